What follows belongs to an exercise in optimizing a design on an open flow for small area and a short achievable clock period; a production flow would make more cautious choices. Where RTL was checked, it was by simulation tests only, not by an equivalence proof against the original. The runs stand in the order in which they began. Some may have run side by side, so a run need not build on the results above it, and the first need not be the original design. Some runs may be left out. An edit can pass the tests and still lose a function that they never use. No functional check of the RTL was part of runs 6 to 10, 15, 18, 19, 23, 24 and 29. The clock cells of runs 15 to 30 come from the design's own scripts or RTL, not from TritonCTS. The clock port is modelled as an ideal driver, which makes a skipped or thinned clock tree look cheaper than it is; a real chip needs a root buffer or a tree. No activity file was given, so power comes from the tool's default toggle rates.

$ cat flow/constraint.sdc
create_clock -name core_clock -period 5.0 [get_ports {clk}]
set_input_delay 1.0000 -clock core_clock [delete_from_list [all_inputs] [get_ports {clk}]]
set_output_delay 1.0000 -clock core_clock [all_outputs]
set_load 0.01 [all_outputs]
$ cat flow/design.v
`timescale 1ns / 1ps
module FIFO(
    input  wire clk,
    input  wire rstn,
    input  wire wr_en,
    input  wire rd_en,
    input  wire [7:0] data_in,
    output wire full,
    output wire empty,
    output wire [7:0] data_out
 );
    reg [7:0] mem [0:31];
    reg [5:0] wr_pntr;
    reg [5:0] rd_pntr;
    always@(posedge clk or negedge rstn) begin
        if(!rstn) begin
            wr_pntr <= 5'd0;
        end else if(wr_en && !full)begin
            wr_pntr <= wr_pntr+1;
        end else begin
            wr_pntr <= wr_pntr; 
        end   
    end
    always@(posedge clk or negedge rstn) begin
        if(!rstn) begin
            rd_pntr <= 5'd0;
        end else if(rd_en && !empty)begin
            rd_pntr <= rd_pntr+1;
        end else begin
            rd_pntr <= rd_pntr; 
        end   
    end    
    always@(posedge clk) begin
        if(wr_en && !full)
            mem[wr_pntr[4:0]] <= data_in;
    end
    assign data_out = mem[rd_pntr[4:0]];
    assign empty = (wr_pntr == rd_pntr) ? 1'b1 : 1'b0;
    assign full  = (wr_pntr[5] == !rd_pntr[5]) &&(wr_pntr[4:0] == rd_pntr[4:0]); 
endmodule
$ cat flow/config.mk
export PLATFORM = sky130hd
export DESIGN_NAME = FIFO
export DESIGN_NICKNAME = FIFO
export VERILOG_FILES = /design/flow/design.v
export SDC_FILE = /design/flow/constraint.sdc
export NUM_CORES = 4
export LEC_CHECK = 0
export CAP_MARGIN = 20
export CORE_MARGIN = 2
export CORE_UTILIZATION = 40
export SLEW_MARGIN = 20
$ cat flow/run.sh
#!/bin/bash
# synth_recipe.tcl (not shown) runs the flow's synth.tcl, then flattens the netlist and writes it again
# the make line also repeats each setting of config.mk as NAME=value (left out here)
make -C /OpenROAD-flow-scripts/flow DESIGN_CONFIG=/design/flow/config.mk WORK_HOME=/design/flow/orfs CLKGATE_MAP_FILE= SYNTH_SCRIPT=/design/flow/synth_recipe.tcl finish
==> impl_results.md, run 1 <==
- Run status: timing/DRC/antenna clean
- Worst Path Required: 4000 ps
- Starting DRC count in detailed routing: 467
- Worst slack at placement: 900 ps
- Clock H-tree levels: 1
- Number of synthesis warnings: 1
- Critical path arrival: 3590 ps
- Highest clock frequency the design can meet: 218 MHz
- Number of cell rows: 59
- Power per Cell Area: 574 nW/um2
- Area Overhead vs Synth: 13.8%
- Critical Path Start Type: flip-flop
- CP Capture Type: output port
- CTS Root Cell: sky130_fd_sc_hd__clkbuf_16
- Die ar.: 27700 um2
- Worst hold-check path type: reg2reg
- Aggregate global-route resource usage: 16.0%
- Post-synthesis compound-gate area fraction: 0.415%
- Final worst path period share: 91.7%
- Post-synthesis share of cell area spent on and, or, nand and nor gates: 2.67%
- Drt via density: 5.62
- Skew-Pair Late Insertion Delay: 530 ps
- # Max-Cap Violations: 0
- Detailed-router iteration count before antenna repair: 5
- Number of setup buffers added after CTS: 0
- Placed cell count: 811
- Startpoint of the most critical setup path: rd_pntr[1]
- Buffer depth of the longest clock path: 3
- Final Hold Fails: 0
- Total Nets Final: 523
- Peak supply drop: 714 uV
- Flip-flop and latch count after synthesis: 268
- Residual DRC count: 0
- Post-synthesis instance area: 10600 um2
- Layout Cells excl Fill: 863
- RSZ-0062 raised after global routing: false
- R2R setup slack: 1450 ps
- Setup violation total in the final timing report: 0
- Post-cts hold buffer count: 0
- Commonest non-fill, non-tap cells in the layout: sky130_fd_sc_hd__edfxtp_1, sky130_fd_sc_hd__mux4_2, sky130_fd_sc_hd__nor2_1, sky130_fd_sc_hd__clkbuf_16, sky130_fd_sc_hd__clkdlybuf4s50_1
- Multiplexer area fraction after synthesis: 18.0%
- Startpoint-to-endpoint class of the critical path: reg2out
- Aggregate routed wire length: 22000 um
- Fin worst setup slack: 413 ps
- Aggregate negative setup slack: 0 ps
- Post-layout power: 6.89 mW
- Total global routing overflow: 0
- Worst r2r path cells: 5
- Post-Synth XOR/XNOR Area: 1.16%
- Fraction of final layout cells sized beyond drive strength 1: 27.1%
- Initial Utilization: 40.6%
- CTS clock-pin slew for the worst setup and hold paths: 60 ps
- Routed via count: 4846
- Boundary pin count: 22
- Critical path destination: data_out[0]
- Number of diodes added for antenna fixing: 0
- Relative slew slack: 23.4%
- Maximum fanout encountered on the critical timing path: 41
- Slew at the pin closest to its max-slew limit: 1150 ps
- Hpwl dp: 13500 um
- Share of synthesized cell area in full adder, half adder and majority cells: 0.593%
- Sink Count: 268
- Number of antenna-violating nets in the routed design: 0
- Average footprint of a synthesized cell: 22.2 um2
- Vias in the first global route: 5044
- Resized cells post-CTS: 0
- Final min period: 4590 ps
- Post-synthesis cell type count: 25
- Total count of max-transition violations in the final report: 0
- Die Y-Extent: 166 um
- Placer congestion estimate: 0.768
- Synthesized instance count: 476
- First-pass GRT wire length: 33100 um
- Worst reg2reg endpoint: mem[29][6]
- WL/cell: 25.4 um
- Share of synthesized area occupied by flip-flops and latches: 75.7%
- Horizontal extent of the die: 166 um
- Combinational family with the most area after synthesis: multiplexers
- TritonCTS clock tree: built
- Critical register-to-register path startpoint: rd_pntr[4]
- Largest net degree at the start of global routing: 69
- CTS buffer count: 28
- Number of antenna violations at the first check in global routing: 0
- Number of buffers added on ports: 21
- Clock skew: 10.1 ps
- CORE AREA: 26000 um2
- Most frequent standard cell in the layout excluding fill and tap cells: sky130_fd_sc_hd__edfxtp_1
- Leakage component of the power: 3.77 nW
## cell type report
type	count	area [um2]
Multi-Input combinational cell	177	2410
Clock inverter	10	124
Tap cell	335	419
Sequential cell	268	7990
Inverter	6	22.5
Fill cell	2125	14000
Timing Repair Buffer	25	238
Clock buffer	42	805
## kinds of logic (layout without fill, tap and decap cells)
group / Yosys count / count (layout)
adder cells (fa/ha/maj): 5 / 5
AND/OR/NAND/NOR: 65 / 65
buffers and inverters: 31 / 83
AO/OA/AOI/OAI: 4 / 4
XOR/XNOR: 14 / 14
flip-flops: 268 / 268
multiplexers: 89 / 89
## registers in the layout, indices dropped and copies added (netlist names)
signal / flops
rd_pntr: 6
wr_pntr: 6
mem: 256
## per-layer routing
layer  GRT usage [%]  part of all wire, %  vias up
li1                -                    -     2025
met1            23.8                   44     2595
met2            25.2                   48      194
met3            2.78                  6.6       32
met4            3.15                  1.4        0
met5               0                    0        -
## worst max-delay path, stage by stage, from the launching register on
cell	delay, ps
sky130_fd_sc_hd__dfrtp_4	950
sky130_fd_sc_hd__buf_12	270
sky130_fd_sc_hd__mux4_2	550
sky130_fd_sc_hd__mux4_2	460
sky130_fd_sc_hd__mux2_2	280
sky130_fd_sc_hd__clkdlybuf4s50_1	480
## metrics by stage
step	hold WS [ps]	util [%]	instance area, um2
floorplan	462	-	10600
global placement	478	42.8	11100
detailed placement	491	42.8	11100
CTS	499	46.4	12100
global route	515	46.2	12000
finish	495	46.2	12000
## worst min path at each step
stage	startpoint	to	cells after the start
global route	rd_pntr[5]	rd_pntr[5]	1
floorplan	rd_pntr[5]	rd_pntr[5]	1
detailed placement	wr_pntr[5]	wr_pntr[5]	1
CTS	wr_pntr[5]	wr_pntr[5]	1
global placement	rd_pntr[5]	rd_pntr[5]	1
finish	wr_pntr[5]	wr_pntr[5]	1
## report_power, final
group	internal (mW)	leakage, nW	switching (mW)
logic	1.05	0.867	0.880
clock network	1.26	0.450	0.806
registers	2.65	2.45	0.250
## cell usage after synthesis (all sizes together)
| cell type | instances | area share (%) |
|---|---|---|
| edfxtp | 256 | 73 |
| mux4 | 80 | 17 |
| nor2 | 40 | 1.4 |
| clkbuf | 14 | 0.50 |
| dfrtp | 12 | 2.8 |
| buf | 11 | 0.76 |
| nand2 | 10 | 0.38 |
| mux2 | 9 | 0.96 |
| xnor2 | 8 | 0.66 |
| inv | 6 | 0.21 |
| xor2 | 6 | 0.50 |
| ha | 5 | 0.59 |
| nand3 | 4 | 0.19 |
| nand3b | 3 | 0.21 |
| nand4 | 3 | 0.18 |
| nor2b | 2 | 0.12 |
| nor3 | 2 | 0.095 |
| o21ai | 1 | 0.047 |
| o221ai | 1 | 0.083 |
| o31a | 1 | 0.083 |
| o31ai | 1 | 0.20 |
| or4 | 1 | 0.071 |
==> run 2, diff against run 1 <==
==> flow/design.v (replaced) <==
module FIFO(
    input  wire clk,
    input  wire rstn,
    input  wire wr_en,
    input  wire rd_en,
    input  wire [7:0] data_in,
    output wire full,
    output wire empty,
    output wire [7:0] data_out
 );
    reg [7:0] mem [0:31];
    reg [4:0] wp;        
    reg [4:0] np;        
    reg       empty_r;
    reg       full_r;
    reg [7:0] out_r;     
    wire w   = wr_en & ~full_r;
    wire r   = rd_en & ~empty_r;
    wire eq1  = (wp == np);              
    wire eq31 = (wp + 5'd2 == np);       
    always @(posedge clk or negedge rstn) begin
        if (!rstn) begin
            wp      <= 5'd0;
            np      <= 5'd1;
            empty_r <= 1'b1;
            full_r  <= 1'b0;
        end else begin
            if (w) wp <= wp + 5'd1;
            if (r) np <= np + 5'd1;
            if (w & ~r) begin
                empty_r <= 1'b0;
                full_r  <= eq31;
            end else if (r & ~w) begin
                empty_r <= eq1;
                full_r  <= 1'b0;
            end
        end
    end
    always @(posedge clk) begin
        if (w) mem[wp] <= data_in;
    end
    always @(posedge clk) begin
        if (empty_r ? wr_en : rd_en)
            out_r <= (empty_r | eq1) ? data_in : mem[np];
    end
    assign data_out = out_r;
    assign empty    = empty_r;
    assign full     = full_r;
endmodule
==> impl_results.md, run 2 <==
- Run status: timing/DRC/antenna clean
- Leakage component of the power: 3.96 nW (+5.0%)
- Worst r2r path cells: 4 (-1)
- Aggregate global-route resource usage: 17.0% (+1.1 points)
- Wire length the detailed router placed on met1: 10400 um (+7.1%)
- Top cells by count, synth: sky130_fd_sc_hd__edfxtp_1, sky130_fd_sc_hd__mux4_2, sky130_fd_sc_hd__nor2_1
- TritonCTS clock tree: built
- Post-synthesis instance area: 11000 um2 (+4.0%)
- Maximum fanout encountered on the critical timing path: 9 (-78%)
- Largest net degree at the start of global routing: 42 (-39%)
- Number of buffers added on ports: 21 (unchanged)
- Skew-Pair Late Insertion Delay: 540 ps (about the same)
- CP Cell Sequence: clkdlybuf4s50_1, nor2b_1, nand2_1, nor2_1
- Critical Path Start Type: input pin
- Hpwl dp: 15400 um (+14%)
- Startpoint-to-endpoint class of the critical path: in2reg
- Die ar.: 28800 um2 (+3.9%)
- Boundary pin count: 22 (unchanged)
- Flip-flop and latch count after synthesis: 276 (+3.0%)
- Final Hold Fails: 0 (unchanged)
- Horizontal extent of the die: 170 um (+1.9%)
- Initial Utilization: 40.7% (+0.095 points)
- Placer congestion estimate: 0.809 (+5.4%)
- Aggregate negative setup slack: 0 ps (unchanged)
- Buffer depth of the longest clock path: 3 (unchanged)
- Clock H-tree levels: 1 (unchanged)
- Average footprint of a synthesized cell: 20.9 um2 (-5.7%)
- Area Overhead vs Synth: 14.0%
- Met3 Routed Length: 1960 um (+35%)
- Post-cts hold buffer count: 0 (unchanged)
- Detailed-router iteration count before antenna repair: 5 (unchanged)
- Fill cell instance count of the final layout: 2169 (+2.1%)
- Cell depth of the worst min-delay path: 2 (+1)
- Number of synthesized flops with an enable pin: 264 (+3.1%)
- Clock skew: 13.9 ps (+3.84 ps)
- Relative slew slack: 41.6% (+18 points)
- Number of antenna-violating nets in the routed design: 0 (unchanged)
- Sink Count: 276 (+3.0%)
- Number of synthesis warnings: 1 (unchanged)
- Most numerous cell in the Yosys netlist: sky130_fd_sc_hd__edfxtp_1
- RSZ-0062 raised after global routing: false
- Post-synth top flop: sky130_fd_sc_hd__edfxtp_1
- WL/cell: 26.1 um (+2.7%)
- Flip-flop count of the largest register, all copies and words added: 256 (unchanged)
- Fraction of final layout cells sized beyond drive strength 1: 21.6% (-5.5 points)
- Vias in the first global route: 5363 (+6.3%)
- # Max-Cap Violations: 0 (unchanged)
- Critical path arrival: 3390 ps (-200 ps)
- Drt via density: 5.81 (+3.5%)
- Total count of max-transition violations in the final report: 0 (unchanged)
- Total global routing overflow: 0 (unchanged)
- Wire length on met2: 11200 um (+6.6%)
- Routed via count: 5346 (+10%)
- Library cell with the largest summed area after synthesis: sky130_fd_sc_hd__edfxtp_1
- Number of cell rows: 60 (+1.7%)
- Post-synthesis cell type count: 40 (+60%)
- Most frequent standard cell in the layout excluding fill and tap cells: sky130_fd_sc_hd__edfxtp_1
- Total Nets Final: 578 (+11%)
- Aggregate routed wire length: 24000 um (+9.5%)
- Setup violation total in the final timing report: 0 (unchanged)
- Slowest stage cell on the critical path: sky130_fd_sc_hd__nor2_1
- Slowest stage delay, CP: 750 ps (-200 ps)
- Power per Cell Area: 574 nW/um2 (about the same)
- Worst hold-check path type: reg2reg
- Worst Path Required: 5170 ps (+1170 ps)
- Final worst path period share: 64.4% (-27 points)
- Die Y-Extent: 170 um (+1.9%)
- Layout Utilization: 46.4% (+0.20 points)
- CTS clock-pin slew for the worst setup and hold paths: 60 ps (about the same)
- First-pass GRT wire length: 36000 um (+8.5%)
- Residual DRC count: 0 (unchanged)
- Slew at the pin closest to its max-slew limit: 873 ps (-276 ps)
- Async S/R FF share, synth: 4.35% (-0.13 points)
- Final min period: 3220 ps (-1370 ps)
- Number of antenna violations at the first check in global routing: 0 (unchanged)
- Resized cells post-CTS: 0 (unchanged)
- Synthesized instance count: 525 (+10%)
- Highest clock frequency the design can meet: 310 MHz (+42%)
- Peak supply drop: 372 uV (-48%)
- Commonest non-fill, non-tap cells in the layout: sky130_fd_sc_hd__edfxtp_1, sky130_fd_sc_hd__mux4_2, sky130_fd_sc_hd__nor2_1, sky130_fd_sc_hd__clkbuf_16, sky130_fd_sc_hd__clkdlybuf4s50_1
- Share of synthesized area occupied by flip-flops and latches: 75.0% (-0.67 points)
- Portion of synthesized cell area occupied by the leading cell type: 72.2% (-0.58 points)
- Number of setup buffers added after CTS: 0 (unchanged)
- CTS Root Cell: sky130_fd_sc_hd__clkbuf_16
- Dominant cells by area after synthesis: sky130_fd_sc_hd__edfxtp_1, sky130_fd_sc_hd__mux4_2, sky130_fd_sc_hd__dfrtp_1, sky130_fd_sc_hd__mux4_1, sky130_fd_sc_hd__nor2_1
- Number of diodes added for antenna fixing: 0 (unchanged)
- Starting DRC count in detailed routing: 738 (+58%)
- CORE AREA: 27000 um2 (+3.7%)
- DR top layer: met4
- CTS buffer count: 27 (-3.6%)
- CP Capture Type: flip-flop
==> run 2: worst paths after layout <==
kind	from	endpoint	slack, ps
setup / recovery	wr_en	mem[5][5]	1780
hold / removal	full_r	full_r	530
setup reg to reg	np[0]	out_r[1]	1930
hold reg to reg	full_r	full_r	530
max in group asynchronous	rstn	np[1]	3780
min in group asynchronous	rstn	full_r	820
==> run 2: layer usage <==
metal	GRT usage, %	vias up
li1	-	2253
met1	25.2	2792
met2	26.4	261
met3	3.03	40
met4	4.50	0
met5	0	-
==> run 2: worst max-delay path: cells and delay by family <==
kind	cells	cell delay (ps)
AND/OR/NAND/NOR	3	1900
buffers and inverters	1	470
==> run 2: power by group <==
part	internal [mW]	switching, mW	leakage [nW]
registers	2.79	0.309	2.53
clock network	1.31	0.851	0.459
logic	0.959	0.970	0.971
total	5.05	2.13	3.96
==> run 2: per-stage QoR <==
step | cells | hold slack (ps) | setup slack, ps | power (mW) | instance area (um2)
3_5_place_dp | 870 | 529 | 1250 | 5.07 | 11600
2_1_floorplan | 525 | 529 | 2550 | 4.44 | 11000
4_1_cts | 919 | 543 | 1800 | 7.23 | 12500
6_report | 920 | 535 | 1780 | 7.18 | 12500
5_1_grt | 920 | 550 | 1610 | 7.47 | 12500
3_3_place_gp | 869 | 503 | 1370 | 5.02 | 11500
==> run 2: cell families (layout without fill, tap and decap cells) <==
| group | count (synthesis) | after routing | synth area share (%) |
|---|---|---|---|
| fa+ha+maj | 7 | 7 | 0.798 |
| compound gates | 35 | 35 | 2.58 |
| simple gates | 82 | 82 | 3.79 |
| xor+xnor | 15 | 15 | 1.20 |
| buf+inv | 33 | 87 | 1.64 |
| flops | 276 | 276 | 75.0 |
| mux | 77 | 77 | 15.0 |
==> run 2: cell type report <==
type,instances,area [um2],area share [%]
Clock buffer,32,694,5.55
Multi-Input combinational cell,216,2560,20.5
Timing Repair Buffer,35,330,2.64
Inverter,3,11.3,0.0900
Tap cell,341,427,3.41
Clock inverter,17,251,2.01
Sequential cell,276,8240,65.8
==> run 3, diff against run 2 <==
--- a/flow/config.mk
+++ b/flow/config.mk
@@ -9,3 +9,4 @@
 export CORE_MARGIN = 2
 export CORE_UTILIZATION = 40
+export SETUP_SLACK_MARGIN = 3.0
 export SLEW_MARGIN = 20
==> impl_results.md, run 3 <==
- Run status: timing/DRC/antenna clean
- CTS Root Cell: sky130_fd_sc_hd__clkbuf_16
- Average footprint of a synthesized cell: 20.9 um2 (unchanged)
- Worst slack at placement: 1820 ps (+568 ps)
- Startpoint-to-endpoint class of the critical path: reg2reg
- # Max-Cap Violations: 0 (unchanged)
- Setup violation total in the final timing report: 0 (unchanged)
- Worst hold-check path type: reg2reg
- Number of diodes added for antenna fixing: 0 (unchanged)
- Hpwl dp: 14500 um (-5.8%)
- Critical Path Start Type: flip-flop
- Flip-flop and latch count after synthesis: 276 (unchanged)
- Dominant cells by area after synthesis: sky130_fd_sc_hd__edfxtp_1, sky130_fd_sc_hd__mux4_2, sky130_fd_sc_hd__dfrtp_1, sky130_fd_sc_hd__mux4_1, sky130_fd_sc_hd__nor2_1
- Share of synthesized area occupied by flip-flops and latches: 75.0% (unchanged)
- Power per Cell Area: 571 nW/um2 (-0.63%)
- Clock H-tree levels: 1 (unchanged)
- Total Nets Final: 623 (+7.8%)
- Share of synthesized cell area in full adder, half adder and majority cells: 0.798% (unchanged)
- Detailed-router iteration count before antenna repair: 5 (unchanged)
- Post-synthesis compound-gate area fraction: 2.58% (unchanged)
- Worst Path Required: 5290 ps (+120 ps)
- Final worst path period share: 49.6% (-15 points)
- Starting DRC count in detailed routing: 445 (-40%)
- Skew-Pair Late Insertion Delay: 540 ps (about the same)
- Net switching power: 2.42 mW (+14%)
- CTS buffer count: 28 (+3.7%)
- Number of antenna violations at the first check in global routing: 0 (unchanged)
- Post-Synth XOR/XNOR Area: 1.20% (unchanged)
- Number of cell rows: 60 (unchanged)
- Vias in the first global route: 5631 (+5.0%)
- Drt via density: 5.61 (-3.5%)
- Clock skew: 15.7 ps (+1.77 ps)
- Aggregate routed wire length: 25000 um (+4.2%)
- Number of buffers added on ports: 21 (unchanged)
- Sw frac: 31.4% (+1.8 points)
- TritonCTS clock tree: built
- Placed cell count: 870 (unchanged)
- Dpl cell area: 11800 um2 (+2.2%)
- Combinational family with the most area after synthesis: multiplexers
- RSZ-0062 raised after global routing: true
- Post-layout power: 7.70 mW (+7.2%)
- Die Y-Extent: 170 um (unchanged)
- Number of antenna-violating nets in the routed design: 0 (unchanged)
- Library cell with the largest summed area after synthesis: sky130_fd_sc_hd__edfxtp_1
- Worst Hold Slack: 625 ps (+89.6 ps)
- Fin worst setup slack: 2520 ps (+740 ps)
- Synthesized instance count: 525 (unchanged)
- Post-cts hold buffer count: 0 (unchanged)
- Number of synthesis warnings: 1 (unchanged)
- Final min period: 2480 ps (-740 ps)
- CTS clock-pin slew for the worst setup and hold paths: 60 ps (about the same)
- Die ar.: 28800 um2 (unchanged)
- Post-synth top flop: sky130_fd_sc_hd__edfxtp_1
- Aggregate global-route resource usage: 17.6% (+0.60 points)
- Placer congestion estimate: 0.776 (-4.2%)
- Boundary pin count: 22 (unchanged)
- Buffer depth of the longest clock path: 3 (unchanged)
- Post-synthesis instance area: 11000 um2 (unchanged)
- Highest clock frequency the design can meet: 403 MHz (+30%)
- Portion of synthesized cell area occupied by the leading cell type: 72.2% (unchanged)
- Fraction of power consumed by sequential logic: 39.1% (-4.0 points)
- Fill cell instance count of the final layout: 2109 (-2.8%)
- WL/cell: 25.9 um (-0.67%)
- Flip-flop count of the largest register, all copies and words added: 256 (unchanged)
- Area Overhead vs Synth: 23.0%
- Async S/R FF share, synth: 4.35% (unchanged)
- Multiplexer area fraction after synthesis: 15.0% (unchanged)
- Clock network power share: 25.5% (-4.6 points)
- Layout Utilization: 50.1% (+3.7 points)
- Routed via count: 5412 (+1.2%)
- Largest net degree at the start of global routing: 34 (-19%)
- Layout Cells excl Fill: 965 (+4.9%)
- Residual DRC count: 0 (unchanged)
- Top cells by count, synth: sky130_fd_sc_hd__edfxtp_1, sky130_fd_sc_hd__mux4_2, sky130_fd_sc_hd__nor2_1
- Fraction of final layout cells sized beyond drive strength 1: 37.3% (+16 points)
- Initial Utilization: 40.7% (unchanged)
- Post-synthesis share of cell area spent on and, or, nand and nor gates: 3.79% (unchanged)
- Internal power: 5.28 mW (+4.5%)
- Most numerous cell in the Yosys netlist: sky130_fd_sc_hd__edfxtp_1
- Post-synthesis cell type count: 40 (unchanged)
- Sink Count: 276 (unchanged)
- Leakage component of the power: 4.28 nW (+8.1%)
- Total global routing overflow: 0 (unchanged)
- First-pass GRT wire length: 36900 um (+2.5%)
- Total count of max-transition violations in the final report: 0 (unchanged)
- Aggregate negative setup slack: 0 ps (unchanged)
- Combinational group share of total power: 35.4% (+8.6 points)
- Most frequent standard cell in the layout excluding fill and tap cells: sky130_fd_sc_hd__edfxtp_1
- Horizontal extent of the die: 170 um (unchanged)
- Slew at the pin closest to its max-slew limit: 1010 ps (+140 ps)
- Peak supply drop: 252 uV (-32%)
- Critical path arrival: 2770 ps (-620 ps)
- Number of synthesized flops with an enable pin: 264 (unchanged)
- CP Capture Type: flip-flop
- Maximum fanout encountered on the critical timing path: 4 (-5)
- Final Hold Fails: 0 (unchanged)
- Final instance area: 13500 um2 (+7.9%)
- Relative slew slack: 32.4% (-9.2 points)
- CORE AREA: 27000 um2 (unchanged)
- Commonest non-fill, non-tap cells in the layout: sky130_fd_sc_hd__edfxtp_1, sky130_fd_sc_hd__mux4_2, sky130_fd_sc_hd__nor2_4, sky130_fd_sc_hd__clkbuf_16, sky130_fd_sc_hd__buf_4
-- run 3: changes by cell type in the layout (fill, tap and decap cells not counted), sizes merged, moves of 3 or more --
cell	delta
clkinv	+7
dlygate4sd2	+3
inv	-3
clkdlybuf4s50	-12
bufinv	-4
clkbuf	+3
buf	+49
-- run 3: cells by family after synthesis --
| kind of cell | Yosys count |
|---|---|
| compound gates | 35 |
| xor+xnor | 15 |
| fa+ha+maj | 7 |
| buf+inv | 33 |
| flops | 276 |
| mux | 77 |
| simple gates | 82 |
-- run 3: cell type report --
class | instances | area [um2] | area share [%]
Multi-Input combinational cell | 217 | 2960 | 21.9
Clock inverter | 17 | 125 | 0.927
Timing Repair Buffer | 78 | 997 | 7.39
Clock buffer | 33 | 741 | 5.49
Sequential cell | 276 | 8240 | 61.0
Tap cell | 341 | 427 | 3.16
Inverter | 3 | 11.3 | 0.0834
-- run 3: per-layer routing --
| metal | vias up | part of all wire [%] | track usage [%] |
|---|---|---|---|
| met5 | - | 0 | 0 |
| met4 | 0 | 2.5 | 5.35 |
| met3 | 40 | 6.3 | 2.85 |
| met2 | 180 | 47 | 27.7 |
| met1 | 2855 | 45 | 25.6 |
| li1 | 2337 | - | - |
-- run 3: repair_timing --
item | in CTS | in global routing
endpoints found under the hold margin | 0 | 0
pin swaps | 15 | 4
setup endpoints to repair | 333 | 20
buffers inserted | 36 | 5
gates cloned | 2 | 2
resized for setup | 69 | 14
-- run 3: final timing paths --
check	from	endpoint	slack [ps]	depth (start not counted)
setup / recovery	np[0]	out_r[5]	2520	5
hold reg to reg	full_r	full_r	620	3
hold / removal	full_r	full_r	620	3
min in group asynchronous	rstn	wp[2]	850	1
max in group asynchronous	rstn	np[1]	3710	1
setup reg to reg	np[0]	out_r[5]	2520	5
-- run 3: worst max-delay path, stage by stage (launching register included) --
cell and delay, ps:
sky130_fd_sc_hd__dfstp_4 650, sky130_fd_sc_hd__buf_6 150, sky130_fd_sc_hd__buf_6 130, sky130_fd_sc_hd__mux4_2 560, sky130_fd_sc_hd__mux4_2 530, sky130_fd_sc_hd__o221a_1 220
-- run 3: power groups by stage --
stage	logic (mW)	registers [mW]	clock network, mW
CTS	2.54	3.00	2.01
global placement	1.99	3.20	0
detailed placement	2.02	3.21	0
floorplan	1.71	2.91	0
global route	2.88	3.03	2.10
finish	2.72	3.01	1.97
==> run 4, diff against run 3 <==
--- a/flow/config.mk
+++ b/flow/config.mk
@@ -6,7 +6,8 @@
 export NUM_CORES = 4
 export LEC_CHECK = 0
+export ABC_CLOCK_PERIOD_IN_PS = 1500
 export CAP_MARGIN = 20
 export CORE_MARGIN = 2
 export CORE_UTILIZATION = 40
-export SETUP_SLACK_MARGIN = 3.0
+export SETUP_SLACK_MARGIN = 3.3
 export SLEW_MARGIN = 20
==> impl_results.md, run 4 <==
- Async S/R FF share, synth: 4.35% (unchanged)
- Boundary pin count: 22 (unchanged)
- Setup violation total in the final timing report: 0 (unchanged)
- Post-synthesis compound-gate area fraction: 2.58% (unchanged)
- Vias in the first global route: 5592 (-0.69%)
- Aggregate global-route resource usage: 18.0% (+0.39 points)
- GR met3 Demand/Resource: 3.36% (+0.51 points)
- Worst Path Required: 5290 ps (about the same)
- Leakage component of the power: 4.34 nW (+1.5%)
- Internal power: 5.38 mW (+1.9%)
- Total Nets Final: 629 (+0.96%)
- Clock network power share: 27.0% (+1.5 points)
- Most frequent standard cell in the layout excluding fill and tap cells: sky130_fd_sc_hd__edfxtp_1
- Critical Path Start Type: flip-flop
- Fill cell instance count of the final layout: 2087 (-1.0%)
- Slowest stage delay, CP: 690 ps (+40 ps)
- Share of synthesized area occupied by flip-flops and latches: 75.0% (unchanged)
- Die ar.: 28800 um2 (unchanged)
- Portion of synthesized cell area occupied by the leading cell type: 72.2% (unchanged)
- R2R setup slack: 2500 ps (-20 ps)
- Flip-flop count of the largest register, all copies and words added: 256 (unchanged)
- Cell depth of the worst min-delay path: 3 (unchanged)
- Post-synthesis share of cell area spent on and, or, nand and nor gates: 3.79% (unchanged)
- Horizontal extent of the die: 170 um (unchanged)
- Critical register-to-register path startpoint: np[0]
- First-pass GRT wire length: 37500 um (+1.7%)
- CTS clock-pin slew for the worst setup and hold paths: 60 ps (about the same)
- Share of synthesized cell area in full adder, half adder and majority cells: 0.798% (unchanged)
- Number of cell rows: 60 (unchanged)
- Combinational group share of total power: 34.3% (-1.1 points)
- TritonCTS clock tree: built
- Aggregate routed wire length: 25500 um (+1.7%)
- Peak supply drop: 262 uV (+4.0%)
- Worst r2r path cells: 5 (unchanged)
- Post-synthesis cell type count: 40 (unchanged)
- CP Cell Sequence: buf_12, buf_16, mux4_2, mux4_2, o221a_1
- CTS Root Cell: sky130_fd_sc_hd__clkbuf_16
- Number of antenna-violating nets in the routed design: 0 (unchanged)
- Met2 capacity usage during global routing: 28.7% (+0.99 points)
- Critical path's most frequent cell: sky130_fd_sc_hd__mux4_2
- Hpwl dp: 14800 um (+2.3%)
- Buffers plus inverters on the worst setup path: 2 (unchanged)
- Number of diodes added for antenna fixing: 0 (unchanged)
- Final Hold Fails: 0 (unchanged)
- Slowest stage cell on the critical path: sky130_fd_sc_hd__dfstp_4
- CP top delay family: multiplexers
- Worst reg2reg endpoint: out_r[7]
- Post-layout power: 7.85 mW (+2.0%)
- Synthesized instance count: 525 (unchanged)
- Clock skew: 12.2 ps (-3.53 ps)
- Total count of max-transition violations in the final report: 0 (unchanged)
- CORE AREA: 27000 um2 (unchanged)
- Combinational family with the most area after synthesis: multiplexers
- Number of buffers added on ports: 21 (unchanged)
- Post-synthesis instance area: 11000 um2 (unchanged)
- Buffer depth of the longest clock path: 3 (unchanged)
- Final min period: 2500 ps (+23.0 ps)
- Post-synth top flop: sky130_fd_sc_hd__edfxtp_1
- Initial Utilization: 40.7% (unchanged)
- Skew-Pair Late Insertion Delay: 540 ps (about the same)
- Multiplexer area fraction after synthesis: 15.0% (unchanged)
- Total global routing overflow: 0 (unchanged)
- Routed via count: 5582 (+3.1%)
- Most crowded layer after global routing: met2
- End point of the most critical hold path: full_r
- Fraction of final layout cells sized beyond drive strength 1: 41.9% (+4.6 points)
- Most numerous cell in the Yosys netlist: sky130_fd_sc_hd__edfxtp_1
- Placer congestion estimate: 0.764 (-1.5%)
- Net switching power: 2.47 mW (+2.0%)
- Post-Synth XOR/XNOR Area: 1.20% (unchanged)
- WL/cell: 26.2 um (+0.89%)
- Post-cts hold buffer count: 0 (unchanged)
- Maximum fanout encountered on the critical timing path: 11 (+7)
- # Max-Cap Violations: 0 (unchanged)
- Critical path arrival: 2800 ps (+30 ps)
- Highest clock frequency the design can meet: 399 MHz (-0.92%)
- Starting DRC count in detailed routing: 488 (+9.7%)
- Run status: timing/DRC/antenna clean
- Commonest non-fill, non-tap cells in the layout: sky130_fd_sc_hd__edfxtp_1, sky130_fd_sc_hd__mux4_2, sky130_fd_sc_hd__nor2_4, sky130_fd_sc_hd__clkbuf_16, sky130_fd_sc_hd__buf_4
- Largest net degree at the start of global routing: 34 (unchanged)
- Library cell with the largest summed area after synthesis: sky130_fd_sc_hd__edfxtp_1
- Die Y-Extent: 170 um (unchanged)
- Worst hold-check path type: reg2reg
- Relative slew slack: 51.0% (+19 points)
- Startpoint-to-endpoint class of the critical path: reg2reg
- Met1 global-route usage: 25.5% (-0.10 points)
- Number of synthesis warnings: 1 (unchanged)
- Aggregate negative setup slack: 0 ps (unchanged)
- Number of antenna violations at the first check in global routing: 0 (unchanged)
- Sink Count: 276 (unchanged)
- Detailed-router iteration count before antenna repair: 5 (unchanged)
- Area Overhead vs Synth: 24.6%
- Dominant cells by area after synthesis: sky130_fd_sc_hd__edfxtp_1, sky130_fd_sc_hd__mux4_2, sky130_fd_sc_hd__dfrtp_1, sky130_fd_sc_hd__mux4_1, sky130_fd_sc_hd__nor2_1
- Top cells by count, synth: sky130_fd_sc_hd__edfxtp_1, sky130_fd_sc_hd__mux4_2, sky130_fd_sc_hd__nor2_1
- CTS buffer count: 29 (+3.6%)
- Fraction of power consumed by sequential logic: 38.6% (-0.5 points)
- Residual DRC count: 0 (unchanged)
- Clock H-tree levels: 1 (unchanged)
- Sw frac: 31.5% (about the same)
- RSZ-0062 raised after global routing: true
- Drt via density: 5.74 (+2.3%)
- Final worst path period share: 50.1% (+0.46 points)
- Number of synthesized flops with an enable pin: 264 (unchanged)
- Min-delay src: full_r
- CP Capture Type: flip-flop
- Flip-flop and latch count after synthesis: 276 (unchanged)
- Slew at the pin closest to its max-slew limit: 733 ps (-281 ps)
- Power per Cell Area: 574 nW/um2 (+0.68%)
- Average footprint of a synthesized cell: 20.9 um2 (unchanged)
run 4: worst register-to-register path, stage by stage, from the launching register on:
cell and delay, ps:
sky130_fd_sc_hd__dfstp_4 690, sky130_fd_sc_hd__buf_12 160, sky130_fd_sc_hd__buf_16 170, sky130_fd_sc_hd__mux4_2 560, sky130_fd_sc_hd__mux4_2 480, sky130_fd_sc_hd__o221a_1 210
run 4: cells by family (layout without fill, tap and decap cells):
kind of cell,Yosys count,after routing
flip-flops,276,276
AND/OR/NAND/NOR,82,83
multiplexers,77,77
AO/OA/AOI/OAI,35,35
buffers and inverters,33,139
XOR/XNOR,15,15
adder cells (fa/ha/maj),7,7
run 4: how the worst max path moves through the flow:
| stage | startpoint | endpoint | slack, ps | cells past startpoint |
|---|---|---|---|---|
| floorplan | np[0] | out_r[0] | 2790 | 5 |
| global placement | np[0] | out_r[7] | 1240 | 5 |
| detailed placement | np[0] | out_r[4] | 1790 | 5 |
| CTS | np[0] | out_r[5] | 2510 | 5 |
| global route | np[0] | out_r[3] | 2460 | 5 |
| finish | np[0] | out_r[7] | 2500 | 5 |
run 4: metal layers:
layer	wire (um)	up-vias	part of all wire [%]
li1	-	2351	-
met1	10800	2991	42
met2	12300	202	48
met3	1790	38	7.0
met4	611	0	2.4
met5	0	-	0
run 4: cell type report:
type / count / area (um2) / area share, %
timing repair buffer: 83 / 1010 / 7.42
tap: 341 / 427 / 3.12
clock inverter: 18 / 174 / 1.27
clock buffer: 35 / 778 / 5.69
multi-input combinational: 217 / 3020 / 22.1
inverter: 3 / 11.3 / 0.0824
sequential: 276 / 8240 / 60.3
run 4: power groups by stage:
stage               Sequential (mW)  Clock [mW]  Combinational, mW
floorplan                      2.91           0               1.74
global placement               3.18           0               2.04
detailed placement             3.19           0               2.09
CTS                            3.03        2.16               2.55
global route                   3.05        2.26               2.86
finish                         3.03        2.12               2.70
run 4: per-stage QoR:
stage / worst slack [ps] / instance area (um2) / util (%) / cells / hold slack, ps
floorplan: 2790 / 11300 / - / 525 / 579
global placement: 1240 / 11800 / 44.0 / 870 / 554
detailed placement: 1790 / 11900 / 44.0 / 871 / 596
CTS: 2510 / 13300 / 49.4 / 958 / 657
global route: 2460 / 13700 / 50.7 / 973 / 701
finish: 2500 / 13700 / 50.7 / 973 / 653
run 4: timing repair:
| item | CTS | global route |
|---|---|---|
| endpoints found under the setup margin | 421 | 263 |
| resized for setup | 86 | 25 |
| buffers inserted | 31 | 14 |
| gates cloned | 3 | 1 |
| pin swaps | 12 | 23 |
==> run 5, diff against run 4 <==
--- a/flow/design.v
+++ b/flow/design.v
@@ -15,8 +15,18 @@
     reg       full_r;
     reg [7:0] out_r;     
-    wire w   = wr_en & ~full_r;
-    wire r   = rd_en & ~empty_r;
+    wire w    = wr_en & ~full_r;
+    wire r    = rd_en & ~empty_r;
     wire eq1  = (wp == np);              
     wire eq31 = (wp + 5'd2 == np);       
+    wire [31:0] wsel, rsel;
+    fifo_dec32 u_wdec (.a(wp), .y(wsel));
+    fifo_dec32 u_rdec (.a(np), .y(rsel));
+    wire [255:0] flat;
+    genvar g;
+    generate for (g = 0; g < 32; g = g + 1) begin : fl
+        assign flat[8*g +: 8] = mem[g];
+    end endgenerate
+    wire [7:0] rdata;
+    fifo_aomux u_rmux (.d(flat), .sel(rsel), .y(rdata));
     always @(posedge clk or negedge rstn) begin
         if (!rstn) begin
@@ -37,10 +47,12 @@
         end
     end
+    integer i;
     always @(posedge clk) begin
-        if (w) mem[wp] <= data_in;
+        for (i = 0; i < 32; i = i + 1)
+            if (w & wsel[i]) mem[i] <= data_in;
     end
     always @(posedge clk) begin
         if (empty_r ? wr_en : rd_en)
-            out_r <= (empty_r | eq1) ? data_in : mem[np];
+            out_r <= (empty_r | eq1) ? data_in : rdata;
     end
     assign data_out = out_r;
@@ -48,2 +60,25 @@
     assign full     = full_r;
 endmodule
+module fifo_dec32(
+    input  wire [4:0]  a,
+    output wire [31:0] y
+);
+    wire [3:0] lo = 4'd1 << a[1:0];
+    wire [7:0] hi = 8'd1 << a[4:2];
+    genvar g;
+    generate for (g = 0; g < 32; g = g + 1) begin : d
+        assign y[g] = lo[g % 4] & hi[g / 4];
+    end endgenerate
+endmodule
+module fifo_aomux(
+    input  wire [255:0] d,
+    input  wire [31:0]  sel,
+    output reg  [7:0]   y
+);
+    integer i;
+    always @(*) begin
+        y = 8'd0;
+        for (i = 0; i < 32; i = i + 1)
+            y = y | (d[8*i +: 8] & {8{sel[i]}});
+    end
+endmodule
--- a/flow/config.mk
+++ b/flow/config.mk
@@ -6,8 +6,8 @@
 export NUM_CORES = 4
 export LEC_CHECK = 0
-export ABC_CLOCK_PERIOD_IN_PS = 1500
 export CAP_MARGIN = 20
 export CORE_MARGIN = 2
 export CORE_UTILIZATION = 40
-export SETUP_SLACK_MARGIN = 3.3
+export SETUP_SLACK_MARGIN = 3.1
 export SLEW_MARGIN = 20
+export SYNTH_HIERARCHICAL = 1
==> impl_results.md, run 5 <==
- Peak supply drop: 323 uV (+23%)
- Maximum fanout encountered on the critical timing path: 8 (-3)
- Routed via count: 6362 (+14%)
- Die ar.: 28200 um2 (-1.9%)
- First-pass GRT wire length: 40900 um (+9.1%)
- Met1 global-route usage: 26.5% (+0.94 points)
- CTS Root Cell: sky130_fd_sc_hd__clkbuf_16
- Share of synthesized cell area in full adder, half adder and majority cells: 0.465% (-0.33 points)
- Detailed-router iteration count before antenna repair: 5 (unchanged)
- Aggregate routed wire length: 28300 um (+11%)
- Relative slew slack: 40.3% (-11 points)
- Fill cell instance count of the final layout: 2178 (+4.4%)
- Post-Synth XOR/XNOR Area: 1.30% (+0.10 points)
- Fin worst setup slack: 2380 ps (-119 ps)
- Most crowded layer after global routing: met2
- WL/cell: 26.4 um (+0.84%)
- RSZ-0062 raised after global routing: true
- Dominant cells by area after synthesis: sky130_fd_sc_hd__edfxtp_1, sky130_fd_sc_hd__a22oi_1, sky130_fd_sc_hd__dfrtp_1, sky130_fd_sc_hd__nor2_1, sky130_fd_sc_hd__nand4_1
- Most frequent standard cell in the layout excluding fill and tap cells: sky130_fd_sc_hd__edfxtp_1
- Number of antenna violations at the first check in global routing: 1 (+1)
- Total Nets Final: 729 (+16%)
- Fraction of final layout cells sized beyond drive strength 1: 33.5% (-8.5 points)
- Total global routing overflow: 0 (unchanged)
- Number of synthesis warnings: 9 (+8)
- Post-synthesis compound-gate area fraction: 9.26% (+6.7 points)
- Post-synthesis cell type count: 34 (-15%)
- Critical Path Start Type: flip-flop
- Commonest non-fill, non-tap cells in the layout: sky130_fd_sc_hd__edfxtp_1, sky130_fd_sc_hd__a22oi_1, sky130_fd_sc_hd__nor2_1, sky130_fd_sc_hd__a22oi_2, sky130_fd_sc_hd__buf_4
- Library cell with the largest summed area after synthesis: sky130_fd_sc_hd__edfxtp_1
- Combinational family with the most area after synthesis: compound AO/OA/AOI/OAI gates
- Power per Cell Area: 550 nW/um2 (-4.2%)
- Buffer depth of the longest clock path: 3 (unchanged)
- Share of synthesized area occupied by flip-flops and latches: 76.5% (+1.5 points)
- Worst Path Required: 5290 ps (about the same)
- Horizontal extent of the die: 168 um (-0.94%)
- Number of cell rows: 60 (unchanged)
- CTS clock-pin slew for the worst setup and hold paths: 60 ps (about the same)
- Die Y-Extent: 168 um (-0.94%)
- Clock skew: 7.25 ps (-4.91 ps)
- Aggregate global-route resource usage: 19.9% (+1.8 points)
- # Max-Cap Violations: 0 (unchanged)
- Post-synth top flop: sky130_fd_sc_hd__edfxtp_1
- Min-delay src: wp[2]
- Hpwl dp: 17600 um (+19%)
- Most numerous cell in the Yosys netlist: sky130_fd_sc_hd__edfxtp_1
- Vias in the first global route: 6320 (+13%)
- Residual DRC count: 0 (unchanged)
- Number of synthesized flops with an enable pin: 264 (unchanged)
- Area Overhead vs Synth: 20.2%
- Aggregate negative setup slack: 0 ps (unchanged)
- CORE AREA: 26700 um2 (-1.1%)
- Critical register-to-register path startpoint: np[0]
- Flip-flop and latch count after synthesis: 276 (unchanged)
- Skew-Pair Late Insertion Delay: 540 ps (about the same)
- Starting DRC count in detailed routing: 873 (+79%)
- Largest net degree at the start of global routing: 34 (unchanged)
- Multiplexer area fraction after synthesis: 1.12% (-14 points)
- Drt via density: 5.93 (+3.4%)
- Final worst path period share: 52.5% (+2.4 points)
- Final Hold Fails: 0 (unchanged)
- Worst hold-check path type: reg2reg
- Number of diodes added for antenna fixing: 0 (unchanged)
- Post-cts hold buffer count: 0 (unchanged)
- Average footprint of a synthesized cell: 16.3 um2 (-22%)
- Highest clock frequency the design can meet: 381 MHz (-4.5%)
- Top cells by count, synth: sky130_fd_sc_hd__edfxtp_1, sky130_fd_sc_hd__a22oi_1, sky130_fd_sc_hd__nor2_1
- Clock H-tree levels: 1 (unchanged)
- Boundary pin count: 22 (unchanged)
- Placer congestion estimate: 0.889 (+16%)
- Total count of max-transition violations in the final report: 0 (unchanged)
- Run status: timing/DRC/antenna clean
- Async S/R FF share, synth: 4.35% (unchanged)
- Sink Count: 276 (unchanged)
- Post-synthesis instance area: 10800 um2 (-1.9%)
- CP Capture Type: flip-flop
- Worst slack at placement: 1750 ps (-43.7 ps)
- CTS buffer count: 29 (unchanged)
- Setup violation total in the final timing report: 0 (unchanged)
- Met2 capacity usage during global routing: 31.8% (+3.2 points)
- Synthesized instance count: 659 (+26%)
- GR met3 Demand/Resource: 5.01% (+1.6 points)
- Critical path arrival: 2910 ps (+110 ps)
- Startpoint of the most critical setup path: np[0]
- Final min period: 2620 ps (+119 ps)
- Flip-flop count of the largest register, all copies and words added: 256 (unchanged)
- Leakage component of the power: 4.13 nW (-4.8%)
- Slew at the pin closest to its max-slew limit: 895 ps (+162 ps)
- Startpoint-to-endpoint class of the critical path: reg2reg
- Post-synthesis share of cell area spent on and, or, nand and nor gates: 9.05% (+5.3 points)
- Portion of synthesized cell area occupied by the leading cell type: 73.6% (+1.4 points)
- Initial Utilization: 40.4% (-0.33 points)
- Number of buffers added on ports: 21 (unchanged)
- Number of antenna-violating nets in the routed design: 0 (unchanged)
- TritonCTS clock tree: built
## run 5: cell types whose count changed after synthesis, sizes merged, moves of 8 or more
cell / before / now
a22oi: 15 / 128
and2: 1 / 32
buf: 17 / 26
mux4: 67 / 0
nand2: 15 / 7
nand4: 2 / 35
nor2: 36 / 66
or4: 0 / 8
## run 5: per-layer routing
layer	part of all wire (%)	vias to the layer above	wire length [um]
li1	-	2728	-
met1	40	3182	11400
met2	46	374	13200
met3	9.8	76	2770
met4	3.4	2	973
met5	0.042	-	12
## run 5: area by class of cell
type                    count  area, um2  area share (%)
clock inverters            19        194            1.50
inverters                   1       3.75          0.0290
flip-flops and latches    276       8240            63.7
repair buffers             66        569            4.40
well taps                 341        427            3.30
clock buffers              31        733            5.67
multi-input cells         339       2780            21.5
## run 5: cells by family after synthesis
group	count (synthesis)
mux	10
buf+inv	45
fa+ha+maj	4
xor+xnor	16
simple gates	177
flops	276
compound gates	131
## run 5: final timing paths
| check | slack [ps] | cells after the start | to |
|---|---|---|---|
| min in group asynchronous | 820 | 1 | wp[1] |
| setup reg to reg | 2380 | 7 | out_r[7] |
| max in group asynchronous | 3780 | 1 | full_r |
| hold reg to reg | 660 | 1 | wp[2] |
| setup / recovery | 2380 | 7 | out_r[7] |
| hold / removal | 660 | 1 | wp[2] |
## run 5: worst max-delay path: stages, from the launching register on
cell                       delay, ps
sky130_fd_sc_hd__dfstp_2         600
sky130_fd_sc_hd__nand2b_4        290
sky130_fd_sc_hd__buf_6           150
sky130_fd_sc_hd__nor2_4           60
sky130_fd_sc_hd__a22oi_2         180
sky130_fd_sc_hd__nand4_1         230
sky130_fd_sc_hd__or4_4           590
sky130_fd_sc_hd__mux2_4          270
## run 5: Yosys stat by module (local to each module, per instance)
module | cells | copies in the design
FIFO | 365 | 1
fifo_dec32 | 47 | 2
fifo_aomux | 200 | 1
## run 5: power breakdown
group | internal (mW) | total (mW) | switching [mW]
Clock | 1.25 | 2.09 | 0.840
Sequential | 2.81 | 2.99 | 0.177
Combinational | 0.869 | 2.04 | 1.17
Total | 4.93 | 7.12 | 2.19
## run 5: through the flow
stage	hold slack, ps	cells	power, mW	utilization [%]	instance area [um2]
3_5_place_dp	595	984	4.57	42.3	11300
6_report	664	1073	7.12	48.6	12900
2_1_floorplan	547	659	3.99	-	10900
4_1_cts	668	1064	6.89	47.5	12700
5_1_grt	708	1073	7.36	48.6	12900
3_3_place_gp	583	984	4.54	42.3	11300
## run 5: timing repair
action / 4_1_cts / 5_1_grt
endpoints found under the hold margin: 0 / 0
gates resized for setup: 107 / 58
setup endpoints to repair: 355 / 103
pin swaps: 32 / 30
gates cloned: 1 / 0
setup buffers: 29 / 9
==> run 6, diff against run 5 <==
==> flow/design.v (replaced) <==
module FIFO(
    input  wire clk,
    input  wire rstn,
    input  wire wr_en,
    input  wire rd_en,
    input  wire [7:0] data_in,
    output wire full,
    output wire empty,
    output wire [7:0] data_out
 );
    reg [7:0] mem [0:30];
    reg [4:0] tp;        
    reg [4:0] hp;        
    reg       empty_r;
    reg       full_r;
    reg [7:0] out_r;     
    wire w    = wr_en & ~full_r;
    wire r    = rd_en & ~empty_r;
    wire [4:0] tp1 = (tp == 5'd30) ? 5'd0 : tp + 5'd1;
    wire [4:0] hp1 = (hp == 5'd30) ? 5'd0 : hp + 5'd1;
    wire one  = ~empty_r & ~full_r & (hp == tp);    
    wire n31  = (tp1 == hp);                         
    wire [31:0] wsel, rsel;
    fifo_dec32 u_wdec (.a(tp), .en(w),    .y(wsel));
    fifo_dec32 u_rdec (.a(hp), .en(1'b1), .y(rsel));
    wire [247:0] flat;
    genvar g;
    generate for (g = 0; g < 31; g = g + 1) begin : fl
        assign flat[8*g +: 8] = mem[g];
    end endgenerate
    wire [7:0] rdata;
    fifo_aomux u_rmux (.d(flat), .sel(rsel[30:0]), .y(rdata));
    always @(posedge clk or negedge rstn) begin
        if (!rstn) begin
            tp      <= 5'd0;
            hp      <= 5'd0;
            empty_r <= 1'b1;
            full_r  <= 1'b0;
        end else begin
            if (w) tp <= tp1;
            if (empty_r ? wr_en : (rd_en & (~one | wr_en))) hp <= hp1;
            if (w & ~r) begin
                empty_r <= 1'b0;
                full_r  <= n31;
            end else if (r & ~w) begin
                empty_r <= one;
                full_r  <= 1'b0;
            end
        end
    end
    integer i;
    always @(posedge clk) begin
        for (i = 0; i < 31; i = i + 1)
            if (wsel[i]) mem[i] <= data_in;
    end
    always @(posedge clk) begin
        if (empty_r ? wr_en : rd_en)
            out_r <= (empty_r | one) ? data_in : rdata;
    end
    assign data_out = out_r;
    assign empty    = empty_r;
    assign full     = full_r;
endmodule
module fifo_dec32(
    input  wire [4:0]  a,
    input  wire        en,
    output wire [31:0] y
);
    wire [3:0] lo = {3'd0, en} << a[1:0];
    wire [7:0] hi = 8'd1 << a[4:2];
    genvar g;
    generate for (g = 0; g < 32; g = g + 1) begin : d
        assign y[g] = lo[g % 4] & hi[g / 4];
    end endgenerate
endmodule
module fifo_aomux(
    input  wire [247:0] d,
    input  wire [30:0]  sel,
    output reg  [7:0]   y
);
    integer i;
    always @(*) begin
        y = 8'd0;
        for (i = 0; i < 31; i = i + 1)
            y = y | (d[8*i +: 8] & {8{sel[i]}});
    end
endmodule
--- a/flow/config.mk
+++ b/flow/config.mk
@@ -6,8 +6,9 @@
 export NUM_CORES = 4
 export LEC_CHECK = 0
+export ABC_CLOCK_PERIOD_IN_PS = 1000
 export CAP_MARGIN = 20
 export CORE_MARGIN = 2
 export CORE_UTILIZATION = 40
-export SETUP_SLACK_MARGIN = 3.1
+export SETUP_SLACK_MARGIN = 3.2
 export SLEW_MARGIN = 20
 export SYNTH_HIERARCHICAL = 1
==> impl_results.md, run 6 <==
- First-pass GRT wire length: 41000 um (+0.24%)
- Layout Utilization: 50.3% (+1.7 points)
- Die ar.: 27500 um2 (-2.6%)
- Post-cts hold buffer count: 0 (unchanged)
- Aggregate routed wire length: 27800 um (-2.0%)
- CTS clock-pin slew for the worst setup and hold paths: 60 ps (about the same)
- Critical path's most frequent cell: sky130_fd_sc_hd__buf_6
- Average footprint of a synthesized cell: 16.3 um2 (-0.37%)
- Drt via density: 5.97 (+0.73%)
- Most frequent standard cell in the layout excluding fill and tap cells: sky130_fd_sc_hd__edfxtp_1
- Buffers plus inverters on the worst setup path: 2 (+1)
- Final instance area: 13000 um2 (+0.63%)
- Initial Utilization: 40.4% (+0.057 points)
- Number of antenna-violating nets in the routed design: 0 (unchanged)
- CTS buffer count: 27 (-6.9%)
- Slowest stage cell on the critical path: sky130_fd_sc_hd__or4_1
- R2R setup slack: 2410 ps (+30 ps)
- Routed via count: 6450 (+1.4%)
- Power per Cell Area: 503 nW/um2 (-8.7%)
- Vias in the first global route: 6510 (+3.0%)
- Worst Hold Slack: 637 ps (-27.1 ps)
- Maximum fanout encountered on the critical timing path: 8 (unchanged)
- Placed cell count: 971 (-1.3%)
- End point of the most critical hold path: full_r
- Post-synthesis instance area: 10500 um2 (-2.6%)
- Flip-flop count of the largest register, all copies and words added: 248 (-3.1%)
- Dpl cell area: 11100 um2 (-1.8%)
- Startpoint-to-endpoint class of the critical path: reg2reg
- Highest clock frequency the design can meet: 386 MHz (+1.3%)
- CP Capture Type: flip-flop
- Number of diodes added for antenna fixing: 0 (unchanged)
- Critical Path Start Type: flip-flop
- Aggregate global-route resource usage: 19.7% (-0.23 points)
- Number of synthesis warnings: 9 (unchanged)
- Critical path arrival: 2860 ps (-50 ps)
- Relative slew slack: 45.4% (+5.1 points)
- Final worst path period share: 51.8% (-0.66 points)
- CP Cell Sequence: buf_6, nand4_1, buf_6, nor2_4, a222oi_1, nand3_1, or4_1, mux2_4
- Skew-Pair Late Insertion Delay: 520 ps (-20 ps)
- RSZ-0062 raised after global routing: true
- WL/cell: 25.7 um (-2.6%)
- Number of cell rows: 59 (-1.7%)
- Aggregate negative setup slack: 0 ps (unchanged)
- Worst hold-check path type: reg2reg
- Worst reg2reg endpoint: out_r[7]
- Sink Count: 268 (-2.9%)
- Post-layout power: 6.55 mW (-8.1%)
- Leakage component of the power: 4.14 nW (+0.27%)
- Hpwl dp: 17100 um (-3.1%)
- Total global routing overflow: 0 (unchanged)
- Fin worst setup slack: 2410 ps (+32.9 ps)
- Residual DRC count: 0 (unchanged)
- CP top delay family: simple AND/OR/NAND/NOR gates
- # Max-Cap Violations: 0 (unchanged)
- Worst Path Required: 5270 ps (-20 ps)
- Synthesized instance count: 644 (-2.3%)
- Area Overhead vs Synth: 24.3%
- Placer congestion estimate: 0.852 (-4.2%)
- Clock H-tree levels: 1 (unchanged)
- Starting DRC count in detailed routing: 795 (-8.9%)
- Detailed-router iteration count before antenna repair: 5 (unchanged)
- Number of buffers added on ports: 21 (unchanged)
- Die Y-Extent: 166 um (-1.3%)
- Worst r2r path cells: 8 (+1)
- Buffer depth of the longest clock path: 3 (unchanged)
- Commonest non-fill, non-tap cells in the layout: sky130_fd_sc_hd__edfxtp_1, sky130_fd_sc_hd__a22oi_1, sky130_fd_sc_hd__buf_4, sky130_fd_sc_hd__nor2_4, sky130_fd_sc_hd__clkbuf_16
- Peak supply drop: 338 uV (+4.7%)
- Boundary pin count: 22 (unchanged)
- Fraction of final layout cells sized beyond drive strength 1: 34.2% (+0.76 points)
- Layout Cells excl Fill: 1080 (+0.65%)
- Critical register-to-register path startpoint: hp[0]
- Total Nets Final: 745 (+2.2%)
- Clock skew: 5.87 ps (-1.38 ps)
- Total count of max-transition violations in the final report: 0 (unchanged)
- Horizontal extent of the die: 166 um (-1.3%)
- Slew at the pin closest to its max-slew limit: 819 ps (-76.3 ps)
- CORE AREA: 25900 um2 (-2.8%)
- Cell depth of the worst min-delay path: 3 (+2)
- TritonCTS clock tree: built
- Run status: timing/DRC/antenna clean
- Final Hold Fails: 0 (unchanged)
- Slowest stage delay, CP: 500 ps (-100 ps)
- Startpoint of the most critical setup path: hp[0]
- Setup violation total in the final timing report: 0 (unchanged)
- Final min period: 2590 ps (-32.9 ps)
- Min-delay src: full_r
- CTS Root Cell: sky130_fd_sc_hd__clkbuf_16
- Number of antenna violations at the first check in global routing: 0 (-1)
- Largest net degree at the start of global routing: 33 (-2.9%)
- Worst slack at placement: 1680 ps (-72.2 ps)
[run 6: worst max path at each step]
| stage | slack (ps) | endpoint | cells past startpoint |
|---|---|---|---|
| detailed placement | 1680 | mem[19][1] | 5 |
| CTS | 2490 | out_r[7] | 8 |
| floorplan | 2700 | mem[18][0] | 5 |
| global route | 2380 | out_r[1] | 8 |
| finish | 2410 | out_r[7] | 8 |
| global placement | 1710 | mem[19][2] | 5 |
[run 6: area by class of cell]
| cell class | count | area [um2] |
|---|---|---|
| sequential | 268 | 8000 |
| timing repair buffer | 91 | 766 |
| tap | 335 | 419 |
| clock inverter | 15 | 170 |
| clock buffer | 31 | 691 |
| multi-input combinational | 336 | 2950 |
| inverter | 4 | 22.5 |
| fill | 2063 | 12900 |
[run 6: worst reg2reg max path, cell delays in order, from the launching register on]
cell and delay (ps):
sky130_fd_sc_hd__dfrtp_2 400, sky130_fd_sc_hd__buf_6 140, sky130_fd_sc_hd__nand4_1 150, sky130_fd_sc_hd__buf_6 140, sky130_fd_sc_hd__nor2_4 60, sky130_fd_sc_hd__a222oi_1 480
sky130_fd_sc_hd__nand3_1 200, sky130_fd_sc_hd__or4_1 500, sky130_fd_sc_hd__mux2_4 280
[run 6: repair_timing]
action	in CTS	in global routing
gates resized for setup	179	20
setup buffers	47	16
setup endpoints to repair	343	218
pin swaps	49	31
[run 6: power by group]
group          switching [mW]  internal [mW]
Sequential              0.158           2.69
Combinational            1.02          0.732
Clock                   0.804           1.15
[run 6: per-layer routing]
metal / up-vias / part of all wire [%] / GRT usage (%)
li1: 2779 / - / -
met1: 3279 / 40 / 26.0
met2: 337 / 50 / 34.1
met3: 55 / 7.3 / 3.05
met4: 0 / 2.4 / 5.07
met5: - / 0 / 0
==> run 7, diff against run 6 <==
--- a/flow/config.mk
+++ b/flow/config.mk
@@ -10,4 +10,7 @@
 export CORE_MARGIN = 2
 export CORE_UTILIZATION = 40
+export CTS_BUF_LIST = sky130_fd_sc_hd__clkbuf_8
+export CTS_CLUSTER_DIAMETER = 60
+export CTS_CLUSTER_SIZE = 30
 export SETUP_SLACK_MARGIN = 3.2
 export SLEW_MARGIN = 20
==> impl_results.md, run 7 <==
- CORE AREA: 25900 um2 (unchanged)
- Initial Utilization: 40.4% (unchanged)
- Number of diodes added for antenna fixing: 0 (unchanged)
- CP Cell Sequence: buf_6, nand4_1, buf_6, nor2_4, a222oi_1, nand3_1, or4_1, mux2_4
- Number of synthesis warnings: 9 (unchanged)
- Starting DRC count in detailed routing: 860 (+8.2%)
- RSZ-0062 raised after global routing: true
- Worst Hold Slack: 641 ps (+3.59 ps)
- First-pass GRT wire length: 40600 um (-1.1%)
- Slowest stage cell on the critical path: sky130_fd_sc_hd__or4_1
- Routed via count: 6333 (-1.8%)
- Final worst path period share: 51.6% (-0.23 points)
- Largest net degree at the start of global routing: 33 (unchanged)
- Clock skew: 25.9 ps (+20.1 ps)
- Number of cell rows: 59 (unchanged)
- Worst Path Required: 5310 ps (+40 ps)
- CTS clock-pin slew for the worst setup and hold paths: 120 ps (+60 ps)
- Leakage component of the power: 3.96 nW (-4.3%)
- Maximum fanout encountered on the critical timing path: 8 (unchanged)
- Post-synthesis instance area: 10500 um2 (unchanged)
- Dpl cell area: 11100 um2 (unchanged)
- Final Hold Fails: 0 (unchanged)
- Power per Cell Area: 475 nW/um2 (-5.5%)
- Worst hold-check path type: reg2reg
- Critical path's most frequent cell: sky130_fd_sc_hd__buf_6
- Area Overhead vs Synth: 20.3%
- CP Capture Type: flip-flop
- Synthesized instance count: 644 (unchanged)
- Sink Count: 268 (unchanged)
- Die Y-Extent: 166 um (unchanged)
- Drt via density: 5.98 (+0.13%)
- Slowest stage delay, CP: 500 ps (about the same)
- Number of antenna-violating nets in the routed design: 0 (unchanged)
- Placer congestion estimate: 0.852 (unchanged)
- Critical path arrival: 2890 ps (+30 ps)
- Number of antenna violations at the first check in global routing: 0 (unchanged)
- CTS buffer count: 19 (-30%)
- Aggregate routed wire length: 27100 um (-2.5%)
- Detailed-router iteration count before antenna repair: 7 (+2)
- WL/cell: 25.6 um (-0.56%)
- Number of buffers added on ports: 21 (unchanged)
- Residual DRC count: 0 (unchanged)
- Average footprint of a synthesized cell: 16.3 um2 (unchanged)
- Total count of max-transition violations in the final report: 0 (unchanged)
- TritonCTS clock tree: built
- Final instance area: 12600 um2 (-3.2%)
- Relative slew slack: 39.0% (-6.4 points)
- Startpoint-to-endpoint class of the critical path: reg2reg
- Slew at the pin closest to its max-slew limit: 911 ps (+92.4 ps)
- Fraction of final layout cells sized beyond drive strength 1: 32.3% (-1.9 points)
- Peak supply drop: 321 uV (-5.0%)
- Commonest non-fill, non-tap cells in the layout: sky130_fd_sc_hd__edfxtp_1, sky130_fd_sc_hd__a22oi_1, sky130_fd_sc_hd__buf_4, sky130_fd_sc_hd__nor2_4, sky130_fd_sc_hd__nor2_2
- Highest clock frequency the design can meet: 388 MHz (+0.46%)
- Die ar.: 27500 um2 (unchanged)
- Aggregate global-route resource usage: 19.4% (-0.21 points)
- Flip-flop count of the largest register, all copies and words added: 248 (unchanged)
- Hpwl dp: 17100 um (unchanged)
- Buffer depth of the longest clock path: 3 (unchanged)
- Total global routing overflow: 0 (unchanged)
- CTS Root Cell: sky130_fd_sc_hd__clkbuf_8
- Final min period: 2580 ps (-11.8 ps)
- # Max-Cap Violations: 0 (unchanged)
- Vias in the first global route: 6367 (-2.2%)
- Aggregate negative setup slack: 0 ps (unchanged)
- Fill cell instance count of the final layout: 2111 (+2.3%)
- Most frequent standard cell in the layout excluding fill and tap cells: sky130_fd_sc_hd__edfxtp_1
- Clock H-tree levels: 1 (unchanged)
- Total Nets Final: 728 (-2.3%)
- Run status: timing/DRC/antenna clean
- Critical Path Start Type: flip-flop
- Boundary pin count: 22 (unchanged)
- Setup violation total in the final timing report: 0 (unchanged)
- Skew-Pair Late Insertion Delay: 540 ps (+20 ps)
- Horizontal extent of the die: 166 um (unchanged)
## run 7: cell type report
| cell class | instances | area, um2 | share of cell area [%] |
|---|---|---|---|
| Inverter | 4 | 25.0 | 0.199 |
| Clock buffer | 19 | 262 | 2.07 |
| Timing Repair Buffer | 82 | 698 | 5.54 |
| Tap cell | 335 | 419 | 3.33 |
| Sequential cell | 268 | 8000 | 63.5 |
| Multi-Input combinational cell | 336 | 2950 | 23.4 |
| Clock inverter | 15 | 248 | 1.97 |
## run 7: worst max-delay path, delay by kind of cell (launching register included)
kind            cells  cell delay [ps]
compound gates      1              480
buf+inv             2              280
flops               1              420
mux                 1              280
simple gates        4              890
## run 7: metrics by stage
step | total power, mW | setup slack (ps) | instances | utilization [%]
3_5_place_dp | 4.14 | 1680 | 971 | 42.8
4_1_cts | 5.90 | 2490 | 1052 | 48.1
6_report | 5.99 | 2420 | 1059 | 48.7
3_3_place_gp | 4.11 | 1710 | 971 | 42.8
2_1_floorplan | 3.72 | 2700 | 651 | -
5_1_grt | 6.20 | 2360 | 1059 | 48.7
## run 7: path summary, 6_finish.rpt
check                        from  endpoint  cells past startpoint  slack [ps]
setup / recovery            hp[0]  out_r[7]                      8        2420
setup reg to reg            hp[0]  out_r[7]                      8        2420
hold reg to reg            full_r    full_r                      3         640
max in group asynchronous    rstn     hp[4]                      1        3750
min in group asynchronous    rstn     tp[4]                      1         820
hold / removal             full_r    full_r                      3         640
## run 7: metal layers
layer  vias to the layer above  routed length [um]  GRT usage [%]  share of wire [%]
met5                         -                   0              0                  0
met4                         0                 539           4.35                2.0
met3                        42                1610           2.74                6.0
met2                       283               13500           33.6                 50
met1                      3276               11400           26.3                 42
li1                       2732                   -              -                  -
## run 7: repair_timing
item | in CTS | in global routing
hold buffers | 0 | 0
pin swaps | 42 | 19
setup buffers | 47 | 7
endpoints found under the hold margin | 0 | 0
gates resized for setup | 176 | 20
setup endpoints to repair | 343 | 273
## run 7: where the power goes
| group | switching (mW) | internal [mW] |
|---|---|---|
| Combinational | 1.02 | 0.745 |
| Clock | 0.730 | 0.651 |
| Sequential | 0.161 | 2.68 |
| Total | 1.91 | 4.08 |
==> run 8, diff against run 7 <==
==> flow/design.v (replaced) <==
module FIFO(
    input  wire clk,
    input  wire rstn,
    input  wire wr_en,
    input  wire rd_en,
    input  wire [7:0] data_in,
    output wire full,
    output wire empty,
    output wire [7:0] data_out
 );
    reg [7:0] mem [0:30];
    reg [4:0] tp;        
    reg [4:0] hp;        
    reg       ne_r;      
    reg       full_r;
    reg       le1_r;     
    reg [3:0] rlo_r;     
    reg [7:0] rhi_r;     
    reg [7:0] out_r;     
    wire empty_r = ~ne_r;
    wire w    = wr_en & ~full_r;
    wire r    = rd_en & ne_r;
    wire [4:0] tp1 = (tp == 5'd30) ? 5'd0 : tp + 5'd1;
    wire [4:0] hp1 = (hp == 5'd30) ? 5'd0 : hp + 5'd1;
    wire one  = ne_r & ~full_r & (hp == tp);     
    wire two  = (tp == hp1);                      
    wire n31  = (tp1 == hp);                      
    wire       hp_inc = empty_r ? wr_en : (rd_en & (~one | wr_en));
    wire [4:0] hp_nx  = hp_inc ? hp1 : hp;
    wire       le1_nx = (w & ~r) ? empty_r : (r & ~w) ? (one | two) : le1_r;
    wire [31:0] wsel, rsel;
    fifo_dec32 u_wdec (.a(tp), .en(w), .y(wsel));
    fifo_and8x4 u_rdec (.lo(rlo_r), .hi(rhi_r), .y(rsel));
    wire [7:0] nhead;
    genvar g, b;
    generate for (b = 0; b < 8; b = b + 1) begin : bit_
        wire [31:0] d;
        wire [31:0] s;
        for (g = 0; g < 31; g = g + 1) begin : sl
            assign d[g] = mem[g][b];
            assign s[g] = rsel[g];
        end
        assign d[31] = data_in[b];
        assign s[31] = le1_r;
        fifo_ao32 u_ao (.d(d), .s(s), .y(nhead[b]));
    end endgenerate
    wire [7:0] out_nx;
    fifo_mux2x8 u_omux (.s(empty_r ? wr_en : rd_en), .a(out_r), .b(nhead), .y(out_nx));
    always @(posedge clk or negedge rstn) begin
        if (!rstn) begin
            tp     <= 5'd0;
            hp     <= 5'd0;
            ne_r   <= 1'b0;
            full_r <= 1'b0;
            le1_r  <= 1'b1;
            rlo_r  <= 4'd0;
        end else begin
            if (w) tp <= tp1;
            hp    <= hp_nx;
            le1_r <= le1_nx;
            rlo_r <= le1_nx ? 4'd0 : (4'd1 << hp_nx[1:0]);
            if (w & ~r) begin
                ne_r   <= 1'b1;
                full_r <= n31;
            end else if (r & ~w) begin
                ne_r   <= ~one;
                full_r <= 1'b0;
            end
        end
    end
    always @(posedge clk) begin
        rhi_r <= 8'd1 << hp_nx[4:2];
        out_r <= out_nx;
    end
    integer i;
    always @(posedge clk) begin
        for (i = 0; i < 31; i = i + 1)
            if (wsel[i]) mem[i] <= data_in;
    end
    assign data_out = out_r;
    assign empty    = empty_r;
    assign full     = full_r;
endmodule
module fifo_dec32(
    input  wire [4:0]  a,
    input  wire        en,
    output wire [31:0] y
);
    wire [3:0] lo = {3'd0, en} << a[1:0];
    wire [7:0] hi = 8'd1 << a[4:2];
    genvar g;
    generate for (g = 0; g < 32; g = g + 1) begin : d
        assign y[g] = lo[g % 4] & hi[g / 4];
    end endgenerate
endmodule
module fifo_and8x4(
    input  wire [3:0]  lo,
    input  wire [7:0]  hi,
    output wire [31:0] y
);
    genvar g;
    generate for (g = 0; g < 32; g = g + 1) begin : d
        assign y[g] = lo[g % 4] & hi[g / 4];
    end endgenerate
endmodule
module fifo_mux2x8(
    input  wire       s,
    input  wire [7:0] a,
    input  wire [7:0] b,
    output wire [7:0] y
);
    assign y = s ? b : a;
endmodule
module fifo_ao32(
    input  wire [31:0] d,
    input  wire [31:0] s,
    output wire        y
);
    wire [3:0] l2;
    wire [1:0] l3;
    genvar g;
    generate
        for (g = 0; g < 4; g = g + 1) begin : n
            fifo_ao8 u (.d(d[8*g +: 8]), .s(s[8*g +: 8]), .y(l2[g]));
        end
        for (g = 0; g < 2; g = g + 1) begin : o
            fifo_nor2 u (.a(l2[2*g]), .b(l2[2*g+1]), .y(l3[g]));
        end
    endgenerate
    fifo_nand2 u_y (.a(l3[0]), .b(l3[1]), .y(y));
endmodule
module fifo_ao8(
    input  wire [7:0] d,
    input  wire [7:0] s,
    output wire       y
);
    assign y = |(d & s);
endmodule
module fifo_nor2(input wire a, b, output wire y);
    assign y = ~(a | b);
endmodule
module fifo_nand2(input wire a, b, output wire y);
    assign y = ~(a & b);
endmodule
==> flow/config.mk (replaced) <==
export PLATFORM = sky130hd
export DESIGN_NAME = FIFO
export DESIGN_NICKNAME = FIFO
export VERILOG_FILES = /design/flow/design.v
export SDC_FILE = /design/flow/constraint.sdc
export NUM_CORES = 4
export LEC_CHECK = 0
export CAP_MARGIN = 20
export CORE_MARGIN = 2
export CORE_UTILIZATION = 40
export CTS_BUF_LIST = sky130_fd_sc_hd__clkbuf_8
export CTS_CLUSTER_DIAMETER = 50
export CTS_CLUSTER_SIZE = 20
export SETUP_SLACK_MARGIN = 3.3
export SLEW_MARGIN = 20
export SYNTH_HIERARCHICAL = 1
==> impl_results.md, run 8 <==
- Number of antenna-violating nets in the routed design: 0 (unchanged)
- Aggregate routed wire length: 30900 um (+14%)
- CP Cell Sequence: inv_2, ha_4, o211ai_1, a21boi_2, xor2_1, a41oi_2, a211oi_2, buf_4, nor4_4
- Number of antenna violations at the first check in global routing: 0 (unchanged)
- Aggregate negative setup slack: 0 ps (unchanged)
- Number of buffers added on ports: 21 (unchanged)
- Peak supply drop: 387 uV (+21%)
- Total Nets Final: 837 (+15%)
- Fraction of final layout cells sized beyond drive strength 1: 46.7% (+14 points)
- Skew-Pair Late Insertion Delay: 600 ps (+60 ps)
- WL/cell: 26.1 um (+2.2%)
- Highest clock frequency the design can meet: 456 MHz (+18%)
- Worst Path Required: 5460 ps (+150 ps)
- Slew at the pin closest to its max-slew limit: 823 ps (-88.3 ps)
- Worst hold-check path type: reg2reg
- RSZ-0062 raised after global routing: true
- Run status: timing/DRC/antenna clean
- Number of synthesis warnings: 8 (-1)
- Number of diodes added for antenna fixing: 0 (unchanged)
- Slowest stage cell on the critical path: sky130_fd_sc_hd__dfrtp_2
- Number of cell rows: 60 (+1.7%)
- Placer congestion estimate: 0.855 (+0.33%)
- CP Capture Type: flip-flop
- Buffer depth of the longest clock path: 3 (unchanged)
- Area Overhead vs Synth: 30.8%
- Drt via density: 5.97 (-0.16%)
- Commonest non-fill, non-tap cells in the layout: sky130_fd_sc_hd__edfxtp_1, sky130_fd_sc_hd__a22oi_2, sky130_fd_sc_hd__a22oi_1, sky130_fd_sc_hd__buf_4, sky130_fd_sc_hd__nor2_4
- Layout Cells excl Fill: 1182 (+12%)
- Startpoint-to-endpoint class of the critical path: reg2reg
- Boundary pin count: 22 (unchanged)
- Critical path arrival: 2660 ps (-230 ps)
- Total count of max-transition violations in the final report: 0 (unchanged)
- Post-synthesis instance area: 10900 um2 (+4.2%)
- Clock skew: 43.6 ps (+17.7 ps)
- Hpwl dp: 17900 um (+4.6%)
- Vias in the first global route: 7321 (+15%)
- Horizontal extent of the die: 169 um (+2.0%)
- TritonCTS clock tree: built
- Flip-flop count of the largest register, all copies and words added: 248 (unchanged)
- Residual DRC count: 0 (unchanged)
- Power per Cell Area: 502 nW/um2 (+5.7%)
- Leakage component of the power: 4.61 nW (+16%)
- CORE AREA: 26900 um2 (+3.7%)
- Synthesized instance count: 696 (+8.1%)
- Initial Utilization: 40.6% (+0.17 points)
- Total global routing overflow: 0 (unchanged)
- First-pass GRT wire length: 45300 um (+12%)
- Routed via count: 7057 (+11%)
- Die ar.: 28600 um2 (+4.0%)
- Sink Count: 281 (+4.9%)
- Aggregate global-route resource usage: 21.5% (+2.1 points)
- Post-cts hold buffer count: 0 (unchanged)
- Placed cell count: 1054 (+8.5%)
- Clock H-tree levels: 1 (unchanged)
- Setup violation total in the final timing report: 0 (unchanged)
- Final Hold Fails: 0 (unchanged)
- Die Y-Extent: 169 um (+2.0%)
- Critical Path Start Type: flip-flop
- CTS clock-pin slew for the worst setup and hold paths: 110 ps (about the same)
- # Max-Cap Violations: 0 (unchanged)
- Buffers plus inverters on the worst setup path: 2 (unchanged)
- Relative slew slack: 45.0% (+5.9 points)
- Average footprint of a synthesized cell: 15.7 um2 (-3.6%)
- Final min period: 2190 ps (-386 ps)
- Maximum fanout encountered on the critical timing path: 6 (-2)
- Detailed-router iteration count before antenna repair: 6 (-1)
- Slowest stage delay, CP: 500 ps (about the same)
- Largest net degree at the start of global routing: 32 (-3.0%)
- Starting DRC count in detailed routing: 690 (-20%)
- CTS buffer count: 28 (+9)
- CP top delay family: compound AO/OA/AOI/OAI gates
- Most frequent standard cell in the layout excluding fill and tap cells: sky130_fd_sc_hd__edfxtp_1
- Fill cell instance count of the final layout: 2094 (-0.81%)
- Final worst path period share: 43.9% (-7.7 points)
- Post-layout power: 7.17 mW (+20%)
- Worst Hold Slack: 557 ps (-83.0 ps)
- CTS Root Cell: sky130_fd_sc_hd__clkbuf_8
-- run 8: through the flow --
step	utilization, %	instance area (um2)	worst slack [ps]
2_1_floorplan	-	11100	2780
4_1_cts	51.8	13900	2810
5_1_grt	53.1	14300	2710
6_report	53.1	14300	2810
3_5_place_dp	43.7	11700	1580
3_3_place_gp	43.7	11700	1650
-- run 8: metal layers --
metal | part of all wire (%) | GRT usage [%]
met1 | 38 | 26.8
met2 | 50 | 37.3
met3 | 7.8 | 4.01
met4 | 4.6 | 8.58
met5 | 0 | 0
-- run 8: final timing paths --
path,start,cells after the start,to,slack (ps)
max,hp[0],9,rlo_r[0],2810
min,out_r[2],1,out_r[2],560
max reg2reg,hp[0],9,rlo_r[0],2810
min reg2reg,out_r[2],1,out_r[2],560
max in group asynchronous,rstn,1,tp[2],3500
min in group asynchronous,rstn,1,rlo_r[1],890
-- run 8: power by group --
| part | switching, mW | internal (mW) |
|---|---|---|
| registers | 0.370 | 2.81 |
| logic | 1.30 | 1.14 |
| clock network | 0.933 | 0.620 |
-- run 8: timing repair --
action / 4_1_cts / 5_1_grt
gates resized for setup: 354 / 60
setup endpoints to repair: 321 / 286
buffers inserted: 53 / 16
pin swaps: 66 / 49
cloned: 7 / 0
-- run 8: cell type report --
cell class              instances  area [um2]  share of cell area, %
clock inverters                24         251                   1.76
well taps                     341         427                   2.99
clock buffers                  28         385                   2.70
flip-flops and latches        281        8230                   57.6
repair buffers                105        1180                   8.24
inverters                      10        60.1                  0.421
multi-input cells             393        3750                   26.3
-- run 8: worst register-to-register path: stages, from the launching register on --
cell and delay (ps):
sky130_fd_sc_hd__dfrtp_2 500, sky130_fd_sc_hd__inv_2 110, sky130_fd_sc_hd__ha_4 200, sky130_fd_sc_hd__o211ai_1 150, sky130_fd_sc_hd__a21boi_2 210, sky130_fd_sc_hd__xor2_1 200
sky130_fd_sc_hd__a41oi_2 190, sky130_fd_sc_hd__a211oi_2 270, sky130_fd_sc_hd__buf_4 220, sky130_fd_sc_hd__nor4_4 50
==> run 9, diff against run 8 <==
--- a/flow/design.v
+++ b/flow/design.v
@@ -9,5 +9,5 @@
     output wire [7:0] data_out
  );
-    reg [7:0] mem [0:30];
+    reg [7:0] mem [1:31];
     reg [4:0] tp;        
     reg [4:0] hp;        
@@ -21,6 +21,6 @@
     wire w    = wr_en & ~full_r;
     wire r    = rd_en & ne_r;
-    wire [4:0] tp1 = (tp == 5'd30) ? 5'd0 : tp + 5'd1;
-    wire [4:0] hp1 = (hp == 5'd30) ? 5'd0 : hp + 5'd1;
+    wire [4:0] tp1 = {tp[3:0], tp[4] ^ tp[2]};
+    wire [4:0] hp1 = {hp[3:0], hp[4] ^ hp[2]};
     wire one  = ne_r & ~full_r & (hp == tp);     
     wire two  = (tp == hp1);                      
@@ -37,10 +37,10 @@
         wire [31:0] d;
         wire [31:0] s;
-        for (g = 0; g < 31; g = g + 1) begin : sl
+        for (g = 1; g < 32; g = g + 1) begin : sl
             assign d[g] = mem[g][b];
             assign s[g] = rsel[g];
         end
-        assign d[31] = data_in[b];
-        assign s[31] = le1_r;
+        assign d[0] = data_in[b];
+        assign s[0] = le1_r;
         fifo_ao32 u_ao (.d(d), .s(s), .y(nhead[b]));
     end endgenerate
@@ -49,6 +49,6 @@
     always @(posedge clk or negedge rstn) begin
         if (!rstn) begin
-            tp     <= 5'd0;
-            hp     <= 5'd0;
+            tp     <= 5'd1;
+            hp     <= 5'd1;
             ne_r   <= 1'b0;
             full_r <= 1'b0;
@@ -75,5 +75,5 @@
     integer i;
     always @(posedge clk) begin
-        for (i = 0; i < 31; i = i + 1)
+        for (i = 1; i < 32; i = i + 1)
             if (wsel[i]) mem[i] <= data_in;
     end
--- a/flow/config.mk
+++ b/flow/config.mk
@@ -12,5 +12,5 @@
 export CTS_CLUSTER_DIAMETER = 50
 export CTS_CLUSTER_SIZE = 20
-export SETUP_SLACK_MARGIN = 3.3
+export SETUP_SLACK_MARGIN = 2.95
 export SLEW_MARGIN = 20
 export SYNTH_HIERARCHICAL = 1
==> impl_results.md, run 9 <==
- Drt via density: 5.87 (-1.8%)
- Slew at the pin closest to its max-slew limit: 855 ps (+32.1 ps)
- Post-cts hold buffer count: 0 (unchanged)
- Layout Utilization: 47.9% (-5.2 points)
- Boundary pin count: 22 (unchanged)
- Setup violation total in the final timing report: 0 (unchanged)
- Number of antenna-violating nets in the routed design: 0 (unchanged)
- Hpwl dp: 17600 um (-1.5%)
- Routed via count: 6317 (-10%)
- Cell depth of the worst min-delay path: 1 (unchanged)
- Clock H-tree levels: 1 (unchanged)
- Starting DRC count in detailed routing: 792 (+15%)
- R2R setup slack: 2850 ps (+40 ps)
- Worst Path Required: 5460 ps (about the same)
- Dpl cell area: 11600 um2 (-0.81%)
- Buffer depth of the longest clock path: 3 (unchanged)
- Total count of max-transition violations in the final report: 0 (unchanged)
- Aggregate negative setup slack: 0 ps (unchanged)
- RSZ-0062 raised after global routing: true
- Skew-Pair Late Insertion Delay: 580 ps (-20 ps)
- Wire length on met2: 13100 um (-14%)
- Critical path arrival: 2630 ps (-30 ps)
- CTS Root Cell: sky130_fd_sc_hd__clkbuf_8
- Horizontal extent of the die: 168 um (-0.84%)
- Leakage component of the power: 3.98 nW (-14%)
- Post-synthesis instance area: 10700 um2 (-1.7%)
- WL/cell: 25.4 um (-2.9%)
- Area Overhead vs Synth: 17.1%
- Run status: timing/DRC/antenna clean
- Worst hold-check path type: reg2reg
- Relative slew slack: 42.1% (-2.9 points)
- Aggregate global-route resource usage: 19.4% (-2.1 points)
- Initial Utilization: 40.9% (+0.32 points)
- Highest clock frequency the design can meet: 461 MHz (+0.98%)
- Number of synthesis warnings: 8 (unchanged)
- Number of diodes added for antenna fixing: 0 (unchanged)
- Number of cell rows: 59 (-1.7%)
- Flip-flop count of the largest register, all copies and words added: 248 (unchanged)
- Final instance area: 12600 um2 (-12%)
- Final min period: 2170 ps (-21.3 ps)
- DR top layer: met4
- Synthesized instance count: 660 (-5.2%)
- Final worst path period share: 43.4% (-0.43 points)
- Die Y-Extent: 168 um (-0.84%)
- Aggregate routed wire length: 27300 um (-12%)
- Wire length the detailed router placed on met1: 11600 um (-1.7%)
- Detailed-router iteration count before antenna repair: 5 (-1)
- CTS buffer count: 24 (-14%)
- Vias in the first global route: 6372 (-13%)
- Worst reg2reg endpoint: rlo_r[2]
- CORE AREA: 26200 um2 (-2.5%)
- Number of buffers added on ports: 21 (unchanged)
- Clock skew: 36.4 ps (-7.21 ps)
- Residual DRC count: 0 (unchanged)
- Largest net degree at the start of global routing: 33 (+3.1%)
- Number of antenna violations at the first check in global routing: 0 (unchanged)
- Placer congestion estimate: 0.928 (+8.6%)
- Critical Path Start Type: input pin
- Worst r2r path cells: 7 (-2)
- Final Hold Fails: 0 (unchanged)
- CTS clock-pin slew for the worst setup and hold paths: 100 ps (about the same)
- Total global routing overflow: 0 (unchanged)
- Die ar.: 28100 um2 (-1.7%)
- First-pass GRT wire length: 40600 um (-10%)
- End point of the most critical hold path: out_r[0]
- Min-delay src: out_r[0]
- Peak supply drop: 349 uV (-9.9%)
- Fraction of final layout cells sized beyond drive strength 1: 24.0% (-23 points)
- CP Capture Type: flip-flop
- Fill cell instance count of the final layout: 2140 (+2.2%)
- Total Nets Final: 740 (-12%)
- # Max-Cap Violations: 0 (unchanged)
- Average footprint of a synthesized cell: 16.3 um2 (+3.6%)
- Power per Cell Area: 486 nW/um2 (-3.2%)
- Fin worst setup slack: 2830 ps (+21.3 ps)
- Maximum fanout encountered on the critical timing path: 6 (unchanged)
- Startpoint-to-endpoint class of the critical path: in2reg
- Most frequent standard cell in the layout excluding fill and tap cells: sky130_fd_sc_hd__edfxtp_1
- Sink Count: 281 (unchanged)
- Met3 Routed Length: 1540 um (-36%)
- Critical register-to-register path startpoint: full_r
- Worst slack at placement: 1580 ps (-6.42 ps)
- Commonest non-fill, non-tap cells in the layout: sky130_fd_sc_hd__edfxtp_1, sky130_fd_sc_hd__a22oi_1, sky130_fd_sc_hd__nand4_1, sky130_fd_sc_hd__and2_1, sky130_fd_sc_hd__nor2_4
- TritonCTS clock tree: built
## run 9: how the worst max path moves through the flow
stage                             to   from  depth (start not counted)  slack (ps)
final                       rlo_r[2]  wr_en                          7        2830
after global routing        rlo_r[0]   ne_r                          7        2780
after CTS                      empty   ne_r                          2        2820
after detailed placement  mem[28][0]  wr_en                          5        1580
after global placement    mem[14][0]  wr_en                          5        1630
after floorplan             rlo_r[2]  wr_en                          7        2400
## run 9: per-stage QoR
stage	instances	hold slack (ps)	power (mW)
after global placement	1010	481	4.44
after detailed placement	1010	472	4.48
after floorplan	660	533	3.97
after global routing	1077	525	6.36
after CTS	1070	504	6.08
final	1077	504	6.11
## run 9: where the power goes
group	switching (mW)	total (mW)	internal (mW)
sequential	0.278	3.08	2.80
combinational	0.930	1.60	0.668
clock	0.825	1.43	0.608
## run 9: timing repair
item / CTS / global route
buffers inserted: 18 / 7
setup endpoints to repair: 286 / 55
gates cloned: 0 / 0
gates resized for setup: 97 / 10
pin swaps: 9 / 4
## run 9: final cells by class
cell class	instances	area [um2]	share of cell area, %
sequential	281	8230	65.5
timing repair buffer	54	503	4.00
multi-input combinational	359	2830	22.5
inverter	6	35.0	0.279
clock buffer	24	330	2.63
tap	335	419	3.34
clock inverter	18	218	1.73
## run 9: worst max-delay path: stages
cell	delay, ps
sky130_fd_sc_hd__buf_4	140
sky130_fd_sc_hd__or3b_1	340
sky130_fd_sc_hd__or4_4	460
sky130_fd_sc_hd__o21a_4	250
sky130_fd_sc_hd__mux2i_4	210
sky130_fd_sc_hd__inv_2	90
sky130_fd_sc_hd__nor4_4	140
## run 9: metal layers
metal	global-route usage, %	vias up
met5	0	-
met4	7.98	0
met3	2.34	56
met2	31.9	244
met1	26.3	3220
li1	-	2797
==> run 10, diff against run 9 <==
--- a/flow/config.mk
+++ b/flow/config.mk
@@ -9,7 +9,4 @@
 export CORE_MARGIN = 2
 export CORE_UTILIZATION = 40
-export CTS_BUF_LIST = sky130_fd_sc_hd__clkbuf_8
-export CTS_CLUSTER_DIAMETER = 50
-export CTS_CLUSTER_SIZE = 20
 export SETUP_SLACK_MARGIN = 2.95
 export SLEW_MARGIN = 20
==> impl_results.md, run 10 <==
- Fin worst setup slack: 2760 ps (-70.5 ps)
- Min-delay src: out_r[3]
- Buffer depth of the longest clock path: 3 (unchanged)
- CTS buffer count: 27 (+13%)
- Hpwl dp: 17600 um (unchanged)
- Post-cts hold buffer count: 0 (unchanged)
- Residual DRC count: 0 (unchanged)
- Final worst path period share: 44.8% (+1.4 points)
- Number of synthesis warnings: 8 (unchanged)
- Total Nets Final: 749 (+1.2%)
- Dpl cell area: 11600 um2 (unchanged)
- Skew-Pair Late Insertion Delay: 550 ps (-30 ps)
- Initial Utilization: 40.9% (unchanged)
- Number of antenna violations at the first check in global routing: 0 (unchanged)
- Area Overhead vs Synth: 22.0%
- Worst Hold Slack: 484 ps (-20.5 ps)
- Worst r2r path cells: 6 (-1)
- WL/cell: 26.4 um (+4.2%)
- Net switching power: 2.11 mW (+3.9%)
- Total global routing overflow: 0 (unchanged)
- Clock skew: 30.1 ps (-6.29 ps)
- Combinational group share of total power: 24.5% (-1.7 points)
- Placer congestion estimate: 0.928 (unchanged)
- Post-synthesis instance area: 10700 um2 (unchanged)
- Worst reg2reg endpoint: rlo_r[2]
- Fraction of power consumed by sequential logic: 45.7% (-4.7 points)
- Sink Count: 281 (unchanged)
- Clock H-tree levels: 1 (unchanged)
- Startpoint of the most critical setup path: wr_en
- Layout Utilization: 49.9% (+2.0 points)
- Routed via count: 6498 (+2.9%)
- Starting DRC count in detailed routing: 792 (unchanged)
- Boundary pin count: 22 (unchanged)
- Run status: timing/DRC/antenna clean
- Average footprint of a synthesized cell: 16.3 um2 (unchanged)
- Number of diodes added for antenna fixing: 0 (unchanged)
- Aggregate routed wire length: 28800 um (+5.5%)
- Clock network power share: 29.8% (+6.3 points)
- End point of the most critical hold path: out_r[3]
- Final Hold Fails: 0 (unchanged)
- Post-layout power: 6.74 mW (+10%)
- Highest clock frequency the design can meet: 446 MHz (-3.1%)
- Worst slack at placement: 1580 ps (unchanged)
- Largest net degree at the start of global routing: 33 (unchanged)
- Horizontal extent of the die: 168 um (unchanged)
- Flip-flop count of the largest register, all copies and words added: 248 (unchanged)
- Drt via density: 5.96 (+1.6%)
- Detailed-router iteration count before antenna repair: 5 (unchanged)
- Power per Cell Area: 515 nW/um2 (+6.0%)
- Critical Path Start Type: input pin
- Die ar.: 28100 um2 (unchanged)
- Synthesized instance count: 660 (unchanged)
- Internal power: 4.63 mW (+14%)
- # Max-Cap Violations: 0 (unchanged)
- Final min period: 2240 ps (+70.5 ps)
- Setup violation total in the final timing report: 0 (unchanged)
- Number of cell rows: 59 (unchanged)
- Peak supply drop: 349 uV (about the same)
- Sw frac: 31.3% (-2.0 points)
- Layout Cells excl Fill: 1090 (+1.2%)
- Relative slew slack: 42.5% (+0.37 points)
- R2R setup slack: 2780 ps (-70 ps)
- CTS Root Cell: sky130_fd_sc_hd__clkbuf_16
- First-pass GRT wire length: 40900 um (+0.80%)
- TritonCTS clock tree: built
- CTS clock-pin slew for the worst setup and hold paths: 60 ps (-40 ps)
- Cell depth of the worst min-delay path: 1 (unchanged)
- CORE AREA: 26200 um2 (unchanged)
- Total count of max-transition violations in the final report: 0 (unchanged)
- Slew at the pin closest to its max-slew limit: 850 ps (-5.44 ps)
- Final instance area: 13100 um2 (+4.1%)
- Worst hold-check path type: reg2reg
- Number of buffers added on ports: 21 (unchanged)
- Critical register-to-register path startpoint: hp[4]
- Startpoint-to-endpoint class of the critical path: in2reg
- Aggregate global-route resource usage: 19.5% (+0.11 points)
- RSZ-0062 raised after global routing: true
- Number of antenna-violating nets in the routed design: 0 (unchanged)
- Maximum fanout encountered on the critical timing path: 3 (-3)
- CP Capture Type: flip-flop
- Vias in the first global route: 6427 (+0.86%)
- Die Y-Extent: 168 um (unchanged)
- Critical path arrival: 2670 ps (+40 ps)
- Worst Path Required: 5430 ps (-30 ps)
- Leakage component of the power: 4.23 nW (+6.4%)
- Aggregate negative setup slack: 0 ps (unchanged)
- Fraction of final layout cells sized beyond drive strength 1: 26.4% (+2.4 points)
- Placed cell count: 1010 (unchanged)
- Commonest non-fill, non-tap cells in the layout: sky130_fd_sc_hd__edfxtp_1, sky130_fd_sc_hd__a22oi_1, sky130_fd_sc_hd__nand4_1, sky130_fd_sc_hd__nor2_4, sky130_fd_sc_hd__clkbuf_16
- Most frequent standard cell in the layout excluding fill and tap cells: sky130_fd_sc_hd__edfxtp_1
==> run 10: layout make-up <==
type,count,area [um2]
tap,335,419
fill,2119,13100
clock buffer,31,691
timing repair buffer,60,624
multi-input combinational,359,2910
sequential,281,8230
clock inverter,18,180
inverter,6,35.0
==> run 10: per-layer routing <==
layer | vias to the layer above | global-route usage (%) | share of wire, % | wire, um
li1 | 2822 | - | - | -
met1 | 3336 | 26.0 | 41 | 11900
met2 | 277 | 32.2 | 49 | 14000
met3 | 63 | 2.36 | 5.6 | 1600
met4 | 0 | 8.92 | 4.7 | 1350
met5 | - | 0 | 0 | 0
==> run 10: worst max-delay path, stage by stage <==
cell and delay [ps]:
sky130_fd_sc_hd__buf_8 90, sky130_fd_sc_hd__or3b_1 350, sky130_fd_sc_hd__or4_4 470, sky130_fd_sc_hd__o21a_4 240
sky130_fd_sc_hd__mux2i_4 180, sky130_fd_sc_hd__inv_2 80, sky130_fd_sc_hd__nor4_4 260
==> run 10: how the worst max path moves through the flow <==
stage / depth (start not counted) / to
2_1_floorplan: 7 / rlo_r[2]
3_3_place_gp: 5 / mem[14][0]
3_5_place_dp: 5 / mem[28][0]
4_1_cts: 7 / rlo_r[2]
5_1_grt: 7 / rlo_r[2]
6_report: 7 / rlo_r[2]
==> run 10: timing repair <==
item | in CTS | in global routing
gates cloned | 0 | 4
pin swaps | 9 | 7
resized for setup | 90 | 51
endpoints found under the setup margin | 286 | 42
buffers inserted | 17 | 10
==> run 10: power groups by stage <==
| stage | registers [mW] | clock network [mW] | logic, mW |
|---|---|---|---|
| after floorplan | 2.96 | 0 | 1.01 |
| after global placement | 3.13 | 0 | 1.31 |
| after detailed placement | 3.13 | 0 | 1.34 |
| after CTS | 3.07 | 2.02 | 1.50 |
| after global routing | 3.10 | 2.12 | 1.76 |
| final | 3.08 | 2.01 | 1.65 |
==> run 11, diff against run 10 <==
--- a/flow/design.v
+++ b/flow/design.v
@@ -26,7 +26,10 @@
     wire two  = (tp == hp1);                      
     wire n31  = (tp1 == hp);                      
-    wire       hp_inc = empty_r ? wr_en : (rd_en & (~one | wr_en));
+    wire       hp_inc, le1_nx;
+    fifo_ctl u_ctl (.wr(wr_en), .rd(rd_en), .e(empty_r), .f(full_r), .one(one),
+                    .le1(le1_r), .le1_rd(one | two), .hp_inc(hp_inc), .le1_nx(le1_nx));
     wire [4:0] hp_nx  = hp_inc ? hp1 : hp;
-    wire       le1_nx = (w & ~r) ? empty_r : (r & ~w) ? (one | two) : le1_r;
+    wire [3:0] rlo_nx = {4{~le1_nx}} & (hp_inc ? (4'd1 << hp1[1:0]) : (4'd1 << hp[1:0]));
+    wire [7:0] rhi_nx = hp_inc ? (8'd1 << hp1[4:2]) : (8'd1 << hp[4:2]);
     wire [31:0] wsel, rsel;
     fifo_dec32 u_wdec (.a(tp), .en(w), .y(wsel));
@@ -59,5 +62,5 @@
             hp    <= hp_nx;
             le1_r <= le1_nx;
-            rlo_r <= le1_nx ? 4'd0 : (4'd1 << hp_nx[1:0]);
+            rlo_r <= rlo_nx;
             if (w & ~r) begin
                 ne_r   <= 1'b1;
@@ -70,5 +73,5 @@
     end
     always @(posedge clk) begin
-        rhi_r <= 8'd1 << hp_nx[4:2];
+        rhi_r <= rhi_nx;
         out_r <= out_nx;
     end
@@ -81,4 +84,20 @@
     assign empty    = empty_r;
     assign full     = full_r;
+endmodule
+module fifo_ctl(
+    input  wire wr,
+    input  wire rd,
+    input  wire e,        
+    input  wire f,        
+    input  wire one,      
+    input  wire le1,      
+    input  wire le1_rd,   
+    output wire hp_inc,
+    output wire le1_nx
+);
+    assign hp_inc = (wr & rd) | (wr & e) | (rd & ~e & ~one);
+    wire wo = wr & ~rd & ~f;
+    wire ro = rd & ~wr & ~e;
+    assign le1_nx = wo ? e : ro ? le1_rd : le1;
 endmodule
 module fifo_dec32(
--- a/flow/config.mk
+++ b/flow/config.mk
@@ -9,4 +9,7 @@
 export CORE_MARGIN = 2
 export CORE_UTILIZATION = 40
+export CTS_BUF_LIST = sky130_fd_sc_hd__clkbuf_8
+export CTS_CLUSTER_DIAMETER = 50
+export CTS_CLUSTER_SIZE = 20
 export SETUP_SLACK_MARGIN = 2.95
 export SLEW_MARGIN = 20
==> impl_results.md, run 11 <==
- Final Hold Fails: 0 (unchanged)
- Slew at the pin closest to its max-slew limit: 1070 ps (+221 ps)
- Skew-Pair Late Insertion Delay: 570 ps (+20 ps)
- Setup violation total in the final timing report: 0 (unchanged)
- Sink Count: 281 (unchanged)
- Detailed-router iteration count before antenna repair: 5 (unchanged)
- Area Overhead vs Synth: 19.8%
- Critical path arrival: 1140 ps (-1530 ps)
- CTS Root Cell: sky130_fd_sc_hd__clkbuf_8
- Leakage component of the power: 4.03 nW (-4.7%)
- RSZ-0062 raised after global routing: true
- Boundary pin count: 22 (unchanged)
- Aggregate global-route resource usage: 19.3% (-0.24 points)
- Horizontal extent of the die: 167 um (-0.55%)
- Synthesized instance count: 642 (-2.7%)
- Placed cell count: 995 (-1.5%)
- Net switching power: 2.18 mW (+3.1%)
- Buffer depth of the longest clock path: 3 (unchanged)
- Final worst path period share: 42.7% (-2.1 points)
- Die ar.: 27800 um2 (-1.1%)
- Number of antenna-violating nets in the routed design: 0 (unchanged)
- Vias in the first global route: 6225 (-3.1%)
- Worst hold-check path type: reg2reg
- Power per Cell Area: 503 nW/um2 (-2.4%)
- Combinational group share of total power: 29.4% (+4.9 points)
- First-pass GRT wire length: 39900 um (-2.5%)
- Critical register-to-register path startpoint: rlo_r[2]
- CTS buffer count: 26 (-3.7%)
- Clock skew: 23.2 ps (-6.90 ps)
- TritonCTS clock tree: built
- Total count of max-transition violations in the final report: 0 (unchanged)
- WL/cell: 25.4 um (-4.0%)
- Fraction of final layout cells sized beyond drive strength 1: 29.7% (+3.3 points)
- Flip-flop count of the largest register, all copies and words added: 248 (unchanged)
- Post-synthesis instance area: 10600 um2 (-1.1%)
- CP Capture Type: output port
- Number of buffers added on ports: 21 (unchanged)
- Peak supply drop: 369 uV (+5.9%)
- Layout Cells excl Fill: 1093 (+0.28%)
- Sw frac: 34.1% (+2.7 points)
- Clock H-tree levels: 1 (unchanged)
- CTS clock-pin slew for the worst setup and hold paths: 100 ps (+40 ps)
- Min-delay src: out_r[3]
- Relative slew slack: 28.6% (-14 points)
- Startpoint of the most critical setup path: ne_r
- Commonest non-fill, non-tap cells in the layout: sky130_fd_sc_hd__edfxtp_1, sky130_fd_sc_hd__a22oi_1, sky130_fd_sc_hd__buf_4, sky130_fd_sc_hd__nand4_1, sky130_fd_sc_hd__nor2_4
- Drt via density: 5.81 (-2.6%)
- Fill cell instance count of the final layout: 2137 (+0.85%)
- Critical Path Start Type: flip-flop
- Aggregate routed wire length: 27700 um (-3.7%)
- Placer congestion estimate: 0.890 (-4.1%)
- Initial Utilization: 40.7% (-0.23 points)
- Run status: timing/DRC/antenna clean
- Routed via count: 6346 (-2.3%)
- Startpoint-to-endpoint class of the critical path: reg2out
- Worst Hold Slack: 491 ps (+7.29 ps)
- Final min period: 2140 ps (-107 ps)
- Number of cell rows: 59 (unchanged)
- Clock network power share: 22.7% (-7.1 points)
- Number of antenna violations at the first check in global routing: 0 (unchanged)
- Internal power: 4.22 mW (-8.9%)
- Most frequent standard cell in the layout excluding fill and tap cells: sky130_fd_sc_hd__edfxtp_1
- Largest net degree at the start of global routing: 33 (unchanged)
- Aggregate negative setup slack: 0 ps (unchanged)
- Maximum fanout encountered on the critical timing path: 2 (-1)
- CORE AREA: 26100 um2 (-0.56%)
- Fraction of power consumed by sequential logic: 47.9% (+2.2 points)
- Starting DRC count in detailed routing: 759 (-4.2%)
- # Max-Cap Violations: 0 (unchanged)
- Number of synthesis warnings: 8 (unchanged)
- Highest clock frequency the design can meet: 468 MHz (+5.0%)
- Post-cts hold buffer count: 0 (unchanged)
- Worst Path Required: 4000 ps (-1430 ps)
- Die Y-Extent: 167 um (-0.55%)
- Average footprint of a synthesized cell: 16.5 um2 (+1.7%)
- Residual DRC count: 0 (unchanged)
- Total global routing overflow: 0 (unchanged)
- Hpwl dp: 17600 um (-0.27%)
- Total Nets Final: 752 (+0.40%)
- Number of diodes added for antenna fixing: 0 (unchanged)
[run 11: per-layer routing]
metal,track usage [%],wire length (um)
met4,5.21,735
met5,0,0
met2,33.3,13900
met3,2.47,1820
met1,25.7,11300
[run 11: worst max-delay path, cell delays in order (launching register included)]
cell and delay, ps:
sky130_fd_sc_hd__dfrtp_1 410, sky130_fd_sc_hd__inv_2 70, sky130_fd_sc_hd__buf_6 100
[run 11: layout make-up]
type                    count  area, um2  share of cell area [%]
clock inverters            20        221                    1.74
multi-input cells         345       2760                    21.7
inverters                   5       26.3                   0.207
repair buffers             80        682                    5.36
flip-flops and latches    281       8230                    64.8
well taps                 335        419                    3.30
clock buffers              27        372                    2.92
[run 11: what timing repair did]
action                                  CTS  global route
resized for setup                       134            40
setup buffers                            13            37
gates cloned                              1             0
pin swaps                                 2             5
endpoints found under the setup margin  301            86
[run 11: worst paths after layout]
kind / to / slack [ps] / cells past startpoint
setup / recovery: empty / 2860 / 2
hold / removal: out_r[3] / 490 / 1
setup reg to reg: out_r[5] / 2950 / 6
hold reg to reg: out_r[3] / 490 / 1
max in group asynchronous: tp[2] / 3580 / 1
min in group asynchronous: ne_r / 880 / 1
[run 11: power by group through the flow]
stage	clock network (mW)	registers (mW)	logic, mW
floorplan	0	2.97	0.945
global placement	0	3.14	1.32
detailed placement	0	3.15	1.34
CTS	1.48	3.10	1.52
global route	1.57	3.09	1.99
finish	1.45	3.07	1.88
[run 11: through the flow]
step	setup WS [ps]	area [um2]	power (mW)	utilization, %
floorplan	2720	10700	3.92	-
global placement	1890	11300	4.47	43.4
detailed placement	1800	11300	4.49	43.4
CTS	2860	12300	6.10	47.1
global route	2830	12700	6.65	48.8
finish	2860	12700	6.39	48.8
==> run 12, diff against run 11 <==
--- a/flow/config.mk
+++ b/flow/config.mk
@@ -9,7 +9,7 @@
 export CORE_MARGIN = 2
 export CORE_UTILIZATION = 40
-export CTS_BUF_LIST = sky130_fd_sc_hd__clkbuf_8
-export CTS_CLUSTER_DIAMETER = 50
-export CTS_CLUSTER_SIZE = 20
+export CTS_BUF_LIST = sky130_fd_sc_hd__clkbuf_16
+export CTS_CLUSTER_DIAMETER = 45
+export CTS_CLUSTER_SIZE = 25
 export SETUP_SLACK_MARGIN = 2.95
 export SLEW_MARGIN = 20
==> impl_results.md, run 12 <==
- Critical Path Start Type: flip-flop
- Fill cell instance count of the final layout: 2128 (-0.42%)
- First-pass GRT wire length: 40300 um (+1.0%)
- Hpwl dp: 17600 um (unchanged)
- Leakage component of the power: 4.14 nW (+2.8%)
- Total count of max-transition violations in the final report: 0 (unchanged)
- Largest net degree at the start of global routing: 33 (unchanged)
- Drt via density: 5.85 (+0.70%)
- Detailed-router iteration count before antenna repair: 5 (unchanged)
- Final min period: 2100 ps (-37.2 ps)
- Highest clock frequency the design can meet: 477 MHz (+1.8%)
- CTS Root Cell: sky130_fd_sc_hd__clkbuf_16
- TritonCTS clock tree: built
- Number of diodes added for antenna fixing: 0 (unchanged)
- Area Overhead vs Synth: 22.0%
- Run status: timing/DRC/antenna clean
- Total Nets Final: 734 (-2.4%)
- CTS clock-pin slew for the worst setup and hold paths: 60 ps (-40 ps)
- Final worst path period share: 42.0% (-0.74 points)
- Horizontal extent of the die: 167 um (unchanged)
- Maximum fanout encountered on the critical timing path: 2 (unchanged)
- WL/cell: 25.6 um (+0.95%)
- Aggregate routed wire length: 27600 um (-0.43%)
- Commonest non-fill, non-tap cells in the layout: sky130_fd_sc_hd__edfxtp_1, sky130_fd_sc_hd__a22oi_1, sky130_fd_sc_hd__buf_4, sky130_fd_sc_hd__nand4_1, sky130_fd_sc_hd__and2_1
- Worst hold-check path type: reg2reg
- Boundary pin count: 22 (unchanged)
- Clock skew: 27.4 ps (+4.20 ps)
- Synthesized instance count: 642 (unchanged)
- Die ar.: 27800 um2 (unchanged)
- Slowest stage cell on the critical path: sky130_fd_sc_hd__dfrtp_1
- Total global routing overflow: 0 (unchanged)
- Starting DRC count in detailed routing: 780 (+2.8%)
- Number of buffers added on ports: 21 (unchanged)
- RSZ-0062 raised after global routing: true
- Initial Utilization: 40.7% (unchanged)
- # Max-Cap Violations: 0 (unchanged)
- Die Y-Extent: 167 um (unchanged)
- Worst Path Required: 4000 ps (about the same)
- Routed via count: 6303 (-0.68%)
- Critical path arrival: 1100 ps (-40 ps)
- Clock H-tree levels: 1 (unchanged)
- Placer congestion estimate: 0.890 (unchanged)
- Most frequent standard cell in the layout excluding fill and tap cells: sky130_fd_sc_hd__edfxtp_1
- Skew-Pair Late Insertion Delay: 550 ps (-20 ps)
- Number of cell rows: 59 (unchanged)
- Aggregate negative setup slack: 0 ps (unchanged)
- Relative slew slack: 42.8% (+14 points)
- Post-cts hold buffer count: 0 (unchanged)
- Startpoint-to-endpoint class of the critical path: reg2out
- Aggregate global-route resource usage: 19.4% (+0.17 points)
- Sink Count: 281 (unchanged)
- Buffer depth of the longest clock path: 3 (unchanged)
- CORE AREA: 26100 um2 (unchanged)
- Residual DRC count: 0 (unchanged)
- Flip-flop count of the largest register, all copies and words added: 248 (unchanged)
- CP Cell Sequence: inv_2, buf_6
- Vias in the first global route: 6307 (+1.3%)
- Fraction of final layout cells sized beyond drive strength 1: 27.7% (-2.0 points)
- Post-synthesis instance area: 10600 um2 (unchanged)
- Power per Cell Area: 545 nW/um2 (+8.3%)
- CP Capture Type: output port
- Number of synthesis warnings: 8 (unchanged)
- Number of antenna violations at the first check in global routing: 0 (unchanged)
- CTS buffer count: 29 (+12%)
- Number of antenna-violating nets in the routed design: 0 (unchanged)
- Setup violation total in the final timing report: 0 (unchanged)
- Slew at the pin closest to its max-slew limit: 857 ps (-213 ps)
- Slowest stage delay, CP: 390 ps (-20 ps)
- Final Hold Fails: 0 (unchanged)
- Peak supply drop: 422 uV (+14%)
- Post-layout power: 7.05 mW (+10%)
- Average footprint of a synthesized cell: 16.5 um2 (unchanged)
[run 12: worst paths after layout]
check,start,endpoint,slack [ps],depth (start not counted)
worst max-delay path,ne_r,empty,2900,2
worst min-delay path,out_r[4],out_r[4],490,1
worst max register to register,rlo_r[2],out_r[6],2960,6
worst min register to register,out_r[4],out_r[4],490,1
max in group asynchronous,rstn,tp[2],3510,1
min in group asynchronous,rstn,hp[4],920,1
[run 12: layout make-up]
class	count	area, um2	area share, %
flip-flops and latches	281	8230	63.6
repair buffers	59	497	3.84
clock inverters	24	318	2.46
clock buffers	29	726	5.61
well taps	335	419	3.24
multi-input cells	345	2720	21.0
inverters	5	26.3	0.203
[run 12: power by group]
group,internal (mW),switching [mW]
Clock,1.24,1.01
Sequential,2.82,0.272
Combinational,0.711,0.989
Total,4.77,2.28
[run 12: metrics by stage]
stage          instance area (um2)  hold slack (ps)  setup WS [ps]  utilization (%)  instances
4_1_cts                      12700              496           2880             48.6       1062
5_1_grt                      12900              510           2870             49.7       1078
3_3_place_gp                 11300              492           1890             43.4        995
2_1_floorplan                10700              533           2720                -        642
3_5_place_dp                 11300              481           1800             43.4        995
6_report                     12900              486           2900             49.7       1078
[run 12: layer usage]
| layer | global-route usage, % | up-vias | part of all wire, % |
|---|---|---|---|
| li1 | - | 2768 | - |
| met1 | 26.3 | 3220 | 41 |
| met2 | 33.2 | 253 | 50 |
| met3 | 2.61 | 62 | 6.1 |
| met4 | 5.13 | 0 | 3.0 |
| met5 | 0 | - | 0 |
[run 12: what timing repair did]
action,4_1_cts,5_1_grt
cloned,1,0
pin swaps,3,4
resized for setup,130,37
buffers inserted,13,16
endpoints found under the setup margin,302,64
[run 12: critical path, delay by kind of cell (launching register included)]
kind	cells	cell delay, ps
buf+inv	2	170
flops	1	390
==> run 13, diff against run 12 <==
--- a/flow/config.mk
+++ b/flow/config.mk
@@ -8,8 +8,9 @@
 export CAP_MARGIN = 20
 export CORE_MARGIN = 2
-export CORE_UTILIZATION = 40
+export CORE_UTILIZATION = 60
 export CTS_BUF_LIST = sky130_fd_sc_hd__clkbuf_16
 export CTS_CLUSTER_DIAMETER = 45
 export CTS_CLUSTER_SIZE = 25
+export PLACE_DENSITY = 0.7
 export SETUP_SLACK_MARGIN = 2.95
 export SLEW_MARGIN = 20
==> impl_results.md, run 13 <==
- CTS Root Cell: sky130_fd_sc_hd__clkbuf_16
- Number of antenna violations at the first check in global routing: 0 (unchanged)
- Worst reg2reg endpoint: out_r[5]
- Clock skew: 22.2 ps (-5.20 ps)
- Fin worst setup slack: 2850 ps (-51.1 ps)
- First-pass GRT wire length: 39400 um (-2.3%)
- Detailed-router iteration count before antenna repair: 9 (+4)
- CP Cell Sequence: and2_1, a22oi_1, nand4_1, nor2_2, nand2_1, mux2_4
- CTS clock-pin slew for the worst setup and hold paths: 70 ps (about the same)
- WL/cell: 28.7 um (+12%)
- Most frequent standard cell in the layout excluding fill and tap cells: sky130_fd_sc_hd__edfxtp_1
- Sink Count: 281 (unchanged)
- Area Overhead vs Synth: 22.1%
- Number of diodes added for antenna fixing: 0 (unchanged)
- Critical register-to-register path startpoint: rlo_r[0]
- Dpl cell area: 11200 um2 (-1.2%)
- Layout Cells excl Fill: 976 (-9.5%)
- Average footprint of a synthesized cell: 16.5 um2 (unchanged)
- Final Hold Fails: 0 (unchanged)
- Largest net degree at the start of global routing: 33 (unchanged)
- Slowest stage cell on the critical path: sky130_fd_sc_hd__dfrtp_1
- Setup violation total in the final timing report: 0 (unchanged)
- CORE AREA: 17300 um2 (-34%)
- Slowest stage delay, CP: 550 ps (+160 ps)
- CTS buffer count: 27 (-6.9%)
- Critical Path Start Type: flip-flop
- Starting DRC count in detailed routing: 1197 (+53%)
- Commonest non-fill, non-tap cells in the layout: sky130_fd_sc_hd__edfxtp_1, sky130_fd_sc_hd__a22oi_1, sky130_fd_sc_hd__buf_4, sky130_fd_sc_hd__nand4_1, sky130_fd_sc_hd__nor2_4
- Worst slack at placement: 1650 ps (-146 ps)
- Run status: timing/DRC/antenna clean
- Maximum fanout encountered on the critical timing path: 8 (+6)
- Fill cell instance count of the final layout: 1007 (-53%)
- Die ar.: 18800 um2 (-33%)
- Residual DRC count: 0 (unchanged)
- Flip-flop count of the largest register, all copies and words added: 248 (unchanged)
- # Max-Cap Violations: 0 (unchanged)
- Power per Cell Area: 541 nW/um2 (-0.66%)
- Boundary pin count: 22 (unchanged)
- Final min period: 2150 ps (+51.1 ps)
- Cell depth of the worst min-delay path: 1 (unchanged)
- Fraction of final layout cells sized beyond drive strength 1: 27.0% (-0.69 points)
- Drt via density: 6.83 (+17%)
- Startpoint-to-endpoint class of the critical path: reg2reg
- Final instance area: 13000 um2 (+0.12%)
- R2R setup slack: 2850 ps (-110 ps)
- Number of cell rows: 48 (-19%)
- Initial Utilization: 61.3% (+21 points)
- Worst hold-check path type: reg2reg
- Highest clock frequency the design can meet: 465 MHz (-2.4%)
- Vias in the first global route: 6243 (-1.0%)
- Slew at the pin closest to its max-slew limit: 1060 ps (+206 ps)
- Aggregate global-route resource usage: 29.9% (+10 points)
- Relative slew slack: 29.1% (-14 points)
- Worst Hold Slack: 491 ps (+5.03 ps)
- Horizontal extent of the die: 137 um (-18%)
- Buffer depth of the longest clock path: 3 (unchanged)
- End point of the most critical hold path: out_r[7]
- Peak supply drop: 411 uV (-2.5%)
- Number of synthesis warnings: 8 (unchanged)
- Aggregate negative setup slack: 0 ps (unchanged)
- Total global routing overflow: 0 (unchanged)
- Synthesized instance count: 642 (unchanged)
- TritonCTS clock tree: built
- Critical path arrival: 2580 ps (+1480 ps)
- Number of buffers added on ports: 21 (unchanged)
- Final worst path period share: 43.0% (+1.0 points)
- Min-delay src: out_r[7]
- Die Y-Extent: 137 um (-18%)
- Total count of max-transition violations in the final report: 0 (unchanged)
- Aggregate routed wire length: 28000 um (+1.5%)
- Routed via count: 6666 (+5.8%)
- Placed cell count: 885 (-11%)
- CP Capture Type: flip-flop
- Number of antenna-violating nets in the routed design: 0 (unchanged)
- Worst Path Required: 5430 ps (+1430 ps)
- RSZ-0062 raised after global routing: true
- Post-synthesis instance area: 10600 um2 (unchanged)
- Total area of multi-input combinational cells: 2720 um2 (-0.23%)
- Skew-Pair Late Insertion Delay: 550 ps (about the same)
- Leakage component of the power: 4.26 nW (+2.7%)
- Hpwl dp: 16000 um (-9.1%)
- Total Nets Final: 743 (+1.2%)
- Clock H-tree levels: 1 (unchanged)
- Storage element area: 8220 um2 (-0.20%)
- Worst r2r path cells: 6 (unchanged)
- Placer congestion estimate: 0.971 (+9.1%)
## run 13: critical path, delay by kind of cell, from the launching register on
kind / cells / cell delay [ps]
AND/OR/NAND/NOR: 4 / 940
flip-flops: 1 / 550
AO/OA/AOI/OAI: 1 / 280
multiplexers: 1 / 270
## run 13: cell type report
cell class | instances | area share [%]
Tap cell | 225 | 2.17
Sequential cell | 281 | 63.4
Inverter | 5 | 0.241
Clock inverter | 23 | 2.28
Clock buffer | 27 | 5.22
Multi-Input combinational cell | 345 | 21.0
Timing Repair Buffer | 70 | 5.71
## run 13: where the power goes
group          total (mW)  internal, mW  switching (mW)
Combinational        1.82         0.758            1.06
Clock                2.14          1.10            1.04
Sequential           3.05          2.81           0.243
## run 13: worst max path at each step
stage	slack, ps	endpoint	startpoint	cells past startpoint
after global routing	2860	empty	ne_r	2
after CTS	2870	empty	ne_r	2
after global placement	1820	mem[26][7]	wr_en	5
after floorplan	2720	mem[18][0]	wr_en	5
after detailed placement	1650	mem[24][7]	wr_en	5
final	2850	out_r[5]	rlo_r[0]	6
## run 13: timing repair
item,in CTS,in global routing
endpoints found under the hold margin,0,0
setup buffers,16,19
gates cloned,5,1
pin swaps,6,7
hold buffers,0,0
setup endpoints to repair,285,172
resized for setup,134,35
## run 13: metrics by stage
step / utilization (%) / total power [mW]
6_report: 74.9 / 7.01
5_1_grt: 74.9 / 7.21
4_1_cts: 73.2 / 6.73
3_5_place_dp: 64.7 / 4.44
3_3_place_gp: 64.7 / 4.41
2_1_floorplan: - / 3.92
## run 13: routing by layer
layer  routed length, um  vias to the layer above  global-route usage [%]
met1               10900                     3253                    43.8
met5                   0                        -                       0
met4                1500                        0                    12.4
met2               12400                      515                    44.3
li1                    -                     2778                       -
met3                3170                      120                    6.11
==> run 14, diff against run 13 <==
--- a/flow/config.mk
+++ b/flow/config.mk
@@ -8,9 +8,9 @@
 export CAP_MARGIN = 20
 export CORE_MARGIN = 2
-export CORE_UTILIZATION = 60
+export CORE_UTILIZATION = 70
 export CTS_BUF_LIST = sky130_fd_sc_hd__clkbuf_16
 export CTS_CLUSTER_DIAMETER = 45
 export CTS_CLUSTER_SIZE = 25
-export PLACE_DENSITY = 0.7
+export PLACE_DENSITY = 0.8
 export SETUP_SLACK_MARGIN = 2.95
 export SLEW_MARGIN = 20
==> impl_results.md, run 14 <==
- Sw frac: 33.3% (-0.19 points)
- Aggregate routed wire length: 28100 um (+0.32%)
- Final min period: 2150 ps (-3.69 ps)
- Clock skew: 33.5 ps (+11.2 ps)
- Number of cell rows: 44 (-8.3%)
- Startpoint-to-endpoint class of the critical path: reg2reg
- Vias in the first global route: 6394 (+2.4%)
- Critical Path Start Type: flip-flop
- Residual DRC count: 0 (unchanged)
- Commonest non-fill, non-tap cells in the layout: sky130_fd_sc_hd__edfxtp_1, sky130_fd_sc_hd__a22oi_1, sky130_fd_sc_hd__buf_4, sky130_fd_sc_hd__nand4_1
- Number of buffers added on ports: 21 (unchanged)
- Fraction of final layout cells sized beyond drive strength 1: 26.4% (-0.62 points)
- Hpwl dp: 15600 um (-2.4%)
- Post-synthesis instance area: 10600 um2 (unchanged)
- Worst Path Required: 5430 ps (about the same)
- Total count of max-transition violations in the final report: 0 (unchanged)
- Average footprint of a synthesized cell: 16.5 um2 (unchanged)
- Number of synthesis warnings: 8 (unchanged)
- Final Hold Fails: 0 (unchanged)
- CTS Root Cell: sky130_fd_sc_hd__clkbuf_16
- Fraction of power consumed by sequential logic: 45.7% (+2.2 points)
- Buffer depth of the longest clock path: 3 (unchanged)
- Net switching power: 2.26 mW (-4.0%)
- CTS clock-pin slew for the worst setup and hold paths: 90 ps (+20 ps)
- Sink Count: 281 (unchanged)
- Clock H-tree levels: 1 (unchanged)
- Clock network power share: 27.6% (-2.9 points)
- Total global routing overflow: 0 (unchanged)
- # Max-Cap Violations: 0 (unchanged)
- Routed via count: 6832 (+2.5%)
- Skew-Pair Late Insertion Delay: 540 ps (about the same)
- Power per Cell Area: 534 nW/um2 (-1.3%)
- Setup violation total in the final timing report: 0 (unchanged)
- Synthesized instance count: 642 (unchanged)
- Flip-flop count of the largest register, all copies and words added: 248 (unchanged)
- Highest clock frequency the design can meet: 466 MHz (+0.17%)
- Horizontal extent of the die: 127 um (-7.2%)
- Layout Cells excl Fill: 926 (-5.1%)
- CP Capture Type: flip-flop
- First-pass GRT wire length: 39900 um (+1.3%)
- Slew at the pin closest to its max-slew limit: 1010 ps (-51.0 ps)
- Die ar.: 16200 um2 (-14%)
- Peak supply drop: 496 uV (+21%)
- Critical path arrival: 2570 ps (about the same)
- Number of antenna violations at the first check in global routing: 1 (+1)
- CTS buffer count: 22 (-19%)
- Combinational group share of total power: 26.7% (+0.7 points)
- CP Cell Sequence: xnor2_1, nand4_1, buf_4, nor2_4, nor2_1, o22a_2, mux2i_4, inv_2, nor3b_2
- Placer congestion estimate: 0.904 (-6.9%)
- CORE AREA: 14600 um2 (-15%)
- Area Overhead vs Synth: 19.4%
- Starting DRC count in detailed routing: 1425 (+19%)
- Number of diodes added for antenna fixing: 0 (unchanged)
- Number of antenna-violating nets in the routed design: 0 (unchanged)
- RSZ-0062 raised after global routing: true
- Aggregate global-route resource usage: 34.1% (+4.2 points)
- Detailed-router iteration count before antenna repair: 6 (-3)
- Largest net degree at the start of global routing: 33 (unchanged)
- Aggregate negative setup slack: 0 ps (unchanged)
- WL/cell: 30.4 um (+5.7%)
- Boundary pin count: 22 (unchanged)
- Most frequent standard cell in the layout excluding fill and tap cells: sky130_fd_sc_hd__edfxtp_1
- Total Nets Final: 739 (-0.54%)
- TritonCTS clock tree: built
- Initial Utilization: 72.4% (+11 points)
- Placed cell count: 843 (-4.7%)
- Drt via density: 7.38 (+8.0%)
- Die Y-Extent: 127 um (-7.2%)
- Maximum fanout encountered on the critical timing path: 9 (+1)
- Slowest stage delay, CP: 550 ps (about the same)
- Final worst path period share: 42.9% (-0.074 points)
- Worst Hold Slack: 515 ps (+24.1 ps)
- Internal power: 4.51 mW (-3.2%)
- Slowest stage cell on the critical path: sky130_fd_sc_hd__dfrtp_4
- Relative slew slack: 32.5% (+3.4 points)
- Leakage component of the power: 4.14 nW (-2.7%)
- Worst hold-check path type: reg2reg
- Run status: timing/DRC/antenna clean
[run 14: what timing repair did]
| item | CTS | global route |
|---|---|---|
| pin swaps | 7 | 5 |
| hold buffers | 0 | 0 |
| cloned | 3 | 2 |
| resized for setup | 128 | 33 |
| endpoints found under the hold margin | 0 | 0 |
| setup endpoints to repair | 286 | 74 |
| buffers inserted | 18 | 20 |
[run 14: layout make-up]
| class | instances | area, um2 |
|---|---|---|
| well taps | 184 | 230 |
| clock buffers | 24 | 601 |
| multi-input cells | 345 | 2710 |
| fillers | 567 | 1970 |
| clock inverters | 16 | 184 |
| repair buffers | 71 | 702 |
| inverters | 5 | 23.8 |
| flip-flops and latches | 281 | 8220 |
[run 14: metrics by stage]
| stage | setup WS (ps) | util [%] | instance area (um2) | total power [mW] |
|---|---|---|---|---|
| floorplan | 2720 | - | 10700 | 3.92 |
| global placement | 1880 | 76.0 | 11100 | 4.36 |
| detailed placement | 1790 | 76.0 | 11100 | 4.42 |
| CTS | 2900 | 84.4 | 12400 | 6.39 |
| global route | 2750 | 86.5 | 12700 | 6.93 |
| finish | 2850 | 86.5 | 12700 | 6.77 |
[run 14: power by group through the flow]
| stage | logic, mW | clock network, mW | registers [mW] |
|---|---|---|---|
| detailed placement | 1.28 | 0 | 3.14 |
| finish | 1.81 | 1.87 | 3.09 |
| floorplan | 0.945 | 0 | 2.97 |
| global placement | 1.24 | 0 | 3.12 |
| global route | 1.89 | 1.94 | 3.10 |
| CTS | 1.46 | 1.85 | 3.08 |
[run 14: path summary, 6_finish.rpt]
path	start	end	slack, ps	cells after the start
min in group asynchronous	rstn	tp[1]	920	1
max in group asynchronous	rstn	tp[2]	3520	1
worst max register to register	tp[2]	rlo_r[1]	2850	9
worst min-delay path	out_r[0]	out_r[0]	520	1
worst min register to register	out_r[0]	out_r[0]	520	1
worst max-delay path	tp[2]	rlo_r[1]	2850	9
[run 14: critical path, delay by kind of cell, from the launching register on]
family | cells | cell delay, ps
mux | 1 | 350
xor+xnor | 1 | 150
buf+inv | 2 | 230
simple gates | 4 | 470
compound gates | 1 | 300
flops | 1 | 550
[run 14: metal layers]
| layer | global-route usage (%) | up-vias | part of all wire [%] |
|---|---|---|---|
| met5 | 0 | - | 0 |
| met4 | 13.4 | 0 | 4.8 |
| met3 | 5.53 | 123 | 12 |
| met2 | 52.9 | 666 | 48 |
| met1 | 49.9 | 3264 | 36 |
| li1 | - | 2779 | - |
==> run 15, diff against run 14 <==
--- a/flow/design.v
+++ b/flow/design.v
@@ -33,18 +33,24 @@
     wire [7:0] rhi_nx = hp_inc ? (8'd1 << hp1[4:2]) : (8'd1 << hp[4:2]);
     wire [31:0] wsel, rsel;
-    fifo_dec32 u_wdec (.a(tp), .en(w), .y(wsel));
+    wire [3:0] wlo_pre = {4{~full_r}} & (4'd1 << tp[1:0]);
+    wire [7:0] whi_n   = ~(8'd1 << tp[4:2]);
+    wire [3:0] wlo_n;
+    genvar k;
+    generate for (k = 0; k < 4; k = k + 1) begin : wl
+        fifo_nand2 u (.a(wr_en), .b(wlo_pre[k]), .y(wlo_n[k]));
+    end
+    for (k = 1; k < 32; k = k + 1) begin : ws
+        fifo_nor2 u (.a(wlo_n[k % 4]), .b(whi_n[k / 4]), .y(wsel[k]));
+    end endgenerate
+    assign wsel[0] = 1'b0;
     fifo_and8x4 u_rdec (.lo(rlo_r), .hi(rhi_r), .y(rsel));
     wire [7:0] nhead;
-    genvar g, b;
+    genvar b;
     generate for (b = 0; b < 8; b = b + 1) begin : bit_
-        wire [31:0] d;
-        wire [31:0] s;
-        for (g = 1; g < 32; g = g + 1) begin : sl
-            assign d[g] = mem[g][b];
-            assign s[g] = rsel[g];
+        wire [30:0] d;
+        for (k = 1; k < 32; k = k + 1) begin : sl
+            assign d[k-1] = mem[k][b];
         end
-        assign d[0] = data_in[b];
-        assign s[0] = le1_r;
-        fifo_ao32 u_ao (.d(d), .s(s), .y(nhead[b]));
+        fifo_ao31 u_ao (.d(d), .s(rsel[31:1]), .din(data_in[b]), .sdin(le1_r), .y(nhead[b]));
     end endgenerate
     wire [7:0] out_nx;
@@ -101,16 +107,4 @@
     assign le1_nx = wo ? e : ro ? le1_rd : le1;
 endmodule
-module fifo_dec32(
-    input  wire [4:0]  a,
-    input  wire        en,
-    output wire [31:0] y
-);
-    wire [3:0] lo = {3'd0, en} << a[1:0];
-    wire [7:0] hi = 8'd1 << a[4:2];
-    genvar g;
-    generate for (g = 0; g < 32; g = g + 1) begin : d
-        assign y[g] = lo[g % 4] & hi[g / 4];
-    end endgenerate
-endmodule
 module fifo_and8x4(
     input  wire [3:0]  lo,
@@ -131,21 +125,32 @@
     assign y = s ? b : a;
 endmodule
-module fifo_ao32(
-    input  wire [31:0] d,
-    input  wire [31:0] s,
+module fifo_ao31(
+    input  wire [30:0] d,
+    input  wire [30:0] s,
+    input  wire        din,
+    input  wire        sdin,
     output wire        y
 );
     wire [3:0] l2;
     wire [1:0] l3;
-    genvar g;
-    generate
-        for (g = 0; g < 4; g = g + 1) begin : n
-            fifo_ao8 u (.d(d[8*g +: 8]), .s(s[8*g +: 8]), .y(l2[g]));
-        end
-        for (g = 0; g < 2; g = g + 1) begin : o
-            fifo_nor2 u (.a(l2[2*g]), .b(l2[2*g+1]), .y(l3[g]));
-        end
-    endgenerate
-    fifo_nand2 u_y (.a(l3[0]), .b(l3[1]), .y(y));
+    wire       dn;
+    fifo_ao8 u0 (.d(d[7:0]),   .s(s[7:0]),   .y(l2[0]));
+    fifo_ao8 u1 (.d(d[15:8]),  .s(s[15:8]),  .y(l2[1]));
+    fifo_ao8 u2 (.d(d[23:16]), .s(s[23:16]), .y(l2[2]));
+    fifo_ao7 u3 (.d(d[30:24]), .s(s[30:24]), .y(l2[3]));
+    fifo_nor2 o0 (.a(l2[0]), .b(l2[1]), .y(l3[0]));
+    fifo_nor2 o1 (.a(l2[2]), .b(l2[3]), .y(l3[1]));
+    fifo_nand2 n0 (.a(din), .b(sdin), .y(dn));
+    fifo_nand3 n1 (.a(l3[0]), .b(l3[1]), .c(dn), .y(y));
+endmodule
+module fifo_ao7(
+    input  wire [6:0] d,
+    input  wire [6:0] s,
+    output wire       y
+);
+    assign y = |(d & s);
+endmodule
+module fifo_nand3(input wire a, b, c, output wire y);
+    assign y = ~(a & b & c);
 endmodule
 module fifo_ao8(
==> flow/flow/run.sh (new file) <==
#!/bin/bash
# The standard layout, with the clock tree built by flow/cts_pre.tcl in
# place of TritonCTS. make's output goes to standard.log; each ORFS step
# keeps its own log under orfs/logs.
set -euo pipefail
export PRE_CTS_TCL="$PWD/flow/cts_pre.tcl"
bash standard.sh PRE_CTS_TCL="$PRE_CTS_TCL" finish > standard.log 2>&1
==> flow/flow/clock_tree.tcl (new file) <==
# Manual two-level clock tree: a root clkbuf_16 next to the clock port
# drives one clkbuf_16 per cluster of flip-flops (k-means on position).
proc build_clock_tree { k leafcell rootcell {nroot 1} } {
  set block [ord::get_db_block]
  set clknet [$block findNet clk]
  set sinks {}
  foreach it [$clknet getITerms] {
    set inst [$it getInst]
    set bb [$inst getBBox]
    lappend sinks [list $it [expr {([$bb xMin]+[$bb xMax])/2}] [expr {([$bb yMin]+[$bb yMax])/2}]]
  }
  set n [llength $sinks]
  # init centers: spread along sorted order
  set sorted [lsort -real -index 1 $sinks]
  set cx {}; set cy {}
  for {set i 0} {$i < $k} {incr i} {
    set s [lindex $sorted [expr {int(($i+0.5)*$n/$k)}]]
    lappend cx [lindex $s 1]; lappend cy [lindex $s 2]
  }
  set cap [expr {int(ceil(1.0*$n/$k))+2}]
  for {set iter 0} {$iter < 30} {incr iter} {
    # capacitated greedy assignment: sinks in order of best distance
    set cnt [lrepeat $k 0]
    set assign [dict create]
    set pairs {}
    foreach s $sinks {
      set best 1e18; set bi 0
      for {set i 0} {$i < $k} {incr i} {
        set d [expr {abs([lindex $s 1]-[lindex $cx $i]) + abs([lindex $s 2]-[lindex $cy $i])}]
        lappend pairs [list $d [lindex $s 0] $i [lindex $s 1] [lindex $s 2]]
      }
    }
    set sx [lrepeat $k 0.0]; set sy [lrepeat $k 0.0]
    foreach p [lsort -real -index 0 $pairs] {
      lassign $p d it i x y
      if {[dict exists $assign $it]} continue
      if {[lindex $cnt $i] >= $cap} continue
      dict set assign $it [list $i $x $y]
      lset cnt $i [expr {[lindex $cnt $i]+1}]
      lset sx $i [expr {[lindex $sx $i]+$x}]; lset sy $i [expr {[lindex $sy $i]+$y}]
    }
    for {set i 0} {$i < $k} {incr i} {
      if {[lindex $cnt $i] > 0} {
        lset cx $i [expr {[lindex $sx $i]/[lindex $cnt $i]}]
        lset cy $i [expr {[lindex $sy $i]/[lindex $cnt $i]}]
      }
    }
  }
  set db [ord::get_db]
  set leafm [$db findMaster $leafcell]
  set rootm [$db findMaster $rootcell]
  # R roots, each driving the leaves nearest to it (leaves split by x then y)
  set order {}
  for {set i 0} {$i < $k} {incr i} { lappend order [list $i [lindex $cx $i] [lindex $cy $i]] }
  set groups {}
  if {$nroot == 1} {
    set groups [list $order]
  } elseif {$nroot == 2} {
    set o [lsort -real -index 1 $order]
    set h [expr {$k/2}]
    set groups [list [lrange $o 0 [expr {$h-1}]] [lrange $o $h end]]
  } else {
    set o [lsort -real -index 1 $order]
    set h [expr {$k/2}]
    foreach half [list [lrange $o 0 [expr {$h-1}]] [lrange $o $h end]] {
      set oo [lsort -real -index 2 $half]
      set hh [expr {[llength $oo]/2}]
      lappend groups [lrange $oo 0 [expr {$hh-1}]] [lrange $oo $hh end]
    }
  }
  set leaves [lrepeat $k {}]
  set r 0
  foreach grp $groups {
    set rx 0; set ry 0
    foreach e $grp { set rx [expr {$rx+[lindex $e 1]}]; set ry [expr {$ry+[lindex $e 2]}] }
    set rx [expr {int($rx/[llength $grp])}]; set ry [expr {int($ry/[llength $grp])}]
    set root [odb::dbInst_create $block $rootm clktree_root_$r]
    $root setLocation $rx $ry; $root setPlacementStatus PLACED
    set rootnet [odb::dbNet_create $block clktree_rootnet_$r]
    $rootnet setSigType CLOCK
    [$root findITerm A] connect $clknet
    [$root findITerm X] connect $rootnet
    foreach e $grp {
      set i [lindex $e 0]
      set b [odb::dbInst_create $block $leafm clktree_leaf_$i]
      $b setLocation [expr {int([lindex $cx $i])}] [expr {int([lindex $cy $i])}]
      $b setPlacementStatus PLACED
      set net [odb::dbNet_create $block clktree_net_$i]
      $net setSigType CLOCK
      [$b findITerm A] connect $rootnet
      [$b findITerm X] connect $net
      lset leaves $i $net
    }
    incr r
  }
  dict for {it v} $assign {
    set i [lindex $v 0]
    $it disconnect
    $it connect [lindex $leaves $i]
  }
  puts "clock tree: $n sinks, $nroot roots, $k leaves, counts $cnt"
}
==> flow/flow/cts_pre.tcl (new file) <==
# Runs before ORFS's CTS step (PRE_CTS_TCL): builds the clock tree by hand,
# then makes the step's clock_tree_synthesis call a no-op. The clock port
# drives 4 root buffers; each drives the leaf buffers of its quarter of the
# core; each leaf buffer drives a cluster of about 24 flip-flops. The tree
# is balanced: every flip-flop is two buffers from the port.
source [file join [file dirname [info script]] clock_tree.tcl]
build_clock_tree 12 sky130_fd_sc_hd__clkbuf_16 sky130_fd_sc_hd__clkbuf_16 4
rename clock_tree_synthesis orig_clock_tree_synthesis
proc clock_tree_synthesis { args } {
  puts "clock tree built by cts_pre.tcl; skipping clock_tree_synthesis $args"
}
==> flow/standard.sh (new file) <==
#!/bin/bash
# synth_recipe.tcl (not shown) runs the flow's synth.tcl, then flattens the netlist and writes it again
# the make line also repeats each setting of config.mk as NAME=value (left out here)
make -C /OpenROAD-flow-scripts/flow DESIGN_CONFIG=/design/flow/config.mk WORK_HOME=/design/flow/orfs CLKGATE_MAP_FILE= SYNTH_SCRIPT=/design/flow/synth_recipe.tcl "${@:-finish}"
==> flow/config.mk (replaced) <==
export PLATFORM = sky130hd
export DESIGN_NAME = FIFO
export DESIGN_NICKNAME = FIFO
export VERILOG_FILES = /design/flow/design.v
export SDC_FILE = /design/flow/constraint.sdc
export NUM_CORES = 4
export LEC_CHECK = 0
export CAP_MARGIN = 20
export CORE_MARGIN = 2
export CORE_UTILIZATION = 40
export SETUP_SLACK_MARGIN = 3.1
export SLEW_MARGIN = 20
export SYNTH_HIERARCHICAL = 1
removed: flow/run.sh
==> impl_results.md, run 15 <==
- Run status: timing/DRC/antenna clean
- Storage element area: 8210 um2 (-0.11%)
- Peak supply drop: 303 uV (-39%)
- Fraction of final layout cells sized beyond drive strength 1: 30.8% (+4.4 points)
- Starting DRC count in detailed routing: 745 (-48%)
- Number of synthesis warnings: 8 (unchanged)
- Placed cell count: 1003 (+19%)
- Detailed-router iteration count before antenna repair: 7 (+1)
- Number of buffers added on ports: 21 (unchanged)
- WL/cell: 25.4 um (-16%)
- Largest net degree at the start of global routing: 27 (-18%)
- CTS clock-pin slew for the worst setup and hold paths: 90 ps (about the same)
- CP Capture Type: flip-flop
- First-pass GRT wire length: 39700 um (-0.59%)
- Setup violation total in the final timing report: 0 (unchanged)
- Number of antenna-violating nets in the routed design: 0 (unchanged)
- Drt via density: 5.90 (-20%)
- Synthesized instance count: 646 (+0.62%)
- Worst hold-check path type: reg2reg
- Average footprint of a synthesized cell: 16.4 um2 (-0.64%)
- Final Hold Fails: 0 (unchanged)
- Commonest non-fill, non-tap cells in the layout: sky130_fd_sc_hd__edfxtp_1, sky130_fd_sc_hd__a22oi_1, sky130_fd_sc_hd__buf_4, sky130_fd_sc_hd__nor2_4, sky130_fd_sc_hd__nand4_1
- Leakage component of the power: 4.09 nW (-1.3%)
- Number of antenna violations at the first check in global routing: 0 (-1)
- Total global routing overflow: 0 (unchanged)
- Post-layout power: 6.02 mW (-11%)
- Fill cell instance count of the final layout: 2100 (+270%)
- Initial Utilization: 40.7% (-32 points)
- Aggregate global-route resource usage: 18.7% (-15 points)
- Routed via count: 6233 (-8.8%)
- Die ar.: 27800 um2 (+72%)
- Critical Path Start Type: flip-flop
- Startpoint-to-endpoint class of the critical path: reg2reg
- Final instance area: 12600 um2 (-0.40%)
- Post-cts hold buffer count: 0 (unchanged)
- Flip-flop count of the largest register, all copies and words added: 248 (unchanged)
- Total Nets Final: 736 (-0.41%)
- # Max-Cap Violations: 0 (unchanged)
- Number of cell rows: 59 (+34%)
- Total area of multi-input combinational cells: 2870 um2 (+6.0%)
- Number of diodes added for antenna fixing: 0 (unchanged)
- Placer congestion estimate: 0.873 (-3.4%)
- Clock skew: 18.2 ps (-15.3 ps)
- Dpl cell area: 11300 um2 (+1.5%)
- Maximum fanout encountered on the critical timing path: 8 (-1)
- Hpwl dp: 17900 um (+15%)
- Most frequent standard cell in the layout excluding fill and tap cells: sky130_fd_sc_hd__edfxtp_1
- RSZ-0062 raised after global routing: true
- Area Overhead vs Synth: 19.0%
- Critical path arrival: 2240 ps (-330 ps)
- Residual DRC count: 0 (unchanged)
- Slew at the pin closest to its max-slew limit: 790 ps (-223 ps)
- CORE AREA: 26100 um2 (+78%)
- Aggregate negative setup slack: 0 ps (unchanged)
- Layout Cells excl Fill: 1056 (+14%)
- Aggregate routed wire length: 26800 um (-4.6%)
- Worst Path Required: 5200 ps (-230 ps)
- Boundary pin count: 22 (unchanged)
- Power per Cell Area: 477 nW/um2 (-11%)
- Skew-Pair Late Insertion Delay: 300 ps (-240 ps)
- Die Y-Extent: 167 um (+31%)
- Total count of max-transition violations in the final report: 0 (unchanged)
- Vias in the first global route: 6242 (-2.4%)
- Post-synthesis instance area: 10600 um2 (about the same)
- Horizontal extent of the die: 167 um (+31%)
- Worst Hold Slack: 492 ps (-23.2 ps)
- Final worst path period share: 40.7% (-2.2 points)
- Final min period: 2030 ps (-111 ps)
- Relative slew slack: 47.4% (+15 points)
- Highest clock frequency the design can meet: 491 MHz (+5.5%)
[run 15: final cells by class]
type,count,share of cell area (%)
tap,335,3.32
timing repair buffer,70,5.24
buffer,16,3.17
multi-input combinational,340,22.8
sequential,281,65.1
inverter,14,0.436
[run 15: final timing paths]
path	startpoint	to	slack (ps)	cells after the start
max in group asynchronous	rstn	hp[1]	3570	1
worst min register to register	out_r[6]	out_r[6]	490	1
worst min-delay path	out_r[6]	out_r[6]	490	1
worst max-delay path	rlo_r[1]	out_r[6]	2970	6
min in group asynchronous	rstn	tp[3]	880	1
worst max register to register	rlo_r[1]	out_r[6]	2970	6
[run 15: worst max-delay path: stages (launching register included)]
cell	delay, ps
sky130_fd_sc_hd__dfrtp_2	520
sky130_fd_sc_hd__and2_4	210
sky130_fd_sc_hd__a222oi_1	420
sky130_fd_sc_hd__nand3_1	180
sky130_fd_sc_hd__nor2_2	180
sky130_fd_sc_hd__nand3_1	150
sky130_fd_sc_hd__mux2_4	280
[run 15: where the power goes]
| group | total (mW) | internal (mW) | switching (mW) | leakage, nW |
|---|---|---|---|---|
| Combinational | 1.79 | 0.762 | 1.03 | 1.33 |
| Sequential | 3.02 | 2.79 | 0.233 | 2.55 |
| Clock | 1.21 | 0.576 | 0.631 | 0.197 |
| Total | 6.02 | 4.13 | 1.90 | 4.09 |
[run 15: per-stage QoR]
stage	utilization (%)	worst slack, ps
floorplan	-	3010
CTS	47.3	2960
detailed placement	43.3	1700
finish	48.4	2970
global route	48.4	2870
global placement	43.3	1790
[run 15: timing repair]
action | in CTS | in global routing
cloned | 1 | 0
setup endpoints to repair | 548 | 284
pin swaps | 21 | 27
setup buffers | 20 | 16
resized for setup | 174 | 70
[run 15: per-layer routing]
metal | track usage (%) | vias to the layer above | wire (um)
met3 | 2.28 | 48 | 1720
met4 | 4.01 | 0 | 629
met5 | 0 | - | 0
met2 | 32.4 | 276 | 13300
met1 | 25.5 | 3186 | 11200
li1 | - | 2723 | -
==> run 16, diff against run 15 <==
--- a/flow/design.v
+++ b/flow/design.v
@@ -14,4 +14,5 @@
     reg       ne_r;      
     reg       full_r;
+    reg       one_r;     
     reg       le1_r;     
     reg [3:0] rlo_r;     
@@ -23,10 +24,11 @@
     wire [4:0] tp1 = {tp[3:0], tp[4] ^ tp[2]};
     wire [4:0] hp1 = {hp[3:0], hp[4] ^ hp[2]};
-    wire one  = ne_r & ~full_r & (hp == tp);     
     wire two  = (tp == hp1);                      
     wire n31  = (tp1 == hp);                      
-    wire       hp_inc, le1_nx;
+    wire       one = one_r;
+    wire       hp_inc, le1_nx, one_nx;
     fifo_ctl u_ctl (.wr(wr_en), .rd(rd_en), .e(empty_r), .f(full_r), .one(one),
-                    .le1(le1_r), .le1_rd(one | two), .hp_inc(hp_inc), .le1_nx(le1_nx));
+                    .le1(le1_r), .le1_rd(one | two), .two(two),
+                    .hp_inc(hp_inc), .le1_nx(le1_nx), .one_nx(one_nx));
     wire [4:0] hp_nx  = hp_inc ? hp1 : hp;
     wire [3:0] rlo_nx = {4{~le1_nx}} & (hp_inc ? (4'd1 << hp1[1:0]) : (4'd1 << hp[1:0]));
@@ -54,6 +56,4 @@
         fifo_ao31 u_ao (.d(d), .s(rsel[31:1]), .din(data_in[b]), .sdin(le1_r), .y(nhead[b]));
     end endgenerate
-    wire [7:0] out_nx;
-    fifo_mux2x8 u_omux (.s(empty_r ? wr_en : rd_en), .a(out_r), .b(nhead), .y(out_nx));
     always @(posedge clk or negedge rstn) begin
         if (!rstn) begin
@@ -63,4 +63,5 @@
             full_r <= 1'b0;
             le1_r  <= 1'b1;
+            one_r  <= 1'b0;
             rlo_r  <= 4'd0;
         end else begin
@@ -68,4 +69,5 @@
             hp    <= hp_nx;
             le1_r <= le1_nx;
+            one_r <= one_nx;
             rlo_r <= rlo_nx;
             if (w & ~r) begin
@@ -80,5 +82,5 @@
     always @(posedge clk) begin
         rhi_r <= rhi_nx;
-        out_r <= out_nx;
+        if (empty_r ? wr_en : rd_en) out_r <= nhead;
     end
     integer i;
@@ -99,6 +101,8 @@
     input  wire le1,      
     input  wire le1_rd,   
+    input  wire two,      
     output wire hp_inc,
-    output wire le1_nx
+    output wire le1_nx,
+    output wire one_nx
 );
     assign hp_inc = (wr & rd) | (wr & e) | (rd & ~e & ~one);
@@ -106,4 +110,5 @@
     wire ro = rd & ~wr & ~e;
     assign le1_nx = wo ? e : ro ? le1_rd : le1;
+    assign one_nx = wo ? e : ro ? two : (one | (wr & e));
 endmodule
 module fifo_and8x4(
@@ -116,12 +121,4 @@
         assign y[g] = lo[g % 4] & hi[g / 4];
     end endgenerate
-endmodule
-module fifo_mux2x8(
-    input  wire       s,
-    input  wire [7:0] a,
-    input  wire [7:0] b,
-    output wire [7:0] y
-);
-    assign y = s ? b : a;
 endmodule
 module fifo_ao31(
@@ -138,16 +135,9 @@
     fifo_ao8 u1 (.d(d[15:8]),  .s(s[15:8]),  .y(l2[1]));
     fifo_ao8 u2 (.d(d[23:16]), .s(s[23:16]), .y(l2[2]));
-    fifo_ao7 u3 (.d(d[30:24]), .s(s[30:24]), .y(l2[3]));
+    fifo_ao8 u3 (.d({1'b0, d[30:24]}), .s({1'b0, s[30:24]}), .y(l2[3]));
     fifo_nor2 o0 (.a(l2[0]), .b(l2[1]), .y(l3[0]));
     fifo_nor2 o1 (.a(l2[2]), .b(l2[3]), .y(l3[1]));
     fifo_nand2 n0 (.a(din), .b(sdin), .y(dn));
     fifo_nand3 n1 (.a(l3[0]), .b(l3[1]), .c(dn), .y(y));
-endmodule
-module fifo_ao7(
-    input  wire [6:0] d,
-    input  wire [6:0] s,
-    output wire       y
-);
-    assign y = |(d & s);
 endmodule
 module fifo_nand3(input wire a, b, c, output wire y);
--- a/flow/config.mk
+++ b/flow/config.mk
@@ -9,5 +9,5 @@
 export CORE_MARGIN = 2
 export CORE_UTILIZATION = 40
-export SETUP_SLACK_MARGIN = 3.1
+export SETUP_SLACK_MARGIN = 3.25
 export SLEW_MARGIN = 20
 export SYNTH_HIERARCHICAL = 1
==> impl_results.md, run 16 <==
- Run status: timing/DRC/antenna clean
- Worst reg2reg endpoint: out_r[3]
- Total count of max-transition violations in the final report: 0 (unchanged)
- Final min period: 1910 ps (-129 ps)
- Drt via density: 5.70 (-3.4%)
- Maximum fanout encountered on the critical timing path: 3 (-5)
- Buffers plus inverters on the worst setup path: 2 (+2)
- Aggregate global-route resource usage: 18.8% (+0.074 points)
- Detailed-router iteration count before antenna repair: 5 (-2)
- CP Capture Type: output port
- Aggregate routed wire length: 26400 um (-1.7%)
- Total Nets Final: 760 (+3.3%)
- Leakage component of the power: 4.20 nW (+2.8%)
- Power per Cell Area: 444 nW/um2 (-7.1%)
- # Max-Cap Violations: 0 (unchanged)
- DR top layer: met4
- Worst slack at placement: 1850 ps (+153 ps)
- Worst r2r path cells: 5 (-1)
- Startpoint-to-endpoint class of the critical path: reg2out
- Critical register-to-register path startpoint: rlo_r[1]
- Met3 Routed Length: 1720 um (unchanged)
- Stages on worst setup path: 2 (-4)
- Slowest stage cell on the critical path: sky130_fd_sc_hd__dfrtp_2
- Worst hold-check path type: reg2reg
- Wire length on met2: 12700 um (-4.6%)
- Worst Path Required: 4000 ps (-1200 ps)
- Number of synthesis warnings: 8 (unchanged)
- Clock skew: 20.4 ps (+2.26 ps)
- Synthesized instance count: 647 (+0.15%)
- WL/cell: 24.4 um (-3.9%)
- Routed via count: 6157 (-1.2%)
- Die ar.: 27700 um2 (-0.46%)
- CP Cell Sequence: inv_2, buf_6
- Aggregate negative setup slack: 0 ps (unchanged)
- Number of diodes added for antenna fixing: 0 (unchanged)
- CTS clock-pin slew for the worst setup and hold paths: 80 ps (about the same)
- Startpoint of the most critical setup path: ne_r
- Peak supply drop: 393 uV (+30%)
- Vias in the first global route: 6165 (-1.2%)
- Boundary pin count: 22 (unchanged)
- Horizontal extent of the die: 166 um (-0.23%)
- Layout Utilization: 51.2% (+2.7 points)
- Skew-Pair Late Insertion Delay: 310 ps (about the same)
- Number of antenna-violating nets in the routed design: 0 (unchanged)
- R2R setup slack: 3250 ps (+280 ps)
- Starting DRC count in detailed routing: 606 (-19%)
- RSZ-0062 raised after global routing: true
- Slowest stage delay, CP: 440 ps (-80 ps)
- Final Hold Fails: 0 (unchanged)
- Final worst path period share: 38.1% (-2.6 points)
- Post-synthesis instance area: 10600 um2 (-0.47%)
- CORE AREA: 26000 um2 (-0.28%)
- First-pass GRT wire length: 39500 um (-0.28%)
- Initial Utilization: 40.6% (-0.077 points)
- Number of antenna violations at the first check in global routing: 0 (unchanged)
- Most frequent standard cell in the layout excluding fill and tap cells: sky130_fd_sc_hd__edfxtp_1
- Critical Path Start Type: flip-flop
- Average footprint of a synthesized cell: 16.3 um2 (-0.63%)
- Residual DRC count: 0 (unchanged)
- Total global routing overflow: 0 (unchanged)
- Hpwl dp: 16300 um (-9.3%)
- CP top delay family: flip-flops
- Final instance area: 13300 um2 (+5.3%)
- Critical path destination: empty
- Post-layout power: 5.90 mW (-2.1%)
- Number of buffers added on ports: 21 (unchanged)
- Highest clock frequency the design can meet: 525 MHz (+6.8%)
- Area Overhead vs Synth: 25.9%
- Wire length the detailed router placed on met1: 11400 um (+2.2%)
- Largest net degree at the start of global routing: 33 (+22%)
- Placer congestion estimate: 0.855 (-2.1%)
- Critical path arrival: 910 ps (-1330 ps)
- Setup violation total in the final timing report: 0 (unchanged)
- Fin worst setup slack: 3090 ps (+129 ps)
- Die Y-Extent: 166 um (-0.23%)
- Dpl cell area: 11600 um2 (+2.7%)
- Flip-flop count of the largest register, all copies and words added: 248 (unchanged)
- Fraction of final layout cells sized beyond drive strength 1: 36.9% (+6.1 points)
- Number of cell rows: 59 (unchanged)
- Commonest non-fill, non-tap cells in the layout: sky130_fd_sc_hd__edfxtp_1, sky130_fd_sc_hd__a22oi_1, sky130_fd_sc_hd__a22oi_2, sky130_fd_sc_hd__nand4_1, sky130_fd_sc_hd__nor2_4
==> run 16: metrics by stage <==
step / std cells / hold WS, ps
final: 1080 / 600
after global placement: 1013 / 547
after floorplan: 655 / 554
after global routing: 1080 / 614
after detailed placement: 1013 / 569
after CTS: 1064 / 574
==> run 16: layout make-up <==
type | instances | area [um2]
Sequential cell | 282 | 8320
Fill cell | 2094 | 12700
Buffer | 16 | 400
Tap cell | 335 | 419
Timing Repair Buffer | 79 | 1030
Inverter | 12 | 45.0
Multi-Input combinational cell | 356 | 3080
==> run 16: worst min path at each step <==
stage / slack (ps) / depth (start not counted) / startpoint / endpoint
2_1_floorplan: 550 / 2 / hp[0] / hp[0]
3_3_place_gp: 550 / 2 / tp[0] / tp[0]
3_5_place_dp: 570 / 2 / tp[0] / tp[0]
4_1_cts: 570 / 2 / tp[0] / tp[0]
5_1_grt: 610 / 1 / tp[1] / tp[1]
6_report: 600 / 1 / tp[1] / tp[1]
==> run 16: power by group <==
group	internal [mW]	total (mW)	switching (mW)
registers	2.83	3.09	0.256
clock network	0.576	1.22	0.640
logic	0.675	1.59	0.916
==> run 16: worst reg2reg max path: stages, from the launching register on <==
cell,delay (ps)
sky130_fd_sc_hd__dfrtp_2,530
sky130_fd_sc_hd__and2_4,250
sky130_fd_sc_hd__a22oi_2,200
sky130_fd_sc_hd__nand4_1,200
sky130_fd_sc_hd__nor2_1,210
sky130_fd_sc_hd__nand3_1,100
==> run 16: routing by layer <==
| metal | vias to the layer above | global-route usage, % |
|---|---|---|
| met5 | - | 0 |
| met4 | 0 | 3.60 |
| met3 | 36 | 1.95 |
| met2 | 210 | 30.7 |
| met1 | 3141 | 27.8 |
| li1 | 2770 | - |
==> run 16: what timing repair did <==
action                                  4_1_cts  5_1_grt
pin swaps                                    22       35
gates resized for setup                     153      116
endpoints found under the hold margin         0        0
hold buffers                                  0        0
buffers inserted                             27       16
gates cloned                                  8        0
endpoints found under the setup margin      566      276
==> run 17, diff against run 16 <==
--- a/flow/config.mk
+++ b/flow/config.mk
@@ -9,5 +9,5 @@
 export CORE_MARGIN = 2
 export CORE_UTILIZATION = 40
-export SETUP_SLACK_MARGIN = 3.25
+export SETUP_SLACK_MARGIN = 3.1
 export SLEW_MARGIN = 20
 export SYNTH_HIERARCHICAL = 1
==> impl_results.md, run 17 <==
- Run status: timing/DRC/antenna clean
- Die Y-Extent: 166 um (unchanged)
- Number of cell rows: 59 (unchanged)
- Aggregate negative setup slack: 0 ps (unchanged)
- Placer congestion estimate: 0.916 (+7.2%)
- CP Cell Sequence: dlymetal6s2s_1
- Final worst path period share: 38.3% (+0.22 points)
- Hpwl dp: 16800 um (+3.4%)
- Worst Path Required: 4000 ps (about the same)
- Post-synthesis instance area: 10600 um2 (unchanged)
- CP top delay family: flip-flops
- Final min period: 1920 ps (+10.8 ps)
- Number of antenna violations at the first check in global routing: 0 (unchanged)
- Most frequent standard cell in the layout excluding fill and tap cells: sky130_fd_sc_hd__edfxtp_1
- Fraction of final layout cells sized beyond drive strength 1: 21.2% (-16 points)
- CP Capture Type: output port
- Routed via count: 6174 (+0.28%)
- Area Overhead vs Synth: 16.6%
- Maximum fanout encountered on the critical timing path: 5 (+2)
- Number of buffers added on ports: 21 (unchanged)
- Aggregate global-route resource usage: 18.5% (-0.27 points)
- Residual DRC count: 0 (unchanged)
- Synthesized instance count: 647 (unchanged)
- Aggregate routed wire length: 26500 um (+0.65%)
- Largest net degree at the start of global routing: 33 (unchanged)
- Slowest stage delay, CP: 450 ps (about the same)
- Clock skew: 27.7 ps (+7.31 ps)
- Initial Utilization: 40.6% (unchanged)
- Highest clock frequency the design can meet: 522 MHz (-0.56%)
- Total Nets Final: 724 (-4.7%)
- Placed cell count: 1006 (-0.69%)
- Drt via density: 5.91 (+3.7%)
- RSZ-0062 raised after global routing: true
- Total area of multi-input combinational cells: 2690 um2 (-13%)
- Met2 capacity usage during global routing: 31.0% (+0.29 points)
- Starting DRC count in detailed routing: 836 (+38%)
- Skew-Pair Late Insertion Delay: 310 ps (about the same)
- Startpoint-to-endpoint class of the critical path: reg2out
- Total count of max-transition violations in the final report: 0 (unchanged)
- Power per Cell Area: 463 nW/um2 (+4.4%)
- Storage element area: 8310 um2 (about the same)
- Critical path arrival: 920 ps (about the same)
- Commonest non-fill, non-tap cells in the layout: sky130_fd_sc_hd__edfxtp_1, sky130_fd_sc_hd__a22oi_1, sky130_fd_sc_hd__nand4_1, sky130_fd_sc_hd__nor2_4, sky130_fd_sc_hd__and2_1
- Flip-flop count of the largest register, all copies and words added: 248 (unchanged)
- GR met3 Demand/Resource: 1.52% (-0.43 points)
- Detailed-router iteration count before antenna repair: 5 (unchanged)
- Buffers plus inverters on the worst setup path: 1 (-1)
- Met1 global-route usage: 26.4% (-1.4 points)
- Number of synthesis warnings: 8 (unchanged)
- Worst Hold Slack: 574 ps (-25.5 ps)
- Fill cell instance count of the final layout: 2202 (+5.2%)
- Horizontal extent of the die: 166 um (unchanged)
- Setup violation total in the final timing report: 0 (unchanged)
- Slew at the pin closest to its max-slew limit: 810 ps
- Number of diodes added for antenna fixing: 0 (unchanged)
- Relative slew slack: 46.0%
- Average footprint of a synthesized cell: 16.3 um2 (unchanged)
- Layout Cells excl Fill: 1044 (-3.3%)
- Slowest stage cell on the critical path: sky130_fd_sc_hd__dfrtp_2
- Leakage component of the power: 3.87 nW (-7.7%)
- Final Hold Fails: 0 (unchanged)
- First-pass GRT wire length: 38600 um (-2.3%)
- Total global routing overflow: 0 (unchanged)
- Worst hold-check path type: reg2reg
- CORE AREA: 26000 um2 (unchanged)
- CTS clock-pin slew for the worst setup and hold paths: 80 ps (about the same)
- Vias in the first global route: 6076 (-1.4%)
- WL/cell: 25.4 um (+4.1%)
- Post-cts hold buffer count: 0 (unchanged)
- Die ar.: 27700 um2 (unchanged)
- Critical Path Start Type: flip-flop
- Boundary pin count: 22 (unchanged)
- Most crowded layer after global routing: met2
- Peak supply drop: 351 uV (-11%)
- Number of antenna-violating nets in the routed design: 0 (unchanged)
- # Max-Cap Violations: 0 (unchanged)
## run 17: cell types whose count changed in the layout (fill, tap and decap cells not counted), moves of 7 or more
cell,before,now
sky130_fd_sc_hd__a22oi_1,85,127
sky130_fd_sc_hd__clkbuf_2,9,1
sky130_fd_sc_hd__and2_1,1,29
sky130_fd_sc_hd__a22oi_2,45,3
sky130_fd_sc_hd__buf_12,19,2
sky130_fd_sc_hd__and2_4,26,1
sky130_fd_sc_hd__nor2_1,13,20
sky130_fd_sc_hd__dlymetal6s2s_1,0,8
## run 17: layer usage
| layer | share of wire, % | routed length (um) |
|---|---|---|
| met3 | 7.1 | 1890 |
| met5 | 0 | 0 |
| met4 | 2.9 | 758 |
| met2 | 48 | 12600 |
| met1 | 42 | 11200 |
## run 17: final cells by class
type | count | share of cell area (%)
buffer | 16 | 3.25
inverter | 12 | 0.407
multi-input combinational | 356 | 21.9
sequential | 282 | 67.6
tap | 335 | 3.41
timing repair buffer | 43 | 3.53
## run 17: worst paths after layout
path	startpoint	end	slack [ps]	cells after the start
max	full_r	full	3080	1
max in group asynchronous	rstn	full_r	3540	1
max reg2reg	rlo_r[1]	out_r[7]	3120	5
min	full_r	full_r	570	2
min in group asynchronous	rstn	tp[4]	900	1
min reg2reg	full_r	full_r	570	2
## run 17: power breakdown
part | switching [mW] | internal [mW]
Sequential | 0.265 | 2.83
Clock | 0.631 | 0.576
Combinational | 0.854 | 0.542
## run 17: timing repair
action,CTS,global route
setup endpoints to repair,558,247
gates cloned,1,0
setup buffers,13,8
pin swaps,13,5
resized for setup,126,41
## run 17: through the flow
stage / total power, mW / util [%] / cell area, um2 / worst slack [ps]
detailed placement: 4.20 / 43.2 / 11200 / 1620
floorplan: 3.70 / - / 10700 / 2970
global placement: 4.17 / 43.2 / 11200 / 1750
finish: 5.70 / 47.4 / 12300 / 3080
CTS: 5.41 / 46.7 / 12100 / 2870
global route: 5.91 / 47.4 / 12300 / 3070
==> run 18, diff against run 17 <==
--- a/flow/design.v
+++ b/flow/design.v
@@ -131,16 +131,11 @@
     wire [3:0] l2;
     wire [1:0] l3;
-    wire       dn;
     fifo_ao8 u0 (.d(d[7:0]),   .s(s[7:0]),   .y(l2[0]));
     fifo_ao8 u1 (.d(d[15:8]),  .s(s[15:8]),  .y(l2[1]));
     fifo_ao8 u2 (.d(d[23:16]), .s(s[23:16]), .y(l2[2]));
-    fifo_ao8 u3 (.d({1'b0, d[30:24]}), .s({1'b0, s[30:24]}), .y(l2[3]));
+    fifo_ao8 u3 (.d({din, d[30:24]}), .s({sdin, s[30:24]}), .y(l2[3]));
     fifo_nor2 o0 (.a(l2[0]), .b(l2[1]), .y(l3[0]));
     fifo_nor2 o1 (.a(l2[2]), .b(l2[3]), .y(l3[1]));
-    fifo_nand2 n0 (.a(din), .b(sdin), .y(dn));
-    fifo_nand3 n1 (.a(l3[0]), .b(l3[1]), .c(dn), .y(y));
-endmodule
-module fifo_nand3(input wire a, b, c, output wire y);
-    assign y = ~(a & b & c);
+    fifo_nand2 n0 (.a(l3[0]), .b(l3[1]), .y(y));
 endmodule
 module fifo_ao8(
==> impl_results.md, run 18 <==
- Run status: timing/DRC/antenna clean
- Detailed-router iteration count before antenna repair: 6 (+1)
- Startpoint-to-endpoint class of the critical path: reg2out
- Critical path arrival: 1170 ps (+250 ps)
- RSZ-0062 raised after global routing: true
- Residual DRC count: 0 (unchanged)
- Relative slew slack: 42.8% (-3.2 points)
- Placed cell count: 990 (-1.6%)
- Peak supply drop: 399 uV (+14%)
- Starting DRC count in detailed routing: 911 (+9.0%)
- Number of synthesis warnings: 8 (unchanged)
- Vias in the first global route: 6160 (+1.4%)
- DR top layer: met4
- Number of antenna-violating nets in the routed design: 0 (unchanged)
- Total global routing overflow: 0 (unchanged)
- Highest clock frequency the design can meet: 462 MHz (-12%)
- Slew at the pin closest to its max-slew limit: 858 ps (+48.3 ps)
- Worst Path Required: 4000 ps (about the same)
- CORE AREA: 25900 um2 (-0.28%)
- Initial Utilization: 40.5% (-0.15 points)
- Total count of max-transition violations in the final report: 0 (unchanged)
- Most frequent standard cell in the layout excluding fill and tap cells: sky130_fd_sc_hd__edfxtp_1
- Largest net degree at the start of global routing: 32 (-3.0%)
- Drt via density: 6.06 (+2.5%)
- Die ar.: 27500 um2 (-0.65%)
- Die Y-Extent: 166 um (-0.32%)
- CTS clock-pin slew for the worst setup and hold paths: 90 ps (about the same)
- Post-synthesis instance area: 10500 um2 (-0.66%)
- Post-layout power: 5.77 mW (+1.3%)
- Aggregate negative setup slack: 0 ps (unchanged)
- Hpwl dp: 17200 um (+2.5%)
- Final min period: 2170 ps (+249 ps)
- CP top delay family: flip-flops
- Horizontal extent of the die: 166 um (-0.32%)
- CP Cell Sequence: inv_4, dlygate4sd2_1
- Worst Hold Slack: 606 ps (+31.5 ps)
- Leakage component of the power: 4.00 nW (+3.3%)
- Met3 Routed Length: 2210 um (+17%)
- First-pass GRT wire length: 40600 um (+5.1%)
- Final worst path period share: 43.3% (+5.0 points)
- # Max-Cap Violations: 0 (unchanged)
- CP Capture Type: output port
- Worst hold-check path type: reg2reg
- Clock skew: 14.9 ps (-12.8 ps)
- Critical Path Start Type: flip-flop
- Number of antenna violations at the first check in global routing: 0 (unchanged)
- Boundary pin count: 22 (unchanged)
- Layout Cells excl Fill: 1041 (-0.29%)
- Total Nets Final: 720 (-0.55%)
- Aggregate global-route resource usage: 19.5% (+0.98 points)
- Fill cell instance count of the final layout: 2070 (-6.0%)
- Number of cell rows: 59 (unchanged)
- Wire length on met2: 13100 um (+3.9%)
- Slowest stage cell on the critical path: sky130_fd_sc_hd__dfrtp_2
- Fraction of final layout cells sized beyond drive strength 1: 24.8% (+3.7 points)
- Number of buffers added on ports: 21 (unchanged)
- WL/cell: 26.7 um (+4.9%)
- Routed via count: 6308 (+2.2%)
- Commonest non-fill, non-tap cells in the layout: sky130_fd_sc_hd__edfxtp_1, sky130_fd_sc_hd__a22oi_1, sky130_fd_sc_hd__nand4_1, sky130_fd_sc_hd__nor2_4, sky130_fd_sc_hd__and2_1
- Maximum fanout encountered on the critical timing path: 10 (+5)
- Flip-flop count of the largest register, all copies and words added: 248 (unchanged)
- Placer congestion estimate: 0.911 (-0.63%)
- Slowest stage delay, CP: 450 ps (about the same)
- Synthesized instance count: 631 (-2.5%)
- Final Hold Fails: 0 (unchanged)
- Setup violation total in the final timing report: 0 (unchanged)
- Wire length the detailed router placed on met1: 11700 um (+3.8%)
- Average footprint of a synthesized cell: 16.6 um2 (+1.9%)
- Power per Cell Area: 457 nW/um2 (-1.3%)
- Buffers plus inverters on the worst setup path: 2 (+1)
- Skew-Pair Late Insertion Delay: 300 ps (about the same)
- Area Overhead vs Synth: 20.4%
- Aggregate routed wire length: 27800 um (+4.6%)
-- run 18: stage by stage --
step	utilization, %	instance area [um2]	worst slack (ps)
4_1_cts	48.4	12500	2870
3_5_place_dp	43.3	11200	1510
3_3_place_gp	43.3	11200	1730
5_1_grt	48.7	12600	2790
2_1_floorplan	-	10600	2970
6_report	48.7	12600	2830
-- run 18: what timing repair did --
| item | in CTS | in global routing |
|---|---|---|
| hold buffers | 0 | 0 |
| endpoints found under the setup margin | 559 | 244 |
| gates resized for setup | 205 | 33 |
| buffers inserted | 28 | 1 |
| cloned | 5 | 0 |
| pin swaps | 27 | 0 |
-- run 18: layout make-up --
cell class / count / area, um2 / share of cell area [%]
flip-flops and latches: 282 / 8310 / 65.9
multi-input cells: 332 / 2640 / 20.9
repair buffers: 63 / 797 / 6.31
well taps: 335 / 419 / 3.32
plain buffers: 16 / 400 / 3.17
inverters: 12 / 47.5 / 0.377
diodes: 1 / 2.50 / 0.0198
-- run 18: worst paths after layout --
kind,start,cells after the start,slack (ps),end
max in group asynchronous,rstn,1,3500,rlo_r[1]
hold reg to reg,tp[0],2,610,tp[0]
min in group asynchronous,rstn,1,910,one_r
setup / recovery,ne_r,2,2830,empty
hold / removal,tp[0],2,610,tp[0]
setup reg to reg,rlo_r[2],5,3130,out_r[3]
-- run 18: worst min-delay path, delay by kind of cell (launching register included) --
family | cells | cell delay, ps
AND/OR/NAND/NOR | 1 | 70
AO/OA/AOI/OAI | 1 | 90
flip-flops | 1 | 430
-- run 18: power by group --
| group | internal (mW) | switching [mW] | leakage, nW | total (mW) |
|---|---|---|---|---|
| combinational | 0.562 | 0.891 | 1.22 | 1.45 |
| sequential | 2.84 | 0.272 | 2.58 | 3.11 |
| clock | 0.576 | 0.634 | 0.197 | 1.21 |
| total | 3.98 | 1.80 | 4.00 | 5.77 |
-- run 18: routing by layer --
layer / up-vias / GRT usage (%)
met4: 0 / 4.23
met5: - / 0
met3: 52 / 2.48
met1: 3227 / 28.4
met2: 331 / 31.8
li1: 2698 / -
==> run 19, diff against run 18 <==
==> flow/flow/cts_pre.tcl (replaced) <==
# Runs before ORFS's CTS step (PRE_CTS_TCL): builds the clock tree by hand,
# then makes the step's clock_tree_synthesis call a no-op. The clock port
# drives 4 root buffers; each drives the leaf buffers of its quarter of the
# core; each leaf buffer drives a cluster of about 18 flip-flops. The tree
# is balanced: every flip-flop is two buffers from the port.
source [file join [file dirname [info script]] clock_tree.tcl]
build_clock_tree 16 sky130_fd_sc_hd__clkbuf_8 sky130_fd_sc_hd__clkbuf_16 4
rename clock_tree_synthesis orig_clock_tree_synthesis
proc clock_tree_synthesis { args } {
  puts "clock tree built by cts_pre.tcl; skipping clock_tree_synthesis $args"
}
==> impl_results.md, run 19 <==
- Aggregate routed wire length: 27600 um (-0.67%)
- Critical Path Start Type: flip-flop
- CP top delay family: flip-flops
- Number of antenna-violating nets in the routed design: 0 (unchanged)
- Area Overhead vs Synth: 19.8%
- Setup violation total in the final timing report: 0 (unchanged)
- Boundary pin count: 22 (unchanged)
- Total global routing overflow: 0 (unchanged)
- Slowest stage cell on the critical path: sky130_fd_sc_hd__dfrtp_2
- Clock skew: 41.3 ps (+26.4 ps)
- CP Cell Sequence: inv_4, clkdlybuf4s15_1
- Aggregate negative setup slack: 0 ps (unchanged)
- Power per Cell Area: 448 nW/um2 (-2.0%)
- Drt via density: 5.98 (-1.3%)
- Worst Path Required: 4000 ps (about the same)
- Horizontal extent of the die: 166 um (unchanged)
- Slowest stage delay, CP: 460 ps (about the same)
- Number of buffers added on ports: 21 (unchanged)
- Buffers plus inverters on the worst setup path: 2 (unchanged)
- Run status: timing/DRC/antenna clean
- Net switching power: 1.78 mW (-0.86%)
- Number of antenna violations at the first check in global routing: 0 (unchanged)
- Leakage component of the power: 3.96 nW (-1.0%)
- Routed via count: 6260 (-0.76%)
- Commonest non-fill, non-tap cells in the layout: sky130_fd_sc_hd__edfxtp_1, sky130_fd_sc_hd__a22oi_1, sky130_fd_sc_hd__nand4_1, sky130_fd_sc_hd__nor2_4, sky130_fd_sc_hd__buf_4
- Total count of max-transition violations in the final report: 0 (unchanged)
- Die Y-Extent: 166 um (unchanged)
- Hpwl dp: 17200 um (unchanged)
- Number of synthesis warnings: 8 (unchanged)
- First-pass GRT wire length: 40400 um (-0.39%)
- Final min period: 2150 ps (-14.4 ps)
- Combinational group share of total power: 26.2% (+1.0 points)
- Flip-flop count of the largest register, all copies and words added: 248 (unchanged)
- Starting DRC count in detailed routing: 839 (-7.9%)
- Clock network power share: 18.7% (-2.3 points)
- Final worst path period share: 43.0% (-0.29 points)
- Initial Utilization: 40.5% (unchanged)
- CP Capture Type: output port
- Residual DRC count: 0 (unchanged)
- Total Nets Final: 727 (+0.97%)
- Final Hold Fails: 0 (unchanged)
- Vias in the first global route: 6190 (+0.49%)
- Maximum fanout encountered on the critical timing path: 10 (unchanged)
- Die ar.: 27500 um2 (unchanged)
- Post-synthesis instance area: 10500 um2 (unchanged)
- RSZ-0062 raised after global routing: true
- CORE AREA: 25900 um2 (unchanged)
- WL/cell: 26.3 um (-1.2%)
- Number of cell rows: 59 (unchanged)
- Layout Cells excl Fill: 1047 (+0.58%)
- Fraction of final layout cells sized beyond drive strength 1: 26.0% (+1.2 points)
- # Max-Cap Violations: 0 (unchanged)
- Average footprint of a synthesized cell: 16.6 um2 (unchanged)
- Skew-Pair Late Insertion Delay: 310 ps (about the same)
- Detailed-router iteration count before antenna repair: 7 (+1)
- Number of diodes added for antenna fixing: 0 (-1)
- Post-cts hold buffer count: 0 (unchanged)
- Critical path arrival: 1150 ps (-20 ps)
- Internal power: 3.85 mW (-3.2%)
- Most frequent standard cell in the layout excluding fill and tap cells: sky130_fd_sc_hd__edfxtp_1
- Highest clock frequency the design can meet: 465 MHz (+0.67%)
- Synthesized instance count: 631 (unchanged)
- Placer congestion estimate: 0.911 (unchanged)
- Startpoint-to-endpoint class of the critical path: reg2out
- Aggregate global-route resource usage: 19.4% (-0.067 points)
- Fraction of power consumed by sequential logic: 55.1% (+1.2 points)
- Worst hold-check path type: reg2reg
- Largest net degree at the start of global routing: 32 (unchanged)
- Slew at the pin closest to its max-slew limit: 867 ps (+8.96 ps)
- Sw frac: 31.6% (+0.52 points)
- CTS clock-pin slew for the worst setup and hold paths: 110 ps (+20 ps)
- Peak supply drop: 255 uV (-36%)
- Relative slew slack: 42.2% (-0.60 points)
- Placed cell count: 990 (unchanged)
-- run 19: worst paths after layout --
kind                           from        to  slack [ps]  depth (start not counted)
setup / recovery               ne_r     empty        2850                          2
hold reg to reg               tp[0]     tp[0]         570                          2
hold / removal                tp[0]     tp[0]         570                          2
max in group asynchronous      rstn  rlo_r[1]        3500                          1
setup reg to reg           rlo_r[3]  out_r[0]        3130                          5
min in group asynchronous      rstn     one_r         900                          1
-- run 19: power by group through the flow --
stage	sequential (mW)	combinational, mW	clock, mW
after floorplan	3.02	0.703	0
after global placement	3.12	1.08	0
after detailed placement	3.13	1.11	0
after CTS	3.15	1.40	0.810
after global routing	3.12	1.57	1.15
final	3.10	1.47	1.05
-- run 19: what timing repair did --
| action | CTS | global route |
|---|---|---|
| endpoints found under the hold margin | 0 | 0 |
| setup endpoints to repair | 559 | 246 |
| gates cloned | 5 | 0 |
| buffers inserted | 28 | 4 |
| pin swaps | 27 | 5 |
| gates resized for setup | 205 | 38 |
-- run 19: through the flow --
stage / setup WS, ps / area [um2] / hold slack (ps) / util, % / total power, mW
2_1_floorplan: 2970 / 10600 / 547 / - / 3.72
3_3_place_gp: 1730 / 11200 / 548 / 43.3 / 4.20
3_5_place_dp: 1510 / 11200 / 579 / 43.3 / 4.24
4_1_cts: 2870 / 12500 / 586 / 48.1 / 5.35
5_1_grt: 2790 / 12600 / 600 / 48.5 / 5.84
6_report: 2850 / 12600 / 570 / 48.5 / 5.63
-- run 19: final cells by class --
cell class	count	area, um2
timing repair buffer	66	806
fill	2078	13300
multi-input combinational	332	2660
inverter	12	47.5
sequential	282	8310
buffer	20	320
tap	335	419
-- run 19: layer usage --
metal | part of all wire [%] | track usage (%) | routed length, um | vias up
met3 | 6.9 | 2.03 | 1920 | 55
met2 | 48 | 31.5 | 13100 | 299
met4 | 3.2 | 5.63 | 894 | 0
li1 | - | - | - | 2702
met1 | 42 | 28.1 | 11600 | 3204
met5 | 0 | 0 | 0 | -
-- run 19: worst min-delay path, cell delays in order (launching register included) --
cell and delay [ps]:
sky130_fd_sc_hd__dfstp_2 410, sky130_fd_sc_hd__nand2_1 60, sky130_fd_sc_hd__o21ai_0 90
==> run 20, diff against run 19 <==
--- a/flow/design.v
+++ b/flow/design.v
@@ -131,11 +131,16 @@
     wire [3:0] l2;
     wire [1:0] l3;
+    wire       dn;
     fifo_ao8 u0 (.d(d[7:0]),   .s(s[7:0]),   .y(l2[0]));
     fifo_ao8 u1 (.d(d[15:8]),  .s(s[15:8]),  .y(l2[1]));
     fifo_ao8 u2 (.d(d[23:16]), .s(s[23:16]), .y(l2[2]));
-    fifo_ao8 u3 (.d({din, d[30:24]}), .s({sdin, s[30:24]}), .y(l2[3]));
+    fifo_ao8 u3 (.d({1'b0, d[30:24]}), .s({1'b0, s[30:24]}), .y(l2[3]));
     fifo_nor2 o0 (.a(l2[0]), .b(l2[1]), .y(l3[0]));
     fifo_nor2 o1 (.a(l2[2]), .b(l2[3]), .y(l3[1]));
-    fifo_nand2 n0 (.a(l3[0]), .b(l3[1]), .y(y));
+    fifo_nand2 n0 (.a(din), .b(sdin), .y(dn));
+    fifo_nand3 n1 (.a(l3[0]), .b(l3[1]), .c(dn), .y(y));
+endmodule
+module fifo_nand3(input wire a, b, c, output wire y);
+    assign y = ~(a & b & c);
 endmodule
 module fifo_ao8(
==> flow/flow/cts_pre.tcl (replaced) <==
# Runs before ORFS's CTS step (PRE_CTS_TCL): builds the clock tree by hand,
# then makes the step's clock_tree_synthesis call a no-op. The clock port
# drives 4 root buffers; each drives the leaf buffers of its quarter of the
# core; each leaf buffer drives a cluster of about 24 flip-flops. The tree
# is balanced: every flip-flop is two buffers from the port.
source [file join [file dirname [info script]] clock_tree.tcl]
build_clock_tree 12 sky130_fd_sc_hd__clkbuf_16 sky130_fd_sc_hd__clkbuf_16 4
rename clock_tree_synthesis orig_clock_tree_synthesis
proc clock_tree_synthesis { args } {
  puts "clock tree built by cts_pre.tcl; skipping clock_tree_synthesis $args"
}
--- a/flow/config.mk
+++ b/flow/config.mk
@@ -9,5 +9,5 @@
 export CORE_MARGIN = 2
 export CORE_UTILIZATION = 40
-export SETUP_SLACK_MARGIN = 3.1
+export SETUP_SLACK_MARGIN = 3.0
 export SLEW_MARGIN = 20
 export SYNTH_HIERARCHICAL = 1
==> impl_results.md, run 20 <==
- Run status: timing/DRC/antenna clean
- Storage element area: 8310 um2 (about the same)
- Relative slew slack: 44.5% (+2.4 points)
- Skew-Pair Late Insertion Delay: 310 ps (about the same)
- Routed via count: 6135 (-2.0%)
- Critical path arrival: 2000 ps (+850 ps)
- Residual DRC count: 0 (unchanged)
- Largest net degree at the start of global routing: 33 (+3.1%)
- Cell depth of the worst min-delay path: 2 (unchanged)
- Boundary pin count: 22 (unchanged)
- Fill cell instance count of the final layout: 2215 (+6.6%)
- Die ar.: 27700 um2 (+0.65%)
- Worst r2r path cells: 5 (unchanged)
- Aggregate global-route resource usage: 18.8% (-0.61 points)
- Critical Path Start Type: flip-flop
- Synthesized instance count: 647 (+2.5%)
- Hpwl dp: 17000 um (-1.6%)
- Post-cts hold buffer count: 0 (unchanged)
- Initial Utilization: 40.6% (+0.15 points)
- Aggregate negative setup slack: 0 ps (unchanged)
- Dpl cell area: 11200 um2 (-0.37%)
- Area Overhead vs Synth: 14.9%
- Met3 Routed Length: 1780 um (-7.0%)
- Vias in the first global route: 6222 (+0.52%)
- CORE AREA: 26000 um2 (+0.28%)
- Number of antenna violations at the first check in global routing: 0 (unchanged)
- Commonest non-fill, non-tap cells in the layout: sky130_fd_sc_hd__edfxtp_1, sky130_fd_sc_hd__a22oi_1, sky130_fd_sc_hd__nand4_1, sky130_fd_sc_hd__nor2_4, sky130_fd_sc_hd__and2_1
- Peak supply drop: 362 uV (+42%)
- Drt via density: 5.94 (-0.67%)
- Highest clock frequency the design can meet: 508 MHz (+9.2%)
- Number of antenna-violating nets in the routed design: 0 (unchanged)
- First-pass GRT wire length: 39400 um (-2.6%)
- Number of buffers added on ports: 21 (unchanged)
- Fraction of final layout cells sized beyond drive strength 1: 16.9% (-9.1 points)
- Total area of multi-input combinational cells: 2620 um2 (-1.5%)
- Number of cell rows: 59 (unchanged)
- Aggregate routed wire length: 26800 um (-2.9%)
- Wire length the detailed router placed on met1: 11200 um (-4.2%)
- Leakage component of the power: 3.81 nW (-3.7%)
- Total Nets Final: 713 (-1.9%)
- Setup violation total in the final timing report: 0 (unchanged)
- Die Y-Extent: 166 um (+0.33%)
- Placer congestion estimate: 0.883 (-3.1%)
- Slew at the pin closest to its max-slew limit: 832 ps (-35.6 ps)
- Starting DRC count in detailed routing: 619 (-26%)
- Number of diodes added for antenna fixing: 0 (unchanged)
- Wire length on met2: 12900 um (-1.3%)
- Startpoint-to-endpoint class of the critical path: reg2reg
- Maximum fanout encountered on the critical timing path: 8 (-2)
- DR top layer: met4
- Worst hold-check path type: reg2reg
- Horizontal extent of the die: 166 um (+0.33%)
- Power per Cell Area: 463 nW/um2 (+3.3%)
- Post-synthesis instance area: 10600 um2 (+0.67%)
- Detailed-router iteration count before antenna repair: 5 (-2)
- Final min period: 1970 ps (-182 ps)
- CP Capture Type: flip-flop
- Final instance area: 12100 um2 (-3.4%)
- Worst Path Required: 5030 ps (+1030 ps)
- Final Hold Fails: 0 (unchanged)
- RSZ-0062 raised after global routing: true
- CTS clock-pin slew for the worst setup and hold paths: 90 ps (-20 ps)
- Average footprint of a synthesized cell: 16.3 um2 (-1.8%)
- Total global routing overflow: 0 (unchanged)
- Number of synthesis warnings: 8 (unchanged)
- # Max-Cap Violations: 0 (unchanged)
- Clock skew: 16.5 ps (-24.8 ps)
- WL/cell: 25.9 um (-1.5%)
- Total count of max-transition violations in the final report: 0 (unchanged)
- Most frequent standard cell in the layout excluding fill and tap cells: sky130_fd_sc_hd__edfxtp_1
- Flip-flop count of the largest register, all copies and words added: 248 (unchanged)
- Final worst path period share: 39.4% (-3.6 points)
==> run 20: cell types whose count changed in the layout (fill, tap and decap cells not counted), moves of 5 or more <==
cell,previous run,this run
sky130_fd_sc_hd__buf_12,6,0
sky130_fd_sc_hd__clkbuf_8,16,0
sky130_fd_sc_hd__dlymetal6s2s_1,4,9
sky130_fd_sc_hd__dfrtp_2,10,5
sky130_fd_sc_hd__clkbuf_16,4,16
sky130_fd_sc_hd__a22oi_2,7,0
sky130_fd_sc_hd__conb_1,0,16
sky130_fd_sc_hd__a22oi_1,123,130
sky130_fd_sc_hd__buf_8,6,0
sky130_fd_sc_hd__buf_4,29,16
sky130_fd_sc_hd__dfrtp_1,5,10
sky130_fd_sc_hd__nand3_1,1,13
==> run 20: critical path, cell delays in order (launching register included) <==
cell and delay [ps]:
sky130_fd_sc_hd__dfrtp_2 520, sky130_fd_sc_hd__and2_2 300, sky130_fd_sc_hd__a22oi_1 250, sky130_fd_sc_hd__nand4_1 200
sky130_fd_sc_hd__nor2_1 290, sky130_fd_sc_hd__nand3_1 120
==> run 20: path summary, 6_finish.rpt <==
| kind | from | endpoint | slack (ps) |
|---|---|---|---|
| max in group asynchronous | rstn | ne_r | 3530 |
| worst min-delay path | tp[0] | tp[0] | 570 |
| min in group asynchronous | rstn | one_r | 900 |
| worst max-delay path | rlo_r[1] | out_r[0] | 3030 |
| worst max register to register | rlo_r[1] | out_r[0] | 3030 |
| worst min register to register | tp[0] | tp[0] | 570 |
==> run 20: power by group <==
group          total [mW]  switching (mW)  internal [mW]
Sequential           3.08           0.246           2.83
Combinational        1.33           0.846          0.488
Clock                1.20           0.627          0.576
Total                5.61            1.72           3.89
==> run 20: timing repair <==
action	CTS	global route
gates cloned	1	0
endpoints found under the setup margin	377	73
gates resized for setup	129	17
buffers inserted	9	1
hold endpoints to repair	0	0
pin swaps	10	1
==> run 20: routing by layer <==
| metal | GRT usage (%) | vias up |
|---|---|---|
| li1 | - | 2664 |
| met1 | 26.3 | 3114 |
| met2 | 31.8 | 296 |
| met3 | 1.62 | 61 |
| met4 | 5.47 | 0 |
| met5 | 0 | - |
==> run 20: layout make-up <==
type,instances,share of cell area [%]
Sequential cell,282,68.5
Multi-Input combinational cell,356,21.6
Tap cell,335,3.46
Buffer,16,3.30
Timing Repair Buffer,32,2.81
Inverter,12,0.392
==> run 20: through the flow <==
stage               cells  hold WS, ps  setup slack (ps)  power, mW  util, %
floorplan             655          543              2970       3.65        -
global placement     1006          555              1680       4.12     43.0
detailed placement   1006          551              1530       4.15     43.0
CTS                  1032          563              2910       5.40     46.5
global route         1033          592              2940       5.82     46.7
finish               1033          572              3030       5.61     46.7
==> run 21, diff against run 20 <==
==> flow/flow/cts_pre.tcl (replaced) <==
# Runs before ORFS's CTS step (PRE_CTS_TCL): builds the clock tree by hand,
# then makes the step's clock_tree_synthesis call a no-op. The clock port
# drives 4 root buffers; each drives the leaf buffers of its quarter of the
# core; each leaf buffer drives a cluster of about 18 flip-flops. The tree
# is balanced: every flip-flop is two buffers from the port.
source [file join [file dirname [info script]] clock_tree.tcl]
build_clock_tree 16 sky130_fd_sc_hd__clkbuf_8 sky130_fd_sc_hd__clkbuf_16 4
rename clock_tree_synthesis orig_clock_tree_synthesis
proc clock_tree_synthesis { args } {
  puts "clock tree built by cts_pre.tcl; skipping clock_tree_synthesis $args"
}
--- a/flow/config.mk
+++ b/flow/config.mk
@@ -9,5 +9,5 @@
 export CORE_MARGIN = 2
 export CORE_UTILIZATION = 40
-export SETUP_SLACK_MARGIN = 3.0
+export SETUP_SLACK_MARGIN = 3.1
 export SLEW_MARGIN = 20
 export SYNTH_HIERARCHICAL = 1
==> impl_results.md, run 21 <==
- Number of antenna-violating nets in the routed design: 0 (unchanged)
- Placed cell count: 1006 (unchanged)
- Die ar.: 27700 um2 (unchanged)
- Wire length on met2: 12900 um (-0.47%)
- Commonest non-fill, non-tap cells in the layout: sky130_fd_sc_hd__edfxtp_1, sky130_fd_sc_hd__a22oi_1, sky130_fd_sc_hd__nand4_1, sky130_fd_sc_hd__nor2_4, sky130_fd_sc_hd__and2_1
- Buffers plus inverters on the worst setup path: 1 (+1)
- # Max-Cap Violations: 0 (unchanged)
- Worst r2r path cells: 5 (unchanged)
- Horizontal extent of the die: 166 um (unchanged)
- Run status: timing/DRC/antenna clean
- Total count of max-transition violations in the final report: 0 (unchanged)
- WL/cell: 25.4 um (-1.9%)
- Maximum fanout encountered on the critical timing path: 5 (-3)
- Number of antenna violations at the first check in global routing: 0 (unchanged)
- RSZ-0062 raised after global routing: true
- Hpwl dp: 16800 um (-0.86%)
- Area Overhead vs Synth: 16.2%
- Average footprint of a synthesized cell: 16.3 um2 (unchanged)
- Total Nets Final: 730 (+2.4%)
- Critical Path Start Type: flip-flop
- Dpl cell area: 11200 um2 (+0.37%)
- Aggregate negative setup slack: 0 ps (unchanged)
- Highest clock frequency the design can meet: 517 MHz (+1.8%)
- Wire length the detailed router placed on met1: 11200 um (+0.65%)
- Starting DRC count in detailed routing: 848 (+37%)
- CP top delay family: flip-flops
- Fraction of final layout cells sized beyond drive strength 1: 22.1% (+5.2 points)
- Peak supply drop: 300 uV (-17%)
- Flip-flop count of the largest register, all copies and words added: 248 (unchanged)
- Layout Utilization: 47.2% (+0.50 points)
- Slowest stage cell on the critical path: sky130_fd_sc_hd__dfrtp_2
- CP Capture Type: output port
- Number of cell rows: 59 (unchanged)
- Startpoint-to-endpoint class of the critical path: reg2out
- Skew-Pair Late Insertion Delay: 310 ps (about the same)
- Aggregate routed wire length: 26700 um (-0.27%)
- Final Hold Fails: 0 (unchanged)
- Power per Cell Area: 454 nW/um2 (-1.8%)
- Detailed-router iteration count before antenna repair: 5 (unchanged)
- Clock skew: 24.1 ps (+7.61 ps)
- Die Y-Extent: 166 um (unchanged)
- DR top layer: met4
- Worst slack at placement: 1620 ps (+90.1 ps)
- CTS clock-pin slew for the worst setup and hold paths: 100 ps (about the same)
- Boundary pin count: 22 (unchanged)
- Placer congestion estimate: 0.916 (+3.8%)
- Fin worst setup slack: 3070 ps (+35.2 ps)
- Worst Path Required: 4000 ps (-1030 ps)
- Largest net degree at the start of global routing: 33 (unchanged)
- First-pass GRT wire length: 38900 um (-1.4%)
- Total global routing overflow: 0 (unchanged)
- Layout Cells excl Fill: 1050 (+1.6%)
- Final instance area: 12300 um2 (+1.1%)
- CORE AREA: 26000 um2 (unchanged)
- Synthesized instance count: 647 (unchanged)
- Critical path arrival: 930 ps (-1070 ps)
- Cell depth of the worst min-delay path: 2 (unchanged)
- Most frequent standard cell in the layout excluding fill and tap cells: sky130_fd_sc_hd__edfxtp_1
- Vias in the first global route: 6121 (-1.6%)
- Relative slew slack: 44.3% (-0.20 points)
- Number of diodes added for antenna fixing: 0 (unchanged)
- Setup violation total in the final timing report: 0 (unchanged)
- Worst Hold Slack: 578 ps (+6.69 ps)
- Met3 Routed Length: 1890 um (+6.2%)
- Post-layout power: 5.57 mW (-0.80%)
- Final worst path period share: 38.7% (-0.70 points)
- Final min period: 1930 ps (-35.2 ps)
- Slew at the pin closest to its max-slew limit: 835 ps (+3.07 ps)
- CP Cell Sequence: dlymetal6s2s_1
- Number of synthesis warnings: 8 (unchanged)
- Worst hold-check path type: reg2reg
- Slowest stage delay, CP: 450 ps (-70 ps)
- Leakage component of the power: 3.86 nW (+1.3%)
- Post-synthesis instance area: 10600 um2 (unchanged)
- Drt via density: 5.82 (-1.9%)
- Routed via count: 6116 (-0.31%)
- Number of buffers added on ports: 21 (unchanged)
- Initial Utilization: 40.6% (unchanged)
- Residual DRC count: 0 (unchanged)
- Aggregate global-route resource usage: 18.7% (-0.15 points)
- Stages on worst setup path: 1 (-4)
[run 21: changes by cell type in the layout (fill, tap and decap cells not counted), moves of 4 or more]
cell | before | now
sky130_fd_sc_hd__dfrtp_1 | 10 | 5
sky130_fd_sc_hd__dfrtp_2 | 5 | 10
sky130_fd_sc_hd__clkbuf_8 | 0 | 16
sky130_fd_sc_hd__clkbuf_16 | 16 | 4
sky130_fd_sc_hd__buf_4 | 16 | 27
sky130_fd_sc_hd__a22oi_1 | 130 | 126
sky130_fd_sc_hd__a22oi_2 | 0 | 4
[run 21: worst reg2reg max path, stage by stage, from the launching register on]
cell                      delay (ps)
sky130_fd_sc_hd__dfrtp_2         530
sky130_fd_sc_hd__and2_1          290
sky130_fd_sc_hd__a22oi_1         200
sky130_fd_sc_hd__nand4_1         240
sky130_fd_sc_hd__nor2_2          250
sky130_fd_sc_hd__nand3_1         110
[run 21: worst paths after layout]
kind / from / endpoint / slack [ps]
max: full_r / full / 3070
min: tp[0] / tp[0] / 580
max reg2reg: rlo_r[1] / out_r[7] / 3130
min reg2reg: tp[0] / tp[0] / 580
max in group asynchronous: rstn / rlo_r[3] / 3520
min in group asynchronous: rstn / tp[1] / 900
[run 21: routing by layer]
metal,track usage [%],vias up
met5,0,-
met4,5.10,0
met3,2.02,56
met2,31.2,308
met1,26.3,3048
li1,-,2704
[run 21: layout make-up]
cell class,instances,area [um2]
fill,2204,13700
multi-input combinational,356,2700
inverter,12,50.0
tap,335,419
timing repair buffer,45,457
sequential,282,8310
buffer,20,320
[run 21: report_power, final]
part           internal [mW]  switching (mW)
Sequential              2.83           0.259
Combinational          0.556           0.870
Clock                  0.435           0.615
Total                   3.82            1.74
[run 21: repair_timing]
| action | 4_1_cts | 5_1_grt |
|---|---|---|
| setup endpoints to repair | 558 | 247 |
| cloned | 1 | 0 |
| gates resized for setup | 126 | 44 |
| pin swaps | 13 | 3 |
| buffers inserted | 13 | 10 |
| hold buffers | 0 | 0 |
==> run 22, diff against run 21 <==
==> flow/flow/cts_pre.tcl (replaced) <==
# Runs before ORFS's CTS step (PRE_CTS_TCL): builds the clock tree by hand,
# then makes the step's clock_tree_synthesis call a no-op. The clock port
# drives 4 root buffers; each drives the leaf buffers of its quarter of the
# core; each leaf buffer drives a cluster of about 24 flip-flops. The tree
# is balanced: every flip-flop is two buffers from the port.
source [file join [file dirname [info script]] clock_tree.tcl]
build_clock_tree 12 sky130_fd_sc_hd__clkbuf_16 sky130_fd_sc_hd__clkbuf_16 4
rename clock_tree_synthesis orig_clock_tree_synthesis
proc clock_tree_synthesis { args } {
  puts "clock tree built by cts_pre.tcl; skipping clock_tree_synthesis $args"
}
--- a/flow/config.mk
+++ b/flow/config.mk
@@ -9,5 +9,5 @@
 export CORE_MARGIN = 2
 export CORE_UTILIZATION = 40
-export SETUP_SLACK_MARGIN = 3.1
+export SETUP_SLACK_MARGIN = 3.17
 export SLEW_MARGIN = 20
 export SYNTH_HIERARCHICAL = 1
==> impl_results.md, run 22 <==
- Number of diodes added for antenna fixing: 0 (unchanged)
- Final Hold Fails: 0 (unchanged)
- Layout Cells excl Fill: 1038 (-1.1%)
- Maximum fanout encountered on the critical timing path: 3 (-2)
- Storage element area: 8310 um2 (about the same)
- Placer congestion estimate: 0.992 (+8.3%)
- Flip-flop count of the largest register, all copies and words added: 248 (unchanged)
- Number of antenna violations at the first check in global routing: 1 (+1)
- RSZ-0062 raised after global routing: true
- Area Overhead vs Synth: 16.7%
- Critical Path Start Type: flip-flop
- Post-cts hold buffer count: 0 (unchanged)
- Vias in the first global route: 6119 (-0.033%)
- Aggregate global-route resource usage: 18.8% (+0.14 points)
- Number of antenna-violating nets in the routed design: 0 (unchanged)
- Post-layout power: 5.69 mW (+2.1%)
- Number of buffers added on ports: 21 (unchanged)
- Hpwl dp: 17200 um (+2.1%)
- Number of cell rows: 59 (unchanged)
- WL/cell: 26.0 um (+2.2%)
- Die Y-Extent: 166 um (unchanged)
- Placed cell count: 1006 (unchanged)
- Leakage component of the power: 3.77 nW (-2.5%)
- Routed via count: 6108 (-0.13%)
- Boundary pin count: 22 (unchanged)
- Total Nets Final: 718 (-1.6%)
- Total area of multi-input combinational cells: 2800 um2 (+3.8%)
- Average footprint of a synthesized cell: 16.3 um2 (unchanged)
- Total count of max-transition violations in the final report: 0 (unchanged)
- Starting DRC count in detailed routing: 817 (-3.7%)
- Startpoint-to-endpoint class of the critical path: reg2out
- First-pass GRT wire length: 39200 um (+1.0%)
- Total global routing overflow: 0 (unchanged)
- Worst hold-check path type: reg2reg
- Skew-Pair Late Insertion Delay: 310 ps (about the same)
- Drt via density: 5.88 (+1.0%)
- Largest net degree at the start of global routing: 33 (unchanged)
- Final min period: 1900 ps (-34.1 ps)
- Detailed-router iteration count before antenna repair: 5 (unchanged)
- Post-synthesis instance area: 10600 um2 (unchanged)
- Clock skew: 13.1 ps (-11.0 ps)
- Setup violation total in the final timing report: 0 (unchanged)
- Synthesized instance count: 647 (unchanged)
- Aggregate routed wire length: 27000 um (+1.0%)
- CP Capture Type: output port
- Fraction of final layout cells sized beyond drive strength 1: 23.6% (+1.5 points)
- Number of synthesis warnings: 8 (unchanged)
- Aggregate negative setup slack: 0 ps (unchanged)
- Die ar.: 27700 um2 (unchanged)
- CTS clock-pin slew for the worst setup and hold paths: 70 ps (-30 ps)
- Highest clock frequency the design can meet: 526 MHz (+1.8%)
- CORE AREA: 26000 um2 (unchanged)
- Fill cell instance count of the final layout: 2205 (+0.045%)
- Final worst path period share: 38.0% (-0.68 points)
- Initial Utilization: 40.6% (unchanged)
- Most frequent standard cell in the layout excluding fill and tap cells: sky130_fd_sc_hd__edfxtp_1
- Residual DRC count: 0 (unchanged)
- Run status: timing/DRC/antenna clean
- Power per Cell Area: 462 nW/um2 (+1.7%)
- Critical path arrival: 900 ps (-30 ps)
- Slew at the pin closest to its max-slew limit: 811 ps (-23.6 ps)
- Commonest non-fill, non-tap cells in the layout: sky130_fd_sc_hd__edfxtp_1, sky130_fd_sc_hd__a22oi_1, sky130_fd_sc_hd__nand4_1, sky130_fd_sc_hd__nor2_4, sky130_fd_sc_hd__nor2_1
- Relative slew slack: 45.9% (+1.6 points)
- Peak supply drop: 376 uV (+25%)
- Worst Path Required: 4000 ps (about the same)
- Horizontal extent of the die: 166 um (unchanged)
- # Max-Cap Violations: 0 (unchanged)
==> run 22: final timing paths <==
kind	from	to	slack, ps	cells past startpoint
min	tp[0]	tp[0]	560	2
min reg2reg	tp[0]	tp[0]	560	2
max in group asynchronous	rstn	tp[2]	3580	1
max reg2reg	rlo_r[1]	out_r[5]	3150	5
max	ne_r	empty	3100	2
min in group asynchronous	rstn	hp[4]	870	1
==> run 22: layer usage <==
metal / wire, um / part of all wire (%) / vias to the layer above / track usage [%]
met5: 0 / 0 / - / 0
met4: 719 / 2.7 / 0 / 4.39
met3: 2240 / 8.3 / 57 / 3.18
met2: 13000 / 48 / 308 / 31.9
met1: 11000 / 41 / 3061 / 25.6
li1: - / - / 2682 / -
==> run 22: cell type report <==
| class | count | share of cell area [%] |
|---|---|---|
| inverter | 12 | 0.366 |
| multi-input combinational | 356 | 22.7 |
| buffer | 16 | 3.25 |
| timing repair buffer | 37 | 2.72 |
| sequential | 282 | 67.5 |
| tap | 335 | 3.40 |
==> run 22: critical path, stage by stage, from the launching register on <==
cell and delay (ps):
sky130_fd_sc_hd__dfrtp_1 420, sky130_fd_sc_hd__inv_2 90, sky130_fd_sc_hd__buf_6 100
==> run 22: report_power, final <==
group / internal (mW) / total (mW) / switching [mW]
sequential: 2.83 / 3.11 / 0.276
clock: 0.576 / 1.21 / 0.631
combinational: 0.512 / 1.37 / 0.859
==> run 22: stage by stage <==
stage	cell area [um2]	utilization (%)	setup slack, ps	hold WS [ps]
2_1_floorplan	10800	-	2970	548
3_3_place_gp	11300	43.6	1740	549
3_5_place_dp	11300	43.6	1630	554
4_1_cts	12200	46.8	2980	564
5_1_grt	12300	47.4	3060	588
6_report	12300	47.4	3100	564
==> run 22: repair_timing <==
item / in CTS / in global routing
endpoints found under the setup margin: 566 / 140
gates resized for setup: 108 / 63
pin swaps: 15 / 6
buffers inserted: 10 / 5
gates cloned: 1 / 0
endpoints found under the hold margin: 0 / 0
==> run 23, diff against run 22 <==
--- a/flow/design.v
+++ b/flow/design.v
@@ -15,4 +15,6 @@
     reg       full_r;
     reg       one_r;     
+    reg       ne_o;      
+    reg       full_o;    
     reg       le1_r;     
     reg [3:0] rlo_r;     
@@ -27,4 +29,9 @@
     wire n31  = (tp1 == hp);                      
     wire       one = one_r;
+    wire       ne_nx, full_nx, ne_nx_o, full_nx_o;
+    fifo_flags u_fl  (.wr(wr_en), .rd(rd_en), .ne(ne_r), .f(full_r), .one(one), .n31(n31),
+                      .ne_nx(ne_nx), .full_nx(full_nx));
+    fifo_flags u_flo (.wr(wr_en), .rd(rd_en), .ne(ne_r), .f(full_r), .one(one), .n31(n31),
+                      .ne_nx(ne_nx_o), .full_nx(full_nx_o));
     wire       hp_inc, le1_nx, one_nx;
     fifo_ctl u_ctl (.wr(wr_en), .rd(rd_en), .e(empty_r), .f(full_r), .one(one),
@@ -47,5 +54,6 @@
     assign wsel[0] = 1'b0;
     fifo_and8x4 u_rdec (.lo(rlo_r), .hi(rhi_r), .y(rsel));
-    wire [7:0] nhead;
+    wire [7:0] nhead;    
+    wire       out_en = empty_r ? wr_en : rd_en;
     genvar b;
     generate for (b = 0; b < 8; b = b + 1) begin : bit_
@@ -54,5 +62,6 @@
             assign d[k-1] = mem[k][b];
         end
-        fifo_ao31 u_ao (.d(d), .s(rsel[31:1]), .din(data_in[b]), .sdin(le1_r), .y(nhead[b]));
+        fifo_ao31 u_ao (.d(d), .s(rsel[31:1]), .din(data_in[b]), .sdin(le1_r),
+                        .en(out_en), .q(out_r[b]), .y(nhead[b]));
     end endgenerate
     always @(posedge clk or negedge rstn) begin
@@ -62,4 +71,6 @@
             ne_r   <= 1'b0;
             full_r <= 1'b0;
+            ne_o   <= 1'b0;
+            full_o <= 1'b0;
             le1_r  <= 1'b1;
             one_r  <= 1'b0;
@@ -71,16 +82,13 @@
             one_r <= one_nx;
             rlo_r <= rlo_nx;
-            if (w & ~r) begin
-                ne_r   <= 1'b1;
-                full_r <= n31;
-            end else if (r & ~w) begin
-                ne_r   <= ~one;
-                full_r <= 1'b0;
-            end
+            ne_r   <= ne_nx;
+            full_r <= full_nx;
+            ne_o   <= ne_nx_o;
+            full_o <= full_nx_o;
         end
     end
     always @(posedge clk) begin
         rhi_r <= rhi_nx;
-        if (empty_r ? wr_en : rd_en) out_r <= nhead;
+        out_r <= nhead;
     end
     integer i;
@@ -90,6 +98,21 @@
     end
     assign data_out = out_r;
-    assign empty    = empty_r;
-    assign full     = full_r;
+    assign empty    = ~ne_o;
+    assign full     = full_o;
+endmodule
+module fifo_flags(
+    input  wire wr,
+    input  wire rd,
+    input  wire ne,
+    input  wire f,
+    input  wire one,    
+    input  wire n31,    
+    output wire ne_nx,
+    output wire full_nx
+);
+    wire w = wr & ~f;
+    wire r = rd & ne;
+    assign ne_nx   = (w & ~r) ? 1'b1 : (r & ~w) ? ~one : ne;
+    assign full_nx = (w & ~r) ? n31  : (r & ~w) ? 1'b0 : f;
 endmodule
 module fifo_ctl(
@@ -127,4 +150,6 @@
     input  wire        din,
     input  wire        sdin,
+    input  wire        en,
+    input  wire        q,
     output wire        y
 );
@@ -139,8 +164,8 @@
     fifo_nor2 o1 (.a(l2[2]), .b(l2[3]), .y(l3[1]));
     fifo_nand2 n0 (.a(din), .b(sdin), .y(dn));
-    fifo_nand3 n1 (.a(l3[0]), .b(l3[1]), .c(dn), .y(y));
+    fifo_hold h (.a(l3[0]), .b(l3[1]), .c(dn), .en(en), .q(q), .y(y));
 endmodule
-module fifo_nand3(input wire a, b, c, output wire y);
-    assign y = ~(a & b & c);
+module fifo_hold(input wire a, b, c, en, q, output wire y);
+    assign y = en ? ~(a & b & c) : q;
 endmodule
 module fifo_ao8(
==> impl_results.md, run 23 <==
- Number of antenna violations at the first check in global routing: 0 (-1)
- Highest clock frequency the design can meet: 534 MHz (+1.5%)
- Boundary pin count: 22 (unchanged)
- Internal power: 4.02 mW (+2.5%)
- Clock skew: 31.1 ps (+18.1 ps)
- Critical path arrival: 2060 ps (+1160 ps)
- Number of buffers added on ports: 21 (unchanged)
- Slowest stage cell on the critical path: sky130_fd_sc_hd__dfrtp_1
- Number of synthesis warnings: 8 (unchanged)
- Detailed-router iteration count before antenna repair: 17 (+12)
- Synthesized instance count: 669 (+3.4%)
- Worst r2r path cells: 5 (unchanged)
- Aggregate negative setup slack: 0 ps (unchanged)
- Post-synthesis instance area: 10700 um2 (+1.2%)
- Drt via density: 6.07 (+3.2%)
- Flip-flop count of the largest register, all copies and words added: 248 (unchanged)
- RSZ-0062 raised after global routing: true
- Vias in the first global route: 6338 (+3.6%)
- Setup violation total in the final timing report: 0 (unchanged)
- Initial Utilization: 40.9% (+0.24 points)
- Final min period: 1870 ps (-27.5 ps)
- Area Overhead vs Synth: 18.6%
- Min-delay src: out_r[2]
- Slew at the pin closest to its max-slew limit: 522 ps (-289 ps)
- Number of antenna-violating nets in the routed design: 0 (unchanged)
- Combinational group share of total power: 25.5% (+1.4 points)
- Worst Path Required: 5190 ps (+1190 ps)
- Run status: timing/DRC/antenna clean
- Number of cell rows: 59 (unchanged)
- Final worst path period share: 37.5% (-0.55 points)
- Aggregate global-route resource usage: 19.8% (+0.94 points)
- First-pass GRT wire length: 41000 um (+4.5%)
- Largest net degree at the start of global routing: 33 (unchanged)
- Final Hold Fails: 0 (unchanged)
- Routed via count: 6528 (+6.9%)
- Fill cell instance count of the final layout: 2233 (+1.3%)
- Slowest stage delay, CP: 510 ps (+90 ps)
- Average footprint of a synthesized cell: 16.0 um2 (-2.2%)
- Startpoint-to-endpoint class of the critical path: reg2reg
- CP Capture Type: flip-flop
- Worst hold-check path type: reg2reg
- Placer congestion estimate: 0.846 (-15%)
- Maximum fanout encountered on the critical timing path: 8 (+5)
- Skew-Pair Late Insertion Delay: 320 ps (about the same)
- Total Nets Final: 754 (+5.0%)
- Hpwl dp: 17500 um (+1.7%)
- Post-layout power: 5.88 mW (+3.4%)
- Power per Cell Area: 464 nW/um2 (+0.53%)
- Total count of max-transition violations in the final report: 0 (unchanged)
- Layout Utilization: 48.5% (+1.1 points)
- Starting DRC count in detailed routing: 785 (-3.9%)
- Worst slack at placement: 1580 ps (-45.6 ps)
- Critical Path Start Type: flip-flop
- Critical register-to-register path startpoint: rlo_r[0]
- Fin worst setup slack: 3130 ps (+27.5 ps)
- Total global routing overflow: 0 (unchanged)
- Startpoint of the most critical setup path: rlo_r[0]
- Fraction of final layout cells sized beyond drive strength 1: 25.4% (+1.8 points)
- Sw frac: 31.6% (+0.56 points)
- Leakage component of the power: 3.93 nW (+4.4%)
- Number of diodes added for antenna fixing: 0 (unchanged)
- Peak supply drop: 313 uV (-17%)
- Aggregate routed wire length: 28400 um (+5.2%)
- Residual DRC count: 0 (unchanged)
- CP Cell Sequence: and2_1, a22oi_1, nand4_1, nor2_2, a41oi_2
- End point of the most critical hold path: out_r[2]
- Clock network power share: 20.9% (-0.3 points)
- Commonest non-fill, non-tap cells in the layout: sky130_fd_sc_hd__edfxtp_1, sky130_fd_sc_hd__a22oi_1, sky130_fd_sc_hd__nor2_4, sky130_fd_sc_hd__buf_4, sky130_fd_sc_hd__nand4_1
- Die ar.: 28000 um2 (+1.1%)
- Net switching power: 1.86 mW (+5.2%)
- CORE AREA: 26100 um2 (+0.57%)
- Cell depth of the worst min-delay path: 2 (unchanged)
- Horizontal extent of the die: 167 um (+0.56%)
- # Max-Cap Violations: 0 (unchanged)
- R2R setup slack: 3130 ps (-20 ps)
- Most frequent standard cell in the layout excluding fill and tap cells: sky130_fd_sc_hd__edfxtp_1
- Die Y-Extent: 167 um (+0.56%)
- WL/cell: 26.4 um (+1.6%)
- CTS clock-pin slew for the worst setup and hold paths: 100 ps (+30 ps)
- Fraction of power consumed by sequential logic: 53.6% (-1.1 points)
- Worst reg2reg endpoint: out_r[2]
- Relative slew slack: 65.2% (+19 points)
[run 23: worst max-delay path, delay by kind of cell, from the launching register on]
kind             cells  cell delay [ps]
AO/OA/AOI/OAI        2              480
flip-flops           1              510
AND/OR/NAND/NOR      3              770
[run 23: worst max-delay path by stage]
stage	endpoint	slack, ps
global route	data_out[4]	3120
CTS	rlo_r[1]	2950
global placement	mem[17][0]	1690
finish	out_r[2]	3130
detailed placement	mem[27][6]	1580
floorplan	mem[1][0]	3100
[run 23: area by class of cell]
| class | instances | area (um2) | share of cell area, % |
|---|---|---|---|
| flip-flops and latches | 284 | 8300 | 65.6 |
| multi-input cells | 376 | 3000 | 23.7 |
| repair buffers | 56 | 510 | 4.03 |
| well taps | 335 | 419 | 3.31 |
| plain buffers | 16 | 400 | 3.16 |
| inverters | 8 | 30.0 | 0.237 |
[run 23: repair_timing]
item	CTS	global route
gates resized for setup	168	62
setup buffers	21	13
hold buffers	0	0
gates cloned	2	0
setup endpoints to repair	562	64
pin swaps	12	4
[run 23: power by group through the flow]
stage | clock network (mW) | registers (mW) | logic, mW
floorplan | 0 | 2.97 | 0.677
global placement | 0 | 3.16 | 0.960
detailed placement | 0 | 3.17 | 0.989
CTS | 0.971 | 3.19 | 1.30
global route | 1.33 | 3.17 | 1.59
finish | 1.23 | 3.15 | 1.50
[run 23: stage by stage]
step | hold slack [ps] | std cells | instance area [um2]
2_1_floorplan | 509 | 677 | 10700
5_1_grt | 528 | 1075 | 12700
3_5_place_dp | 509 | 1023 | 11300
6_report | 517 | 1075 | 12700
4_1_cts | 517 | 1062 | 12500
3_3_place_gp | 498 | 1023 | 11300
[run 23: routing by layer]
metal  vias up  track usage [%]  part of all wire [%]
li1       2796                -                     -
met1      3319             27.9                    42
met2       356             32.3                    47
met3        57             2.81                   8.2
met4         0             5.44                   3.3
met5         -                0                     0
==> run 24, diff against run 23 <==
--- a/flow/config.mk
+++ b/flow/config.mk
@@ -9,5 +9,5 @@
 export CORE_MARGIN = 2
 export CORE_UTILIZATION = 40
-export SETUP_SLACK_MARGIN = 3.17
+export SETUP_SLACK_MARGIN = 3.27
 export SLEW_MARGIN = 20
 export SYNTH_HIERARCHICAL = 1
==> impl_results.md, run 24 <==
- Number of buffers added on ports: 21 (unchanged)
- Average footprint of a synthesized cell: 16.0 um2 (unchanged)
- Worst r2r path cells: 3 (-2)
- Slew at the pin closest to its max-slew limit: 501 ps (-21.6 ps)
- Fraction of final layout cells sized beyond drive strength 1: 29.6% (+4.2 points)
- Slowest stage cell on the critical path: sky130_fd_sc_hd__dfrtp_1
- Startpoint-to-endpoint class of the critical path: reg2out
- Die Y-Extent: 167 um (unchanged)
- Min-delay src: out_r[3]
- Routed via count: 6461 (-1.0%)
- CP Capture Type: output port
- Number of diodes added for antenna fixing: 0 (unchanged)
- Internal power: 4.07 mW (+1.1%)
- Power per Cell Area: 454 nW/um2 (-2.1%)
- Maximum fanout encountered on the critical timing path: 1 (-7)
- Buffers plus inverters on the worst setup path: 2 (+2)
- CORE AREA: 26100 um2 (unchanged)
- Combinational group share of total power: 25.3% (-0.2 points)
- End point of the most critical hold path: out_r[3]
- Synthesized instance count: 669 (unchanged)
- CP Cell Sequence: inv_1, buf_2
- Initial Utilization: 40.9% (unchanged)
- Vias in the first global route: 6139 (-3.1%)
- Run status: timing/DRC/antenna clean
- Peak supply drop: 305 uV (-2.4%)
- Starting DRC count in detailed routing: 747 (-4.8%)
- Number of antenna violations at the first check in global routing: 0 (unchanged)
- RSZ-0062 raised after global routing: true
- Boundary pin count: 22 (unchanged)
- Die ar.: 28000 um2 (unchanged)
- Worst reg2reg endpoint: mem[17][0]
- Area Overhead vs Synth: 21.1%
- Relative slew slack: 66.6% (+1.4 points)
- Number of antenna-violating nets in the routed design: 0 (unchanged)
- Hpwl dp: 17400 um (-0.70%)
- Fraction of power consumed by sequential logic: 54.0% (+0.4 points)
- Net switching power: 1.81 mW (-2.7%)
- Post-layout power: 5.87 mW (-0.10%)
- Placer congestion estimate: 0.913 (+7.9%)
- Commonest non-fill, non-tap cells in the layout: sky130_fd_sc_hd__edfxtp_1, sky130_fd_sc_hd__a22oi_1, sky130_fd_sc_hd__nor2_4, sky130_fd_sc_hd__buf_4, sky130_fd_sc_hd__nand4_1
- Final Hold Fails: 0 (unchanged)
- Drt via density: 5.95 (-2.0%)
- Number of synthesis warnings: 8 (unchanged)
- Flip-flop count of the largest register, all copies and words added: 248 (unchanged)
- Post-synthesis instance area: 10700 um2 (unchanged)
- Aggregate routed wire length: 28000 um (-1.5%)
- Final min period: 1850 ps (-17.8 ps)
- Sw frac: 30.8% (-0.81 points)
- Aggregate global-route resource usage: 19.3% (-0.45 points)
- Setup violation total in the final timing report: 0 (unchanged)
- R2R setup slack: 3190 ps (+60 ps)
- # Max-Cap Violations: 0 (unchanged)
- Number of cell rows: 59 (unchanged)
- Most frequent standard cell in the layout excluding fill and tap cells: sky130_fd_sc_hd__edfxtp_1
- Critical register-to-register path startpoint: tp[0]
- CP top delay family: flip-flops
- Slowest stage delay, CP: 380 ps (-130 ps)
- Clock network power share: 20.7% (-0.2 points)
- Skew-Pair Late Insertion Delay: 320 ps (about the same)
- Highest clock frequency the design can meet: 539 MHz (+0.96%)
- First-pass GRT wire length: 40700 um (-0.84%)
- Total global routing overflow: 0 (unchanged)
- Dpl cell area: 11600 um2 (+2.6%)
- Residual DRC count: 0 (unchanged)
- Aggregate negative setup slack: 0 ps (unchanged)
- CTS clock-pin slew for the worst setup and hold paths: 100 ps (about the same)
- Total count of max-transition violations in the final report: 0 (unchanged)
- Critical path arrival: 850 ps (-1210 ps)
- Startpoint of the most critical setup path: ne_o
- Detailed-router iteration count before antenna repair: 16 (-1)
- Final instance area: 12900 um2 (+2.1%)
- WL/cell: 25.7 um (-2.5%)
- Critical Path Start Type: flip-flop
- Horizontal extent of the die: 167 um (unchanged)
- Leakage component of the power: 4.01 nW (+1.9%)
- Total Nets Final: 765 (+1.5%)
- Worst Path Required: 4000 ps (-1190 ps)
- Clock skew: 29.7 ps (-1.48 ps)
- Post-cts hold buffer count: 0 (unchanged)
- Final worst path period share: 37.1% (-0.36 points)
- Worst hold-check path type: reg2reg
- Cell depth of the worst min-delay path: 2 (unchanged)
- Largest net degree at the start of global routing: 33 (unchanged)
run 24: cell types whose count changed in the layout (fill, tap and decap cells not counted), sizes merged:
cell / delta
clkbuf: -6
clkinvlp: +1
inv: -1
buf: +17
run 24: layer usage:
layer  global-route usage [%]  vias up  wire, um
met1                     28.9     3292     11900
li1                         -     2818         -
met4                     3.89        0       714
met2                     31.4      300     13300
met5                        0        -         0
met3                     1.49       51      2070
run 24: power by group through the flow:
stage	Combinational [mW]	Clock, mW	Sequential, mW
2_1_floorplan	0.781	0	2.97
3_3_place_gp	1.05	0	3.15
3_5_place_dp	1.07	0	3.17
4_1_cts	1.23	0.971	3.19
5_1_grt	1.58	1.33	3.19
6_report	1.48	1.22	3.17
run 24: worst max path at each step:
| stage | end | slack (ps) | cells past startpoint |
|---|---|---|---|
| finish | empty | 3150 | 2 |
| detailed placement | mem[17][6] | 1870 | 3 |
| global route | rlo_r[3] | 3110 | 7 |
| floorplan | rlo_r[1] | 3110 | 5 |
| global placement | mem[17][0] | 1950 | 3 |
| CTS | rhi_r[5] | 2940 | 5 |
run 24: cell type report:
cell class	instances	area, um2
inverters	8	33.8
plain buffers	16	400
well taps	335	419
fillers	2176	13200
multi-input cells	376	3070
flip-flops and latches	284	8320
repair buffers	67	678
run 24: repair_timing:
action,in CTS,in global routing
gates resized for setup,124,107
pin swaps,28,12
gates cloned,3,0
setup buffers,20,21
endpoints found under the setup margin,562,287
run 24: metrics by stage:
step | setup WS, ps | hold WS [ps] | instances | utilization (%)
2_1_floorplan | 3110 | 509 | 677 | -
3_5_place_dp | 1870 | 541 | 1026 | 44.3
5_1_grt | 3110 | 560 | 1086 | 49.5
3_3_place_gp | 1950 | 535 | 1026 | 44.3
4_1_cts | 2940 | 521 | 1065 | 47.9
6_report | 3150 | 529 | 1086 | 49.5
run 24: tightest hold or removal path, cell delays in order (launching register included):
cell,delay [ps]
sky130_fd_sc_hd__dfxtp_2,350
sky130_fd_sc_hd__nor2_1,100
sky130_fd_sc_hd__a41oi_1,50
==> run 25, diff against run 24 <==
--- a/flow/design.v
+++ b/flow/design.v
@@ -15,6 +15,4 @@
     reg       full_r;
     reg       one_r;     
-    reg       ne_o;      
-    reg       full_o;    
     reg       le1_r;     
     reg [3:0] rlo_r;     
@@ -29,9 +27,4 @@
     wire n31  = (tp1 == hp);                      
     wire       one = one_r;
-    wire       ne_nx, full_nx, ne_nx_o, full_nx_o;
-    fifo_flags u_fl  (.wr(wr_en), .rd(rd_en), .ne(ne_r), .f(full_r), .one(one), .n31(n31),
-                      .ne_nx(ne_nx), .full_nx(full_nx));
-    fifo_flags u_flo (.wr(wr_en), .rd(rd_en), .ne(ne_r), .f(full_r), .one(one), .n31(n31),
-                      .ne_nx(ne_nx_o), .full_nx(full_nx_o));
     wire       hp_inc, le1_nx, one_nx;
     fifo_ctl u_ctl (.wr(wr_en), .rd(rd_en), .e(empty_r), .f(full_r), .one(one),
@@ -71,6 +64,4 @@
             ne_r   <= 1'b0;
             full_r <= 1'b0;
-            ne_o   <= 1'b0;
-            full_o <= 1'b0;
             le1_r  <= 1'b1;
             one_r  <= 1'b0;
@@ -82,8 +73,11 @@
             one_r <= one_nx;
             rlo_r <= rlo_nx;
-            ne_r   <= ne_nx;
-            full_r <= full_nx;
-            ne_o   <= ne_nx_o;
-            full_o <= full_nx_o;
+            if (w & ~r) begin
+                ne_r   <= 1'b1;
+                full_r <= n31;
+            end else if (r & ~w) begin
+                ne_r   <= ~one;
+                full_r <= 1'b0;
+            end
         end
     end
@@ -98,21 +92,6 @@
     end
     assign data_out = out_r;
-    assign empty    = ~ne_o;
-    assign full     = full_o;
-endmodule
-module fifo_flags(
-    input  wire wr,
-    input  wire rd,
-    input  wire ne,
-    input  wire f,
-    input  wire one,    
-    input  wire n31,    
-    output wire ne_nx,
-    output wire full_nx
-);
-    wire w = wr & ~f;
-    wire r = rd & ne;
-    assign ne_nx   = (w & ~r) ? 1'b1 : (r & ~w) ? ~one : ne;
-    assign full_nx = (w & ~r) ? n31  : (r & ~w) ? 1'b0 : f;
+    assign empty    = empty_r;
+    assign full     = full_r;
 endmodule
 module fifo_ctl(
--- a/flow/config.mk
+++ b/flow/config.mk
@@ -9,5 +9,5 @@
 export CORE_MARGIN = 2
 export CORE_UTILIZATION = 40
-export SETUP_SLACK_MARGIN = 3.27
+export SETUP_SLACK_MARGIN = 3.17
 export SLEW_MARGIN = 20
 export SYNTH_HIERARCHICAL = 1
==> impl_results.md, run 25 <==
- Die Y-Extent: 167 um (-0.21%)
- Area Overhead vs Synth: 15.5%
- Starting DRC count in detailed routing: 786 (+5.2%)
- Power per Cell Area: 465 nW/um2 (+2.4%)
- CP Capture Type: output port
- Aggregate negative setup slack: 0 ps (unchanged)
- Largest net degree at the start of global routing: 33 (unchanged)
- Leakage component of the power: 3.79 nW (-5.4%)
- Hpwl dp: 17000 um (-1.8%)
- Worst Path Required: 4000 ps (about the same)
- CORE AREA: 26100 um2 (-0.28%)
- Cell depth of the worst min-delay path: 2 (unchanged)
- Number of buffers added on ports: 21 (unchanged)
- Post-cts hold buffer count: 0 (unchanged)
- Skew-Pair Late Insertion Delay: 310 ps (about the same)
- Layout Cells excl Fill: 1057 (-2.7%)
- End point of the most critical hold path: out_r[1]
- Slowest stage cell on the critical path: sky130_fd_sc_hd__dfrtp_2
- Worst hold-check path type: reg2reg
- Worst Hold Slack: 499 ps (-30.5 ps)
- Detailed-router iteration count before antenna repair: 5 (-11)
- Aggregate global-route resource usage: 18.7% (-0.64 points)
- Average footprint of a synthesized cell: 15.9 um2 (-0.12%)
- Routed via count: 6342 (-1.8%)
- Critical register-to-register path startpoint: rlo_r[2]
- R2R setup slack: 3200 ps (about the same)
- Aggregate routed wire length: 26900 um (-3.8%)
- Number of cell rows: 59 (unchanged)
- Fraction of final layout cells sized beyond drive strength 1: 21.1% (-8.5 points)
- Residual DRC count: 0 (unchanged)
- First-pass GRT wire length: 39300 um (-3.4%)
- Drt via density: 6.00 (+0.85%)
- CP top delay family: flip-flops
- Flip-flop count of the largest register, all copies and words added: 248 (unchanged)
- Peak supply drop: 443 uV (+45%)
- Critical Path Start Type: flip-flop
- Placer congestion estimate: 0.877 (-3.9%)
- Die ar.: 27900 um2 (-0.41%)
- Total global routing overflow: 0 (unchanged)
- Highest clock frequency the design can meet: 526 MHz (-2.4%)
- Initial Utilization: 40.8% (-0.057 points)
- Min-delay src: out_r[1]
- CTS clock-pin slew for the worst setup and hold paths: 90 ps (about the same)
- Most frequent standard cell in the layout excluding fill and tap cells: sky130_fd_sc_hd__edfxtp_1
- RSZ-0062 raised after global routing: true
- Worst r2r path cells: 5 (+2)
- Total count of max-transition violations in the final report: 0 (unchanged)
- Total Nets Final: 737 (-3.7%)
- Final worst path period share: 38.0% (+0.92 points)
- CP Cell Sequence: inv_4, buf_6
- WL/cell: 25.4 um (-1.2%)
- Worst reg2reg endpoint: out_r[4]
- Number of synthesis warnings: 8 (unchanged)
- Number of antenna violations at the first check in global routing: 0 (unchanged)
- Horizontal extent of the die: 167 um (-0.21%)
- Vias in the first global route: 6131 (-0.13%)
- # Max-Cap Violations: 0 (unchanged)
- Synthesized instance count: 667 (-0.30%)
- Slowest stage delay, CP: 440 ps (+60 ps)
- Run status: timing/DRC/antenna clean
- Final min period: 1900 ps (+45.8 ps)
- Critical path arrival: 900 ps (+50 ps)
- Buffers plus inverters on the worst setup path: 2 (unchanged)
- Setup violation total in the final timing report: 0 (unchanged)
- Number of antenna-violating nets in the routed design: 0 (unchanged)
- Placed cell count: 1021 (-0.49%)
- Clock skew: 15.2 ps (-14.5 ps)
- Commonest non-fill, non-tap cells in the layout: sky130_fd_sc_hd__edfxtp_1, sky130_fd_sc_hd__a22oi_1, sky130_fd_sc_hd__nor2_4, sky130_fd_sc_hd__nand4_1, sky130_fd_sc_hd__and2_1
- Post-synthesis instance area: 10600 um2 (-0.42%)
- Number of diodes added for antenna fixing: 0 (unchanged)
- Boundary pin count: 22 (unchanged)
- Startpoint-to-endpoint class of the critical path: reg2out
- Final Hold Fails: 0 (unchanged)
- Maximum fanout encountered on the critical timing path: 3 (+2)
-- run 25: worst reg2reg max path, cell delays in order (launching register included) --
cell and delay (ps):
sky130_fd_sc_hd__dfrtp_2 530, sky130_fd_sc_hd__and2_1 270, sky130_fd_sc_hd__a22oi_1 250, sky130_fd_sc_hd__nand4_1 200, sky130_fd_sc_hd__nor2_1 280, sky130_fd_sc_hd__a41oi_1 150
-- run 25: worst max-delay path by stage --
stage / cells past startpoint / from / endpoint
floorplan: 5 / rd_en / rhi_r[3]
finish: 2 / ne_r / empty
global route: 2 / ne_r / empty
CTS: 5 / rd_en / rhi_r[4]
detailed placement: 3 / wr_en / mem[22][6]
global placement: 3 / wr_en / mem[22][3]
-- run 25: area by class of cell --
cell class,count,area [um2]
multi-input combinational,374,2840
tap,335,419
buffer,16,400
inverter,10,40.0
sequential,282,8240
timing repair buffer,40,345
fill,2195,13800
-- run 25: timing repair --
action	in CTS	in global routing
resized for setup	130	46
gates cloned	1	0
buffers inserted	12	7
setup endpoints to repair	558	266
pin swaps	10	4
-- run 25: stage by stage --
stage	util, %	setup slack (ps)	power (mW)	cell area, um2
finish	47.1	3100	5.72	12300
global route	47.1	3060	5.93	12300
CTS	46.8	2920	5.42	12200
detailed placement	43.2	1520	4.19	11300
global placement	43.2	1600	4.16	11300
floorplan	-	3060	3.71	10700
-- run 25: metal layers --
metal	part of all wire, %	global-route usage, %	vias up	routed length (um)
li1	-	-	2757	-
met1	41	26.6	3197	11200
met2	48	30.6	337	12800
met3	8.0	2.21	51	2160
met4	2.9	5.02	0	767
met5	0	0	-	0
-- run 25: power by group --
part,internal [mW],switching [mW]
Sequential,2.80,0.295
Combinational,0.556,0.854
Clock,0.576,0.631
Total,3.94,1.78
==> run 26, diff against run 25 <==
--- a/flow/design.v
+++ b/flow/design.v
@@ -36,12 +36,12 @@
     wire [31:0] wsel, rsel;
     wire [3:0] wlo_pre = {4{~full_r}} & (4'd1 << tp[1:0]);
-    wire [7:0] whi_n   = ~(8'd1 << tp[4:2]);
-    wire [3:0] wlo_n;
+    wire [7:0] whi     = 8'd1 << tp[4:2];
+    wire [3:0] wlo;
     genvar k;
     generate for (k = 0; k < 4; k = k + 1) begin : wl
-        fifo_nand2 u (.a(wr_en), .b(wlo_pre[k]), .y(wlo_n[k]));
+        fifo_and2 u (.a(wr_en), .b(wlo_pre[k]), .y(wlo[k]));
     end
     for (k = 1; k < 32; k = k + 1) begin : ws
-        fifo_nor2 u (.a(wlo_n[k % 4]), .b(whi_n[k / 4]), .y(wsel[k]));
+        fifo_and2 u (.a(wlo[k % 4]), .b(whi[k / 4]), .y(wsel[k]));
     end endgenerate
     assign wsel[0] = 1'b0;
@@ -155,4 +155,7 @@
     assign y = |(d & s);
 endmodule
+module fifo_and2(input wire a, b, output wire y);
+    assign y = a & b;
+endmodule
 module fifo_nor2(input wire a, b, output wire y);
     assign y = ~(a | b);
--- a/flow/config.mk
+++ b/flow/config.mk
@@ -9,5 +9,5 @@
 export CORE_MARGIN = 2
 export CORE_UTILIZATION = 40
-export SETUP_SLACK_MARGIN = 3.17
+export SETUP_SLACK_MARGIN = 3.25
 export SLEW_MARGIN = 20
 export SYNTH_HIERARCHICAL = 1
==> impl_results.md, run 26 <==
- Number of cell rows: 59 (unchanged)
- Final instance area: 12300 um2 (+0.43%)
- Commonest non-fill, non-tap cells in the layout: sky130_fd_sc_hd__edfxtp_1, sky130_fd_sc_hd__a22oi_1, sky130_fd_sc_hd__and2_4, sky130_fd_sc_hd__nand4_1, sky130_fd_sc_hd__nor2_1
- Total global routing overflow: 0 (unchanged)
- Post-synthesis instance area: 10700 um2 (+0.66%)
- Relative slew slack: 60.7%
- Number of buffers added on ports: 21 (unchanged)
- Detailed-router iteration count before antenna repair: 5 (unchanged)
- Total Nets Final: 740 (+0.41%)
- Leakage component of the power: 3.94 nW (+4.0%)
- Area Overhead vs Synth: 15.3%
- Fraction of final layout cells sized beyond drive strength 1: 23.7% (+2.7 points)
- Horizontal extent of the die: 168 um (+0.32%)
- WL/cell: 25.5 um (+0.23%)
- Highest clock frequency the design can meet: 528 MHz (+0.27%)
- Critical Path Start Type: flip-flop
- R2R setup slack: 3250 ps (+50 ps)
- Post-layout power: 5.75 mW (+0.66%)
- Power per Cell Area: 466 nW/um2 (+0.24%)
- Clock skew: 21.0 ps (+5.87 ps)
- Routed via count: 6327 (-0.24%)
- # Max-Cap Violations: 0 (unchanged)
- Starting DRC count in detailed routing: 671 (-15%)
- Layout Cells excl Fill: 1060 (+0.28%)
- RSZ-0062 raised after global routing: true
- Worst reg2reg endpoint: mem[8][2]
- Hpwl dp: 17000 um (-0.29%)
- Final worst path period share: 37.9% (-0.10 points)
- Largest net degree at the start of global routing: 33 (unchanged)
- Min-delay src: out_r[1]
- Average footprint of a synthesized cell: 16.1 um2 (+0.96%)
- Worst r2r path cells: 2 (-3)
- Drt via density: 5.97 (-0.52%)
- Die Y-Extent: 168 um (+0.32%)
- CP Capture Type: output port
- Placer congestion estimate: 0.946 (+7.8%)
- Aggregate global-route resource usage: 18.4% (-0.28 points)
- Initial Utilization: 41.0% (+0.15 points)
- Number of antenna violations at the first check in global routing: 1 (+1)
- Number of diodes added for antenna fixing: 0 (unchanged)
- Run status: timing/DRC/antenna clean
- First-pass GRT wire length: 38900 um (-0.90%)
- Placed cell count: 1018 (-0.29%)
- Critical register-to-register path startpoint: tp[3]
- Die ar.: 28100 um2 (+0.64%)
- CORE AREA: 26100 um2 (+0.28%)
- Vias in the first global route: 6076 (-0.90%)
- Aggregate negative setup slack: 0 ps (unchanged)
- Most frequent standard cell in the layout excluding fill and tap cells: sky130_fd_sc_hd__edfxtp_1
- Total count of max-transition violations in the final report: 0 (unchanged)
- Setup violation total in the final timing report: 0 (unchanged)
- Aggregate routed wire length: 27000 um (+0.51%)
- Startpoint-to-endpoint class of the critical path: reg2out
- Peak supply drop: 243 uV (-45%)
- Cell depth of the worst min-delay path: 2 (unchanged)
- Final Hold Fails: 0 (unchanged)
- Worst Path Required: 4000 ps (about the same)
- Dpl cell area: 11400 um2 (+0.94%)
- Maximum fanout encountered on the critical timing path: 3 (unchanged)
- Number of synthesis warnings: 8 (unchanged)
- Worst hold-check path type: reg2reg
- Skew-Pair Late Insertion Delay: 310 ps (about the same)
- Boundary pin count: 22 (unchanged)
- Number of antenna-violating nets in the routed design: 0 (unchanged)
- Slew at the pin closest to its max-slew limit: 586 ps
- Post-cts hold buffer count: 0 (unchanged)
- Fill cell instance count of the final layout: 2221 (+1.2%)
- Final min period: 1900 ps (-5.16 ps)
- End point of the most critical hold path: out_r[1]
- Flip-flop count of the largest register, all copies and words added: 248 (unchanged)
- Critical path arrival: 900 ps (about the same)
- Residual DRC count: 0 (unchanged)
- CTS clock-pin slew for the worst setup and hold paths: 90 ps (about the same)
- Synthesized instance count: 665 (-0.30%)
-- run 26: stage by stage --
stage,hold WS [ps],util (%),setup slack [ps]
final,526,47.2,3100
after floorplan,512,-,3110
after CTS,541,46.1,2960
after detailed placement,543,43.5,1970
after global routing,560,47.2,3060
after global placement,532,43.5,2010
-- run 26: cell type report --
cell class | instances | area (um2) | share of cell area (%)
sequential | 282 | 8260 | 66.9
timing repair buffer | 47 | 472 | 3.82
inverter | 7 | 28.8 | 0.233
tap | 335 | 419 | 3.40
buffer | 16 | 400 | 3.25
multi-input combinational | 373 | 2760 | 22.4
-- run 26: power by group --
group,internal (mW),switching (mW)
Sequential,2.82,0.319
Clock,0.576,0.625
Combinational,0.647,0.765
-- run 26: how the worst max path moves through the flow --
stage / slack (ps) / depth (start not counted) / start / end
after floorplan: 3110 / 5 / rd_en / rlo_r[1]
after global placement: 2010 / 3 / wr_en / mem[14][1]
after detailed placement: 1970 / 3 / wr_en / mem[2][5]
after CTS: 2960 / 5 / rd_en / rhi_r[5]
after global routing: 3060 / 2 / ne_r / empty
final: 3100 / 2 / ne_r / empty
-- run 26: timing repair --
item                       4_1_cts  5_1_grt
pin swaps                       12        6
setup endpoints to repair      558      228
resized for setup              108       85
setup buffers                   10       16
-- run 26: critical path, cell delays in order (launching register included) --
cell	delay [ps]
sky130_fd_sc_hd__dfrtp_2	440
sky130_fd_sc_hd__inv_2	70
sky130_fd_sc_hd__buf_6	100
-- run 26: layer usage --
metal  wire (um)  up-vias  part of all wire (%)  track usage (%)
li1            -     2754                     -                -
met1       11600     3231                    43             26.1
met2       12600      296                    47             29.5
met3        2130       46                   7.9             3.19
met4         725        0                   2.7             4.88
met5           0        -                     0                0
==> run 27, diff against run 26 <==
--- a/flow/config.mk
+++ b/flow/config.mk
@@ -8,6 +8,6 @@
 export CAP_MARGIN = 20
 export CORE_MARGIN = 2
-export CORE_UTILIZATION = 40
-export SETUP_SLACK_MARGIN = 3.25
+export CORE_UTILIZATION = 50
+export SETUP_SLACK_MARGIN = 3.17
 export SLEW_MARGIN = 20
 export SYNTH_HIERARCHICAL = 1
==> impl_results.md, run 27 <==
- Run status: timing/DRC/antenna clean
- Post-synthesis instance area: 10700 um2 (unchanged)
- First-pass GRT wire length: 39500 um (+1.5%)
- Average footprint of a synthesized cell: 16.1 um2 (unchanged)
- Startpoint-to-endpoint class of the critical path: reg2reg
- Number of cell rows: 53 (-10%)
- Horizontal extent of the die: 150 um (-10%)
- Total count of max-transition violations in the final report: 0 (unchanged)
- Most frequent standard cell in the layout excluding fill and tap cells: sky130_fd_sc_hd__edfxtp_1
- Fraction of final layout cells sized beyond drive strength 1: 19.0% (-4.8 points)
- Met3 Routed Length: 1940 um (-9.1%)
- Residual DRC count: 0 (unchanged)
- DR top layer: met4
- Hpwl dp: 16700 um (-1.5%)
- Fin worst setup slack: 3060 ps (-47.9 ps)
- # Max-Cap Violations: 0 (unchanged)
- Worst hold-check path type: reg2reg
- Power per Cell Area: 461 nW/um2 (-1.2%)
- Wire length on met2: 12900 um (+2.5%)
- Worst r2r path cells: 2 (unchanged)
- Number of antenna-violating nets in the routed design: 0 (unchanged)
- Synthesized instance count: 665 (unchanged)
- CP Capture Type: flip-flop
- Dpl cell area: 11300 um2 (-0.84%)
- Commonest non-fill, non-tap cells in the layout: sky130_fd_sc_hd__edfxtp_1, sky130_fd_sc_hd__a22oi_1, sky130_fd_sc_hd__and2_4, sky130_fd_sc_hd__nand4_1, sky130_fd_sc_hd__and2_1
- Die ar.: 22600 um2 (-20%)
- Routed via count: 6218 (-1.7%)
- Final Hold Fails: 0 (unchanged)
- Area Overhead vs Synth: 13.5%
- Vias in the first global route: 6075 (-0.016%)
- Final worst path period share: 38.9% (+0.96 points)
- Total Nets Final: 732 (-1.1%)
- Drt via density: 6.27 (+5.0%)
- Initial Utilization: 50.9% (+10 points)
- Post-cts hold buffer count: 0 (unchanged)
- CTS clock-pin slew for the worst setup and hold paths: 80 ps (about the same)
- Maximum fanout encountered on the critical timing path: 12 (+9)
- Critical path arrival: 1950 ps (+1050 ps)
- Wire length the detailed router placed on met1: 11300 um (-1.9%)
- Relative slew slack: 45.0% (-16 points)
- Total global routing overflow: 0 (unchanged)
- Slew at the pin closest to its max-slew limit: 825 ps (+239 ps)
- Leakage component of the power: 3.91 nW (-0.86%)
- Number of diodes added for antenna fixing: 0 (unchanged)
- Worst reg2reg endpoint: mem[8][4]
- Largest net degree at the start of global routing: 33 (unchanged)
- RSZ-0062 raised after global routing: true
- Number of synthesis warnings: 8 (unchanged)
- Flip-flop count of the largest register, all copies and words added: 248 (unchanged)
- Setup violation total in the final timing report: 0 (unchanged)
- Critical Path Start Type: flip-flop
- Number of buffers added on ports: 21 (unchanged)
- Boundary pin count: 22 (unchanged)
- Clock skew: 19.3 ps (-1.77 ps)
- CORE AREA: 21000 um2 (-20%)
- Worst slack at placement: 1830 ps (-141 ps)
- WL/cell: 27.1 um (+6.4%)
- Final min period: 1940 ps (+47.9 ps)
- Aggregate routed wire length: 26900 um (-0.42%)
- Worst Path Required: 5000 ps (+1000 ps)
- R2R setup slack: 3060 ps (-190 ps)
- End point of the most critical hold path: out_r[5]
- Detailed-router iteration count before antenna repair: 5 (unchanged)
- Placer congestion estimate: 0.852 (-9.9%)
- Number of antenna violations at the first check in global routing: 1 (unchanged)
- Aggregate global-route resource usage: 24.1% (+5.7 points)
- Aggregate negative setup slack: 0 ps (unchanged)
- Cell depth of the worst min-delay path: 2 (unchanged)
- Peak supply drop: 272 uV (+12%)
- Starting DRC count in detailed routing: 748 (+11%)
- Worst Hold Slack: 515 ps (-10.7 ps)
- Final instance area: 12100 um2 (-1.6%)
- Critical register-to-register path startpoint: tp[3]
- Min-delay src: out_r[5]
- Skew-Pair Late Insertion Delay: 310 ps (about the same)
- Highest clock frequency the design can meet: 515 MHz (-2.5%)
- Die Y-Extent: 150 um (-10%)
-- run 27: worst max-delay path by stage --
stage,from,endpoint,cells past startpoint,slack (ps)
after floorplan,rd_en,rhi_r[3],4,3080
after global placement,wr_en,mem[23][0],3,1930
after detailed placement,wr_en,mem[3][1],3,1830
after CTS,rd_en,rhi_r[5],5,2950
after global routing,ne_r,empty,2,3080
final,tp[3],mem[8][4],2,3060
-- run 27: cell type report --
cell class / instances / area, um2
Buffer: 16 / 400
Inverter: 7 / 28.8
Fill cell: 1586 / 8880
Multi-Input combinational cell: 373 / 2680
Timing Repair Buffer: 39 / 453
Sequential cell: 282 / 8240
Tap cell: 275 / 344
-- run 27: worst max-delay path, stage by stage (launching register included) --
cell and delay [ps]:
sky130_fd_sc_hd__dfrtp_1 680, sky130_fd_sc_hd__nor3b_2 620, sky130_fd_sc_hd__and2_4 340
-- run 27: report_power, final --
group / switching [mW] / internal, mW
Combinational: 0.716 / 0.537
Sequential: 0.325 / 2.81
Clock: 0.631 / 0.576
Total: 1.67 / 3.92
-- run 27: timing repair --
item                       CTS  global route
setup endpoints to repair  558            87
pin swaps                    6             1
gates cloned                 4             0
resized for setup          148            41
buffers inserted             8             3
-- run 27: routing by layer --
metal | up-vias | track usage (%)
met4 | 0 | 5.47
met2 | 306 | 39.4
met1 | 3127 | 34.8
li1 | 2745 | -
met3 | 40 | 3.12
met5 | - | 0
-- run 27: per-stage QoR --
stage	utilization [%]	total power [mW]	cells
floorplan	-	3.70	673
global placement	53.6	4.19	961
detailed placement	53.6	4.21	961
CTS	57.6	5.33	989
global route	57.8	5.81	992
finish	57.8	5.60	992
==> run 28, diff against run 27 <==
--- a/flow/config.mk
+++ b/flow/config.mk
@@ -8,5 +8,5 @@
 export CAP_MARGIN = 20
 export CORE_MARGIN = 2
-export CORE_UTILIZATION = 50
+export CORE_UTILIZATION = 40
 export SETUP_SLACK_MARGIN = 3.17
 export SLEW_MARGIN = 20
==> impl_results.md, run 28 <==
- Run status: timing/DRC/antenna clean
- RSZ-0062 raised after global routing: true
- Startpoint-to-endpoint class of the critical path: reg2out
- Clock skew: 26.1 ps (+6.87 ps)
- Peak supply drop: 283 uV (+3.9%)
- Commonest non-fill, non-tap cells in the layout: sky130_fd_sc_hd__edfxtp_1, sky130_fd_sc_hd__a22oi_1, sky130_fd_sc_hd__and2_4, sky130_fd_sc_hd__nand4_1, sky130_fd_sc_hd__nor2_1
- Aggregate negative setup slack: 0 ps (unchanged)
- Critical Path Start Type: flip-flop
- Post-synthesis instance area: 10700 um2 (unchanged)
- Sw frac: 30.0% (+0.16 points)
- WL/cell: 26.0 um (-4.1%)
- Routed via count: 6310 (+1.5%)
- Leakage component of the power: 3.87 nW (-1.2%)
- Net switching power: 1.70 mW (+1.9%)
- Skew-Pair Late Insertion Delay: 310 ps (about the same)
- Fraction of final layout cells sized beyond drive strength 1: 20.2% (+1.2 points)
- CTS clock-pin slew for the worst setup and hold paths: 90 ps (about the same)
- CP Capture Type: output port
- Maximum fanout encountered on the critical timing path: 3 (-9)
- Aggregate global-route resource usage: 19.1% (-5.0 points)
- Number of synthesis warnings: 8 (unchanged)
- Final worst path period share: 37.9% (-1.0 points)
- Die ar.: 28100 um2 (+24%)
- Relative slew slack: 47.6% (+2.6 points)
- Flip-flop count of the largest register, all copies and words added: 248 (unchanged)
- Internal power: 3.97 mW (+1.1%)
- Slowest stage delay, CP: 440 ps (-240 ps)
- Number of antenna violations at the first check in global routing: 0 (-1)
- Area Overhead vs Synth: 13.2%
- # Max-Cap Violations: 0 (unchanged)
- Most frequent standard cell in the layout excluding fill and tap cells: sky130_fd_sc_hd__edfxtp_1
- Number of antenna-violating nets in the routed design: 0 (unchanged)
- Die Y-Extent: 168 um (+11%)
- Total Nets Final: 734 (+0.27%)
- Final instance area: 12100 um2 (-0.25%)
- Horizontal extent of the die: 168 um (+11%)
- Clock network power share: 21.6% (about the same)
- Setup violation total in the final timing report: 0 (unchanged)
- Number of buffers added on ports: 21 (unchanged)
- Initial Utilization: 41.0% (-10 points)
- Worst Path Required: 4000 ps (-1000 ps)
- Highest clock frequency the design can meet: 528 MHz (+2.7%)
- Combinational group share of total power: 23.1% (+0.7 points)
- Average footprint of a synthesized cell: 16.1 um2 (unchanged)
- First-pass GRT wire length: 40200 um (+1.7%)
- Vias in the first global route: 6319 (+4.0%)
- Slowest stage cell on the critical path: sky130_fd_sc_hd__dfrtp_2
- Layout Utilization: 46.4% (-11 points)
- Detailed-router iteration count before antenna repair: 5 (unchanged)
- Residual DRC count: 0 (unchanged)
- Drt via density: 5.99 (-4.5%)
- Hpwl dp: 17200 um (+2.9%)
- Aggregate routed wire length: 27400 um (+1.8%)
- Boundary pin count: 22 (unchanged)
- Largest net degree at the start of global routing: 33 (unchanged)
- Number of cell rows: 59 (+11%)
- Number of diodes added for antenna fixing: 0 (unchanged)
- CORE AREA: 26100 um2 (+24%)
- Final Hold Fails: 0 (unchanged)
- Dpl cell area: 11300 um2 (+0.33%)
- Critical path arrival: 890 ps (-1060 ps)
- CP Cell Sequence: inv_4, buf_6
- Worst hold-check path type: reg2reg
- Power per Cell Area: 468 nW/um2 (+1.6%)
- Total count of max-transition violations in the final report: 0 (unchanged)
- Fraction of power consumed by sequential logic: 55.3% (-0.7 points)
- Starting DRC count in detailed routing: 854 (+14%)
- Total global routing overflow: 0 (unchanged)
- Placer congestion estimate: 0.964 (+13%)
- Worst Hold Slack: 533 ps (+17.5 ps)
- Synthesized instance count: 665 (unchanged)
- Slew at the pin closest to its max-slew limit: 786 ps (-39.4 ps)
- Final min period: 1890 ps (-50.7 ps)
- Post-cts hold buffer count: 0 (unchanged)
==> run 28: cell count changes in the layout (fill, tap and decap cells not counted), sizes merged <==
cell	before	now
buf	26	34
clkdlybuf4s15	4	1
clkbuf	24	22
bufbuf	1	0
==> run 28: timing repair <==
item	in CTS	in global routing
gates resized for setup	134	51
buffers inserted	12	8
pin swaps	10	2
endpoints found under the setup margin	558	154
==> run 28: metal layers <==
metal	GRT usage (%)	routed length (um)	vias to the layer above
li1	-	-	2745
met1	27.3	11400	3200
met2	31.9	13300	318
met3	1.82	2020	47
met4	4.05	635	0
met5	0	0	-
==> run 28: final timing paths <==
check / cells past startpoint / slack [ps] / from / to
worst max-delay path: 2 / 3110 / ne_r / empty
worst min-delay path: 2 / 530 / out_r[1] / out_r[1]
worst max register to register: 5 / 3210 / rlo_r[0] / out_r[6]
worst min register to register: 2 / 530 / out_r[1] / out_r[1]
max in group asynchronous: 1 / 3590 / rstn / hp[2]
min in group asynchronous: 1 / 840 / rstn / tp[2]
==> run 28: cell type report <==
class	count	area [um2]
well taps	335	419
repair buffers	41	348
flip-flops and latches	282	8250
multi-input cells	373	2670
plain buffers	16	400
fillers	2236	14000
inverters	7	31.3
==> run 28: power groups by stage <==
stage               registers, mW  logic, mW  clock network (mW)
floorplan                    2.96      0.740                   0
CTS                          3.17       1.22               0.969
global route                 3.16       1.41                1.33
detailed placement           3.16       1.06                   0
global placement             3.15       1.04                   0
finish                       3.14       1.31                1.23
==> run 28: worst max-delay path, delay by kind of cell, from the launching register on <==
kind | cells | cell delay, ps
buffers and inverters | 2 | 160
flip-flops | 1 | 440
==> run 28: per-stage QoR <==
stage,setup slack (ps),cells,total power [mW]
global route,3080,1054,5.91
finish,3110,1054,5.67
floorplan,3080,673,3.70
CTS,2950,1046,5.36
global placement,1890,1018,4.19
detailed placement,1810,1018,4.23
==> run 29, diff against run 28 <==
--- a/flow/design.v
+++ b/flow/design.v
@@ -139,5 +139,5 @@
     fifo_ao8 u1 (.d(d[15:8]),  .s(s[15:8]),  .y(l2[1]));
     fifo_ao8 u2 (.d(d[23:16]), .s(s[23:16]), .y(l2[2]));
-    fifo_ao8 u3 (.d({1'b0, d[30:24]}), .s({1'b0, s[30:24]}), .y(l2[3]));
+    fifo_ao8 u3 (.d({d[30], d[30:24]}), .s({s[30], s[30:24]}), .y(l2[3]));
     fifo_nor2 o0 (.a(l2[0]), .b(l2[1]), .y(l3[0]));
     fifo_nor2 o1 (.a(l2[2]), .b(l2[3]), .y(l3[1]));
==> impl_results.md, run 29 <==
- Run status: timing/DRC/antenna clean
- Hpwl dp: 17300 um (+0.32%)
- Detailed-router iteration count before antenna repair: 16 (+11)
- Critical register-to-register path startpoint: rlo_r[1]
- Layout Cells excl Fill: 1043 (-1.0%)
- R2R setup slack: 3180 ps (-30 ps)
- Residual DRC count: 0 (unchanged)
- Relative slew slack: 66.2% (+19 points)
- Final min period: 1910 ps (+20.4 ps)
- Leakage component of the power: 3.88 nW (+0.29%)
- CTS clock-pin slew for the worst setup and hold paths: 90 ps (about the same)
- Average footprint of a synthesized cell: 16.2 um2 (+0.93%)
- Critical path arrival: 910 ps (+20 ps)
- Peak supply drop: 354 uV (+25%)
- Highest clock frequency the design can meet: 523 MHz (-1.1%)
- Fill cell instance count of the final layout: 2236 (unchanged)
- Horizontal extent of the die: 167 um (-0.14%)
- Slowest stage cell on the critical path: sky130_fd_sc_hd__dfrtp_2
- Total Nets Final: 723 (-1.5%)
- Startpoint-to-endpoint class of the critical path: reg2out
- Number of cell rows: 59 (unchanged)
- Critical Path Start Type: flip-flop
- First-pass GRT wire length: 38700 um (-3.6%)
- Flip-flop count of the largest register, all copies and words added: 248 (unchanged)
- Synthesized instance count: 657 (-1.2%)
- Post-synthesis instance area: 10700 um2 (-0.28%)
- Boundary pin count: 22 (unchanged)
- Commonest non-fill, non-tap cells in the layout: sky130_fd_sc_hd__edfxtp_1, sky130_fd_sc_hd__a22oi_1, sky130_fd_sc_hd__and2_4, sky130_fd_sc_hd__nand4_1, sky130_fd_sc_hd__nor2_1
- Total area of multi-input combinational cells: 2660 um2 (-0.38%)
- Cell depth of the worst min-delay path: 2 (unchanged)
- Number of synthesis warnings: 8 (unchanged)
- Initial Utilization: 40.8% (-0.11 points)
- Power per Cell Area: 469 nW/um2 (+0.14%)
- Skew-Pair Late Insertion Delay: 310 ps (about the same)
- CORE AREA: 26100 um2 (unchanged)
- Aggregate global-route resource usage: 18.6% (-0.47 points)
- Number of antenna-violating nets in the routed design: 0 (unchanged)
- Slew at the pin closest to its max-slew limit: 503 ps (-283 ps)
- Aggregate routed wire length: 26800 um (-2.3%)
- CP Capture Type: output port
- Final instance area: 12200 um2 (+0.83%)
- Total global routing overflow: 0 (unchanged)
- Starting DRC count in detailed routing: 813 (-4.8%)
- Startpoint of the most critical setup path: ne_r
- Routed via count: 6214 (-1.5%)
- Setup violation total in the final timing report: 0 (unchanged)
- Die Y-Extent: 167 um (-0.14%)
- Die ar.: 28000 um2 (-0.27%)
- Worst hold-check path type: reg2reg
- Drt via density: 5.96 (-0.48%)
- Worst Path Required: 4000 ps (about the same)
- Maximum fanout encountered on the critical timing path: 6 (+3)
- WL/cell: 25.7 um (-1.3%)
- Number of diodes added for antenna fixing: 0 (unchanged)
- Final worst path period share: 38.3% (+0.41 points)
- Worst r2r path cells: 5 (unchanged)
- Post-cts hold buffer count: 0 (unchanged)
- Fraction of final layout cells sized beyond drive strength 1: 22.7% (+2.6 points)
- Clock skew: 19.7 ps (-6.47 ps)
- Worst reg2reg endpoint: out_r[4]
- Most frequent standard cell in the layout excluding fill and tap cells: sky130_fd_sc_hd__edfxtp_1
- Largest net degree at the start of global routing: 33 (unchanged)
- Total count of max-transition violations in the final report: 0 (unchanged)
- RSZ-0062 raised after global routing: true
- Slowest stage delay, CP: 440 ps (about the same)
- Number of antenna violations at the first check in global routing: 0 (unchanged)
- Vias in the first global route: 6097 (-3.5%)
- Dpl cell area: 11300 um2 (-0.31%)
- Number of buffers added on ports: 21 (unchanged)
- Final Hold Fails: 0 (unchanged)
- Storage element area: 8260 um2 (about the same)
- # Max-Cap Violations: 0 (unchanged)
- Placer congestion estimate: 0.869 (-9.8%)
- Critical path destination: empty
- Area Overhead vs Synth: 14.4%
- CP Cell Sequence: clkinv_4, buf_6
- Placed cell count: 1004 (-1.4%)
- Aggregate negative setup slack: 0 ps (unchanged)
run 29: cell count changes in the layout (fill, tap and decap cells not counted), sizes merged:
| cell | before | now |
|---|---|---|
| buf | 34 | 40 |
| conb | 16 | 0 |
| clkinv | 0 | 1 |
| inv | 7 | 6 |
| clkbuf | 22 | 21 |
run 29: metrics by stage:
step | setup WS, ps | hold slack, ps | total power, mW | utilization, %
6_report | 3090 | 528 | 5.73 | 46.7
5_1_grt | 3070 | 562 | 5.93 | 46.7
4_1_cts | 2950 | 534 | 5.40 | 46.3
3_5_place_dp | 1890 | 532 | 4.24 | 43.1
3_3_place_gp | 1950 | 528 | 4.21 | 43.1
2_1_floorplan | 3080 | 512 | 3.71 | -
run 29: layout make-up:
cell class              count  area share, %
repair buffers             46           3.68
flip-flops and latches    282           67.6
well taps                 335           3.43
inverters                   7          0.277
plain buffers              16           3.28
multi-input cells         357           21.7
run 29: how the worst min path moves through the flow:
stage	startpoint	endpoint	slack, ps
after global placement	out_r[1]	out_r[1]	530
final	out_r[1]	out_r[1]	530
after floorplan	out_r[0]	out_r[0]	510
after global routing	out_r[7]	out_r[7]	560
after CTS	out_r[1]	out_r[1]	530
after detailed placement	out_r[1]	out_r[1]	530
run 29: report_power, final:
| group | internal, mW | switching, mW | leakage [nW] |
|---|---|---|---|
| combinational | 0.614 | 0.745 | 1.11 |
| clock | 0.576 | 0.642 | 0.197 |
| sequential | 2.82 | 0.326 | 2.57 |
run 29: critical path: cells and delay by family, from the launching register on:
| family | cells | cell delay [ps] |
|---|---|---|
| buffers and inverters | 2 | 180 |
| flip-flops | 1 | 440 |
run 29: metal layers:
metal	up-vias	wire, um	track usage (%)	share of wire, %
li1	2738	-	-	-
met1	3105	11300	26.0	42
met2	316	12400	30.3	46
met3	55	2150	3.00	8.0
met4	0	906	5.37	3.4
met5	-	0	0	0
run 29: timing repair:
action,in CTS,in global routing
pin swaps,14,2
cloned,1,0
setup buffers,12,10
endpoints found under the setup margin,558,102
resized for setup,166,55
==> run 30, diff against run 29 <==
--- a/flow/design.v
+++ b/flow/design.v
@@ -139,5 +139,5 @@
     fifo_ao8 u1 (.d(d[15:8]),  .s(s[15:8]),  .y(l2[1]));
     fifo_ao8 u2 (.d(d[23:16]), .s(s[23:16]), .y(l2[2]));
-    fifo_ao8 u3 (.d({d[30], d[30:24]}), .s({s[30], s[30:24]}), .y(l2[3]));
+    fifo_ao8 u3 (.d({1'b0, d[30:24]}), .s({1'b0, s[30:24]}), .y(l2[3]));
     fifo_nor2 o0 (.a(l2[0]), .b(l2[1]), .y(l3[0]));
     fifo_nor2 o1 (.a(l2[2]), .b(l2[3]), .y(l3[1]));
--- a/flow/config.mk
+++ b/flow/config.mk
@@ -6,8 +6,8 @@
 export NUM_CORES = 4
 export LEC_CHECK = 0
-export CAP_MARGIN = 20
+export CAP_MARGIN = 5
 export CORE_MARGIN = 2
 export CORE_UTILIZATION = 40
 export SETUP_SLACK_MARGIN = 3.17
-export SLEW_MARGIN = 20
+export SLEW_MARGIN = 5
 export SYNTH_HIERARCHICAL = 1
==> impl_results.md, run 30 <==
- Skew-Pair Late Insertion Delay: 310 ps (about the same)
- Number of cell rows: 59 (unchanged)
- Total count of max-transition violations in the final report: 0 (unchanged)
- Worst Path Required: 4000 ps (about the same)
- Detailed-router iteration count before antenna repair: 5 (-11)
- Vias in the first global route: 6319 (+3.6%)
- Aggregate routed wire length: 27400 um (+2.4%)
- Layout Utilization: 46.4% (-0.38 points)
- Number of buffers added on ports: 21 (unchanged)
- First-pass GRT wire length: 40200 um (+3.7%)
- CP Capture Type: output port
- Aggregate negative setup slack: 0 ps (unchanged)
- Placer congestion estimate: 0.964 (+11%)
- CORE AREA: 26100 um2 (unchanged)
- Routed via count: 6310 (+1.5%)
- Post-synthesis instance area: 10700 um2 (+0.28%)
- CP Cell Sequence: inv_4, buf_6
- Horizontal extent of the die: 168 um (+0.14%)
- Internal power: 3.97 mW (-1.1%)
- End point of the most critical hold path: out_r[1]
- Synthesized instance count: 665 (+1.2%)
- RSZ-0062 raised after global routing: true
- Power per Cell Area: 468 nW/um2 (-0.14%)
- Boundary pin count: 22 (unchanged)
- Maximum fanout encountered on the critical timing path: 3 (-3)
- Buffers plus inverters on the worst setup path: 2 (unchanged)
- Relative slew slack: 47.6% (-19 points)
- Final worst path period share: 37.9% (-0.41 points)
- Dpl cell area: 11300 um2 (+0.31%)
- Peak supply drop: 283 uV (-20%)
- Area Overhead vs Synth: 13.2%
- Slowest stage cell on the critical path: sky130_fd_sc_hd__dfrtp_2
- Starting DRC count in detailed routing: 854 (+5.0%)
- R2R setup slack: 3210 ps (+30 ps)
- Startpoint-to-endpoint class of the critical path: reg2out
- Worst r2r path cells: 5 (unchanged)
- Fraction of power consumed by sequential logic: 55.3% (+0.3 points)
- Worst hold-check path type: reg2reg
- Number of antenna-violating nets in the routed design: 0 (unchanged)
- Critical register-to-register path startpoint: rlo_r[0]
- Die Y-Extent: 168 um (+0.14%)
- Hpwl dp: 17200 um (-0.32%)
- Clock network power share: 21.6% (+0.3 points)
- Sw frac: 30.0% (+0.13 points)
- Largest net degree at the start of global routing: 33 (unchanged)
- Critical Path Start Type: flip-flop
- Setup violation total in the final timing report: 0 (unchanged)
- Clock skew: 26.1 ps (+6.47 ps)
- Leakage component of the power: 3.87 nW (-0.29%)
- Run status: timing/DRC/antenna clean
- Placed cell count: 1018 (+1.4%)
- Total global routing overflow: 0 (unchanged)
- Combinational group share of total power: 23.1% (-0.6 points)
- Worst reg2reg endpoint: out_r[6]
- Initial Utilization: 41.0% (+0.11 points)
- Final min period: 1890 ps (-20.4 ps)
- CTS clock-pin slew for the worst setup and hold paths: 90 ps (about the same)
- Die ar.: 28100 um2 (+0.28%)
- Number of antenna violations at the first check in global routing: 0 (unchanged)
- Highest clock frequency the design can meet: 528 MHz (+1.1%)
- Final Hold Fails: 0 (unchanged)
- Min-delay src: out_r[1]
- Number of synthesis warnings: 8 (unchanged)
- Worst Hold Slack: 533 ps (+4.85 ps)
- Fraction of final layout cells sized beyond drive strength 1: 20.2% (-2.6 points)
- Number of diodes added for antenna fixing: 0 (unchanged)
- Cell depth of the worst min-delay path: 2 (unchanged)
- CP top delay family: flip-flops
- Slew at the pin closest to its max-slew limit: 786 ps (+283 ps)
- Slowest stage delay, CP: 440 ps (about the same)
- Post-cts hold buffer count: 0 (unchanged)
- WL/cell: 26.0 um (+1.3%)
- Flip-flop count of the largest register, all copies and words added: 248 (unchanged)
- Layout Cells excl Fill: 1054 (+1.1%)
- Most frequent standard cell in the layout excluding fill and tap cells: sky130_fd_sc_hd__edfxtp_1
- Commonest non-fill, non-tap cells in the layout: sky130_fd_sc_hd__edfxtp_1, sky130_fd_sc_hd__a22oi_1, sky130_fd_sc_hd__and2_4, sky130_fd_sc_hd__nand4_1, sky130_fd_sc_hd__nor2_1
- Residual DRC count: 0 (unchanged)
- Average footprint of a synthesized cell: 16.1 um2 (-0.93%)
- Aggregate global-route resource usage: 19.1% (+0.47 points)
- Critical path arrival: 890 ps (-20 ps)
- # Max-Cap Violations: 0 (unchanged)
- Total Nets Final: 734 (+1.5%)
- Drt via density: 5.99 (+0.49%)
- Net switching power: 1.70 mW (-0.53%)
- Final instance area: 12100 um2 (-0.82%)
## run 30: routing by layer
metal  wire length (um)  GRT usage (%)  vias to the layer above
met2              13300           31.9                      318
met5                  0              0                        -
met3               2020           1.82                       47
li1                   -              -                     2745
met1              11400           27.3                     3200
met4                635           4.05                        0
## run 30: cell type report
class	instances	area, um2
timing repair buffer	41	348
fill	2236	14000
tap	335	419
sequential	282	8250
multi-input combinational	373	2670
buffer	16	400
inverter	7	31.3
## run 30: power by group through the flow
| stage | Clock (mW) | Sequential (mW) | Combinational, mW |
|---|---|---|---|
| 4_1_cts | 0.969 | 3.17 | 1.22 |
| 5_1_grt | 1.33 | 3.16 | 1.41 |
| 6_report | 1.23 | 3.14 | 1.31 |
| 3_5_place_dp | 0 | 3.16 | 1.06 |
| 2_1_floorplan | 0 | 2.96 | 0.740 |
| 3_3_place_gp | 0 | 3.15 | 1.04 |
## run 30: per-stage QoR
| stage | worst slack [ps] | power [mW] |
|---|---|---|
| floorplan | 3080 | 3.70 |
| global placement | 1890 | 4.19 |
| detailed placement | 1810 | 4.23 |
| CTS | 2950 | 5.36 |
| global route | 3080 | 5.91 |
| finish | 3110 | 5.67 |
## run 30: worst max-delay path by stage
stage	from	end	slack [ps]	depth (start not counted)
global route	hp[4]	rlo_r[2]	3080	7
floorplan	rd_en	rhi_r[3]	3080	4
global placement	wr_en	mem[21][7]	1890	3
CTS	rd_en	rlo_r[1]	2950	6
finish	ne_r	empty	3110	2
detailed placement	wr_en	mem[9][0]	1810	3
## run 30: timing repair
item	CTS	global route
gates resized for setup	134	51
pin swaps	10	2
setup buffers	12	8
setup endpoints to repair	558	154
## run 30: tightest hold or removal path: stages, from the launching register on
cell and delay, ps:
sky130_fd_sc_hd__dfxtp_2 340, sky130_fd_sc_hd__nor2_1 110, sky130_fd_sc_hd__a41oi_1 50

-- re-timing with driven ports --
Ports are ideal in the flow. The routed layouts listed here were re-timed in OpenROAD.
Step 1 assumes that a clkbuf_16 drives the clock port and a buf_2 every other input.
Step 2, shift: input delay + t, output delay - t, t = (earliest + latest rising clock arrival at the registers) / 2. This alone moves slack from input paths to output paths.
a / b / c = ideal ports / drivers / drivers and shift; a / b = the first two.
run | shift t [ns] | slack for setup (ns) | slew at the worst register clock pin (ns)
run 1 | 0.575 | 0.413 / 0.368 / 0.943 | 0.06 / 0.06
run 2 | 0.584 | 1.778 / 1.802 / 1.218 | 0.07 / 0.07
run 3 | 0.575 | 2.518 / 2.518 / 2.518 | 0.06 / 0.06
run 4 | 0.581 | 2.495 / 2.495 / 2.495 | 0.06 / 0.06
run 5 | 0.581 | 2.376 / 2.376 / 2.376 | 0.06 / 0.06
run 6 | 0.568 | 2.409 / 2.409 / 2.409 | 0.06 / 0.06
run 7 | 0.575 | 2.421 / 2.421 / 2.421 | 0.12 / 0.12
run 8 | 0.623 | 2.807 / 2.807 / 2.506 | 0.11 / 0.11
run 9 | 0.604 | 2.828 / 2.809 / 2.245 | 0.11 / 0.11
run 10 | 0.581 | 2.758 / 2.765 / 2.184 | 0.07 / 0.07
run 11 | 0.601 | 2.865 / 2.822 / 2.378 | 0.11 / 0.11
run 12 | 0.585 | 2.902 / 2.856 / 2.416 | 0.08 / 0.08
run 13 | 0.585 | 2.851 / 2.838 / 2.415 | 0.09 / 0.09
run 14 | 0.564 | 2.854 / 2.823 / 2.402 | 0.09 / 0.09
run 15 | 0.395 | 2.965 / 2.965 / 2.925 | 0.09 / 0.09
run 16 | 0.400 | 3.095 / 2.993 / 2.843 | 0.09 / 0.09
run 17 | 0.392 | 3.084 / 2.989 / 2.789 | 0.10 / 0.10
run 18 | 0.400 | 2.835 / 2.732 / 2.837 | 0.09 / 0.09
run 19 | 0.394 | 2.849 / 2.748 / 2.797 | 0.11 / 0.11
run 20 | 0.399 | 3.031 / 2.989 / 2.828 | 0.09 / 0.09
run 21 | 0.401 | 3.066 / 2.962 / 2.795 | 0.11 / 0.11
run 22 | 0.401 | 3.100 / 2.997 / 2.819 | 0.09 / 0.09
run 23 | 0.400 | 3.127 / 3.039 / 2.818 | 0.10 / 0.10
run 24 | 0.405 | 3.145 / 3.042 / 2.865 | 0.10 / 0.10
run 25 | 0.402 | 3.099 / 2.996 / 2.828 | 0.09 / 0.09
run 26 | 0.400 | 3.104 / 3.000 / 2.912 | 0.10 / 0.10
run 27 | 0.398 | 3.057 / 3.009 / 2.857 | 0.09 / 0.09
run 28 | 0.398 | 3.107 / 3.009 / 2.907 | 0.11 / 0.11
run 29 | 0.400 | 3.087 / 2.986 / 2.916 | 0.09 / 0.09
run 30 | 0.398 | 3.107 / 3.009 / 2.907 | 0.11 / 0.11
After both steps every run listed still meets setup and hold. For run 9, which loses most, drivers alone change the setup slack by -0.019 ns; drivers and shift together by -0.583 ns.
